What follows belongs to an exercise in optimizing a design on an open flow for small area; a production flow would make more cautious choices. RTL that was checked went through simulation tests only; none was proved equivalent to the original. The runs stand in the order in which they began. Some may have run side by side, so a run need not build on the results above it, and the first need not be the original design. The series may have gaps, and a smaller design here may also do less where the tests do not look. Function not checked in runs 1 to 3: the RTL went through the layout flow alone.

**config.mk**
```make
export PLATFORM = sky130hd
export DESIGN_NAME = regmap
export DESIGN_NICKNAME = regmap
export VERILOG_FILES = /design/flow/design.v
export SDC_FILE = /design/flow/constraint.sdc
export NUM_CORES = 4
export LEC_CHECK = 0
export CAP_MARGIN = 20
export CORE_MARGIN = 2
export CORE_UTILIZATION = 40
export SLEW_MARGIN = 20
```
**constraint.sdc**
```tcl
create_clock -name core_clock -period 5.0 [get_ports {clk}]
set_input_delay 1.0000 -clock core_clock [delete_from_list [all_inputs] [get_ports {clk}]]
set_output_delay 1.0000 -clock core_clock [all_outputs]
set_load 0.01 [all_outputs]
```
**design.v**
```verilog
module regmap #(
    parameter ADDR_W = 32,
    parameter DATA_W = 32,
    parameter STRB_W = DATA_W / 8
)(
    input clk,
    input rst,
    output [31:0] csr_sampl_num_val_out,
    output [15:0] csr_area0_start_val_out,
    output [15:0] csr_area1_start_val_out,
    output [15:0] csr_area2_start_val_out,
    output [15:0] csr_area0_end_val_out,
    output [15:0] csr_area1_end_val_out,
    output [15:0] csr_area2_end_val_out,
    output  csr_buf_ctrl_spec_req_out,
    output  csr_buf_ctrl_area_req_out,
    output [7:0] csr_acc_start_val_out,
    output [7:0] csr_acc_stop_val_out,
    output [15:0] csr_adc_th_val_out,
    output [2:0] csr_adc_filter_window_size_out,
    output  csr_adc_filter_bypass_out,
    output [3:0] csr_bline_ctrl_averagings_out,
    output  csr_bline_ctrl_auto_baseline_out,
    output [15:0] csr_bline_manual_val_out,
    output [15:0] csr_bline_acc_val_out,
    output [5:0] csr_bline_trend_delay_val_out,
    input csr_bline_actual_val_en,
    input [14:0] csr_bline_actual_val_in,
    output  csr_gate_ctrl_hysteresis_en_out,
    output  csr_gate_ctrl_pileup_reject_out,
    output [5:0] csr_gate_ctrl_pre_trigger_out,
    output  csr_dump_ctrl_enable_out,
    output [10:0] csr_dump_ctrl_samples_out,
    output [15:0] csr_pileup_acc_val_out,
    output [5:0] csr_pileup_trend_delay_val_out,
    input csr_pileup_actual_val_en,
    input  csr_pileup_actual_val_in,
    output  csr_pileup_cnt_ctrl_frame_rst_out,
    output  csr_pileup_cnt_ctrl_pileup_cnt_rst_out,
    input [31:0] csr_pileup_cnt_val_in,
    output [15:0] csr_count_th_0_val_out,
    input csr_count_val_0_val_en,
    input [31:0] csr_count_val_0_val_in,
    output [15:0] csr_count_th_1_val_out,
    input csr_count_val_1_val_en,
    input [31:0] csr_count_val_1_val_in,
    input [7:0] csr_ver_val_in,
    input [7:0] csr_sub_val_in,
    input [7:0] csr_rev_val_in,
    input  [ADDR_W-1:0] axil_awaddr,
    input  [2:0]        axil_awprot,
    input               axil_awvalid,
    output              axil_awready,
    input  [DATA_W-1:0] axil_wdata,
    input  [STRB_W-1:0] axil_wstrb,
    input               axil_wvalid,
    output              axil_wready,
    output [1:0]        axil_bresp,
    output              axil_bvalid,
    input               axil_bready,
    input  [ADDR_W-1:0] axil_araddr,
    input  [2:0]        axil_arprot,
    input               axil_arvalid,
    output              axil_arready,
    output [DATA_W-1:0] axil_rdata,
    output [1:0]        axil_rresp,
    output              axil_rvalid,
    input               axil_rready
);
wire              wready;
wire [ADDR_W-1:0] waddr;
wire [DATA_W-1:0] wdata;
wire              wen;
wire [STRB_W-1:0] wstrb;
wire [DATA_W-1:0] rdata;
wire              rvalid;
wire [ADDR_W-1:0] raddr;
wire              ren;
    reg [ADDR_W-1:0] waddr_int;
    reg [ADDR_W-1:0] raddr_int;
    reg [DATA_W-1:0] wdata_int;
    reg [STRB_W-1:0] strb_int;
    reg              awflag;
    reg              wflag;
    reg              arflag;
    reg              rflag;
    reg              axil_bvalid_int;
    reg [DATA_W-1:0] axil_rdata_int;
    reg              axil_rvalid_int;
    assign axil_awready = ~awflag;
    assign axil_wready  = ~wflag;
    assign axil_bvalid  = axil_bvalid_int;
    assign waddr        = waddr_int;
    assign wdata        = wdata_int;
    assign wstrb        = strb_int;
    assign wen          = awflag && wflag;
    assign axil_bresp   = 'd0;  
    always @(posedge clk) begin
        if (rst == 1'b1) begin
            waddr_int       <= 'd0;
            wdata_int       <= 'd0;
            strb_int        <= 'd0;
            awflag          <= 1'b0;
            wflag           <= 1'b0;
            axil_bvalid_int <= 1'b0;
        end else begin
            if (axil_awvalid == 1'b1 && awflag == 1'b0) begin
                awflag    <= 1'b1;
                waddr_int <= axil_awaddr;
            end else if (wen == 1'b1 && wready == 1'b1) begin
                awflag    <= 1'b0;
            end
            if (axil_wvalid == 1'b1 && wflag == 1'b0) begin
                wflag     <= 1'b1;
                wdata_int <= axil_wdata;
                strb_int  <= axil_wstrb;
            end else if (wen == 1'b1 && wready == 1'b1) begin
                wflag     <= 1'b0;
            end
            if (axil_bvalid_int == 1'b1 && axil_bready == 1'b1) begin
                axil_bvalid_int <= 1'b0;
            end else if ((axil_wvalid == 1'b1 && awflag == 1'b1) || (axil_awvalid == 1'b1 && wflag == 1'b1) || (wflag == 1'b1 && awflag == 1'b1)) begin
                axil_bvalid_int <= wready;
            end
        end
    end
    assign axil_arready = ~arflag;
    assign axil_rdata   = axil_rdata_int;
    assign axil_rvalid  = axil_rvalid_int;
    assign raddr        = raddr_int;
    assign ren          = arflag && ~rflag;
    assign axil_rresp   = 'd0;  
    always @(posedge clk) begin
        if (rst == 1'b1) begin
            raddr_int       <= 'd0;
            arflag          <= 1'b0;
            rflag           <= 1'b0;
            axil_rdata_int  <= 'd0;
            axil_rvalid_int <= 1'b0;
        end else begin
            if (axil_arvalid == 1'b1 && arflag == 1'b0) begin
                arflag    <= 1'b1;
                raddr_int <= axil_araddr;
            end else if (axil_rvalid_int == 1'b1 && axil_rready == 1'b1) begin
                arflag    <= 1'b0;
            end
            if (rvalid == 1'b1 && ren == 1'b1 && rflag == 1'b0) begin
                rflag <= 1'b1;
            end else if (axil_rvalid_int == 1'b1 && axil_rready == 1'b1) begin
                rflag <= 1'b0;
            end
            if (rvalid == 1'b1 && axil_rvalid_int == 1'b0) begin
                axil_rdata_int  <= rdata;
                axil_rvalid_int <= 1'b1;
            end else if (axil_rvalid_int == 1'b1 && axil_rready == 1'b1) begin
                axil_rvalid_int <= 1'b0;
            end
        end
    end
wire [31:0] csr_sampl_num_rdata;
wire csr_sampl_num_wen;
assign csr_sampl_num_wen = wen && (waddr == 32'h0);
wire csr_sampl_num_ren;
assign csr_sampl_num_ren = ren && (raddr == 32'h0);
reg csr_sampl_num_ren_ff;
always @(posedge clk) begin
    if (rst) begin
        csr_sampl_num_ren_ff <= 1'b0;
    end else begin
        csr_sampl_num_ren_ff <= csr_sampl_num_ren;
    end
end
reg [31:0] csr_sampl_num_val_ff;
assign csr_sampl_num_rdata[31:0] = csr_sampl_num_val_ff;
assign csr_sampl_num_val_out = csr_sampl_num_val_ff;
always @(posedge clk) begin
    if (rst) begin
        csr_sampl_num_val_ff <= 32'h7735940;
    end else  begin
     if (csr_sampl_num_wen) begin
            if (wstrb[0]) begin
                csr_sampl_num_val_ff[7:0] <= wdata[7:0];
            end
            if (wstrb[1]) begin
                csr_sampl_num_val_ff[15:8] <= wdata[15:8];
            end
            if (wstrb[2]) begin
                csr_sampl_num_val_ff[23:16] <= wdata[23:16];
            end
            if (wstrb[3]) begin
                csr_sampl_num_val_ff[31:24] <= wdata[31:24];
            end
        end else begin
            csr_sampl_num_val_ff <= csr_sampl_num_val_ff;
        end
    end
end
wire [31:0] csr_area0_start_rdata;
assign csr_area0_start_rdata[31:16] = 16'h0;
wire csr_area0_start_wen;
assign csr_area0_start_wen = wen && (waddr == 32'h4);
wire csr_area0_start_ren;
assign csr_area0_start_ren = ren && (raddr == 32'h4);
reg csr_area0_start_ren_ff;
always @(posedge clk) begin
    if (rst) begin
        csr_area0_start_ren_ff <= 1'b0;
    end else begin
        csr_area0_start_ren_ff <= csr_area0_start_ren;
    end
end
reg [15:0] csr_area0_start_val_ff;
assign csr_area0_start_rdata[15:0] = csr_area0_start_val_ff;
assign csr_area0_start_val_out = csr_area0_start_val_ff;
always @(posedge clk) begin
    if (rst) begin
        csr_area0_start_val_ff <= 16'h0;
    end else  begin
     if (csr_area0_start_wen) begin
            if (wstrb[0]) begin
                csr_area0_start_val_ff[7:0] <= wdata[7:0];
            end
            if (wstrb[1]) begin
                csr_area0_start_val_ff[15:8] <= wdata[15:8];
            end
        end else begin
            csr_area0_start_val_ff <= csr_area0_start_val_ff;
        end
    end
end
wire [31:0] csr_area1_start_rdata;
assign csr_area1_start_rdata[31:16] = 16'h0;
wire csr_area1_start_wen;
assign csr_area1_start_wen = wen && (waddr == 32'h8);
wire csr_area1_start_ren;
assign csr_area1_start_ren = ren && (raddr == 32'h8);
reg csr_area1_start_ren_ff;
always @(posedge clk) begin
    if (rst) begin
        csr_area1_start_ren_ff <= 1'b0;
    end else begin
        csr_area1_start_ren_ff <= csr_area1_start_ren;
    end
end
reg [15:0] csr_area1_start_val_ff;
assign csr_area1_start_rdata[15:0] = csr_area1_start_val_ff;
assign csr_area1_start_val_out = csr_area1_start_val_ff;
always @(posedge clk) begin
    if (rst) begin
        csr_area1_start_val_ff <= 16'h0;
    end else  begin
     if (csr_area1_start_wen) begin
            if (wstrb[0]) begin
                csr_area1_start_val_ff[7:0] <= wdata[7:0];
            end
            if (wstrb[1]) begin
                csr_area1_start_val_ff[15:8] <= wdata[15:8];
            end
        end else begin
            csr_area1_start_val_ff <= csr_area1_start_val_ff;
        end
    end
end
wire [31:0] csr_area2_start_rdata;
assign csr_area2_start_rdata[31:16] = 16'h0;
wire csr_area2_start_wen;
assign csr_area2_start_wen = wen && (waddr == 32'hc);
wire csr_area2_start_ren;
assign csr_area2_start_ren = ren && (raddr == 32'hc);
reg csr_area2_start_ren_ff;
always @(posedge clk) begin
    if (rst) begin
        csr_area2_start_ren_ff <= 1'b0;
    end else begin
        csr_area2_start_ren_ff <= csr_area2_start_ren;
    end
end
reg [15:0] csr_area2_start_val_ff;
assign csr_area2_start_rdata[15:0] = csr_area2_start_val_ff;
assign csr_area2_start_val_out = csr_area2_start_val_ff;
always @(posedge clk) begin
    if (rst) begin
        csr_area2_start_val_ff <= 16'h0;
    end else  begin
     if (csr_area2_start_wen) begin
            if (wstrb[0]) begin
                csr_area2_start_val_ff[7:0] <= wdata[7:0];
            end
            if (wstrb[1]) begin
                csr_area2_start_val_ff[15:8] <= wdata[15:8];
            end
        end else begin
            csr_area2_start_val_ff <= csr_area2_start_val_ff;
        end
    end
end
wire [31:0] csr_area0_end_rdata;
assign csr_area0_end_rdata[31:16] = 16'h0;
wire csr_area0_end_wen;
assign csr_area0_end_wen = wen && (waddr == 32'h10);
wire csr_area0_end_ren;
assign csr_area0_end_ren = ren && (raddr == 32'h10);
reg csr_area0_end_ren_ff;
always @(posedge clk) begin
    if (rst) begin
        csr_area0_end_ren_ff <= 1'b0;
    end else begin
        csr_area0_end_ren_ff <= csr_area0_end_ren;
    end
end
reg [15:0] csr_area0_end_val_ff;
assign csr_area0_end_rdata[15:0] = csr_area0_end_val_ff;
assign csr_area0_end_val_out = csr_area0_end_val_ff;
always @(posedge clk) begin
    if (rst) begin
        csr_area0_end_val_ff <= 16'h3ff;
    end else  begin
     if (csr_area0_end_wen) begin
            if (wstrb[0]) begin
                csr_area0_end_val_ff[7:0] <= wdata[7:0];
            end
            if (wstrb[1]) begin
                csr_area0_end_val_ff[15:8] <= wdata[15:8];
            end
        end else begin
            csr_area0_end_val_ff <= csr_area0_end_val_ff;
        end
    end
end
wire [31:0] csr_area1_end_rdata;
assign csr_area1_end_rdata[31:16] = 16'h0;
wire csr_area1_end_wen;
assign csr_area1_end_wen = wen && (waddr == 32'h14);
wire csr_area1_end_ren;
assign csr_area1_end_ren = ren && (raddr == 32'h14);
reg csr_area1_end_ren_ff;
always @(posedge clk) begin
    if (rst) begin
        csr_area1_end_ren_ff <= 1'b0;
    end else begin
        csr_area1_end_ren_ff <= csr_area1_end_ren;
    end
end
reg [15:0] csr_area1_end_val_ff;
assign csr_area1_end_rdata[15:0] = csr_area1_end_val_ff;
assign csr_area1_end_val_out = csr_area1_end_val_ff;
always @(posedge clk) begin
    if (rst) begin
        csr_area1_end_val_ff <= 16'h0;
    end else  begin
     if (csr_area1_end_wen) begin
            if (wstrb[0]) begin
                csr_area1_end_val_ff[7:0] <= wdata[7:0];
            end
            if (wstrb[1]) begin
                csr_area1_end_val_ff[15:8] <= wdata[15:8];
            end
        end else begin
            csr_area1_end_val_ff <= csr_area1_end_val_ff;
        end
    end
end
wire [31:0] csr_area2_end_rdata;
assign csr_area2_end_rdata[31:16] = 16'h0;
wire csr_area2_end_wen;
assign csr_area2_end_wen = wen && (waddr == 32'h18);
wire csr_area2_end_ren;
assign csr_area2_end_ren = ren && (raddr == 32'h18);
reg csr_area2_end_ren_ff;
always @(posedge clk) begin
    if (rst) begin
        csr_area2_end_ren_ff <= 1'b0;
    end else begin
        csr_area2_end_ren_ff <= csr_area2_end_ren;
    end
end
reg [15:0] csr_area2_end_val_ff;
assign csr_area2_end_rdata[15:0] = csr_area2_end_val_ff;
assign csr_area2_end_val_out = csr_area2_end_val_ff;
always @(posedge clk) begin
    if (rst) begin
        csr_area2_end_val_ff <= 16'h0;
    end else  begin
     if (csr_area2_end_wen) begin
            if (wstrb[0]) begin
                csr_area2_end_val_ff[7:0] <= wdata[7:0];
            end
            if (wstrb[1]) begin
                csr_area2_end_val_ff[15:8] <= wdata[15:8];
            end
        end else begin
            csr_area2_end_val_ff <= csr_area2_end_val_ff;
        end
    end
end
wire [31:0] csr_buf_ctrl_rdata;
assign csr_buf_ctrl_rdata[31:2] = 30'h0;
wire csr_buf_ctrl_wen;
assign csr_buf_ctrl_wen = wen && (waddr == 32'h1c);
reg  csr_buf_ctrl_spec_req_ff;
assign csr_buf_ctrl_rdata[0] = 1'b0;
assign csr_buf_ctrl_spec_req_out = csr_buf_ctrl_spec_req_ff;
always @(posedge clk) begin
    if (rst) begin
        csr_buf_ctrl_spec_req_ff <= 1'b0;
    end else  begin
     if (csr_buf_ctrl_wen) begin
            if (wstrb[0]) begin
                csr_buf_ctrl_spec_req_ff <= wdata[0];
            end
        end else begin
            csr_buf_ctrl_spec_req_ff <= csr_buf_ctrl_spec_req_ff;
        end
    end
end
reg  csr_buf_ctrl_area_req_ff;
assign csr_buf_ctrl_rdata[1] = 1'b0;
assign csr_buf_ctrl_area_req_out = csr_buf_ctrl_area_req_ff;
always @(posedge clk) begin
    if (rst) begin
        csr_buf_ctrl_area_req_ff <= 1'b0;
    end else  begin
     if (csr_buf_ctrl_wen) begin
            if (wstrb[0]) begin
                csr_buf_ctrl_area_req_ff <= wdata[1];
            end
        end else begin
            csr_buf_ctrl_area_req_ff <= csr_buf_ctrl_area_req_ff;
        end
    end
end
wire [31:0] csr_acc_start_rdata;
assign csr_acc_start_rdata[31:8] = 24'h0;
wire csr_acc_start_wen;
assign csr_acc_start_wen = wen && (waddr == 32'h20);
wire csr_acc_start_ren;
assign csr_acc_start_ren = ren && (raddr == 32'h20);
reg csr_acc_start_ren_ff;
always @(posedge clk) begin
    if (rst) begin
        csr_acc_start_ren_ff <= 1'b0;
    end else begin
        csr_acc_start_ren_ff <= csr_acc_start_ren;
    end
end
reg [7:0] csr_acc_start_val_ff;
assign csr_acc_start_rdata[7:0] = csr_acc_start_val_ff;
assign csr_acc_start_val_out = csr_acc_start_val_ff;
always @(posedge clk) begin
    if (rst) begin
        csr_acc_start_val_ff <= 8'h0;
    end else  begin
     if (csr_acc_start_wen) begin
            if (wstrb[0]) begin
                csr_acc_start_val_ff[7:0] <= wdata[7:0];
            end
        end else begin
            csr_acc_start_val_ff <= csr_acc_start_val_ff;
        end
    end
end
wire [31:0] csr_acc_stop_rdata;
assign csr_acc_stop_rdata[31:8] = 24'h0;
wire csr_acc_stop_wen;
assign csr_acc_stop_wen = wen && (waddr == 32'h24);
wire csr_acc_stop_ren;
assign csr_acc_stop_ren = ren && (raddr == 32'h24);
reg csr_acc_stop_ren_ff;
always @(posedge clk) begin
    if (rst) begin
        csr_acc_stop_ren_ff <= 1'b0;
    end else begin
        csr_acc_stop_ren_ff <= csr_acc_stop_ren;
    end
end
reg [7:0] csr_acc_stop_val_ff;
assign csr_acc_stop_rdata[7:0] = csr_acc_stop_val_ff;
assign csr_acc_stop_val_out = csr_acc_stop_val_ff;
always @(posedge clk) begin
    if (rst) begin
        csr_acc_stop_val_ff <= 8'h80;
    end else  begin
     if (csr_acc_stop_wen) begin
            if (wstrb[0]) begin
                csr_acc_stop_val_ff[7:0] <= wdata[7:0];
            end
        end else begin
            csr_acc_stop_val_ff <= csr_acc_stop_val_ff;
        end
    end
end
wire [31:0] csr_adc_th_rdata;
assign csr_adc_th_rdata[31:16] = 16'h0;
wire csr_adc_th_wen;
assign csr_adc_th_wen = wen && (waddr == 32'h28);
wire csr_adc_th_ren;
assign csr_adc_th_ren = ren && (raddr == 32'h28);
reg csr_adc_th_ren_ff;
always @(posedge clk) begin
    if (rst) begin
        csr_adc_th_ren_ff <= 1'b0;
    end else begin
        csr_adc_th_ren_ff <= csr_adc_th_ren;
    end
end
reg [15:0] csr_adc_th_val_ff;
assign csr_adc_th_rdata[15:0] = csr_adc_th_val_ff;
assign csr_adc_th_val_out = csr_adc_th_val_ff;
always @(posedge clk) begin
    if (rst) begin
        csr_adc_th_val_ff <= 16'hfa;
    end else  begin
     if (csr_adc_th_wen) begin
            if (wstrb[0]) begin
                csr_adc_th_val_ff[7:0] <= wdata[7:0];
            end
            if (wstrb[1]) begin
                csr_adc_th_val_ff[15:8] <= wdata[15:8];
            end
        end else begin
            csr_adc_th_val_ff <= csr_adc_th_val_ff;
        end
    end
end
wire [31:0] csr_adc_filter_rdata;
assign csr_adc_filter_rdata[6:3] = 4'h0;
assign csr_adc_filter_rdata[31:8] = 24'h0;
wire csr_adc_filter_wen;
assign csr_adc_filter_wen = wen && (waddr == 32'h2c);
wire csr_adc_filter_ren;
assign csr_adc_filter_ren = ren && (raddr == 32'h2c);
reg csr_adc_filter_ren_ff;
always @(posedge clk) begin
    if (rst) begin
        csr_adc_filter_ren_ff <= 1'b0;
    end else begin
        csr_adc_filter_ren_ff <= csr_adc_filter_ren;
    end
end
reg [2:0] csr_adc_filter_window_size_ff;
assign csr_adc_filter_rdata[2:0] = csr_adc_filter_window_size_ff;
assign csr_adc_filter_window_size_out = csr_adc_filter_window_size_ff;
always @(posedge clk) begin
    if (rst) begin
        csr_adc_filter_window_size_ff <= 3'h2;
    end else  begin
     if (csr_adc_filter_wen) begin
            if (wstrb[0]) begin
                csr_adc_filter_window_size_ff[2:0] <= wdata[2:0];
            end
        end else begin
            csr_adc_filter_window_size_ff <= csr_adc_filter_window_size_ff;
        end
    end
end
reg  csr_adc_filter_bypass_ff;
assign csr_adc_filter_rdata[7] = csr_adc_filter_bypass_ff;
assign csr_adc_filter_bypass_out = csr_adc_filter_bypass_ff;
always @(posedge clk) begin
    if (rst) begin
        csr_adc_filter_bypass_ff <= 1'b1;
    end else  begin
     if (csr_adc_filter_wen) begin
            if (wstrb[0]) begin
                csr_adc_filter_bypass_ff <= wdata[7];
            end
        end else begin
            csr_adc_filter_bypass_ff <= csr_adc_filter_bypass_ff;
        end
    end
end
wire [31:0] csr_bline_ctrl_rdata;
assign csr_bline_ctrl_rdata[6:4] = 3'h0;
assign csr_bline_ctrl_rdata[31:8] = 24'h0;
wire csr_bline_ctrl_wen;
assign csr_bline_ctrl_wen = wen && (waddr == 32'h30);
wire csr_bline_ctrl_ren;
assign csr_bline_ctrl_ren = ren && (raddr == 32'h30);
reg csr_bline_ctrl_ren_ff;
always @(posedge clk) begin
    if (rst) begin
        csr_bline_ctrl_ren_ff <= 1'b0;
    end else begin
        csr_bline_ctrl_ren_ff <= csr_bline_ctrl_ren;
    end
end
reg [3:0] csr_bline_ctrl_averagings_ff;
assign csr_bline_ctrl_rdata[3:0] = csr_bline_ctrl_averagings_ff;
assign csr_bline_ctrl_averagings_out = csr_bline_ctrl_averagings_ff;
always @(posedge clk) begin
    if (rst) begin
        csr_bline_ctrl_averagings_ff <= 4'h6;
    end else  begin
     if (csr_bline_ctrl_wen) begin
            if (wstrb[0]) begin
                csr_bline_ctrl_averagings_ff[3:0] <= wdata[3:0];
            end
        end else begin
            csr_bline_ctrl_averagings_ff <= csr_bline_ctrl_averagings_ff;
        end
    end
end
reg  csr_bline_ctrl_auto_baseline_ff;
assign csr_bline_ctrl_rdata[7] = csr_bline_ctrl_auto_baseline_ff;
assign csr_bline_ctrl_auto_baseline_out = csr_bline_ctrl_auto_baseline_ff;
always @(posedge clk) begin
    if (rst) begin
        csr_bline_ctrl_auto_baseline_ff <= 1'b0;
    end else  begin
     if (csr_bline_ctrl_wen) begin
            if (wstrb[0]) begin
                csr_bline_ctrl_auto_baseline_ff <= wdata[7];
            end
        end else begin
            csr_bline_ctrl_auto_baseline_ff <= csr_bline_ctrl_auto_baseline_ff;
        end
    end
end
wire [31:0] csr_bline_manual_rdata;
assign csr_bline_manual_rdata[31:16] = 16'h0;
wire csr_bline_manual_wen;
assign csr_bline_manual_wen = wen && (waddr == 32'h34);
wire csr_bline_manual_ren;
assign csr_bline_manual_ren = ren && (raddr == 32'h34);
reg csr_bline_manual_ren_ff;
always @(posedge clk) begin
    if (rst) begin
        csr_bline_manual_ren_ff <= 1'b0;
    end else begin
        csr_bline_manual_ren_ff <= csr_bline_manual_ren;
    end
end
reg [15:0] csr_bline_manual_val_ff;
assign csr_bline_manual_rdata[15:0] = csr_bline_manual_val_ff;
assign csr_bline_manual_val_out = csr_bline_manual_val_ff;
always @(posedge clk) begin
    if (rst) begin
        csr_bline_manual_val_ff <= 16'h0;
    end else  begin
     if (csr_bline_manual_wen) begin
            if (wstrb[0]) begin
                csr_bline_manual_val_ff[7:0] <= wdata[7:0];
            end
            if (wstrb[1]) begin
                csr_bline_manual_val_ff[15:8] <= wdata[15:8];
            end
        end else begin
            csr_bline_manual_val_ff <= csr_bline_manual_val_ff;
        end
    end
end
wire [31:0] csr_bline_acc_rdata;
assign csr_bline_acc_rdata[31:16] = 16'h0;
wire csr_bline_acc_wen;
assign csr_bline_acc_wen = wen && (waddr == 32'h38);
wire csr_bline_acc_ren;
assign csr_bline_acc_ren = ren && (raddr == 32'h38);
reg csr_bline_acc_ren_ff;
always @(posedge clk) begin
    if (rst) begin
        csr_bline_acc_ren_ff <= 1'b0;
    end else begin
        csr_bline_acc_ren_ff <= csr_bline_acc_ren;
    end
end
reg [15:0] csr_bline_acc_val_ff;
assign csr_bline_acc_rdata[15:0] = csr_bline_acc_val_ff;
assign csr_bline_acc_val_out = csr_bline_acc_val_ff;
always @(posedge clk) begin
    if (rst) begin
        csr_bline_acc_val_ff <= 16'h14;
    end else  begin
     if (csr_bline_acc_wen) begin
            if (wstrb[0]) begin
                csr_bline_acc_val_ff[7:0] <= wdata[7:0];
            end
            if (wstrb[1]) begin
                csr_bline_acc_val_ff[15:8] <= wdata[15:8];
            end
        end else begin
            csr_bline_acc_val_ff <= csr_bline_acc_val_ff;
        end
    end
end
wire [31:0] csr_bline_trend_delay_rdata;
assign csr_bline_trend_delay_rdata[31:6] = 26'h0;
wire csr_bline_trend_delay_wen;
assign csr_bline_trend_delay_wen = wen && (waddr == 32'h3c);
wire csr_bline_trend_delay_ren;
assign csr_bline_trend_delay_ren = ren && (raddr == 32'h3c);
reg csr_bline_trend_delay_ren_ff;
always @(posedge clk) begin
    if (rst) begin
        csr_bline_trend_delay_ren_ff <= 1'b0;
    end else begin
        csr_bline_trend_delay_ren_ff <= csr_bline_trend_delay_ren;
    end
end
reg [5:0] csr_bline_trend_delay_val_ff;
assign csr_bline_trend_delay_rdata[5:0] = csr_bline_trend_delay_val_ff;
assign csr_bline_trend_delay_val_out = csr_bline_trend_delay_val_ff;
always @(posedge clk) begin
    if (rst) begin
        csr_bline_trend_delay_val_ff <= 6'hf;
    end else  begin
     if (csr_bline_trend_delay_wen) begin
            if (wstrb[0]) begin
                csr_bline_trend_delay_val_ff[5:0] <= wdata[5:0];
            end
        end else begin
            csr_bline_trend_delay_val_ff <= csr_bline_trend_delay_val_ff;
        end
    end
end
wire [31:0] csr_bline_actual_rdata;
assign csr_bline_actual_rdata[31:15] = 17'h0;
wire csr_bline_actual_ren;
assign csr_bline_actual_ren = ren && (raddr == 32'h40);
reg csr_bline_actual_ren_ff;
always @(posedge clk) begin
    if (rst) begin
        csr_bline_actual_ren_ff <= 1'b0;
    end else begin
        csr_bline_actual_ren_ff <= csr_bline_actual_ren;
    end
end
reg [14:0] csr_bline_actual_val_ff;
assign csr_bline_actual_rdata[14:0] = csr_bline_actual_val_ff;
always @(posedge clk) begin
    if (rst) begin
        csr_bline_actual_val_ff <= 15'h0;
    end else  begin
      if (csr_bline_actual_val_en) begin
            csr_bline_actual_val_ff <= csr_bline_actual_val_in;
        end
    end
end
wire [31:0] csr_gate_ctrl_rdata;
assign csr_gate_ctrl_rdata[31:8] = 24'h0;
wire csr_gate_ctrl_wen;
assign csr_gate_ctrl_wen = wen && (waddr == 32'h44);
wire csr_gate_ctrl_ren;
assign csr_gate_ctrl_ren = ren && (raddr == 32'h44);
reg csr_gate_ctrl_ren_ff;
always @(posedge clk) begin
    if (rst) begin
        csr_gate_ctrl_ren_ff <= 1'b0;
    end else begin
        csr_gate_ctrl_ren_ff <= csr_gate_ctrl_ren;
    end
end
reg  csr_gate_ctrl_hysteresis_en_ff;
assign csr_gate_ctrl_rdata[0] = csr_gate_ctrl_hysteresis_en_ff;
assign csr_gate_ctrl_hysteresis_en_out = csr_gate_ctrl_hysteresis_en_ff;
always @(posedge clk) begin
    if (rst) begin
        csr_gate_ctrl_hysteresis_en_ff <= 1'b0;
    end else  begin
     if (csr_gate_ctrl_wen) begin
            if (wstrb[0]) begin
                csr_gate_ctrl_hysteresis_en_ff <= wdata[0];
            end
        end else begin
            csr_gate_ctrl_hysteresis_en_ff <= csr_gate_ctrl_hysteresis_en_ff;
        end
    end
end
reg  csr_gate_ctrl_pileup_reject_ff;
assign csr_gate_ctrl_rdata[1] = csr_gate_ctrl_pileup_reject_ff;
assign csr_gate_ctrl_pileup_reject_out = csr_gate_ctrl_pileup_reject_ff;
always @(posedge clk) begin
    if (rst) begin
        csr_gate_ctrl_pileup_reject_ff <= 1'b0;
    end else  begin
     if (csr_gate_ctrl_wen) begin
            if (wstrb[0]) begin
                csr_gate_ctrl_pileup_reject_ff <= wdata[1];
            end
        end else begin
            csr_gate_ctrl_pileup_reject_ff <= csr_gate_ctrl_pileup_reject_ff;
        end
    end
end
reg [5:0] csr_gate_ctrl_pre_trigger_ff;
assign csr_gate_ctrl_rdata[7:2] = csr_gate_ctrl_pre_trigger_ff;
assign csr_gate_ctrl_pre_trigger_out = csr_gate_ctrl_pre_trigger_ff;
always @(posedge clk) begin
    if (rst) begin
        csr_gate_ctrl_pre_trigger_ff <= 6'h0;
    end else  begin
     if (csr_gate_ctrl_wen) begin
            if (wstrb[0]) begin
                csr_gate_ctrl_pre_trigger_ff[5:0] <= wdata[7:2];
            end
        end else begin
            csr_gate_ctrl_pre_trigger_ff <= csr_gate_ctrl_pre_trigger_ff;
        end
    end
end
wire [31:0] csr_dump_ctrl_rdata;
assign csr_dump_ctrl_rdata[31:12] = 20'h0;
wire csr_dump_ctrl_wen;
assign csr_dump_ctrl_wen = wen && (waddr == 32'h48);
wire csr_dump_ctrl_ren;
assign csr_dump_ctrl_ren = ren && (raddr == 32'h48);
reg csr_dump_ctrl_ren_ff;
always @(posedge clk) begin
    if (rst) begin
        csr_dump_ctrl_ren_ff <= 1'b0;
    end else begin
        csr_dump_ctrl_ren_ff <= csr_dump_ctrl_ren;
    end
end
reg  csr_dump_ctrl_enable_ff;
assign csr_dump_ctrl_rdata[0] = 1'b0;
assign csr_dump_ctrl_enable_out = csr_dump_ctrl_enable_ff;
always @(posedge clk) begin
    if (rst) begin
        csr_dump_ctrl_enable_ff <= 1'b0;
    end else  begin
     if (csr_dump_ctrl_wen) begin
            if (wstrb[0]) begin
                csr_dump_ctrl_enable_ff <= wdata[0];
            end
        end else begin
            csr_dump_ctrl_enable_ff <= 1'b0;
        end
    end
end
reg [10:0] csr_dump_ctrl_samples_ff;
assign csr_dump_ctrl_rdata[11:1] = csr_dump_ctrl_samples_ff;
assign csr_dump_ctrl_samples_out = csr_dump_ctrl_samples_ff;
always @(posedge clk) begin
    if (rst) begin
        csr_dump_ctrl_samples_ff <= 11'h0;
    end else  begin
     if (csr_dump_ctrl_wen) begin
            if (wstrb[0]) begin
                csr_dump_ctrl_samples_ff[6:0] <= wdata[7:1];
            end
            if (wstrb[1]) begin
                csr_dump_ctrl_samples_ff[10:7] <= wdata[11:8];
            end
        end else begin
            csr_dump_ctrl_samples_ff <= csr_dump_ctrl_samples_ff;
        end
    end
end
wire [31:0] csr_pileup_acc_rdata;
assign csr_pileup_acc_rdata[31:16] = 16'h0;
wire csr_pileup_acc_wen;
assign csr_pileup_acc_wen = wen && (waddr == 32'h4c);
wire csr_pileup_acc_ren;
assign csr_pileup_acc_ren = ren && (raddr == 32'h4c);
reg csr_pileup_acc_ren_ff;
always @(posedge clk) begin
    if (rst) begin
        csr_pileup_acc_ren_ff <= 1'b0;
    end else begin
        csr_pileup_acc_ren_ff <= csr_pileup_acc_ren;
    end
end
reg [15:0] csr_pileup_acc_val_ff;
assign csr_pileup_acc_rdata[15:0] = csr_pileup_acc_val_ff;
assign csr_pileup_acc_val_out = csr_pileup_acc_val_ff;
always @(posedge clk) begin
    if (rst) begin
        csr_pileup_acc_val_ff <= 16'h14;
    end else  begin
     if (csr_pileup_acc_wen) begin
            if (wstrb[0]) begin
                csr_pileup_acc_val_ff[7:0] <= wdata[7:0];
            end
            if (wstrb[1]) begin
                csr_pileup_acc_val_ff[15:8] <= wdata[15:8];
            end
        end else begin
            csr_pileup_acc_val_ff <= csr_pileup_acc_val_ff;
        end
    end
end
wire [31:0] csr_pileup_trend_delay_rdata;
assign csr_pileup_trend_delay_rdata[31:6] = 26'h0;
wire csr_pileup_trend_delay_wen;
assign csr_pileup_trend_delay_wen = wen && (waddr == 32'h50);
wire csr_pileup_trend_delay_ren;
assign csr_pileup_trend_delay_ren = ren && (raddr == 32'h50);
reg csr_pileup_trend_delay_ren_ff;
always @(posedge clk) begin
    if (rst) begin
        csr_pileup_trend_delay_ren_ff <= 1'b0;
    end else begin
        csr_pileup_trend_delay_ren_ff <= csr_pileup_trend_delay_ren;
    end
end
reg [5:0] csr_pileup_trend_delay_val_ff;
assign csr_pileup_trend_delay_rdata[5:0] = csr_pileup_trend_delay_val_ff;
assign csr_pileup_trend_delay_val_out = csr_pileup_trend_delay_val_ff;
always @(posedge clk) begin
    if (rst) begin
        csr_pileup_trend_delay_val_ff <= 6'h0;
    end else  begin
     if (csr_pileup_trend_delay_wen) begin
            if (wstrb[0]) begin
                csr_pileup_trend_delay_val_ff[5:0] <= wdata[5:0];
            end
        end else begin
            csr_pileup_trend_delay_val_ff <= csr_pileup_trend_delay_val_ff;
        end
    end
end
wire [31:0] csr_pileup_actual_rdata;
assign csr_pileup_actual_rdata[31:1] = 31'h0;
wire csr_pileup_actual_ren;
assign csr_pileup_actual_ren = ren && (raddr == 32'h54);
reg csr_pileup_actual_ren_ff;
always @(posedge clk) begin
    if (rst) begin
        csr_pileup_actual_ren_ff <= 1'b0;
    end else begin
        csr_pileup_actual_ren_ff <= csr_pileup_actual_ren;
    end
end
reg  csr_pileup_actual_val_ff;
assign csr_pileup_actual_rdata[0] = csr_pileup_actual_val_ff;
always @(posedge clk) begin
    if (rst) begin
        csr_pileup_actual_val_ff <= 1'b0;
    end else  begin
      if (csr_pileup_actual_val_en) begin
            csr_pileup_actual_val_ff <= csr_pileup_actual_val_in;
        end
    end
end
wire [31:0] csr_pileup_cnt_ctrl_rdata;
assign csr_pileup_cnt_ctrl_rdata[31:2] = 30'h0;
wire csr_pileup_cnt_ctrl_wen;
assign csr_pileup_cnt_ctrl_wen = wen && (waddr == 32'h58);
wire csr_pileup_cnt_ctrl_ren;
assign csr_pileup_cnt_ctrl_ren = ren && (raddr == 32'h58);
reg csr_pileup_cnt_ctrl_ren_ff;
always @(posedge clk) begin
    if (rst) begin
        csr_pileup_cnt_ctrl_ren_ff <= 1'b0;
    end else begin
        csr_pileup_cnt_ctrl_ren_ff <= csr_pileup_cnt_ctrl_ren;
    end
end
reg  csr_pileup_cnt_ctrl_frame_rst_ff;
assign csr_pileup_cnt_ctrl_rdata[0] = csr_pileup_cnt_ctrl_frame_rst_ff;
assign csr_pileup_cnt_ctrl_frame_rst_out = csr_pileup_cnt_ctrl_frame_rst_ff;
always @(posedge clk) begin
    if (rst) begin
        csr_pileup_cnt_ctrl_frame_rst_ff <= 1'b0;
    end else  begin
     if (csr_pileup_cnt_ctrl_wen) begin
            if (wstrb[0]) begin
                csr_pileup_cnt_ctrl_frame_rst_ff <= wdata[0];
            end
        end else begin
            csr_pileup_cnt_ctrl_frame_rst_ff <= csr_pileup_cnt_ctrl_frame_rst_ff;
        end
    end
end
reg  csr_pileup_cnt_ctrl_pileup_cnt_rst_ff;
assign csr_pileup_cnt_ctrl_rdata[1] = 1'b0;
assign csr_pileup_cnt_ctrl_pileup_cnt_rst_out = csr_pileup_cnt_ctrl_pileup_cnt_rst_ff;
always @(posedge clk) begin
    if (rst) begin
        csr_pileup_cnt_ctrl_pileup_cnt_rst_ff <= 1'b0;
    end else  begin
     if (csr_pileup_cnt_ctrl_wen) begin
            if (wstrb[0]) begin
                csr_pileup_cnt_ctrl_pileup_cnt_rst_ff <= wdata[1];
            end
        end else begin
            csr_pileup_cnt_ctrl_pileup_cnt_rst_ff <= 1'b0;
        end
    end
end
wire [31:0] csr_pileup_cnt_rdata;
wire csr_pileup_cnt_ren;
assign csr_pileup_cnt_ren = ren && (raddr == 32'h5c);
reg csr_pileup_cnt_ren_ff;
always @(posedge clk) begin
    if (rst) begin
        csr_pileup_cnt_ren_ff <= 1'b0;
    end else begin
        csr_pileup_cnt_ren_ff <= csr_pileup_cnt_ren;
    end
end
reg [31:0] csr_pileup_cnt_val_ff;
assign csr_pileup_cnt_rdata[31:0] = csr_pileup_cnt_val_ff;
always @(posedge clk) begin
    if (rst) begin
        csr_pileup_cnt_val_ff <= 32'h0;
    end else  begin
              begin            csr_pileup_cnt_val_ff <= csr_pileup_cnt_val_in;
        end
    end
end
wire [31:0] csr_count_th_0_rdata;
assign csr_count_th_0_rdata[31:16] = 16'h0;
wire csr_count_th_0_wen;
assign csr_count_th_0_wen = wen && (waddr == 32'h60);
wire csr_count_th_0_ren;
assign csr_count_th_0_ren = ren && (raddr == 32'h60);
reg csr_count_th_0_ren_ff;
always @(posedge clk) begin
    if (rst) begin
        csr_count_th_0_ren_ff <= 1'b0;
    end else begin
        csr_count_th_0_ren_ff <= csr_count_th_0_ren;
    end
end
reg [15:0] csr_count_th_0_val_ff;
assign csr_count_th_0_rdata[15:0] = csr_count_th_0_val_ff;
assign csr_count_th_0_val_out = csr_count_th_0_val_ff;
always @(posedge clk) begin
    if (rst) begin
        csr_count_th_0_val_ff <= 16'hfa;
    end else  begin
     if (csr_count_th_0_wen) begin
            if (wstrb[0]) begin
                csr_count_th_0_val_ff[7:0] <= wdata[7:0];
            end
            if (wstrb[1]) begin
                csr_count_th_0_val_ff[15:8] <= wdata[15:8];
            end
        end else begin
            csr_count_th_0_val_ff <= csr_count_th_0_val_ff;
        end
    end
end
wire [31:0] csr_count_val_0_rdata;
wire csr_count_val_0_ren;
assign csr_count_val_0_ren = ren && (raddr == 32'h64);
reg csr_count_val_0_ren_ff;
always @(posedge clk) begin
    if (rst) begin
        csr_count_val_0_ren_ff <= 1'b0;
    end else begin
        csr_count_val_0_ren_ff <= csr_count_val_0_ren;
    end
end
reg [31:0] csr_count_val_0_val_ff;
assign csr_count_val_0_rdata[31:0] = csr_count_val_0_val_ff;
always @(posedge clk) begin
    if (rst) begin
        csr_count_val_0_val_ff <= 32'h0;
    end else  begin
      if (csr_count_val_0_val_en) begin
            csr_count_val_0_val_ff <= csr_count_val_0_val_in;
        end
    end
end
wire [31:0] csr_count_th_1_rdata;
assign csr_count_th_1_rdata[31:16] = 16'h0;
wire csr_count_th_1_wen;
assign csr_count_th_1_wen = wen && (waddr == 32'h68);
wire csr_count_th_1_ren;
assign csr_count_th_1_ren = ren && (raddr == 32'h68);
reg csr_count_th_1_ren_ff;
always @(posedge clk) begin
    if (rst) begin
        csr_count_th_1_ren_ff <= 1'b0;
    end else begin
        csr_count_th_1_ren_ff <= csr_count_th_1_ren;
    end
end
reg [15:0] csr_count_th_1_val_ff;
assign csr_count_th_1_rdata[15:0] = csr_count_th_1_val_ff;
assign csr_count_th_1_val_out = csr_count_th_1_val_ff;
always @(posedge clk) begin
    if (rst) begin
        csr_count_th_1_val_ff <= 16'h1f4;
    end else  begin
     if (csr_count_th_1_wen) begin
            if (wstrb[0]) begin
                csr_count_th_1_val_ff[7:0] <= wdata[7:0];
            end
            if (wstrb[1]) begin
                csr_count_th_1_val_ff[15:8] <= wdata[15:8];
            end
        end else begin
            csr_count_th_1_val_ff <= csr_count_th_1_val_ff;
        end
    end
end
wire [31:0] csr_count_val_1_rdata;
wire csr_count_val_1_ren;
assign csr_count_val_1_ren = ren && (raddr == 32'h6c);
reg csr_count_val_1_ren_ff;
always @(posedge clk) begin
    if (rst) begin
        csr_count_val_1_ren_ff <= 1'b0;
    end else begin
        csr_count_val_1_ren_ff <= csr_count_val_1_ren;
    end
end
reg [31:0] csr_count_val_1_val_ff;
assign csr_count_val_1_rdata[31:0] = csr_count_val_1_val_ff;
always @(posedge clk) begin
    if (rst) begin
        csr_count_val_1_val_ff <= 32'h0;
    end else  begin
      if (csr_count_val_1_val_en) begin
            csr_count_val_1_val_ff <= csr_count_val_1_val_in;
        end
    end
end
wire [31:0] csr_ver_rdata;
assign csr_ver_rdata[31:8] = 24'h0;
wire csr_ver_ren;
assign csr_ver_ren = ren && (raddr == 32'h400);
reg csr_ver_ren_ff;
always @(posedge clk) begin
    if (rst) begin
        csr_ver_ren_ff <= 1'b0;
    end else begin
        csr_ver_ren_ff <= csr_ver_ren;
    end
end
reg [7:0] csr_ver_val_ff;
assign csr_ver_rdata[7:0] = csr_ver_val_ff;
always @(posedge clk) begin
    if (rst) begin
        csr_ver_val_ff <= 8'h0;
    end else  begin
              begin            csr_ver_val_ff <= csr_ver_val_in;
        end
    end
end
wire [31:0] csr_sub_rdata;
assign csr_sub_rdata[31:8] = 24'h0;
wire csr_sub_ren;
assign csr_sub_ren = ren && (raddr == 32'h404);
reg csr_sub_ren_ff;
always @(posedge clk) begin
    if (rst) begin
        csr_sub_ren_ff <= 1'b0;
    end else begin
        csr_sub_ren_ff <= csr_sub_ren;
    end
end
reg [7:0] csr_sub_val_ff;
assign csr_sub_rdata[7:0] = csr_sub_val_ff;
always @(posedge clk) begin
    if (rst) begin
        csr_sub_val_ff <= 8'h0;
    end else  begin
              begin            csr_sub_val_ff <= csr_sub_val_in;
        end
    end
end
wire [31:0] csr_rev_rdata;
assign csr_rev_rdata[31:8] = 24'h0;
wire csr_rev_ren;
assign csr_rev_ren = ren && (raddr == 32'h408);
reg csr_rev_ren_ff;
always @(posedge clk) begin
    if (rst) begin
        csr_rev_ren_ff <= 1'b0;
    end else begin
        csr_rev_ren_ff <= csr_rev_ren;
    end
end
reg [7:0] csr_rev_val_ff;
assign csr_rev_rdata[7:0] = csr_rev_val_ff;
always @(posedge clk) begin
    if (rst) begin
        csr_rev_val_ff <= 8'h0;
    end else  begin
              begin            csr_rev_val_ff <= csr_rev_val_in;
        end
    end
end
assign wready = 1'b1;
reg [31:0] rdata_ff;
always @(posedge clk) begin
    if (rst) begin
        rdata_ff <= 32'h0;
    end else if (ren) begin
        case (raddr)
            32'h0: rdata_ff <= csr_sampl_num_rdata;
            32'h4: rdata_ff <= csr_area0_start_rdata;
            32'h8: rdata_ff <= csr_area1_start_rdata;
            32'hc: rdata_ff <= csr_area2_start_rdata;
            32'h10: rdata_ff <= csr_area0_end_rdata;
            32'h14: rdata_ff <= csr_area1_end_rdata;
            32'h18: rdata_ff <= csr_area2_end_rdata;
            32'h1c: rdata_ff <= csr_buf_ctrl_rdata;
            32'h20: rdata_ff <= csr_acc_start_rdata;
            32'h24: rdata_ff <= csr_acc_stop_rdata;
            32'h28: rdata_ff <= csr_adc_th_rdata;
            32'h2c: rdata_ff <= csr_adc_filter_rdata;
            32'h30: rdata_ff <= csr_bline_ctrl_rdata;
            32'h34: rdata_ff <= csr_bline_manual_rdata;
            32'h38: rdata_ff <= csr_bline_acc_rdata;
            32'h3c: rdata_ff <= csr_bline_trend_delay_rdata;
            32'h40: rdata_ff <= csr_bline_actual_rdata;
            32'h44: rdata_ff <= csr_gate_ctrl_rdata;
            32'h48: rdata_ff <= csr_dump_ctrl_rdata;
            32'h4c: rdata_ff <= csr_pileup_acc_rdata;
            32'h50: rdata_ff <= csr_pileup_trend_delay_rdata;
            32'h54: rdata_ff <= csr_pileup_actual_rdata;
            32'h58: rdata_ff <= csr_pileup_cnt_ctrl_rdata;
            32'h5c: rdata_ff <= csr_pileup_cnt_rdata;
            32'h60: rdata_ff <= csr_count_th_0_rdata;
            32'h64: rdata_ff <= csr_count_val_0_rdata;
            32'h68: rdata_ff <= csr_count_th_1_rdata;
            32'h6c: rdata_ff <= csr_count_val_1_rdata;
            32'h400: rdata_ff <= csr_ver_rdata;
            32'h404: rdata_ff <= csr_sub_rdata;
            32'h408: rdata_ff <= csr_rev_rdata;
            default: rdata_ff <= 32'h0;
        endcase
    end else begin
        rdata_ff <= 32'h0;
    end
end
assign rdata = rdata_ff;
reg rvalid_ff;
always @(posedge clk) begin
    if (rst) begin
        rvalid_ff <= 1'b0;
    end else if (ren && rvalid) begin
        rvalid_ff <= 1'b0;
    end else if (ren) begin
        rvalid_ff <= 1'b1;
    end
end
assign rvalid = rvalid_ff;
endmodule
```
**run.sh**
```bash
#!/bin/bash
# synth_recipe.tcl (not shown) runs the flow's synth.tcl, then flattens the netlist and writes it again
# the make line also repeats each setting of config.mk as NAME=value (left out here)
make -C /OpenROAD-flow-scripts/flow DESIGN_CONFIG=/design/flow/config.mk WORK_HOME=/design/flow/orfs CLKGATE_MAP_FILE= SYNTH_SCRIPT=/design/flow/synth_recipe.tcl finish
```
==> results of run 1 <==
==> layout make-up <==
| class | instances | area share (%) |
|---|---|---|
| flip-flops and latches | 592 | 37.1 |
| well taps | 773 | 3.03 |
| inverters | 20 | 0.235 |
| diodes | 1 | 0.00783 |
| multi-input cells | 1839 | 33.8 |
| repair buffers | 624 | 19.2 |
| clock inverters | 19 | 0.849 |
| clock buffers | 95 | 5.77 |
==> cell usage in the layout, fill, tap and decap left out, types with 7 or more instances in the layout <==
master           count
a21oi_1            302
clkbuf_16           62
nor4_2               7
buf_4               52
and3_1              17
mux2i_1            183
nor4_4              18
a221oi_1            46
nand3_1             85
o21ai_0             88
clkbuf_1            16
and4_1               7
nand2_1            474
nor2b_1             70
a22oi_1             73
nand3b_1            28
inv_1               20
a211o_1             28
clkdlybuf4s50_1    565
a22o_1              44
a31oi_1             11
dfxtp_1            591
nor4_1               8
nor2_1             253
clkbuf_8            17
a222oi_1            15
clkinv_2            11
==> cell families (layout without fill, tap and decap cells) <==
family	count (synthesis)	after routing
muxes	183	183
xor gates and xnor gates	1	1
AOI/OAI and AO/OA	629	629
DFF	592	592
and+or+nand+nor	1022	1022
other	1	5
buffers and inverters	238	758
==> state kept, by name, summed over array words and instances (netlist names), 32 cells and up <==
| name | flops |
|---|---|
| axil_rdata_int | 32 |
| csr_count_val_0_val_ff | 32 |
| csr_count_val_1_val_ff | 32 |
| csr_pileup_cnt_val_ff | 32 |
| csr_sampl_num_val_ff | 32 |
| raddr_int | 32 |
| rdata_ff | 32 |
| waddr_int | 32 |
| wdata_int | 32 |
==> through the flow <==
step	area, um2	worst slack, ns	std cells
after floorplan	23700	2.64	2669
after global placement	29800	1.33	3846
after detailed placement	29800	1.41	3848
after CTS	32000	1.37	3962
after global routing	32000	1.19	3963
final	32000	1.30	3963
==> synth_stat cells (2+ instances only) <==
cell type and count:
a2111oi_0 2, a211o_1 28, a21oi_1 302, a21oi_2 2
a221oi_1 46, a222oi_1 15, a22o_1 44, a22oi_1 73
a31oi_1 11, a32oi_1 3, a41oi_2 3, and2_1 2
and3_1 17, and3b_1 3, and4_1 7, buf_1 18
buf_2 14, buf_4 14, buf_6 7, clkbuf_1 163
dfxtp_1 592, inv_1 20, mux2i_1 183, nand2_1 474
nand2b_1 6, nand3_1 85, nand3b_1 28, nand4_1 6
nand4b_1 2, nor2_1 254, nor2b_1 75, nor3_1 7
nor3_4 2, nor3b_1 2, nor4_1 10, nor4_2 6
nor4_4 17, o2111a_1 2, o21ai_0 88, or2_2 3
or3_1 3, or4_1 2
==> worst reg2reg max path: stages, from the launching register on <==
cell and delay (ns):
dfxtp_1 0.31, or4_1 0.54, nand2b_2 0.58, buf_4 0.44, nor4_4 0.58, buf_4 0.49, a22o_1 0.24, a221oi_1 0.09
and4_1 0.25, a41oi_2 0.12
==> per-layer routing <==
metal	global-route usage, %	up-vias
met5	0	-
met4	12.0	4
met3	8.19	200
met2	50.9	1307
met1	45.7	11000
li1	-	10300
==> worst max path at each step <==
stage / from / end / slack (ns) / cells after the start
5_1_grt: raddr_int[11] / rdata_ff[13] / 1.19 / 9
6_report: raddr_int[11] / rdata_ff[6] / 1.30 / 9
4_1_cts: raddr_int[11] / rdata_ff[12] / 1.37 / 8
3_5_place_dp: raddr_int[11] / rdata_ff[6] / 1.41 / 9
2_1_floorplan: raddr_int[11] / rdata_ff[11] / 2.64 / 9
3_3_place_gp: raddr_int[27] / rdata_ff[4] / 1.33 / 7
==> impl_metrics.json, run 1 <==
{
  "netlist_area_um2": 23600,
  "max_freq_mhz": 270,
  "initial_utilization_pct": 40.3,
  "die_width_um": 247,
  "required_ns": 5.56,
  "ioPinCount": 579,
  "wl_met3_mm": 11.7,
  "dieArea_um2": 61100,
  "yosysWarningCount": 1,
  "clk_latency_ns": 0.66,
  "via_per_inst": 5.75,
  "m1WireLength_mm": 44.0,
  "period_needed_ns": 3.70,
  "run_status": "finished clean",
  "hold_buffers": 0,
  "slew_violations": 0,
  "rsz0062_at_grt": "no",
  "cts_tree": "done",
  "min-delay-start": "rdata_ff[17]",
  "r2r_setup_slack_ns": 1.30,
  "root_buffer": "clkbuf_16",
  "hold_path_depth": 2,
  "cp-end-kind": "register",
  "wl_per_cell_um": 26.8,
  "cp_cell_sequence": "or4_1 > nand2b_2 > buf_4 > nor4_4 > buf_4 > a22o_1 > a221oi_1 > and4_1 > a41oi_2",
  "synth_top_area_share_pct": 50.1,
  "rows": 89,
  "setup_violations": 0,
  "dieHeight_um": 247,
  "num_vias": 22800,
  "first_pass_iters": 7,
  "multiInputGateArea_um2": 10800,
  "grt_pass1_wl_mm": 149,
  "synth.area.mux_share_pct": 7.75,
  "timing_hold_violations_final": 0,
  "r2r-start": "raddr_int[11]",
  "synthArstFlopShare_pct": 0,
  "crit_family": "simple AND/OR/NAND/NOR gates",
  "syn_avg_cell_area_um2": 8.87,
  "portBuffers": 568,
  "grt_overflow": 0,
  "synth_edf_count": 0,
  "start_kind": "register",
  "cp_num_buf_inv": 2,
  "ant_nets": 0,
  "cts.sinks": 592,
  "grt_max_degree": 181,
  "highest_layer": "met5",
  "grt_usage_pct": 33.4,
  "hp-class": "reg -> reg",
  "crit_top_cell": "buf_4",
  "ys_seq_area_share_pct": 50.1,
  "dr_wl_met2_mm": 46.4,
  "cts_max_path_buffers": 3,
  "antenna_found_initial": 3,
  "core_area_um2": 58700,
  "post_cts_buffers": 0,
  "path_clk_slew_ns": 0.06,
  "regArea_um2": 11900,
  "synthTopCellsByArea": "dfxtp_1, mux2i_1, nand2_1",
  "yosys.area_share.simple_pct": 20.8,
  "fin_hold_ws_ns": 0.436,
  "htreeDepth": 2,
  "ys.flop_type": "dfxtp_1",
  "worst_pin_slew_ns": 1.19,
  "fillCellCount": 5394,
  "synth_cell_types": 67,
  "dp.final_hpwl_mm": 77.7,
  "synth_compound_area_share_pct": 16.9,
  "ys_ff_latch": 592,
  "whs_endpoint": "axil_rdata_int[17]",
  "yosysTopAreaCell": "dfxtp_1",
  "fin_skew_ns": 0.0355,
  "cts_resized": 0,
  "finalWirelength_mm": 106,
  "cp_data_arrival_time_ns": 4.26,
  "max_slew_margin_pct": 20.5,
  "grt_pass1_vias": 21300,
  "synth_top_family_by_area": "simple AND/OR/NAND/NOR gates",
  "drive_gt1_share_pct": 6.65,
  "syn2layout_area_growth_pct": 35.2,
  "fin_crit_sh_pct": 74.0,
  "max-cap-violations": 0,
  "fin_setup_tns_ns": 0,
  "numCtsBuffers": 61,
  "gp_congestion": 0.961,
  "critPathMaxFanout": 27,
  "drtIter0Drc": 2632,
  "crit_type": "reg -> reg",
  "synth_xor_area_share_pct": 0.0370,
  "drc": 0,
  "fin_nets": 3391,
  "synthCells": 2666,
  "max_stage_delay_ns": 0.58,
  "final_util_pct": 54.5,
  "r2r_cells": 9,
  "timing.rr.end": "rdata_ff[6]",
  "synthAdderAreaFrac_pct": 0,
  "crit_slowest_cell": "nand2b_2"
}
Power of run 1 is not shown: the default activity estimate is doubtful for this run.
==> run 2, diff against run 1 <==
==> design.v (replaced) <==
module regmap #(
    parameter ADDR_W = 32,
    parameter DATA_W = 32,
    parameter STRB_W = DATA_W / 8
)(
    input clk,
    input rst,
    output [31:0] csr_sampl_num_val_out,
    output [15:0] csr_area0_start_val_out,
    output [15:0] csr_area1_start_val_out,
    output [15:0] csr_area2_start_val_out,
    output [15:0] csr_area0_end_val_out,
    output [15:0] csr_area1_end_val_out,
    output [15:0] csr_area2_end_val_out,
    output  csr_buf_ctrl_spec_req_out,
    output  csr_buf_ctrl_area_req_out,
    output [7:0] csr_acc_start_val_out,
    output [7:0] csr_acc_stop_val_out,
    output [15:0] csr_adc_th_val_out,
    output [2:0] csr_adc_filter_window_size_out,
    output  csr_adc_filter_bypass_out,
    output [3:0] csr_bline_ctrl_averagings_out,
    output  csr_bline_ctrl_auto_baseline_out,
    output [15:0] csr_bline_manual_val_out,
    output [15:0] csr_bline_acc_val_out,
    output [5:0] csr_bline_trend_delay_val_out,
    input csr_bline_actual_val_en,
    input [14:0] csr_bline_actual_val_in,
    output  csr_gate_ctrl_hysteresis_en_out,
    output  csr_gate_ctrl_pileup_reject_out,
    output [5:0] csr_gate_ctrl_pre_trigger_out,
    output  csr_dump_ctrl_enable_out,
    output [10:0] csr_dump_ctrl_samples_out,
    output [15:0] csr_pileup_acc_val_out,
    output [5:0] csr_pileup_trend_delay_val_out,
    input csr_pileup_actual_val_en,
    input  csr_pileup_actual_val_in,
    output  csr_pileup_cnt_ctrl_frame_rst_out,
    output  csr_pileup_cnt_ctrl_pileup_cnt_rst_out,
    input [31:0] csr_pileup_cnt_val_in,
    output [15:0] csr_count_th_0_val_out,
    input csr_count_val_0_val_en,
    input [31:0] csr_count_val_0_val_in,
    output [15:0] csr_count_th_1_val_out,
    input csr_count_val_1_val_en,
    input [31:0] csr_count_val_1_val_in,
    input [7:0] csr_ver_val_in,
    input [7:0] csr_sub_val_in,
    input [7:0] csr_rev_val_in,
    input  [ADDR_W-1:0] axil_awaddr,
    input  [2:0]        axil_awprot,
    input               axil_awvalid,
    output              axil_awready,
    input  [DATA_W-1:0] axil_wdata,
    input  [STRB_W-1:0] axil_wstrb,
    input               axil_wvalid,
    output              axil_wready,
    output [1:0]        axil_bresp,
    output              axil_bvalid,
    input               axil_bready,
    input  [ADDR_W-1:0] axil_araddr,
    input  [2:0]        axil_arprot,
    input               axil_arvalid,
    output              axil_arready,
    output [DATA_W-1:0] axil_rdata,
    output [1:0]        axil_rresp,
    output              axil_rvalid,
    input               axil_rready
);
reg        awflag, wflag, bvalid_q;
reg  [4:0] widx;
reg [31:0] sdat;
reg  [3:0] sstrb;
wire       wen = awflag & wflag;
assign axil_awready = ~awflag;
assign axil_wready  = ~wflag;
assign axil_bvalid  = bvalid_q;
assign axil_bresp   = 2'd0;
always @(posedge clk) begin
    awflag   <= ~rst & (awflag ? ~wflag : axil_awvalid);
    wflag    <= ~rst & (wflag ? ~awflag : axil_wvalid);
    bvalid_q <= ~rst & ~(bvalid_q & axil_bready) &
                (bvalid_q | (axil_wvalid & awflag) | (axil_awvalid & wflag) | wen);
    if (!awflag)
        widx <= (axil_awaddr[31:7] == 25'd0 && axil_awaddr[1:0] == 2'd0) ? axil_awaddr[6:2] : 5'h1f;
    if (!wflag) begin
        sdat  <= axil_wdata;
        sstrb <= axil_wstrb;
    end
end
wire [31:0] d_lo = sdat & {32{~rst}};
wire [31:0] d_hi = sdat | {32{rst}};
reg  [1:0] rstate;    
reg [31:0] rdata_q;
wire       r_idle = (rstate == 2'b00);
assign axil_arready = r_idle;
assign axil_rvalid  = (rstate == 2'b10);
assign axil_rdata   = rdata_q;
assign axil_rresp   = 2'd0;
always @(posedge clk) begin
    rstate[0] <= ~rst & ~rstate[1] & (rstate[0] | axil_arvalid);
    rstate[1] <= ~rst & (rstate[0] | (rstate[1] & ~axil_rready));
end
wire ra_lo = (axil_araddr[31:7] == 25'd0) && (axil_araddr[1:0] == 2'd0);
wire ra_hi = (axil_araddr[31:11] == 21'd0) && axil_araddr[10] && (axil_araddr[9:4] == 6'd0)
             && (axil_araddr[1:0] == 2'd0);
wire sampl_num_hit = wen && (widx == 5'd0);
wire [3:0] sampl_num_be = {4{rst}} | ({4{sampl_num_hit}} & sstrb[3:0]);
wire [31:0] sampl_num_rd;
reg  [31:0] sampl_num_val_q;
wire [31:0] sampl_num_val_n;
assign sampl_num_val_n[0] = sampl_num_be[0] ? d_lo[0] : sampl_num_val_q[0];
assign sampl_num_val_n[1] = sampl_num_be[0] ? d_lo[1] : sampl_num_val_q[1];
assign sampl_num_val_n[2] = sampl_num_be[0] ? d_lo[2] : sampl_num_val_q[2];
assign sampl_num_val_n[3] = sampl_num_be[0] ? d_lo[3] : sampl_num_val_q[3];
assign sampl_num_val_n[4] = sampl_num_be[0] ? d_lo[4] : sampl_num_val_q[4];
assign sampl_num_val_n[5] = sampl_num_be[0] ? d_lo[5] : sampl_num_val_q[5];
assign sampl_num_val_n[6] = sampl_num_be[0] ? d_hi[6] : sampl_num_val_q[6];
assign sampl_num_val_n[7] = sampl_num_be[0] ? d_lo[7] : sampl_num_val_q[7];
assign sampl_num_val_n[8] = sampl_num_be[1] ? d_hi[8] : sampl_num_val_q[8];
assign sampl_num_val_n[9] = sampl_num_be[1] ? d_lo[9] : sampl_num_val_q[9];
assign sampl_num_val_n[10] = sampl_num_be[1] ? d_lo[10] : sampl_num_val_q[10];
assign sampl_num_val_n[11] = sampl_num_be[1] ? d_hi[11] : sampl_num_val_q[11];
assign sampl_num_val_n[12] = sampl_num_be[1] ? d_hi[12] : sampl_num_val_q[12];
assign sampl_num_val_n[13] = sampl_num_be[1] ? d_lo[13] : sampl_num_val_q[13];
assign sampl_num_val_n[14] = sampl_num_be[1] ? d_hi[14] : sampl_num_val_q[14];
assign sampl_num_val_n[15] = sampl_num_be[1] ? d_lo[15] : sampl_num_val_q[15];
assign sampl_num_val_n[16] = sampl_num_be[2] ? d_hi[16] : sampl_num_val_q[16];
assign sampl_num_val_n[17] = sampl_num_be[2] ? d_hi[17] : sampl_num_val_q[17];
assign sampl_num_val_n[18] = sampl_num_be[2] ? d_lo[18] : sampl_num_val_q[18];
assign sampl_num_val_n[19] = sampl_num_be[2] ? d_lo[19] : sampl_num_val_q[19];
assign sampl_num_val_n[20] = sampl_num_be[2] ? d_hi[20] : sampl_num_val_q[20];
assign sampl_num_val_n[21] = sampl_num_be[2] ? d_hi[21] : sampl_num_val_q[21];
assign sampl_num_val_n[22] = sampl_num_be[2] ? d_hi[22] : sampl_num_val_q[22];
assign sampl_num_val_n[23] = sampl_num_be[2] ? d_lo[23] : sampl_num_val_q[23];
assign sampl_num_val_n[24] = sampl_num_be[3] ? d_hi[24] : sampl_num_val_q[24];
assign sampl_num_val_n[25] = sampl_num_be[3] ? d_hi[25] : sampl_num_val_q[25];
assign sampl_num_val_n[26] = sampl_num_be[3] ? d_hi[26] : sampl_num_val_q[26];
assign sampl_num_val_n[27] = sampl_num_be[3] ? d_lo[27] : sampl_num_val_q[27];
assign sampl_num_val_n[28] = sampl_num_be[3] ? d_lo[28] : sampl_num_val_q[28];
assign sampl_num_val_n[29] = sampl_num_be[3] ? d_lo[29] : sampl_num_val_q[29];
assign sampl_num_val_n[30] = sampl_num_be[3] ? d_lo[30] : sampl_num_val_q[30];
assign sampl_num_val_n[31] = sampl_num_be[3] ? d_lo[31] : sampl_num_val_q[31];
always @(posedge clk) sampl_num_val_q <= sampl_num_val_n;
assign csr_sampl_num_val_out = sampl_num_val_q;
assign sampl_num_rd[31:0] = sampl_num_val_n;
wire area0_start_hit = wen && (widx == 5'd1);
wire [1:0] area0_start_be = {2{rst}} | ({2{area0_start_hit}} & sstrb[1:0]);
wire [31:0] area0_start_rd;
reg  [15:0] area0_start_val_q;
wire [15:0] area0_start_val_n;
assign area0_start_val_n[0] = area0_start_be[0] ? d_lo[0] : area0_start_val_q[0];
assign area0_start_val_n[1] = area0_start_be[0] ? d_lo[1] : area0_start_val_q[1];
assign area0_start_val_n[2] = area0_start_be[0] ? d_lo[2] : area0_start_val_q[2];
assign area0_start_val_n[3] = area0_start_be[0] ? d_lo[3] : area0_start_val_q[3];
assign area0_start_val_n[4] = area0_start_be[0] ? d_lo[4] : area0_start_val_q[4];
assign area0_start_val_n[5] = area0_start_be[0] ? d_lo[5] : area0_start_val_q[5];
assign area0_start_val_n[6] = area0_start_be[0] ? d_lo[6] : area0_start_val_q[6];
assign area0_start_val_n[7] = area0_start_be[0] ? d_lo[7] : area0_start_val_q[7];
assign area0_start_val_n[8] = area0_start_be[1] ? d_lo[8] : area0_start_val_q[8];
assign area0_start_val_n[9] = area0_start_be[1] ? d_lo[9] : area0_start_val_q[9];
assign area0_start_val_n[10] = area0_start_be[1] ? d_lo[10] : area0_start_val_q[10];
assign area0_start_val_n[11] = area0_start_be[1] ? d_lo[11] : area0_start_val_q[11];
assign area0_start_val_n[12] = area0_start_be[1] ? d_lo[12] : area0_start_val_q[12];
assign area0_start_val_n[13] = area0_start_be[1] ? d_lo[13] : area0_start_val_q[13];
assign area0_start_val_n[14] = area0_start_be[1] ? d_lo[14] : area0_start_val_q[14];
assign area0_start_val_n[15] = area0_start_be[1] ? d_lo[15] : area0_start_val_q[15];
always @(posedge clk) area0_start_val_q <= area0_start_val_n;
assign csr_area0_start_val_out = area0_start_val_q;
assign area0_start_rd[15:0] = area0_start_val_n;
assign area0_start_rd[31:16] = 16'd0;
wire area1_start_hit = wen && (widx == 5'd2);
wire [1:0] area1_start_be = {2{rst}} | ({2{area1_start_hit}} & sstrb[1:0]);
wire [31:0] area1_start_rd;
reg  [15:0] area1_start_val_q;
wire [15:0] area1_start_val_n;
assign area1_start_val_n[0] = area1_start_be[0] ? d_lo[0] : area1_start_val_q[0];
assign area1_start_val_n[1] = area1_start_be[0] ? d_lo[1] : area1_start_val_q[1];
assign area1_start_val_n[2] = area1_start_be[0] ? d_lo[2] : area1_start_val_q[2];
assign area1_start_val_n[3] = area1_start_be[0] ? d_lo[3] : area1_start_val_q[3];
assign area1_start_val_n[4] = area1_start_be[0] ? d_lo[4] : area1_start_val_q[4];
assign area1_start_val_n[5] = area1_start_be[0] ? d_lo[5] : area1_start_val_q[5];
assign area1_start_val_n[6] = area1_start_be[0] ? d_lo[6] : area1_start_val_q[6];
assign area1_start_val_n[7] = area1_start_be[0] ? d_lo[7] : area1_start_val_q[7];
assign area1_start_val_n[8] = area1_start_be[1] ? d_lo[8] : area1_start_val_q[8];
assign area1_start_val_n[9] = area1_start_be[1] ? d_lo[9] : area1_start_val_q[9];
assign area1_start_val_n[10] = area1_start_be[1] ? d_lo[10] : area1_start_val_q[10];
assign area1_start_val_n[11] = area1_start_be[1] ? d_lo[11] : area1_start_val_q[11];
assign area1_start_val_n[12] = area1_start_be[1] ? d_lo[12] : area1_start_val_q[12];
assign area1_start_val_n[13] = area1_start_be[1] ? d_lo[13] : area1_start_val_q[13];
assign area1_start_val_n[14] = area1_start_be[1] ? d_lo[14] : area1_start_val_q[14];
assign area1_start_val_n[15] = area1_start_be[1] ? d_lo[15] : area1_start_val_q[15];
always @(posedge clk) area1_start_val_q <= area1_start_val_n;
assign csr_area1_start_val_out = area1_start_val_q;
assign area1_start_rd[15:0] = area1_start_val_n;
assign area1_start_rd[31:16] = 16'd0;
wire area2_start_hit = wen && (widx == 5'd3);
wire [1:0] area2_start_be = {2{rst}} | ({2{area2_start_hit}} & sstrb[1:0]);
wire [31:0] area2_start_rd;
reg  [15:0] area2_start_val_q;
wire [15:0] area2_start_val_n;
assign area2_start_val_n[0] = area2_start_be[0] ? d_lo[0] : area2_start_val_q[0];
assign area2_start_val_n[1] = area2_start_be[0] ? d_lo[1] : area2_start_val_q[1];
assign area2_start_val_n[2] = area2_start_be[0] ? d_lo[2] : area2_start_val_q[2];
assign area2_start_val_n[3] = area2_start_be[0] ? d_lo[3] : area2_start_val_q[3];
assign area2_start_val_n[4] = area2_start_be[0] ? d_lo[4] : area2_start_val_q[4];
assign area2_start_val_n[5] = area2_start_be[0] ? d_lo[5] : area2_start_val_q[5];
assign area2_start_val_n[6] = area2_start_be[0] ? d_lo[6] : area2_start_val_q[6];
assign area2_start_val_n[7] = area2_start_be[0] ? d_lo[7] : area2_start_val_q[7];
assign area2_start_val_n[8] = area2_start_be[1] ? d_lo[8] : area2_start_val_q[8];
assign area2_start_val_n[9] = area2_start_be[1] ? d_lo[9] : area2_start_val_q[9];
assign area2_start_val_n[10] = area2_start_be[1] ? d_lo[10] : area2_start_val_q[10];
assign area2_start_val_n[11] = area2_start_be[1] ? d_lo[11] : area2_start_val_q[11];
assign area2_start_val_n[12] = area2_start_be[1] ? d_lo[12] : area2_start_val_q[12];
assign area2_start_val_n[13] = area2_start_be[1] ? d_lo[13] : area2_start_val_q[13];
assign area2_start_val_n[14] = area2_start_be[1] ? d_lo[14] : area2_start_val_q[14];
assign area2_start_val_n[15] = area2_start_be[1] ? d_lo[15] : area2_start_val_q[15];
always @(posedge clk) area2_start_val_q <= area2_start_val_n;
assign csr_area2_start_val_out = area2_start_val_q;
assign area2_start_rd[15:0] = area2_start_val_n;
assign area2_start_rd[31:16] = 16'd0;
wire area0_end_hit = wen && (widx == 5'd4);
wire [1:0] area0_end_be = {2{rst}} | ({2{area0_end_hit}} & sstrb[1:0]);
wire [31:0] area0_end_rd;
reg  [15:0] area0_end_val_q;
wire [15:0] area0_end_val_n;
assign area0_end_val_n[0] = area0_end_be[0] ? d_hi[0] : area0_end_val_q[0];
assign area0_end_val_n[1] = area0_end_be[0] ? d_hi[1] : area0_end_val_q[1];
assign area0_end_val_n[2] = area0_end_be[0] ? d_hi[2] : area0_end_val_q[2];
assign area0_end_val_n[3] = area0_end_be[0] ? d_hi[3] : area0_end_val_q[3];
assign area0_end_val_n[4] = area0_end_be[0] ? d_hi[4] : area0_end_val_q[4];
assign area0_end_val_n[5] = area0_end_be[0] ? d_hi[5] : area0_end_val_q[5];
assign area0_end_val_n[6] = area0_end_be[0] ? d_hi[6] : area0_end_val_q[6];
assign area0_end_val_n[7] = area0_end_be[0] ? d_hi[7] : area0_end_val_q[7];
assign area0_end_val_n[8] = area0_end_be[1] ? d_hi[8] : area0_end_val_q[8];
assign area0_end_val_n[9] = area0_end_be[1] ? d_hi[9] : area0_end_val_q[9];
assign area0_end_val_n[10] = area0_end_be[1] ? d_lo[10] : area0_end_val_q[10];
assign area0_end_val_n[11] = area0_end_be[1] ? d_lo[11] : area0_end_val_q[11];
assign area0_end_val_n[12] = area0_end_be[1] ? d_lo[12] : area0_end_val_q[12];
assign area0_end_val_n[13] = area0_end_be[1] ? d_lo[13] : area0_end_val_q[13];
assign area0_end_val_n[14] = area0_end_be[1] ? d_lo[14] : area0_end_val_q[14];
assign area0_end_val_n[15] = area0_end_be[1] ? d_lo[15] : area0_end_val_q[15];
always @(posedge clk) area0_end_val_q <= area0_end_val_n;
assign csr_area0_end_val_out = area0_end_val_q;
assign area0_end_rd[15:0] = area0_end_val_n;
assign area0_end_rd[31:16] = 16'd0;
wire area1_end_hit = wen && (widx == 5'd5);
wire [1:0] area1_end_be = {2{rst}} | ({2{area1_end_hit}} & sstrb[1:0]);
wire [31:0] area1_end_rd;
reg  [15:0] area1_end_val_q;
wire [15:0] area1_end_val_n;
assign area1_end_val_n[0] = area1_end_be[0] ? d_lo[0] : area1_end_val_q[0];
assign area1_end_val_n[1] = area1_end_be[0] ? d_lo[1] : area1_end_val_q[1];
assign area1_end_val_n[2] = area1_end_be[0] ? d_lo[2] : area1_end_val_q[2];
assign area1_end_val_n[3] = area1_end_be[0] ? d_lo[3] : area1_end_val_q[3];
assign area1_end_val_n[4] = area1_end_be[0] ? d_lo[4] : area1_end_val_q[4];
assign area1_end_val_n[5] = area1_end_be[0] ? d_lo[5] : area1_end_val_q[5];
assign area1_end_val_n[6] = area1_end_be[0] ? d_lo[6] : area1_end_val_q[6];
assign area1_end_val_n[7] = area1_end_be[0] ? d_lo[7] : area1_end_val_q[7];
assign area1_end_val_n[8] = area1_end_be[1] ? d_lo[8] : area1_end_val_q[8];
assign area1_end_val_n[9] = area1_end_be[1] ? d_lo[9] : area1_end_val_q[9];
assign area1_end_val_n[10] = area1_end_be[1] ? d_lo[10] : area1_end_val_q[10];
assign area1_end_val_n[11] = area1_end_be[1] ? d_lo[11] : area1_end_val_q[11];
assign area1_end_val_n[12] = area1_end_be[1] ? d_lo[12] : area1_end_val_q[12];
assign area1_end_val_n[13] = area1_end_be[1] ? d_lo[13] : area1_end_val_q[13];
assign area1_end_val_n[14] = area1_end_be[1] ? d_lo[14] : area1_end_val_q[14];
assign area1_end_val_n[15] = area1_end_be[1] ? d_lo[15] : area1_end_val_q[15];
always @(posedge clk) area1_end_val_q <= area1_end_val_n;
assign csr_area1_end_val_out = area1_end_val_q;
assign area1_end_rd[15:0] = area1_end_val_n;
assign area1_end_rd[31:16] = 16'd0;
wire area2_end_hit = wen && (widx == 5'd6);
wire [1:0] area2_end_be = {2{rst}} | ({2{area2_end_hit}} & sstrb[1:0]);
wire [31:0] area2_end_rd;
reg  [15:0] area2_end_val_q;
wire [15:0] area2_end_val_n;
assign area2_end_val_n[0] = area2_end_be[0] ? d_lo[0] : area2_end_val_q[0];
assign area2_end_val_n[1] = area2_end_be[0] ? d_lo[1] : area2_end_val_q[1];
assign area2_end_val_n[2] = area2_end_be[0] ? d_lo[2] : area2_end_val_q[2];
assign area2_end_val_n[3] = area2_end_be[0] ? d_lo[3] : area2_end_val_q[3];
assign area2_end_val_n[4] = area2_end_be[0] ? d_lo[4] : area2_end_val_q[4];
assign area2_end_val_n[5] = area2_end_be[0] ? d_lo[5] : area2_end_val_q[5];
assign area2_end_val_n[6] = area2_end_be[0] ? d_lo[6] : area2_end_val_q[6];
assign area2_end_val_n[7] = area2_end_be[0] ? d_lo[7] : area2_end_val_q[7];
assign area2_end_val_n[8] = area2_end_be[1] ? d_lo[8] : area2_end_val_q[8];
assign area2_end_val_n[9] = area2_end_be[1] ? d_lo[9] : area2_end_val_q[9];
assign area2_end_val_n[10] = area2_end_be[1] ? d_lo[10] : area2_end_val_q[10];
assign area2_end_val_n[11] = area2_end_be[1] ? d_lo[11] : area2_end_val_q[11];
assign area2_end_val_n[12] = area2_end_be[1] ? d_lo[12] : area2_end_val_q[12];
assign area2_end_val_n[13] = area2_end_be[1] ? d_lo[13] : area2_end_val_q[13];
assign area2_end_val_n[14] = area2_end_be[1] ? d_lo[14] : area2_end_val_q[14];
assign area2_end_val_n[15] = area2_end_be[1] ? d_lo[15] : area2_end_val_q[15];
always @(posedge clk) area2_end_val_q <= area2_end_val_n;
assign csr_area2_end_val_out = area2_end_val_q;
assign area2_end_rd[15:0] = area2_end_val_n;
assign area2_end_rd[31:16] = 16'd0;
wire buf_ctrl_hit = wen && (widx == 5'd7);
wire [0:0] buf_ctrl_be = {1{rst}} | ({1{buf_ctrl_hit}} & sstrb[0:0]);
reg  [0:0] buf_ctrl_spec_req_q;
wire [0:0] buf_ctrl_spec_req_n;
assign buf_ctrl_spec_req_n[0] = buf_ctrl_be[0] ? d_lo[0] : buf_ctrl_spec_req_q[0];
always @(posedge clk) buf_ctrl_spec_req_q <= buf_ctrl_spec_req_n;
assign csr_buf_ctrl_spec_req_out = buf_ctrl_spec_req_q;
reg  [0:0] buf_ctrl_area_req_q;
wire [0:0] buf_ctrl_area_req_n;
assign buf_ctrl_area_req_n[0] = buf_ctrl_be[0] ? d_lo[1] : buf_ctrl_area_req_q[0];
always @(posedge clk) buf_ctrl_area_req_q <= buf_ctrl_area_req_n;
assign csr_buf_ctrl_area_req_out = buf_ctrl_area_req_q;
wire acc_start_hit = wen && (widx == 5'd8);
wire [0:0] acc_start_be = {1{rst}} | ({1{acc_start_hit}} & sstrb[0:0]);
wire [31:0] acc_start_rd;
reg  [7:0] acc_start_val_q;
wire [7:0] acc_start_val_n;
assign acc_start_val_n[0] = acc_start_be[0] ? d_lo[0] : acc_start_val_q[0];
assign acc_start_val_n[1] = acc_start_be[0] ? d_lo[1] : acc_start_val_q[1];
assign acc_start_val_n[2] = acc_start_be[0] ? d_lo[2] : acc_start_val_q[2];
assign acc_start_val_n[3] = acc_start_be[0] ? d_lo[3] : acc_start_val_q[3];
assign acc_start_val_n[4] = acc_start_be[0] ? d_lo[4] : acc_start_val_q[4];
assign acc_start_val_n[5] = acc_start_be[0] ? d_lo[5] : acc_start_val_q[5];
assign acc_start_val_n[6] = acc_start_be[0] ? d_lo[6] : acc_start_val_q[6];
assign acc_start_val_n[7] = acc_start_be[0] ? d_lo[7] : acc_start_val_q[7];
always @(posedge clk) acc_start_val_q <= acc_start_val_n;
assign csr_acc_start_val_out = acc_start_val_q;
assign acc_start_rd[7:0] = acc_start_val_n;
assign acc_start_rd[31:8] = 24'd0;
wire acc_stop_hit = wen && (widx == 5'd9);
wire [0:0] acc_stop_be = {1{rst}} | ({1{acc_stop_hit}} & sstrb[0:0]);
wire [31:0] acc_stop_rd;
reg  [7:0] acc_stop_val_q;
wire [7:0] acc_stop_val_n;
assign acc_stop_val_n[0] = acc_stop_be[0] ? d_lo[0] : acc_stop_val_q[0];
assign acc_stop_val_n[1] = acc_stop_be[0] ? d_lo[1] : acc_stop_val_q[1];
assign acc_stop_val_n[2] = acc_stop_be[0] ? d_lo[2] : acc_stop_val_q[2];
assign acc_stop_val_n[3] = acc_stop_be[0] ? d_lo[3] : acc_stop_val_q[3];
assign acc_stop_val_n[4] = acc_stop_be[0] ? d_lo[4] : acc_stop_val_q[4];
assign acc_stop_val_n[5] = acc_stop_be[0] ? d_lo[5] : acc_stop_val_q[5];
assign acc_stop_val_n[6] = acc_stop_be[0] ? d_lo[6] : acc_stop_val_q[6];
assign acc_stop_val_n[7] = acc_stop_be[0] ? d_hi[7] : acc_stop_val_q[7];
always @(posedge clk) acc_stop_val_q <= acc_stop_val_n;
assign csr_acc_stop_val_out = acc_stop_val_q;
assign acc_stop_rd[7:0] = acc_stop_val_n;
assign acc_stop_rd[31:8] = 24'd0;
wire adc_th_hit = wen && (widx == 5'd10);
wire [1:0] adc_th_be = {2{rst}} | ({2{adc_th_hit}} & sstrb[1:0]);
wire [31:0] adc_th_rd;
reg  [15:0] adc_th_val_q;
wire [15:0] adc_th_val_n;
assign adc_th_val_n[0] = adc_th_be[0] ? d_lo[0] : adc_th_val_q[0];
assign adc_th_val_n[1] = adc_th_be[0] ? d_hi[1] : adc_th_val_q[1];
assign adc_th_val_n[2] = adc_th_be[0] ? d_lo[2] : adc_th_val_q[2];
assign adc_th_val_n[3] = adc_th_be[0] ? d_hi[3] : adc_th_val_q[3];
assign adc_th_val_n[4] = adc_th_be[0] ? d_hi[4] : adc_th_val_q[4];
assign adc_th_val_n[5] = adc_th_be[0] ? d_hi[5] : adc_th_val_q[5];
assign adc_th_val_n[6] = adc_th_be[0] ? d_hi[6] : adc_th_val_q[6];
assign adc_th_val_n[7] = adc_th_be[0] ? d_hi[7] : adc_th_val_q[7];
assign adc_th_val_n[8] = adc_th_be[1] ? d_lo[8] : adc_th_val_q[8];
assign adc_th_val_n[9] = adc_th_be[1] ? d_lo[9] : adc_th_val_q[9];
assign adc_th_val_n[10] = adc_th_be[1] ? d_lo[10] : adc_th_val_q[10];
assign adc_th_val_n[11] = adc_th_be[1] ? d_lo[11] : adc_th_val_q[11];
assign adc_th_val_n[12] = adc_th_be[1] ? d_lo[12] : adc_th_val_q[12];
assign adc_th_val_n[13] = adc_th_be[1] ? d_lo[13] : adc_th_val_q[13];
assign adc_th_val_n[14] = adc_th_be[1] ? d_lo[14] : adc_th_val_q[14];
assign adc_th_val_n[15] = adc_th_be[1] ? d_lo[15] : adc_th_val_q[15];
always @(posedge clk) adc_th_val_q <= adc_th_val_n;
assign csr_adc_th_val_out = adc_th_val_q;
assign adc_th_rd[15:0] = adc_th_val_n;
assign adc_th_rd[31:16] = 16'd0;
wire adc_filter_hit = wen && (widx == 5'd11);
wire [0:0] adc_filter_be = {1{rst}} | ({1{adc_filter_hit}} & sstrb[0:0]);
wire [31:0] adc_filter_rd;
reg  [2:0] adc_filter_window_size_q;
wire [2:0] adc_filter_window_size_n;
assign adc_filter_window_size_n[0] = adc_filter_be[0] ? d_lo[0] : adc_filter_window_size_q[0];
assign adc_filter_window_size_n[1] = adc_filter_be[0] ? d_hi[1] : adc_filter_window_size_q[1];
assign adc_filter_window_size_n[2] = adc_filter_be[0] ? d_lo[2] : adc_filter_window_size_q[2];
always @(posedge clk) adc_filter_window_size_q <= adc_filter_window_size_n;
assign csr_adc_filter_window_size_out = adc_filter_window_size_q;
assign adc_filter_rd[2:0] = adc_filter_window_size_n;
reg  [0:0] adc_filter_bypass_q;
wire [0:0] adc_filter_bypass_n;
assign adc_filter_bypass_n[0] = adc_filter_be[0] ? d_hi[7] : adc_filter_bypass_q[0];
always @(posedge clk) adc_filter_bypass_q <= adc_filter_bypass_n;
assign csr_adc_filter_bypass_out = adc_filter_bypass_q;
assign adc_filter_rd[7:7] = adc_filter_bypass_n;
assign adc_filter_rd[6:3] = 4'd0;
assign adc_filter_rd[31:8] = 24'd0;
wire bline_ctrl_hit = wen && (widx == 5'd12);
wire [0:0] bline_ctrl_be = {1{rst}} | ({1{bline_ctrl_hit}} & sstrb[0:0]);
wire [31:0] bline_ctrl_rd;
reg  [3:0] bline_ctrl_averagings_q;
wire [3:0] bline_ctrl_averagings_n;
assign bline_ctrl_averagings_n[0] = bline_ctrl_be[0] ? d_lo[0] : bline_ctrl_averagings_q[0];
assign bline_ctrl_averagings_n[1] = bline_ctrl_be[0] ? d_hi[1] : bline_ctrl_averagings_q[1];
assign bline_ctrl_averagings_n[2] = bline_ctrl_be[0] ? d_hi[2] : bline_ctrl_averagings_q[2];
assign bline_ctrl_averagings_n[3] = bline_ctrl_be[0] ? d_lo[3] : bline_ctrl_averagings_q[3];
always @(posedge clk) bline_ctrl_averagings_q <= bline_ctrl_averagings_n;
assign csr_bline_ctrl_averagings_out = bline_ctrl_averagings_q;
assign bline_ctrl_rd[3:0] = bline_ctrl_averagings_n;
reg  [0:0] bline_ctrl_auto_baseline_q;
wire [0:0] bline_ctrl_auto_baseline_n;
assign bline_ctrl_auto_baseline_n[0] = bline_ctrl_be[0] ? d_lo[7] : bline_ctrl_auto_baseline_q[0];
always @(posedge clk) bline_ctrl_auto_baseline_q <= bline_ctrl_auto_baseline_n;
assign csr_bline_ctrl_auto_baseline_out = bline_ctrl_auto_baseline_q;
assign bline_ctrl_rd[7:7] = bline_ctrl_auto_baseline_n;
assign bline_ctrl_rd[6:4] = 3'd0;
assign bline_ctrl_rd[31:8] = 24'd0;
wire bline_manual_hit = wen && (widx == 5'd13);
wire [1:0] bline_manual_be = {2{rst}} | ({2{bline_manual_hit}} & sstrb[1:0]);
wire [31:0] bline_manual_rd;
reg  [15:0] bline_manual_val_q;
wire [15:0] bline_manual_val_n;
assign bline_manual_val_n[0] = bline_manual_be[0] ? d_lo[0] : bline_manual_val_q[0];
assign bline_manual_val_n[1] = bline_manual_be[0] ? d_lo[1] : bline_manual_val_q[1];
assign bline_manual_val_n[2] = bline_manual_be[0] ? d_lo[2] : bline_manual_val_q[2];
assign bline_manual_val_n[3] = bline_manual_be[0] ? d_lo[3] : bline_manual_val_q[3];
assign bline_manual_val_n[4] = bline_manual_be[0] ? d_lo[4] : bline_manual_val_q[4];
assign bline_manual_val_n[5] = bline_manual_be[0] ? d_lo[5] : bline_manual_val_q[5];
assign bline_manual_val_n[6] = bline_manual_be[0] ? d_lo[6] : bline_manual_val_q[6];
assign bline_manual_val_n[7] = bline_manual_be[0] ? d_lo[7] : bline_manual_val_q[7];
assign bline_manual_val_n[8] = bline_manual_be[1] ? d_lo[8] : bline_manual_val_q[8];
assign bline_manual_val_n[9] = bline_manual_be[1] ? d_lo[9] : bline_manual_val_q[9];
assign bline_manual_val_n[10] = bline_manual_be[1] ? d_lo[10] : bline_manual_val_q[10];
assign bline_manual_val_n[11] = bline_manual_be[1] ? d_lo[11] : bline_manual_val_q[11];
assign bline_manual_val_n[12] = bline_manual_be[1] ? d_lo[12] : bline_manual_val_q[12];
assign bline_manual_val_n[13] = bline_manual_be[1] ? d_lo[13] : bline_manual_val_q[13];
assign bline_manual_val_n[14] = bline_manual_be[1] ? d_lo[14] : bline_manual_val_q[14];
assign bline_manual_val_n[15] = bline_manual_be[1] ? d_lo[15] : bline_manual_val_q[15];
always @(posedge clk) bline_manual_val_q <= bline_manual_val_n;
assign csr_bline_manual_val_out = bline_manual_val_q;
assign bline_manual_rd[15:0] = bline_manual_val_n;
assign bline_manual_rd[31:16] = 16'd0;
wire bline_acc_hit = wen && (widx == 5'd14);
wire [1:0] bline_acc_be = {2{rst}} | ({2{bline_acc_hit}} & sstrb[1:0]);
wire [31:0] bline_acc_rd;
reg  [15:0] bline_acc_val_q;
wire [15:0] bline_acc_val_n;
assign bline_acc_val_n[0] = bline_acc_be[0] ? d_lo[0] : bline_acc_val_q[0];
assign bline_acc_val_n[1] = bline_acc_be[0] ? d_lo[1] : bline_acc_val_q[1];
assign bline_acc_val_n[2] = bline_acc_be[0] ? d_hi[2] : bline_acc_val_q[2];
assign bline_acc_val_n[3] = bline_acc_be[0] ? d_lo[3] : bline_acc_val_q[3];
assign bline_acc_val_n[4] = bline_acc_be[0] ? d_hi[4] : bline_acc_val_q[4];
assign bline_acc_val_n[5] = bline_acc_be[0] ? d_lo[5] : bline_acc_val_q[5];
assign bline_acc_val_n[6] = bline_acc_be[0] ? d_lo[6] : bline_acc_val_q[6];
assign bline_acc_val_n[7] = bline_acc_be[0] ? d_lo[7] : bline_acc_val_q[7];
assign bline_acc_val_n[8] = bline_acc_be[1] ? d_lo[8] : bline_acc_val_q[8];
assign bline_acc_val_n[9] = bline_acc_be[1] ? d_lo[9] : bline_acc_val_q[9];
assign bline_acc_val_n[10] = bline_acc_be[1] ? d_lo[10] : bline_acc_val_q[10];
assign bline_acc_val_n[11] = bline_acc_be[1] ? d_lo[11] : bline_acc_val_q[11];
assign bline_acc_val_n[12] = bline_acc_be[1] ? d_lo[12] : bline_acc_val_q[12];
assign bline_acc_val_n[13] = bline_acc_be[1] ? d_lo[13] : bline_acc_val_q[13];
assign bline_acc_val_n[14] = bline_acc_be[1] ? d_lo[14] : bline_acc_val_q[14];
assign bline_acc_val_n[15] = bline_acc_be[1] ? d_lo[15] : bline_acc_val_q[15];
always @(posedge clk) bline_acc_val_q <= bline_acc_val_n;
assign csr_bline_acc_val_out = bline_acc_val_q;
assign bline_acc_rd[15:0] = bline_acc_val_n;
assign bline_acc_rd[31:16] = 16'd0;
wire bline_trend_delay_hit = wen && (widx == 5'd15);
wire [0:0] bline_trend_delay_be = {1{rst}} | ({1{bline_trend_delay_hit}} & sstrb[0:0]);
wire [31:0] bline_trend_delay_rd;
reg  [5:0] bline_trend_delay_val_q;
wire [5:0] bline_trend_delay_val_n;
assign bline_trend_delay_val_n[0] = bline_trend_delay_be[0] ? d_hi[0] : bline_trend_delay_val_q[0];
assign bline_trend_delay_val_n[1] = bline_trend_delay_be[0] ? d_hi[1] : bline_trend_delay_val_q[1];
assign bline_trend_delay_val_n[2] = bline_trend_delay_be[0] ? d_hi[2] : bline_trend_delay_val_q[2];
assign bline_trend_delay_val_n[3] = bline_trend_delay_be[0] ? d_hi[3] : bline_trend_delay_val_q[3];
assign bline_trend_delay_val_n[4] = bline_trend_delay_be[0] ? d_lo[4] : bline_trend_delay_val_q[4];
assign bline_trend_delay_val_n[5] = bline_trend_delay_be[0] ? d_lo[5] : bline_trend_delay_val_q[5];
always @(posedge clk) bline_trend_delay_val_q <= bline_trend_delay_val_n;
assign csr_bline_trend_delay_val_out = bline_trend_delay_val_q;
assign bline_trend_delay_rd[5:0] = bline_trend_delay_val_n;
assign bline_trend_delay_rd[31:6] = 26'd0;
wire [31:0] bline_actual_rd;
reg  [14:0] bline_actual_val_q;
reg bline_actual_val_q_v;
wire [14:0] bline_actual_val_n = csr_bline_actual_val_en ? csr_bline_actual_val_in : bline_actual_val_q;
wire bline_actual_val_n_v = ~rst & (bline_actual_val_q_v | csr_bline_actual_val_en);
always @(posedge clk) begin
    if (csr_bline_actual_val_en) bline_actual_val_q <= csr_bline_actual_val_in;
    bline_actual_val_q_v <= bline_actual_val_n_v;
end
assign bline_actual_rd[14:0] = bline_actual_val_n & {15{bline_actual_val_n_v}};
assign bline_actual_rd[31:15] = 17'd0;
wire gate_ctrl_hit = wen && (widx == 5'd17);
wire [0:0] gate_ctrl_be = {1{rst}} | ({1{gate_ctrl_hit}} & sstrb[0:0]);
wire [31:0] gate_ctrl_rd;
reg  [0:0] gate_ctrl_hysteresis_en_q;
wire [0:0] gate_ctrl_hysteresis_en_n;
assign gate_ctrl_hysteresis_en_n[0] = gate_ctrl_be[0] ? d_lo[0] : gate_ctrl_hysteresis_en_q[0];
always @(posedge clk) gate_ctrl_hysteresis_en_q <= gate_ctrl_hysteresis_en_n;
assign csr_gate_ctrl_hysteresis_en_out = gate_ctrl_hysteresis_en_q;
assign gate_ctrl_rd[0:0] = gate_ctrl_hysteresis_en_n;
reg  [0:0] gate_ctrl_pileup_reject_q;
wire [0:0] gate_ctrl_pileup_reject_n;
assign gate_ctrl_pileup_reject_n[0] = gate_ctrl_be[0] ? d_lo[1] : gate_ctrl_pileup_reject_q[0];
always @(posedge clk) gate_ctrl_pileup_reject_q <= gate_ctrl_pileup_reject_n;
assign csr_gate_ctrl_pileup_reject_out = gate_ctrl_pileup_reject_q;
assign gate_ctrl_rd[1:1] = gate_ctrl_pileup_reject_n;
reg  [5:0] gate_ctrl_pre_trigger_q;
wire [5:0] gate_ctrl_pre_trigger_n;
assign gate_ctrl_pre_trigger_n[0] = gate_ctrl_be[0] ? d_lo[2] : gate_ctrl_pre_trigger_q[0];
assign gate_ctrl_pre_trigger_n[1] = gate_ctrl_be[0] ? d_lo[3] : gate_ctrl_pre_trigger_q[1];
assign gate_ctrl_pre_trigger_n[2] = gate_ctrl_be[0] ? d_lo[4] : gate_ctrl_pre_trigger_q[2];
assign gate_ctrl_pre_trigger_n[3] = gate_ctrl_be[0] ? d_lo[5] : gate_ctrl_pre_trigger_q[3];
assign gate_ctrl_pre_trigger_n[4] = gate_ctrl_be[0] ? d_lo[6] : gate_ctrl_pre_trigger_q[4];
assign gate_ctrl_pre_trigger_n[5] = gate_ctrl_be[0] ? d_lo[7] : gate_ctrl_pre_trigger_q[5];
always @(posedge clk) gate_ctrl_pre_trigger_q <= gate_ctrl_pre_trigger_n;
assign csr_gate_ctrl_pre_trigger_out = gate_ctrl_pre_trigger_q;
assign gate_ctrl_rd[7:2] = gate_ctrl_pre_trigger_n;
assign gate_ctrl_rd[31:8] = 24'd0;
wire dump_ctrl_hit = wen && (widx == 5'd18);
wire [1:0] dump_ctrl_be = {2{rst}} | ({2{dump_ctrl_hit}} & sstrb[1:0]);
wire [31:0] dump_ctrl_rd;
reg dump_ctrl_enable_q;
always @(posedge clk) dump_ctrl_enable_q <= ~rst & dump_ctrl_hit & sstrb[0] & sdat[0];
assign csr_dump_ctrl_enable_out = dump_ctrl_enable_q;
reg  [10:0] dump_ctrl_samples_q;
wire [10:0] dump_ctrl_samples_n;
assign dump_ctrl_samples_n[0] = dump_ctrl_be[0] ? d_lo[1] : dump_ctrl_samples_q[0];
assign dump_ctrl_samples_n[1] = dump_ctrl_be[0] ? d_lo[2] : dump_ctrl_samples_q[1];
assign dump_ctrl_samples_n[2] = dump_ctrl_be[0] ? d_lo[3] : dump_ctrl_samples_q[2];
assign dump_ctrl_samples_n[3] = dump_ctrl_be[0] ? d_lo[4] : dump_ctrl_samples_q[3];
assign dump_ctrl_samples_n[4] = dump_ctrl_be[0] ? d_lo[5] : dump_ctrl_samples_q[4];
assign dump_ctrl_samples_n[5] = dump_ctrl_be[0] ? d_lo[6] : dump_ctrl_samples_q[5];
assign dump_ctrl_samples_n[6] = dump_ctrl_be[0] ? d_lo[7] : dump_ctrl_samples_q[6];
assign dump_ctrl_samples_n[7] = dump_ctrl_be[1] ? d_lo[8] : dump_ctrl_samples_q[7];
assign dump_ctrl_samples_n[8] = dump_ctrl_be[1] ? d_lo[9] : dump_ctrl_samples_q[8];
assign dump_ctrl_samples_n[9] = dump_ctrl_be[1] ? d_lo[10] : dump_ctrl_samples_q[9];
assign dump_ctrl_samples_n[10] = dump_ctrl_be[1] ? d_lo[11] : dump_ctrl_samples_q[10];
always @(posedge clk) dump_ctrl_samples_q <= dump_ctrl_samples_n;
assign csr_dump_ctrl_samples_out = dump_ctrl_samples_q;
assign dump_ctrl_rd[11:1] = dump_ctrl_samples_n;
assign dump_ctrl_rd[0:0] = 1'd0;
assign dump_ctrl_rd[31:12] = 20'd0;
wire pileup_acc_hit = wen && (widx == 5'd19);
wire [1:0] pileup_acc_be = {2{rst}} | ({2{pileup_acc_hit}} & sstrb[1:0]);
wire [31:0] pileup_acc_rd;
reg  [15:0] pileup_acc_val_q;
wire [15:0] pileup_acc_val_n;
assign pileup_acc_val_n[0] = pileup_acc_be[0] ? d_lo[0] : pileup_acc_val_q[0];
assign pileup_acc_val_n[1] = pileup_acc_be[0] ? d_lo[1] : pileup_acc_val_q[1];
assign pileup_acc_val_n[2] = pileup_acc_be[0] ? d_hi[2] : pileup_acc_val_q[2];
assign pileup_acc_val_n[3] = pileup_acc_be[0] ? d_lo[3] : pileup_acc_val_q[3];
assign pileup_acc_val_n[4] = pileup_acc_be[0] ? d_hi[4] : pileup_acc_val_q[4];
assign pileup_acc_val_n[5] = pileup_acc_be[0] ? d_lo[5] : pileup_acc_val_q[5];
assign pileup_acc_val_n[6] = pileup_acc_be[0] ? d_lo[6] : pileup_acc_val_q[6];
assign pileup_acc_val_n[7] = pileup_acc_be[0] ? d_lo[7] : pileup_acc_val_q[7];
assign pileup_acc_val_n[8] = pileup_acc_be[1] ? d_lo[8] : pileup_acc_val_q[8];
assign pileup_acc_val_n[9] = pileup_acc_be[1] ? d_lo[9] : pileup_acc_val_q[9];
assign pileup_acc_val_n[10] = pileup_acc_be[1] ? d_lo[10] : pileup_acc_val_q[10];
assign pileup_acc_val_n[11] = pileup_acc_be[1] ? d_lo[11] : pileup_acc_val_q[11];
assign pileup_acc_val_n[12] = pileup_acc_be[1] ? d_lo[12] : pileup_acc_val_q[12];
assign pileup_acc_val_n[13] = pileup_acc_be[1] ? d_lo[13] : pileup_acc_val_q[13];
assign pileup_acc_val_n[14] = pileup_acc_be[1] ? d_lo[14] : pileup_acc_val_q[14];
assign pileup_acc_val_n[15] = pileup_acc_be[1] ? d_lo[15] : pileup_acc_val_q[15];
always @(posedge clk) pileup_acc_val_q <= pileup_acc_val_n;
assign csr_pileup_acc_val_out = pileup_acc_val_q;
assign pileup_acc_rd[15:0] = pileup_acc_val_n;
assign pileup_acc_rd[31:16] = 16'd0;
wire pileup_trend_delay_hit = wen && (widx == 5'd20);
wire [0:0] pileup_trend_delay_be = {1{rst}} | ({1{pileup_trend_delay_hit}} & sstrb[0:0]);
wire [31:0] pileup_trend_delay_rd;
reg  [5:0] pileup_trend_delay_val_q;
wire [5:0] pileup_trend_delay_val_n;
assign pileup_trend_delay_val_n[0] = pileup_trend_delay_be[0] ? d_lo[0] : pileup_trend_delay_val_q[0];
assign pileup_trend_delay_val_n[1] = pileup_trend_delay_be[0] ? d_lo[1] : pileup_trend_delay_val_q[1];
assign pileup_trend_delay_val_n[2] = pileup_trend_delay_be[0] ? d_lo[2] : pileup_trend_delay_val_q[2];
assign pileup_trend_delay_val_n[3] = pileup_trend_delay_be[0] ? d_lo[3] : pileup_trend_delay_val_q[3];
assign pileup_trend_delay_val_n[4] = pileup_trend_delay_be[0] ? d_lo[4] : pileup_trend_delay_val_q[4];
assign pileup_trend_delay_val_n[5] = pileup_trend_delay_be[0] ? d_lo[5] : pileup_trend_delay_val_q[5];
always @(posedge clk) pileup_trend_delay_val_q <= pileup_trend_delay_val_n;
assign csr_pileup_trend_delay_val_out = pileup_trend_delay_val_q;
assign pileup_trend_delay_rd[5:0] = pileup_trend_delay_val_n;
assign pileup_trend_delay_rd[31:6] = 26'd0;
wire [31:0] pileup_actual_rd;
reg  [0:0] pileup_actual_val_q;
reg pileup_actual_val_q_v;
wire [0:0] pileup_actual_val_n = csr_pileup_actual_val_en ? csr_pileup_actual_val_in : pileup_actual_val_q;
wire pileup_actual_val_n_v = ~rst & (pileup_actual_val_q_v | csr_pileup_actual_val_en);
always @(posedge clk) begin
    if (csr_pileup_actual_val_en) pileup_actual_val_q <= csr_pileup_actual_val_in;
    pileup_actual_val_q_v <= pileup_actual_val_n_v;
end
assign pileup_actual_rd[0:0] = pileup_actual_val_n & {1{pileup_actual_val_n_v}};
assign pileup_actual_rd[31:1] = 31'd0;
wire pileup_cnt_ctrl_hit = wen && (widx == 5'd22);
wire [0:0] pileup_cnt_ctrl_be = {1{rst}} | ({1{pileup_cnt_ctrl_hit}} & sstrb[0:0]);
wire [31:0] pileup_cnt_ctrl_rd;
reg  [0:0] pileup_cnt_ctrl_frame_rst_q;
wire [0:0] pileup_cnt_ctrl_frame_rst_n;
assign pileup_cnt_ctrl_frame_rst_n[0] = pileup_cnt_ctrl_be[0] ? d_lo[0] : pileup_cnt_ctrl_frame_rst_q[0];
always @(posedge clk) pileup_cnt_ctrl_frame_rst_q <= pileup_cnt_ctrl_frame_rst_n;
assign csr_pileup_cnt_ctrl_frame_rst_out = pileup_cnt_ctrl_frame_rst_q;
assign pileup_cnt_ctrl_rd[0:0] = pileup_cnt_ctrl_frame_rst_n;
reg pileup_cnt_ctrl_pileup_cnt_rst_q;
always @(posedge clk) pileup_cnt_ctrl_pileup_cnt_rst_q <= ~rst & pileup_cnt_ctrl_hit & sstrb[0] & sdat[1];
assign csr_pileup_cnt_ctrl_pileup_cnt_rst_out = pileup_cnt_ctrl_pileup_cnt_rst_q;
assign pileup_cnt_ctrl_rd[31:1] = 31'd0;
wire count_th_0_hit = wen && (widx == 5'd24);
wire [1:0] count_th_0_be = {2{rst}} | ({2{count_th_0_hit}} & sstrb[1:0]);
wire [31:0] count_th_0_rd;
reg  [15:0] count_th_0_val_q;
wire [15:0] count_th_0_val_n;
assign count_th_0_val_n[0] = count_th_0_be[0] ? d_lo[0] : count_th_0_val_q[0];
assign count_th_0_val_n[1] = count_th_0_be[0] ? d_hi[1] : count_th_0_val_q[1];
assign count_th_0_val_n[2] = count_th_0_be[0] ? d_lo[2] : count_th_0_val_q[2];
assign count_th_0_val_n[3] = count_th_0_be[0] ? d_hi[3] : count_th_0_val_q[3];
assign count_th_0_val_n[4] = count_th_0_be[0] ? d_hi[4] : count_th_0_val_q[4];
assign count_th_0_val_n[5] = count_th_0_be[0] ? d_hi[5] : count_th_0_val_q[5];
assign count_th_0_val_n[6] = count_th_0_be[0] ? d_hi[6] : count_th_0_val_q[6];
assign count_th_0_val_n[7] = count_th_0_be[0] ? d_hi[7] : count_th_0_val_q[7];
assign count_th_0_val_n[8] = count_th_0_be[1] ? d_lo[8] : count_th_0_val_q[8];
assign count_th_0_val_n[9] = count_th_0_be[1] ? d_lo[9] : count_th_0_val_q[9];
assign count_th_0_val_n[10] = count_th_0_be[1] ? d_lo[10] : count_th_0_val_q[10];
assign count_th_0_val_n[11] = count_th_0_be[1] ? d_lo[11] : count_th_0_val_q[11];
assign count_th_0_val_n[12] = count_th_0_be[1] ? d_lo[12] : count_th_0_val_q[12];
assign count_th_0_val_n[13] = count_th_0_be[1] ? d_lo[13] : count_th_0_val_q[13];
assign count_th_0_val_n[14] = count_th_0_be[1] ? d_lo[14] : count_th_0_val_q[14];
assign count_th_0_val_n[15] = count_th_0_be[1] ? d_lo[15] : count_th_0_val_q[15];
always @(posedge clk) count_th_0_val_q <= count_th_0_val_n;
assign csr_count_th_0_val_out = count_th_0_val_q;
assign count_th_0_rd[15:0] = count_th_0_val_n;
assign count_th_0_rd[31:16] = 16'd0;
wire [31:0] count_val_0_rd;
reg  [31:0] count_val_0_val_q;
reg count_val_0_val_q_v;
wire [31:0] count_val_0_val_n = csr_count_val_0_val_en ? csr_count_val_0_val_in : count_val_0_val_q;
wire count_val_0_val_n_v = ~rst & (count_val_0_val_q_v | csr_count_val_0_val_en);
always @(posedge clk) begin
    if (csr_count_val_0_val_en) count_val_0_val_q <= csr_count_val_0_val_in;
    count_val_0_val_q_v <= count_val_0_val_n_v;
end
assign count_val_0_rd[31:0] = count_val_0_val_n & {32{count_val_0_val_n_v}};
wire count_th_1_hit = wen && (widx == 5'd26);
wire [1:0] count_th_1_be = {2{rst}} | ({2{count_th_1_hit}} & sstrb[1:0]);
wire [31:0] count_th_1_rd;
reg  [15:0] count_th_1_val_q;
wire [15:0] count_th_1_val_n;
assign count_th_1_val_n[0] = count_th_1_be[0] ? d_lo[0] : count_th_1_val_q[0];
assign count_th_1_val_n[1] = count_th_1_be[0] ? d_lo[1] : count_th_1_val_q[1];
assign count_th_1_val_n[2] = count_th_1_be[0] ? d_hi[2] : count_th_1_val_q[2];
assign count_th_1_val_n[3] = count_th_1_be[0] ? d_lo[3] : count_th_1_val_q[3];
assign count_th_1_val_n[4] = count_th_1_be[0] ? d_hi[4] : count_th_1_val_q[4];
assign count_th_1_val_n[5] = count_th_1_be[0] ? d_hi[5] : count_th_1_val_q[5];
assign count_th_1_val_n[6] = count_th_1_be[0] ? d_hi[6] : count_th_1_val_q[6];
assign count_th_1_val_n[7] = count_th_1_be[0] ? d_hi[7] : count_th_1_val_q[7];
assign count_th_1_val_n[8] = count_th_1_be[1] ? d_hi[8] : count_th_1_val_q[8];
assign count_th_1_val_n[9] = count_th_1_be[1] ? d_lo[9] : count_th_1_val_q[9];
assign count_th_1_val_n[10] = count_th_1_be[1] ? d_lo[10] : count_th_1_val_q[10];
assign count_th_1_val_n[11] = count_th_1_be[1] ? d_lo[11] : count_th_1_val_q[11];
assign count_th_1_val_n[12] = count_th_1_be[1] ? d_lo[12] : count_th_1_val_q[12];
assign count_th_1_val_n[13] = count_th_1_be[1] ? d_lo[13] : count_th_1_val_q[13];
assign count_th_1_val_n[14] = count_th_1_be[1] ? d_lo[14] : count_th_1_val_q[14];
assign count_th_1_val_n[15] = count_th_1_be[1] ? d_lo[15] : count_th_1_val_q[15];
always @(posedge clk) count_th_1_val_q <= count_th_1_val_n;
assign csr_count_th_1_val_out = count_th_1_val_q;
assign count_th_1_rd[15:0] = count_th_1_val_n;
assign count_th_1_rd[31:16] = 16'd0;
wire [31:0] count_val_1_rd;
reg  [31:0] count_val_1_val_q;
reg count_val_1_val_q_v;
wire [31:0] count_val_1_val_n = csr_count_val_1_val_en ? csr_count_val_1_val_in : count_val_1_val_q;
wire count_val_1_val_n_v = ~rst & (count_val_1_val_q_v | csr_count_val_1_val_en);
always @(posedge clk) begin
    if (csr_count_val_1_val_en) count_val_1_val_q <= csr_count_val_1_val_in;
    count_val_1_val_q_v <= count_val_1_val_n_v;
end
assign count_val_1_rd[31:0] = count_val_1_val_n & {32{count_val_1_val_n_v}};
wire [31:0] rmux =
    ({32{(ra_lo && axil_araddr[6:2] == 5'd0)}} & sampl_num_rd)  |
    ({32{(ra_lo && axil_araddr[6:2] == 5'd1)}} & area0_start_rd)  |
    ({32{(ra_lo && axil_araddr[6:2] == 5'd2)}} & area1_start_rd)  |
    ({32{(ra_lo && axil_araddr[6:2] == 5'd3)}} & area2_start_rd)  |
    ({32{(ra_lo && axil_araddr[6:2] == 5'd4)}} & area0_end_rd)  |
    ({32{(ra_lo && axil_araddr[6:2] == 5'd5)}} & area1_end_rd)  |
    ({32{(ra_lo && axil_araddr[6:2] == 5'd6)}} & area2_end_rd)  |
    ({32{(ra_lo && axil_araddr[6:2] == 5'd8)}} & acc_start_rd)  |
    ({32{(ra_lo && axil_araddr[6:2] == 5'd9)}} & acc_stop_rd)  |
    ({32{(ra_lo && axil_araddr[6:2] == 5'd10)}} & adc_th_rd)  |
    ({32{(ra_lo && axil_araddr[6:2] == 5'd11)}} & adc_filter_rd)  |
    ({32{(ra_lo && axil_araddr[6:2] == 5'd12)}} & bline_ctrl_rd)  |
    ({32{(ra_lo && axil_araddr[6:2] == 5'd13)}} & bline_manual_rd)  |
    ({32{(ra_lo && axil_araddr[6:2] == 5'd14)}} & bline_acc_rd)  |
    ({32{(ra_lo && axil_araddr[6:2] == 5'd15)}} & bline_trend_delay_rd)  |
    ({32{(ra_lo && axil_araddr[6:2] == 5'd16)}} & bline_actual_rd)  |
    ({32{(ra_lo && axil_araddr[6:2] == 5'd17)}} & gate_ctrl_rd)  |
    ({32{(ra_lo && axil_araddr[6:2] == 5'd18)}} & dump_ctrl_rd)  |
    ({32{(ra_lo && axil_araddr[6:2] == 5'd19)}} & pileup_acc_rd)  |
    ({32{(ra_lo && axil_araddr[6:2] == 5'd20)}} & pileup_trend_delay_rd)  |
    ({32{(ra_lo && axil_araddr[6:2] == 5'd21)}} & pileup_actual_rd)  |
    ({32{(ra_lo && axil_araddr[6:2] == 5'd22)}} & pileup_cnt_ctrl_rd)  |
    ({32{(ra_lo && axil_araddr[6:2] == 5'd23)}} & csr_pileup_cnt_val_in)  |
    ({32{(ra_lo && axil_araddr[6:2] == 5'd24)}} & count_th_0_rd)  |
    ({32{(ra_lo && axil_araddr[6:2] == 5'd25)}} & count_val_0_rd)  |
    ({32{(ra_lo && axil_araddr[6:2] == 5'd26)}} & count_th_1_rd)  |
    ({32{(ra_lo && axil_araddr[6:2] == 5'd27)}} & count_val_1_rd)  |
    ({32{(ra_hi && axil_araddr[3:2] == 2'd0)}} & {{24{1'b0}}, csr_ver_val_in})  |
    ({32{(ra_hi && axil_araddr[3:2] == 2'd1)}} & {{24{1'b0}}, csr_sub_val_in})  |
    ({32{(ra_hi && axil_araddr[3:2] == 2'd2)}} & {{24{1'b0}}, csr_rev_val_in});
always @(posedge clk)
    if (r_idle) rdata_q <= rmux;
endmodule
==> run 2 against run 1 <==
  * Still clean
  * Cell count fell by 23%
  * Via count fell by 21%
  * Sequential cell count fell by 145
  * Register-to-register slack got worse by 0.26 ns
  * Worst setup slack got worse by 0.26 ns
  * First-iteration DRC count fell by 14%
  * Global-route usage rose by 1.2 points
  * Critical endpoint is now rdata_q[2]
==> impl_metrics.json, run 2 <==
{
  "dieHeight_um": 218,
  "max-cap-violations": 0,
  "gp_congestion": 0.938,
  "numCtsBuffers": 49,
  "synth_top_area_share_pct": 40.5,
  "hold_buffers": 0,
  "first_pass_iters": 10,
  "hp-class": "reg -> reg",
  "finalWirelength_mm": 86.1,
  "period_needed_ns": 3.96,
  "dieArea_um2": 47600,
  "grt_pass1_wl_mm": 119,
  "worst_pin_slew_ns": 1.04,
  "max_freq_mhz": 252,
  "die_width_um": 218,
  "rows": 78,
  "ys_seq_area_share_pct": 52.8,
  "timing.rr.end": "rdata_q[2]",
  "mostFrequentLayoutCells": "clkdlybuf4s50_1, dfxtp_1, nand2_1, nand3_1, a21oi_1",
  "drive_gt1_share_pct": 11.6,
  "whs_endpoint": "count_val_1_val_q[4]",
  "wl_per_cell_um": 28.1,
  "r2r_cells": 8,
  "ioPinCount": 579,
  "slew_violations": 0,
  "cp_cell_sequence": "buf_4 > or4b_2 > nor2_2 > mux2i_1 > nor2_1 > a222oi_1 > nand4_1 > or4_1",
  "grt_overflow": 0,
  "fin_nets": 2668,
  "crit_type": "reg -> reg",
  "min-delay-start": "count_val_1_val_q[4]",
  "dp.final_hpwl_mm": 63.3,
  "grt_usage_pct": 34.6,
  "grt_pass1_vias": 17300,
  "ys_top_cells_by_count": "dfxtp_1, nand2_1, nand3_1",
  "cp_data_arrival_time_ns": 4.29,
  "run_status": "finished clean",
  "rsz0062_at_grt": "no",
  "drtIter0Drc": 2262,
  "syn2layout_area_growth_pct": 44.6,
  "required_ns": 5.32,
  "cts_tree": "done",
  "fin_setup_tns_ns": 0,
  "crit_family": "simple AND/OR/NAND/NOR gates",
  "ant_nets": 0,
  "cts_max_path_buffers": 3,
  "yosysTopAreaCell": "dfxtp_1",
  "crit_slowest_cell": "or4b_2",
  "cts_resized": 0,
  "synthTopCellsByArea": "dfxtp_1, edfxtp_1, mux2i_1",
  "cp_num_buf_inv": 1,
  "root_buffer": "clkbuf_16",
  "startpoint": "widx[3]",
  "yosysMostFrequentCell": "dfxtp_1",
  "timing_hold_violations_final": 0,
  "syn_avg_cell_area_um2": 9.84,
  "fin_crit_sh_pct": 79.3,
  "max_stage_delay_ns": 0.78,
  "grt_max_degree": 120,
  "htreeDepth": 2,
  "antenna_found_initial": 5,
  "clk_latency_ns": 0.60,
  "hold_path_depth": 2,
  "critPathMaxFanout": 20,
  "post_cts_buffers": 0,
  "synthCells": 1866,
  "r2r_setup_slack_ns": 1.04,
  "num_vias": 18100,
  "core_area_um2": 45400,
  "fin_skew_ns": 0.0197,
  "drc": 0,
  "synth_edf_count": 75,
  "initial_utilization_pct": 40.5,
  "ys_ff_latch": 447,
  "via_per_inst": 5.90,
  "netlist_area_um2": 18400,
  "max_slew_margin_pct": 30.6,
  "mostFrequentLayoutCell": "clkdlybuf4s50_1",
  "path_clk_slew_ns": 0.06,
  "cts.sinks": 447,
  "ys.flop_type": "dfxtp_1",
  "portBuffers": 568,
  "start_kind": "register",
  "synth_cell_types": 61,
  "yosysWarningCount": 1,
  "r2r-start": "widx[3]",
  "setup_violations": 0,
  "synthArstFlopShare_pct": 0,
  "cp-end-kind": "register"
}
-- run 2: changes by cell type in the layout (fill, tap and decap cells not counted), moves of 23 or more --
cell and delta:
a21oi_1 -152, o21ai_0 -54, mux2_2 +80, a222oi_1 +23, edfxtp_1 +75, nand2_1 -223
nor2_1 -129, nand3b_1 -28, dfxtp_1 -219, nor2b_1 -64, a211o_1 -27, mux2i_1 -73
a221oi_1 -26, nand3_1 +74
-- run 2: worst min-delay path, cell delays in order (launching register included) --
cell and delay [ns]:
dfxtp_1 0.30, mux2i_1 0.07, inv_1 0.05
-- run 2: how the worst max path moves through the flow --
stage	end	slack, ns	depth (start not counted)
floorplan	rdata_q[31]	1.91	8
global placement	rdata_q[2]	0.68	10
detailed placement	rdata_q[2]	0.66	10
CTS	rdata_q[6]	1.09	8
global route	rdata_q[2]	1.04	8
finish	rdata_q[2]	1.04	8
-- run 2: cells by family after synthesis --
family,after synthesis,synth area share (%)
compound gates,372,13.8
buf+inv,159,3.73
flops,447,52.8
mux,190,10.9
other cells,1,0.0204
simple gates,697,18.7
-- run 2: metrics by stage --
| step | cell area [um2] | cells | utilization, % | hold slack [ns] | setup WS (ns) |
|---|---|---|---|---|---|
| after detailed placement | 24900 | 2964 | 54.9 | 0.445 | 0.657 |
| after floorplan | 18400 | 1869 | - | 0.421 | 1.91 |
| final | 26600 | 3061 | 58.5 | 0.457 | 1.04 |
| after global routing | 26600 | 3061 | 58.5 | 0.484 | 1.04 |
| after global placement | 24900 | 2964 | 54.9 | 0.436 | 0.677 |
| after CTS | 26500 | 3056 | 58.5 | 0.456 | 1.09 |
-- run 2: area by class of cell --
cell class	count	area, um2
clock buffer	76	1510
inverter	8	30.0
antenna	5	12.5
sequential	447	9700
timing repair buffer	646	6350
fill	3946	18800
multi-input combinational	1263	8080
tap	600	751
clock inverter	16	119
-- run 2: routing by layer --
| metal | routed length, um | global-route usage, % | part of all wire, % |
|---|---|---|---|
| met1 | 33900 | 45.0 | 39 |
| met2 | 40200 | 55.4 | 47 |
| met3 | 8260 | 7.22 | 9.6 |
| met4 | 3790 | 15.4 | 4.4 |
| met5 | 0 | 0 | 0 |
Power of run 2 is not shown: the default activity estimate is doubtful for this run.
==> run 3, diff against run 2 <==
==> flow/run.sh (new file) <==
#!/bin/bash
# Standard ORFS layout, with two changes:
#  - port buffers are sky130_fd_sc_hd__buf_1 instead of the default buffer_ports choice;
#  - CTS does not insert dummy loads.
set -euo pipefail
export BUFFER_PORTS_ARGS="-buffer_cell sky130_fd_sc_hd__buf_1"
export CTS_ARGS="-sink_clustering_enable -repair_clock_nets -dont_use_dummy_load"
bash standard.sh > standard_flow.log 2>&1
==> standard.sh (new file) <==
#!/bin/bash
# synth_recipe.tcl (not shown) runs the flow's synth.tcl, then flattens the netlist and writes it again
# the make line also repeats each setting of config.mk as NAME=value (left out here)
make -C /OpenROAD-flow-scripts/flow DESIGN_CONFIG=/design/flow/config.mk WORK_HOME=/design/flow/orfs CLKGATE_MAP_FILE= SYNTH_SCRIPT=/design/flow/synth_recipe.tcl "${@:-finish}"
removed: run.sh
==> run 3 against run 2 <==
  * Still clean on timing, DRC and antenna
  * Maximum frequency is 3.2% lower
  * Die area unchanged
  * Area after synthesis unchanged
  * Highest routed layer unchanged
==> impl_metrics.json, run 3 <==
{
  "grt_pass1_wl_mm": 116,
  "htreeDepth": 2,
  "cp-end-kind": "register",
  "max-cap-violations": 0,
  "ant_nets": 0,
  "start_kind": "register",
  "required_ns": 5.32,
  "initial_utilization_pct": 40.5,
  "dp.final_hpwl_mm": 61.1,
  "synth_edf_count": 75,
  "ys_ff_latch": 447,
  "hold_path_depth": 2,
  "whs_endpoint": "count_val_1_val_q_v",
  "clk_latency_ns": 0.59,
  "slew_violations": 0,
  "first_pass_iters": 6,
  "max_freq_mhz": 244,
  "grt_max_degree": 141,
  "max_slew_margin_pct": 25.1,
  "numCtsBuffers": 50,
  "timing.rr.end": "rdata_q[6]",
  "synthCells": 1866,
  "ys.flop_type": "dfxtp_1",
  "ioPinCount": 579,
  "r2r_cells": 7,
  "worst_pin_slew_ns": 1.12,
  "syn_avg_cell_area_um2": 9.84,
  "timing_hold_violations_final": 0,
  "grt_pass1_vias": 17100,
  "cts.sinks": 447,
  "grt_overflow": 0,
  "drtIter0Drc": 1935,
  "cts_tree": "done",
  "grt_usage_pct": 33.6,
  "cts_max_path_buffers": 3,
  "min-delay-start": "count_val_1_val_q_v",
  "wl_per_cell_um": 27.8,
  "path_clk_slew_ns": 0.06,
  "via_per_inst": 5.93,
  "synth_cell_types": 61,
  "dieHeight_um": 218,
  "dieArea_um2": 47600,
  "rsz0062_at_grt": "no",
  "drc": 0,
  "crit_type": "reg -> reg",
  "die_width_um": 218,
  "rows": 78,
  "yosysTopAreaCell": "dfxtp_1",
  "r2r-start": "awflag",
  "fin_crit_sh_pct": 81.9,
  "synth_top_area_share_pct": 40.5,
  "antenna_found_initial": 2,
  "fin_nets": 2662,
  "finalWirelength_mm": 83.8,
  "num_vias": 17900,
  "cts_resized": 0,
  "setup_violations": 0,
  "post_cts_buffers": 0,
  "netlist_area_um2": 18400,
  "ys_seq_area_share_pct": 52.8,
  "hold_buffers": 0,
  "hp-class": "reg -> reg",
  "synthArstFlopShare_pct": 0,
  "yosysWarningCount": 1,
  "portBuffers": 568,
  "fin_setup_tns_ns": 0,
  "yosysMostFrequentCell": "dfxtp_1",
  "synthTopCellsByArea": "dfxtp_1, edfxtp_1, mux2i_1",
  "core_area_um2": 45400,
  "syn2layout_area_growth_pct": 22.7,
  "root_buffer": "clkbuf_16",
  "drive_gt1_share_pct": 10.3,
  "ys_top_cells_by_count": "dfxtp_1, nand2_1, nand3_1",
  "fin_skew_ns": 0.0444,
  "cp_data_arrival_time_ns": 4.41,
  "gp_congestion": 0.974,
  "r2r_setup_slack_ns": 0.91,
  "period_needed_ns": 4.09,
  "critPathMaxFanout": 20,
  "run_status": "finished clean",
  "mostFrequentLayoutCell": "buf_1",
  "mostFrequentLayoutCells": "buf_1, dfxtp_1, nand2_1, nand3_1, a21oi_1"
}
[run 3: worst max path at each step]
| stage | from | end | slack [ns] | cells past startpoint |
|---|---|---|---|---|
| after floorplan | rst | rdata_q[31] | 1.91 | 8 |
| after global placement | awflag | rdata_q[6] | 0.98 | 7 |
| after detailed placement | awflag | rdata_q[6] | 0.96 | 7 |
| after CTS | awflag | rdata_q[6] | 0.91 | 7 |
| after global routing | awflag | rdata_q[6] | 0.75 | 7 |
| final | awflag | rdata_q[6] | 0.91 | 7 |
[run 3: per-stage QoR]
step                      hold WS [ns]  cell area (um2)  utilization (%)  setup WS [ns]  instances
after detailed placement         0.443            21300             46.9          0.962       2957
final                            0.454            22500             49.6          0.906       3009
after floorplan                  0.421            18400                -           1.91       1869
after global placement           0.435            21300             46.9          0.978       2957
after global routing             0.465            22500             49.6          0.747       3009
after CTS                        0.455            22500             49.6          0.911       3007
[run 3: area by class of cell]
| class | count | area [um2] |
|---|---|---|
| diodes | 2 | 5.00 |
| clock buffers | 50 | 1250 |
| fillers | 4393 | 22900 |
| inverters | 8 | 30.0 |
| multi-input cells | 1263 | 8080 |
| flip-flops and latches | 447 | 9700 |
| well taps | 600 | 751 |
| repair buffers | 639 | 2710 |
[run 3: kinds of logic after synthesis]
logic type | Yosys count | synth area share [%]
compound gates | 372 | 13.8
buf+inv | 159 | 3.73
flops | 447 | 52.8
mux | 190 | 10.9
other cells | 1 | 0.0204
simple gates | 697 | 18.7
[run 3: critical path, stage by stage (launching register included)]
cell and delay, ns:
dfxtp_1 0.52, and4_1 1.00, nand2_1 0.77, mux2i_1 0.34, nand2_1 0.12, a222oi_1 0.35, nand4_1 0.16, or4_1 0.53
[run 3: routing by layer]
layer	wire, um	GRT usage [%]	up-vias	part of all wire (%)
met5	0	0	-	0
met4	3150	13.4	0	3.8
met3	7720	6.24	184	9.2
met2	39200	54.6	1091	47
met1	33700	44.1	8680	40
li1	-	-	7899	-
Power of run 3 is not shown: the default activity estimate is doubtful for this run.
==> run 4, diff against run 3 <==
==> design.v (replaced) <==
module regmap #(
    parameter ADDR_W = 32,
    parameter DATA_W = 32,
    parameter STRB_W = DATA_W / 8
)(
    input clk,
    input rst,
    output [31:0] csr_sampl_num_val_out,
    output [15:0] csr_area0_start_val_out,
    output [15:0] csr_area1_start_val_out,
    output [15:0] csr_area2_start_val_out,
    output [15:0] csr_area0_end_val_out,
    output [15:0] csr_area1_end_val_out,
    output [15:0] csr_area2_end_val_out,
    output  csr_buf_ctrl_spec_req_out,
    output  csr_buf_ctrl_area_req_out,
    output [7:0] csr_acc_start_val_out,
    output [7:0] csr_acc_stop_val_out,
    output [15:0] csr_adc_th_val_out,
    output [2:0] csr_adc_filter_window_size_out,
    output  csr_adc_filter_bypass_out,
    output [3:0] csr_bline_ctrl_averagings_out,
    output  csr_bline_ctrl_auto_baseline_out,
    output [15:0] csr_bline_manual_val_out,
    output [15:0] csr_bline_acc_val_out,
    output [5:0] csr_bline_trend_delay_val_out,
    input csr_bline_actual_val_en,
    input [14:0] csr_bline_actual_val_in,
    output  csr_gate_ctrl_hysteresis_en_out,
    output  csr_gate_ctrl_pileup_reject_out,
    output [5:0] csr_gate_ctrl_pre_trigger_out,
    output  csr_dump_ctrl_enable_out,
    output [10:0] csr_dump_ctrl_samples_out,
    output [15:0] csr_pileup_acc_val_out,
    output [5:0] csr_pileup_trend_delay_val_out,
    input csr_pileup_actual_val_en,
    input  csr_pileup_actual_val_in,
    output  csr_pileup_cnt_ctrl_frame_rst_out,
    output  csr_pileup_cnt_ctrl_pileup_cnt_rst_out,
    input [31:0] csr_pileup_cnt_val_in,
    output [15:0] csr_count_th_0_val_out,
    input csr_count_val_0_val_en,
    input [31:0] csr_count_val_0_val_in,
    output [15:0] csr_count_th_1_val_out,
    input csr_count_val_1_val_en,
    input [31:0] csr_count_val_1_val_in,
    input [7:0] csr_ver_val_in,
    input [7:0] csr_sub_val_in,
    input [7:0] csr_rev_val_in,
    input  [ADDR_W-1:0] axil_awaddr,
    input  [2:0]        axil_awprot,
    input               axil_awvalid,
    output              axil_awready,
    input  [DATA_W-1:0] axil_wdata,
    input  [STRB_W-1:0] axil_wstrb,
    input               axil_wvalid,
    output              axil_wready,
    output [1:0]        axil_bresp,
    output              axil_bvalid,
    input               axil_bready,
    input  [ADDR_W-1:0] axil_araddr,
    input  [2:0]        axil_arprot,
    input               axil_arvalid,
    output              axil_arready,
    output [DATA_W-1:0] axil_rdata,
    output [1:0]        axil_rresp,
    output              axil_rvalid,
    input               axil_rready
);
reg        awflag, wflag, bvalid_q;
reg  [4:0] widx;
reg [31:0] sdat;
reg  [3:0] sstrb;
wire       wen = awflag & wflag;
assign axil_awready = ~awflag;
assign axil_wready  = ~wflag;
assign axil_bvalid  = bvalid_q;
assign axil_bresp   = 2'd0;
always @(posedge clk) begin
    awflag   <= ~rst & (awflag ? ~wflag : axil_awvalid);
    wflag    <= ~rst & (wflag ? ~awflag : axil_wvalid);
    bvalid_q <= ~rst & ~(bvalid_q & axil_bready) &
                (bvalid_q | (axil_wvalid & awflag) | (axil_awvalid & wflag) | wen);
    if (!awflag)
        widx <= (axil_awaddr[31:7] == 25'd0 && axil_awaddr[1:0] == 2'd0) ? axil_awaddr[6:2] : 5'h1f;
    if (!wflag) begin
        sdat  <= axil_wdata;
        sstrb <= axil_wstrb;
    end
end
wire [31:0] d_lo = sdat & {32{~rst}};
wire [31:0] d_hi = sdat | {32{rst}};
reg  [1:0] rstate;    
reg [31:0] rdata_q;
reg        rkeep;    
wire       r_idle = (rstate == 2'b00);
assign axil_arready = r_idle;
assign axil_rvalid  = (rstate == 2'b10);
assign axil_rdata   = rdata_q;
assign axil_rresp   = 2'd0;
always @(posedge clk) begin
    rstate[0] <= ~rst & ~rstate[1] & (rstate[0] | axil_arvalid);
    rstate[1] <= ~rst & (rstate[0] | (rstate[1] & ~axil_rready));
end
wire r_p1   = (rstate == 2'b01);
wire ra_lo = (axil_araddr[31:7] == 25'd0) && (axil_araddr[1:0] == 2'd0);
wire ra_hi = (axil_araddr[31:11] == 21'd0) && axil_araddr[10] && (axil_araddr[9:4] == 6'd0)
             && (axil_araddr[1:0] == 2'd0);
wire sampl_num_hit = wen && (widx == 5'd0);
wire [3:0] sampl_num_be = {4{rst}} | ({4{sampl_num_hit}} & sstrb[3:0]);
wire [31:0] sampl_num_rd;
reg  [31:0] sampl_num_val_q;
always @(posedge clk) begin
    if (sampl_num_be[0]) sampl_num_val_q[0] <= d_lo[0];
    if (sampl_num_be[0]) sampl_num_val_q[1] <= d_lo[1];
    if (sampl_num_be[0]) sampl_num_val_q[2] <= d_lo[2];
    if (sampl_num_be[0]) sampl_num_val_q[3] <= d_lo[3];
    if (sampl_num_be[0]) sampl_num_val_q[4] <= d_lo[4];
    if (sampl_num_be[0]) sampl_num_val_q[5] <= d_lo[5];
    if (sampl_num_be[0]) sampl_num_val_q[6] <= d_hi[6];
    if (sampl_num_be[0]) sampl_num_val_q[7] <= d_lo[7];
    if (sampl_num_be[1]) sampl_num_val_q[8] <= d_hi[8];
    if (sampl_num_be[1]) sampl_num_val_q[9] <= d_lo[9];
    if (sampl_num_be[1]) sampl_num_val_q[10] <= d_lo[10];
    if (sampl_num_be[1]) sampl_num_val_q[11] <= d_hi[11];
    if (sampl_num_be[1]) sampl_num_val_q[12] <= d_hi[12];
    if (sampl_num_be[1]) sampl_num_val_q[13] <= d_lo[13];
    if (sampl_num_be[1]) sampl_num_val_q[14] <= d_hi[14];
    if (sampl_num_be[1]) sampl_num_val_q[15] <= d_lo[15];
    if (sampl_num_be[2]) sampl_num_val_q[16] <= d_hi[16];
    if (sampl_num_be[2]) sampl_num_val_q[17] <= d_hi[17];
    if (sampl_num_be[2]) sampl_num_val_q[18] <= d_lo[18];
    if (sampl_num_be[2]) sampl_num_val_q[19] <= d_lo[19];
    if (sampl_num_be[2]) sampl_num_val_q[20] <= d_hi[20];
    if (sampl_num_be[2]) sampl_num_val_q[21] <= d_hi[21];
    if (sampl_num_be[2]) sampl_num_val_q[22] <= d_hi[22];
    if (sampl_num_be[2]) sampl_num_val_q[23] <= d_lo[23];
    if (sampl_num_be[3]) sampl_num_val_q[24] <= d_hi[24];
    if (sampl_num_be[3]) sampl_num_val_q[25] <= d_hi[25];
    if (sampl_num_be[3]) sampl_num_val_q[26] <= d_hi[26];
    if (sampl_num_be[3]) sampl_num_val_q[27] <= d_lo[27];
    if (sampl_num_be[3]) sampl_num_val_q[28] <= d_lo[28];
    if (sampl_num_be[3]) sampl_num_val_q[29] <= d_lo[29];
    if (sampl_num_be[3]) sampl_num_val_q[30] <= d_lo[30];
    if (sampl_num_be[3]) sampl_num_val_q[31] <= d_lo[31];
end
assign csr_sampl_num_val_out = sampl_num_val_q;
assign sampl_num_rd[31:0] = sampl_num_val_q;
wire area0_start_hit = wen && (widx == 5'd1);
wire [1:0] area0_start_be = {2{rst}} | ({2{area0_start_hit}} & sstrb[1:0]);
wire [31:0] area0_start_rd;
reg  [15:0] area0_start_val_q;
always @(posedge clk) begin
    if (area0_start_be[0]) area0_start_val_q[0] <= d_lo[0];
    if (area0_start_be[0]) area0_start_val_q[1] <= d_lo[1];
    if (area0_start_be[0]) area0_start_val_q[2] <= d_lo[2];
    if (area0_start_be[0]) area0_start_val_q[3] <= d_lo[3];
    if (area0_start_be[0]) area0_start_val_q[4] <= d_lo[4];
    if (area0_start_be[0]) area0_start_val_q[5] <= d_lo[5];
    if (area0_start_be[0]) area0_start_val_q[6] <= d_lo[6];
    if (area0_start_be[0]) area0_start_val_q[7] <= d_lo[7];
    if (area0_start_be[1]) area0_start_val_q[8] <= d_lo[8];
    if (area0_start_be[1]) area0_start_val_q[9] <= d_lo[9];
    if (area0_start_be[1]) area0_start_val_q[10] <= d_lo[10];
    if (area0_start_be[1]) area0_start_val_q[11] <= d_lo[11];
    if (area0_start_be[1]) area0_start_val_q[12] <= d_lo[12];
    if (area0_start_be[1]) area0_start_val_q[13] <= d_lo[13];
    if (area0_start_be[1]) area0_start_val_q[14] <= d_lo[14];
    if (area0_start_be[1]) area0_start_val_q[15] <= d_lo[15];
end
assign csr_area0_start_val_out = area0_start_val_q;
assign area0_start_rd[15:0] = area0_start_val_q;
assign area0_start_rd[31:16] = 16'd0;
wire area1_start_hit = wen && (widx == 5'd2);
wire [1:0] area1_start_be = {2{rst}} | ({2{area1_start_hit}} & sstrb[1:0]);
wire [31:0] area1_start_rd;
reg  [15:0] area1_start_val_q;
always @(posedge clk) begin
    if (area1_start_be[0]) area1_start_val_q[0] <= d_lo[0];
    if (area1_start_be[0]) area1_start_val_q[1] <= d_lo[1];
    if (area1_start_be[0]) area1_start_val_q[2] <= d_lo[2];
    if (area1_start_be[0]) area1_start_val_q[3] <= d_lo[3];
    if (area1_start_be[0]) area1_start_val_q[4] <= d_lo[4];
    if (area1_start_be[0]) area1_start_val_q[5] <= d_lo[5];
    if (area1_start_be[0]) area1_start_val_q[6] <= d_lo[6];
    if (area1_start_be[0]) area1_start_val_q[7] <= d_lo[7];
    if (area1_start_be[1]) area1_start_val_q[8] <= d_lo[8];
    if (area1_start_be[1]) area1_start_val_q[9] <= d_lo[9];
    if (area1_start_be[1]) area1_start_val_q[10] <= d_lo[10];
    if (area1_start_be[1]) area1_start_val_q[11] <= d_lo[11];
    if (area1_start_be[1]) area1_start_val_q[12] <= d_lo[12];
    if (area1_start_be[1]) area1_start_val_q[13] <= d_lo[13];
    if (area1_start_be[1]) area1_start_val_q[14] <= d_lo[14];
    if (area1_start_be[1]) area1_start_val_q[15] <= d_lo[15];
end
assign csr_area1_start_val_out = area1_start_val_q;
assign area1_start_rd[15:0] = area1_start_val_q;
assign area1_start_rd[31:16] = 16'd0;
wire area2_start_hit = wen && (widx == 5'd3);
wire [1:0] area2_start_be = {2{rst}} | ({2{area2_start_hit}} & sstrb[1:0]);
wire [31:0] area2_start_rd;
reg  [15:0] area2_start_val_q;
always @(posedge clk) begin
    if (area2_start_be[0]) area2_start_val_q[0] <= d_lo[0];
    if (area2_start_be[0]) area2_start_val_q[1] <= d_lo[1];
    if (area2_start_be[0]) area2_start_val_q[2] <= d_lo[2];
    if (area2_start_be[0]) area2_start_val_q[3] <= d_lo[3];
    if (area2_start_be[0]) area2_start_val_q[4] <= d_lo[4];
    if (area2_start_be[0]) area2_start_val_q[5] <= d_lo[5];
    if (area2_start_be[0]) area2_start_val_q[6] <= d_lo[6];
    if (area2_start_be[0]) area2_start_val_q[7] <= d_lo[7];
    if (area2_start_be[1]) area2_start_val_q[8] <= d_lo[8];
    if (area2_start_be[1]) area2_start_val_q[9] <= d_lo[9];
    if (area2_start_be[1]) area2_start_val_q[10] <= d_lo[10];
    if (area2_start_be[1]) area2_start_val_q[11] <= d_lo[11];
    if (area2_start_be[1]) area2_start_val_q[12] <= d_lo[12];
    if (area2_start_be[1]) area2_start_val_q[13] <= d_lo[13];
    if (area2_start_be[1]) area2_start_val_q[14] <= d_lo[14];
    if (area2_start_be[1]) area2_start_val_q[15] <= d_lo[15];
end
assign csr_area2_start_val_out = area2_start_val_q;
assign area2_start_rd[15:0] = area2_start_val_q;
assign area2_start_rd[31:16] = 16'd0;
wire area0_end_hit = wen && (widx == 5'd4);
wire [1:0] area0_end_be = {2{rst}} | ({2{area0_end_hit}} & sstrb[1:0]);
wire [31:0] area0_end_rd;
reg  [15:0] area0_end_val_q;
always @(posedge clk) begin
    if (area0_end_be[0]) area0_end_val_q[0] <= d_hi[0];
    if (area0_end_be[0]) area0_end_val_q[1] <= d_hi[1];
    if (area0_end_be[0]) area0_end_val_q[2] <= d_hi[2];
    if (area0_end_be[0]) area0_end_val_q[3] <= d_hi[3];
    if (area0_end_be[0]) area0_end_val_q[4] <= d_hi[4];
    if (area0_end_be[0]) area0_end_val_q[5] <= d_hi[5];
    if (area0_end_be[0]) area0_end_val_q[6] <= d_hi[6];
    if (area0_end_be[0]) area0_end_val_q[7] <= d_hi[7];
    if (area0_end_be[1]) area0_end_val_q[8] <= d_hi[8];
    if (area0_end_be[1]) area0_end_val_q[9] <= d_hi[9];
    if (area0_end_be[1]) area0_end_val_q[10] <= d_lo[10];
    if (area0_end_be[1]) area0_end_val_q[11] <= d_lo[11];
    if (area0_end_be[1]) area0_end_val_q[12] <= d_lo[12];
    if (area0_end_be[1]) area0_end_val_q[13] <= d_lo[13];
    if (area0_end_be[1]) area0_end_val_q[14] <= d_lo[14];
    if (area0_end_be[1]) area0_end_val_q[15] <= d_lo[15];
end
assign csr_area0_end_val_out = area0_end_val_q;
assign area0_end_rd[15:0] = area0_end_val_q;
assign area0_end_rd[31:16] = 16'd0;
wire area1_end_hit = wen && (widx == 5'd5);
wire [1:0] area1_end_be = {2{rst}} | ({2{area1_end_hit}} & sstrb[1:0]);
wire [31:0] area1_end_rd;
reg  [15:0] area1_end_val_q;
always @(posedge clk) begin
    if (area1_end_be[0]) area1_end_val_q[0] <= d_lo[0];
    if (area1_end_be[0]) area1_end_val_q[1] <= d_lo[1];
    if (area1_end_be[0]) area1_end_val_q[2] <= d_lo[2];
    if (area1_end_be[0]) area1_end_val_q[3] <= d_lo[3];
    if (area1_end_be[0]) area1_end_val_q[4] <= d_lo[4];
    if (area1_end_be[0]) area1_end_val_q[5] <= d_lo[5];
    if (area1_end_be[0]) area1_end_val_q[6] <= d_lo[6];
    if (area1_end_be[0]) area1_end_val_q[7] <= d_lo[7];
    if (area1_end_be[1]) area1_end_val_q[8] <= d_lo[8];
    if (area1_end_be[1]) area1_end_val_q[9] <= d_lo[9];
    if (area1_end_be[1]) area1_end_val_q[10] <= d_lo[10];
    if (area1_end_be[1]) area1_end_val_q[11] <= d_lo[11];
    if (area1_end_be[1]) area1_end_val_q[12] <= d_lo[12];
    if (area1_end_be[1]) area1_end_val_q[13] <= d_lo[13];
    if (area1_end_be[1]) area1_end_val_q[14] <= d_lo[14];
    if (area1_end_be[1]) area1_end_val_q[15] <= d_lo[15];
end
assign csr_area1_end_val_out = area1_end_val_q;
assign area1_end_rd[15:0] = area1_end_val_q;
assign area1_end_rd[31:16] = 16'd0;
wire area2_end_hit = wen && (widx == 5'd6);
wire [1:0] area2_end_be = {2{rst}} | ({2{area2_end_hit}} & sstrb[1:0]);
wire [31:0] area2_end_rd;
reg  [15:0] area2_end_val_q;
always @(posedge clk) begin
    if (area2_end_be[0]) area2_end_val_q[0] <= d_lo[0];
    if (area2_end_be[0]) area2_end_val_q[1] <= d_lo[1];
    if (area2_end_be[0]) area2_end_val_q[2] <= d_lo[2];
    if (area2_end_be[0]) area2_end_val_q[3] <= d_lo[3];
    if (area2_end_be[0]) area2_end_val_q[4] <= d_lo[4];
    if (area2_end_be[0]) area2_end_val_q[5] <= d_lo[5];
    if (area2_end_be[0]) area2_end_val_q[6] <= d_lo[6];
    if (area2_end_be[0]) area2_end_val_q[7] <= d_lo[7];
    if (area2_end_be[1]) area2_end_val_q[8] <= d_lo[8];
    if (area2_end_be[1]) area2_end_val_q[9] <= d_lo[9];
    if (area2_end_be[1]) area2_end_val_q[10] <= d_lo[10];
    if (area2_end_be[1]) area2_end_val_q[11] <= d_lo[11];
    if (area2_end_be[1]) area2_end_val_q[12] <= d_lo[12];
    if (area2_end_be[1]) area2_end_val_q[13] <= d_lo[13];
    if (area2_end_be[1]) area2_end_val_q[14] <= d_lo[14];
    if (area2_end_be[1]) area2_end_val_q[15] <= d_lo[15];
end
assign csr_area2_end_val_out = area2_end_val_q;
assign area2_end_rd[15:0] = area2_end_val_q;
assign area2_end_rd[31:16] = 16'd0;
wire buf_ctrl_hit = wen && (widx == 5'd7);
wire [0:0] buf_ctrl_be = {1{rst}} | ({1{buf_ctrl_hit}} & sstrb[0:0]);
reg  [0:0] buf_ctrl_spec_req_q;
always @(posedge clk) begin
    if (buf_ctrl_be[0]) buf_ctrl_spec_req_q[0] <= d_lo[0];
end
assign csr_buf_ctrl_spec_req_out = buf_ctrl_spec_req_q;
reg  [0:0] buf_ctrl_area_req_q;
always @(posedge clk) begin
    if (buf_ctrl_be[0]) buf_ctrl_area_req_q[0] <= d_lo[1];
end
assign csr_buf_ctrl_area_req_out = buf_ctrl_area_req_q;
wire acc_start_hit = wen && (widx == 5'd8);
wire [0:0] acc_start_be = {1{rst}} | ({1{acc_start_hit}} & sstrb[0:0]);
wire [31:0] acc_start_rd;
reg  [7:0] acc_start_val_q;
always @(posedge clk) begin
    if (acc_start_be[0]) acc_start_val_q[0] <= d_lo[0];
    if (acc_start_be[0]) acc_start_val_q[1] <= d_lo[1];
    if (acc_start_be[0]) acc_start_val_q[2] <= d_lo[2];
    if (acc_start_be[0]) acc_start_val_q[3] <= d_lo[3];
    if (acc_start_be[0]) acc_start_val_q[4] <= d_lo[4];
    if (acc_start_be[0]) acc_start_val_q[5] <= d_lo[5];
    if (acc_start_be[0]) acc_start_val_q[6] <= d_lo[6];
    if (acc_start_be[0]) acc_start_val_q[7] <= d_lo[7];
end
assign csr_acc_start_val_out = acc_start_val_q;
assign acc_start_rd[7:0] = acc_start_val_q;
assign acc_start_rd[31:8] = 24'd0;
wire acc_stop_hit = wen && (widx == 5'd9);
wire [0:0] acc_stop_be = {1{rst}} | ({1{acc_stop_hit}} & sstrb[0:0]);
wire [31:0] acc_stop_rd;
reg  [7:0] acc_stop_val_q;
always @(posedge clk) begin
    if (acc_stop_be[0]) acc_stop_val_q[0] <= d_lo[0];
    if (acc_stop_be[0]) acc_stop_val_q[1] <= d_lo[1];
    if (acc_stop_be[0]) acc_stop_val_q[2] <= d_lo[2];
    if (acc_stop_be[0]) acc_stop_val_q[3] <= d_lo[3];
    if (acc_stop_be[0]) acc_stop_val_q[4] <= d_lo[4];
    if (acc_stop_be[0]) acc_stop_val_q[5] <= d_lo[5];
    if (acc_stop_be[0]) acc_stop_val_q[6] <= d_lo[6];
    if (acc_stop_be[0]) acc_stop_val_q[7] <= d_hi[7];
end
assign csr_acc_stop_val_out = acc_stop_val_q;
assign acc_stop_rd[7:0] = acc_stop_val_q;
assign acc_stop_rd[31:8] = 24'd0;
wire adc_th_hit = wen && (widx == 5'd10);
wire [1:0] adc_th_be = {2{rst}} | ({2{adc_th_hit}} & sstrb[1:0]);
wire [31:0] adc_th_rd;
reg  [15:0] adc_th_val_q;
always @(posedge clk) begin
    if (adc_th_be[0]) adc_th_val_q[0] <= d_lo[0];
    if (adc_th_be[0]) adc_th_val_q[1] <= d_hi[1];
    if (adc_th_be[0]) adc_th_val_q[2] <= d_lo[2];
    if (adc_th_be[0]) adc_th_val_q[3] <= d_hi[3];
    if (adc_th_be[0]) adc_th_val_q[4] <= d_hi[4];
    if (adc_th_be[0]) adc_th_val_q[5] <= d_hi[5];
    if (adc_th_be[0]) adc_th_val_q[6] <= d_hi[6];
    if (adc_th_be[0]) adc_th_val_q[7] <= d_hi[7];
    if (adc_th_be[1]) adc_th_val_q[8] <= d_lo[8];
    if (adc_th_be[1]) adc_th_val_q[9] <= d_lo[9];
    if (adc_th_be[1]) adc_th_val_q[10] <= d_lo[10];
    if (adc_th_be[1]) adc_th_val_q[11] <= d_lo[11];
    if (adc_th_be[1]) adc_th_val_q[12] <= d_lo[12];
    if (adc_th_be[1]) adc_th_val_q[13] <= d_lo[13];
    if (adc_th_be[1]) adc_th_val_q[14] <= d_lo[14];
    if (adc_th_be[1]) adc_th_val_q[15] <= d_lo[15];
end
assign csr_adc_th_val_out = adc_th_val_q;
assign adc_th_rd[15:0] = adc_th_val_q;
assign adc_th_rd[31:16] = 16'd0;
wire adc_filter_hit = wen && (widx == 5'd11);
wire [0:0] adc_filter_be = {1{rst}} | ({1{adc_filter_hit}} & sstrb[0:0]);
wire [31:0] adc_filter_rd;
reg  [2:0] adc_filter_window_size_q;
always @(posedge clk) begin
    if (adc_filter_be[0]) adc_filter_window_size_q[0] <= d_lo[0];
    if (adc_filter_be[0]) adc_filter_window_size_q[1] <= d_hi[1];
    if (adc_filter_be[0]) adc_filter_window_size_q[2] <= d_lo[2];
end
assign csr_adc_filter_window_size_out = adc_filter_window_size_q;
assign adc_filter_rd[2:0] = adc_filter_window_size_q;
reg  [0:0] adc_filter_bypass_q;
always @(posedge clk) begin
    if (adc_filter_be[0]) adc_filter_bypass_q[0] <= d_hi[7];
end
assign csr_adc_filter_bypass_out = adc_filter_bypass_q;
assign adc_filter_rd[7:7] = adc_filter_bypass_q;
assign adc_filter_rd[6:3] = 4'd0;
assign adc_filter_rd[31:8] = 24'd0;
wire bline_ctrl_hit = wen && (widx == 5'd12);
wire [0:0] bline_ctrl_be = {1{rst}} | ({1{bline_ctrl_hit}} & sstrb[0:0]);
wire [31:0] bline_ctrl_rd;
reg  [3:0] bline_ctrl_averagings_q;
always @(posedge clk) begin
    if (bline_ctrl_be[0]) bline_ctrl_averagings_q[0] <= d_lo[0];
    if (bline_ctrl_be[0]) bline_ctrl_averagings_q[1] <= d_hi[1];
    if (bline_ctrl_be[0]) bline_ctrl_averagings_q[2] <= d_hi[2];
    if (bline_ctrl_be[0]) bline_ctrl_averagings_q[3] <= d_lo[3];
end
assign csr_bline_ctrl_averagings_out = bline_ctrl_averagings_q;
assign bline_ctrl_rd[3:0] = bline_ctrl_averagings_q;
reg  [0:0] bline_ctrl_auto_baseline_q;
always @(posedge clk) begin
    if (bline_ctrl_be[0]) bline_ctrl_auto_baseline_q[0] <= d_lo[7];
end
assign csr_bline_ctrl_auto_baseline_out = bline_ctrl_auto_baseline_q;
assign bline_ctrl_rd[7:7] = bline_ctrl_auto_baseline_q;
assign bline_ctrl_rd[6:4] = 3'd0;
assign bline_ctrl_rd[31:8] = 24'd0;
wire bline_manual_hit = wen && (widx == 5'd13);
wire [1:0] bline_manual_be = {2{rst}} | ({2{bline_manual_hit}} & sstrb[1:0]);
wire [31:0] bline_manual_rd;
reg  [15:0] bline_manual_val_q;
always @(posedge clk) begin
    if (bline_manual_be[0]) bline_manual_val_q[0] <= d_lo[0];
    if (bline_manual_be[0]) bline_manual_val_q[1] <= d_lo[1];
    if (bline_manual_be[0]) bline_manual_val_q[2] <= d_lo[2];
    if (bline_manual_be[0]) bline_manual_val_q[3] <= d_lo[3];
    if (bline_manual_be[0]) bline_manual_val_q[4] <= d_lo[4];
    if (bline_manual_be[0]) bline_manual_val_q[5] <= d_lo[5];
    if (bline_manual_be[0]) bline_manual_val_q[6] <= d_lo[6];
    if (bline_manual_be[0]) bline_manual_val_q[7] <= d_lo[7];
    if (bline_manual_be[1]) bline_manual_val_q[8] <= d_lo[8];
    if (bline_manual_be[1]) bline_manual_val_q[9] <= d_lo[9];
    if (bline_manual_be[1]) bline_manual_val_q[10] <= d_lo[10];
    if (bline_manual_be[1]) bline_manual_val_q[11] <= d_lo[11];
    if (bline_manual_be[1]) bline_manual_val_q[12] <= d_lo[12];
    if (bline_manual_be[1]) bline_manual_val_q[13] <= d_lo[13];
    if (bline_manual_be[1]) bline_manual_val_q[14] <= d_lo[14];
    if (bline_manual_be[1]) bline_manual_val_q[15] <= d_lo[15];
end
assign csr_bline_manual_val_out = bline_manual_val_q;
assign bline_manual_rd[15:0] = bline_manual_val_q;
assign bline_manual_rd[31:16] = 16'd0;
wire bline_acc_hit = wen && (widx == 5'd14);
wire [1:0] bline_acc_be = {2{rst}} | ({2{bline_acc_hit}} & sstrb[1:0]);
wire [31:0] bline_acc_rd;
reg  [15:0] bline_acc_val_q;
always @(posedge clk) begin
    if (bline_acc_be[0]) bline_acc_val_q[0] <= d_lo[0];
    if (bline_acc_be[0]) bline_acc_val_q[1] <= d_lo[1];
    if (bline_acc_be[0]) bline_acc_val_q[2] <= d_hi[2];
    if (bline_acc_be[0]) bline_acc_val_q[3] <= d_lo[3];
    if (bline_acc_be[0]) bline_acc_val_q[4] <= d_hi[4];
    if (bline_acc_be[0]) bline_acc_val_q[5] <= d_lo[5];
    if (bline_acc_be[0]) bline_acc_val_q[6] <= d_lo[6];
    if (bline_acc_be[0]) bline_acc_val_q[7] <= d_lo[7];
    if (bline_acc_be[1]) bline_acc_val_q[8] <= d_lo[8];
    if (bline_acc_be[1]) bline_acc_val_q[9] <= d_lo[9];
    if (bline_acc_be[1]) bline_acc_val_q[10] <= d_lo[10];
    if (bline_acc_be[1]) bline_acc_val_q[11] <= d_lo[11];
    if (bline_acc_be[1]) bline_acc_val_q[12] <= d_lo[12];
    if (bline_acc_be[1]) bline_acc_val_q[13] <= d_lo[13];
    if (bline_acc_be[1]) bline_acc_val_q[14] <= d_lo[14];
    if (bline_acc_be[1]) bline_acc_val_q[15] <= d_lo[15];
end
assign csr_bline_acc_val_out = bline_acc_val_q;
assign bline_acc_rd[15:0] = bline_acc_val_q;
assign bline_acc_rd[31:16] = 16'd0;
wire bline_trend_delay_hit = wen && (widx == 5'd15);
wire [0:0] bline_trend_delay_be = {1{rst}} | ({1{bline_trend_delay_hit}} & sstrb[0:0]);
wire [31:0] bline_trend_delay_rd;
reg  [5:0] bline_trend_delay_val_q;
always @(posedge clk) begin
    if (bline_trend_delay_be[0]) bline_trend_delay_val_q[0] <= d_hi[0];
    if (bline_trend_delay_be[0]) bline_trend_delay_val_q[1] <= d_hi[1];
    if (bline_trend_delay_be[0]) bline_trend_delay_val_q[2] <= d_hi[2];
    if (bline_trend_delay_be[0]) bline_trend_delay_val_q[3] <= d_hi[3];
    if (bline_trend_delay_be[0]) bline_trend_delay_val_q[4] <= d_lo[4];
    if (bline_trend_delay_be[0]) bline_trend_delay_val_q[5] <= d_lo[5];
end
assign csr_bline_trend_delay_val_out = bline_trend_delay_val_q;
assign bline_trend_delay_rd[5:0] = bline_trend_delay_val_q;
assign bline_trend_delay_rd[31:6] = 26'd0;
wire [31:0] bline_actual_rd;
reg  [14:0] bline_actual_val_q;
reg bline_actual_val_q_v;
always @(posedge clk) begin
    if (csr_bline_actual_val_en) bline_actual_val_q <= csr_bline_actual_val_in;
    bline_actual_val_q_v <= ~rst & (bline_actual_val_q_v | csr_bline_actual_val_en);
end
assign bline_actual_rd[14:0] = bline_actual_val_q & {15{bline_actual_val_q_v}};
assign bline_actual_rd[31:15] = 17'd0;
wire gate_ctrl_hit = wen && (widx == 5'd17);
wire [0:0] gate_ctrl_be = {1{rst}} | ({1{gate_ctrl_hit}} & sstrb[0:0]);
wire [31:0] gate_ctrl_rd;
reg  [0:0] gate_ctrl_hysteresis_en_q;
always @(posedge clk) begin
    if (gate_ctrl_be[0]) gate_ctrl_hysteresis_en_q[0] <= d_lo[0];
end
assign csr_gate_ctrl_hysteresis_en_out = gate_ctrl_hysteresis_en_q;
assign gate_ctrl_rd[0:0] = gate_ctrl_hysteresis_en_q;
reg  [0:0] gate_ctrl_pileup_reject_q;
always @(posedge clk) begin
    if (gate_ctrl_be[0]) gate_ctrl_pileup_reject_q[0] <= d_lo[1];
end
assign csr_gate_ctrl_pileup_reject_out = gate_ctrl_pileup_reject_q;
assign gate_ctrl_rd[1:1] = gate_ctrl_pileup_reject_q;
reg  [5:0] gate_ctrl_pre_trigger_q;
always @(posedge clk) begin
    if (gate_ctrl_be[0]) gate_ctrl_pre_trigger_q[0] <= d_lo[2];
    if (gate_ctrl_be[0]) gate_ctrl_pre_trigger_q[1] <= d_lo[3];
    if (gate_ctrl_be[0]) gate_ctrl_pre_trigger_q[2] <= d_lo[4];
    if (gate_ctrl_be[0]) gate_ctrl_pre_trigger_q[3] <= d_lo[5];
    if (gate_ctrl_be[0]) gate_ctrl_pre_trigger_q[4] <= d_lo[6];
    if (gate_ctrl_be[0]) gate_ctrl_pre_trigger_q[5] <= d_lo[7];
end
assign csr_gate_ctrl_pre_trigger_out = gate_ctrl_pre_trigger_q;
assign gate_ctrl_rd[7:2] = gate_ctrl_pre_trigger_q;
assign gate_ctrl_rd[31:8] = 24'd0;
wire dump_ctrl_hit = wen && (widx == 5'd18);
wire [1:0] dump_ctrl_be = {2{rst}} | ({2{dump_ctrl_hit}} & sstrb[1:0]);
wire [31:0] dump_ctrl_rd;
reg dump_ctrl_enable_q;
always @(posedge clk) dump_ctrl_enable_q <= ~rst & dump_ctrl_hit & sstrb[0] & sdat[0];
assign csr_dump_ctrl_enable_out = dump_ctrl_enable_q;
reg  [10:0] dump_ctrl_samples_q;
always @(posedge clk) begin
    if (dump_ctrl_be[0]) dump_ctrl_samples_q[0] <= d_lo[1];
    if (dump_ctrl_be[0]) dump_ctrl_samples_q[1] <= d_lo[2];
    if (dump_ctrl_be[0]) dump_ctrl_samples_q[2] <= d_lo[3];
    if (dump_ctrl_be[0]) dump_ctrl_samples_q[3] <= d_lo[4];
    if (dump_ctrl_be[0]) dump_ctrl_samples_q[4] <= d_lo[5];
    if (dump_ctrl_be[0]) dump_ctrl_samples_q[5] <= d_lo[6];
    if (dump_ctrl_be[0]) dump_ctrl_samples_q[6] <= d_lo[7];
    if (dump_ctrl_be[1]) dump_ctrl_samples_q[7] <= d_lo[8];
    if (dump_ctrl_be[1]) dump_ctrl_samples_q[8] <= d_lo[9];
    if (dump_ctrl_be[1]) dump_ctrl_samples_q[9] <= d_lo[10];
    if (dump_ctrl_be[1]) dump_ctrl_samples_q[10] <= d_lo[11];
end
assign csr_dump_ctrl_samples_out = dump_ctrl_samples_q;
assign dump_ctrl_rd[11:1] = dump_ctrl_samples_q;
assign dump_ctrl_rd[0:0] = 1'd0;
assign dump_ctrl_rd[31:12] = 20'd0;
wire pileup_acc_hit = wen && (widx == 5'd19);
wire [1:0] pileup_acc_be = {2{rst}} | ({2{pileup_acc_hit}} & sstrb[1:0]);
wire [31:0] pileup_acc_rd;
reg  [15:0] pileup_acc_val_q;
always @(posedge clk) begin
    if (pileup_acc_be[0]) pileup_acc_val_q[0] <= d_lo[0];
    if (pileup_acc_be[0]) pileup_acc_val_q[1] <= d_lo[1];
    if (pileup_acc_be[0]) pileup_acc_val_q[2] <= d_hi[2];
    if (pileup_acc_be[0]) pileup_acc_val_q[3] <= d_lo[3];
    if (pileup_acc_be[0]) pileup_acc_val_q[4] <= d_hi[4];
    if (pileup_acc_be[0]) pileup_acc_val_q[5] <= d_lo[5];
    if (pileup_acc_be[0]) pileup_acc_val_q[6] <= d_lo[6];
    if (pileup_acc_be[0]) pileup_acc_val_q[7] <= d_lo[7];
    if (pileup_acc_be[1]) pileup_acc_val_q[8] <= d_lo[8];
    if (pileup_acc_be[1]) pileup_acc_val_q[9] <= d_lo[9];
    if (pileup_acc_be[1]) pileup_acc_val_q[10] <= d_lo[10];
    if (pileup_acc_be[1]) pileup_acc_val_q[11] <= d_lo[11];
    if (pileup_acc_be[1]) pileup_acc_val_q[12] <= d_lo[12];
    if (pileup_acc_be[1]) pileup_acc_val_q[13] <= d_lo[13];
    if (pileup_acc_be[1]) pileup_acc_val_q[14] <= d_lo[14];
    if (pileup_acc_be[1]) pileup_acc_val_q[15] <= d_lo[15];
end
assign csr_pileup_acc_val_out = pileup_acc_val_q;
assign pileup_acc_rd[15:0] = pileup_acc_val_q;
assign pileup_acc_rd[31:16] = 16'd0;
wire pileup_trend_delay_hit = wen && (widx == 5'd20);
wire [0:0] pileup_trend_delay_be = {1{rst}} | ({1{pileup_trend_delay_hit}} & sstrb[0:0]);
wire [31:0] pileup_trend_delay_rd;
reg  [5:0] pileup_trend_delay_val_q;
always @(posedge clk) begin
    if (pileup_trend_delay_be[0]) pileup_trend_delay_val_q[0] <= d_lo[0];
    if (pileup_trend_delay_be[0]) pileup_trend_delay_val_q[1] <= d_lo[1];
    if (pileup_trend_delay_be[0]) pileup_trend_delay_val_q[2] <= d_lo[2];
    if (pileup_trend_delay_be[0]) pileup_trend_delay_val_q[3] <= d_lo[3];
    if (pileup_trend_delay_be[0]) pileup_trend_delay_val_q[4] <= d_lo[4];
    if (pileup_trend_delay_be[0]) pileup_trend_delay_val_q[5] <= d_lo[5];
end
assign csr_pileup_trend_delay_val_out = pileup_trend_delay_val_q;
assign pileup_trend_delay_rd[5:0] = pileup_trend_delay_val_q;
assign pileup_trend_delay_rd[31:6] = 26'd0;
wire [31:0] pileup_actual_rd;
reg  [0:0] pileup_actual_val_q;
reg pileup_actual_val_q_v;
always @(posedge clk) begin
    if (csr_pileup_actual_val_en) pileup_actual_val_q <= csr_pileup_actual_val_in;
    pileup_actual_val_q_v <= ~rst & (pileup_actual_val_q_v | csr_pileup_actual_val_en);
end
assign pileup_actual_rd[0:0] = pileup_actual_val_q & {1{pileup_actual_val_q_v}};
assign pileup_actual_rd[31:1] = 31'd0;
wire pileup_cnt_ctrl_hit = wen && (widx == 5'd22);
wire [0:0] pileup_cnt_ctrl_be = {1{rst}} | ({1{pileup_cnt_ctrl_hit}} & sstrb[0:0]);
wire [31:0] pileup_cnt_ctrl_rd;
reg  [0:0] pileup_cnt_ctrl_frame_rst_q;
always @(posedge clk) begin
    if (pileup_cnt_ctrl_be[0]) pileup_cnt_ctrl_frame_rst_q[0] <= d_lo[0];
end
assign csr_pileup_cnt_ctrl_frame_rst_out = pileup_cnt_ctrl_frame_rst_q;
assign pileup_cnt_ctrl_rd[0:0] = pileup_cnt_ctrl_frame_rst_q;
reg pileup_cnt_ctrl_pileup_cnt_rst_q;
always @(posedge clk) pileup_cnt_ctrl_pileup_cnt_rst_q <= ~rst & pileup_cnt_ctrl_hit & sstrb[0] & sdat[1];
assign csr_pileup_cnt_ctrl_pileup_cnt_rst_out = pileup_cnt_ctrl_pileup_cnt_rst_q;
assign pileup_cnt_ctrl_rd[31:1] = 31'd0;
wire count_th_0_hit = wen && (widx == 5'd24);
wire [1:0] count_th_0_be = {2{rst}} | ({2{count_th_0_hit}} & sstrb[1:0]);
wire [31:0] count_th_0_rd;
reg  [15:0] count_th_0_val_q;
always @(posedge clk) begin
    if (count_th_0_be[0]) count_th_0_val_q[0] <= d_lo[0];
    if (count_th_0_be[0]) count_th_0_val_q[1] <= d_hi[1];
    if (count_th_0_be[0]) count_th_0_val_q[2] <= d_lo[2];
    if (count_th_0_be[0]) count_th_0_val_q[3] <= d_hi[3];
    if (count_th_0_be[0]) count_th_0_val_q[4] <= d_hi[4];
    if (count_th_0_be[0]) count_th_0_val_q[5] <= d_hi[5];
    if (count_th_0_be[0]) count_th_0_val_q[6] <= d_hi[6];
    if (count_th_0_be[0]) count_th_0_val_q[7] <= d_hi[7];
    if (count_th_0_be[1]) count_th_0_val_q[8] <= d_lo[8];
    if (count_th_0_be[1]) count_th_0_val_q[9] <= d_lo[9];
    if (count_th_0_be[1]) count_th_0_val_q[10] <= d_lo[10];
    if (count_th_0_be[1]) count_th_0_val_q[11] <= d_lo[11];
    if (count_th_0_be[1]) count_th_0_val_q[12] <= d_lo[12];
    if (count_th_0_be[1]) count_th_0_val_q[13] <= d_lo[13];
    if (count_th_0_be[1]) count_th_0_val_q[14] <= d_lo[14];
    if (count_th_0_be[1]) count_th_0_val_q[15] <= d_lo[15];
end
assign csr_count_th_0_val_out = count_th_0_val_q;
assign count_th_0_rd[15:0] = count_th_0_val_q;
assign count_th_0_rd[31:16] = 16'd0;
wire [31:0] count_val_0_rd;
reg  [31:0] count_val_0_val_q;
reg count_val_0_val_q_v;
always @(posedge clk) begin
    if (csr_count_val_0_val_en) count_val_0_val_q <= csr_count_val_0_val_in;
    count_val_0_val_q_v <= ~rst & (count_val_0_val_q_v | csr_count_val_0_val_en);
end
assign count_val_0_rd[31:0] = count_val_0_val_q & {32{count_val_0_val_q_v}};
wire count_th_1_hit = wen && (widx == 5'd26);
wire [1:0] count_th_1_be = {2{rst}} | ({2{count_th_1_hit}} & sstrb[1:0]);
wire [31:0] count_th_1_rd;
reg  [15:0] count_th_1_val_q;
always @(posedge clk) begin
    if (count_th_1_be[0]) count_th_1_val_q[0] <= d_lo[0];
    if (count_th_1_be[0]) count_th_1_val_q[1] <= d_lo[1];
    if (count_th_1_be[0]) count_th_1_val_q[2] <= d_hi[2];
    if (count_th_1_be[0]) count_th_1_val_q[3] <= d_lo[3];
    if (count_th_1_be[0]) count_th_1_val_q[4] <= d_hi[4];
    if (count_th_1_be[0]) count_th_1_val_q[5] <= d_hi[5];
    if (count_th_1_be[0]) count_th_1_val_q[6] <= d_hi[6];
    if (count_th_1_be[0]) count_th_1_val_q[7] <= d_hi[7];
    if (count_th_1_be[1]) count_th_1_val_q[8] <= d_hi[8];
    if (count_th_1_be[1]) count_th_1_val_q[9] <= d_lo[9];
    if (count_th_1_be[1]) count_th_1_val_q[10] <= d_lo[10];
    if (count_th_1_be[1]) count_th_1_val_q[11] <= d_lo[11];
    if (count_th_1_be[1]) count_th_1_val_q[12] <= d_lo[12];
    if (count_th_1_be[1]) count_th_1_val_q[13] <= d_lo[13];
    if (count_th_1_be[1]) count_th_1_val_q[14] <= d_lo[14];
    if (count_th_1_be[1]) count_th_1_val_q[15] <= d_lo[15];
end
assign csr_count_th_1_val_out = count_th_1_val_q;
assign count_th_1_rd[15:0] = count_th_1_val_q;
assign count_th_1_rd[31:16] = 16'd0;
wire [31:0] count_val_1_rd;
reg  [31:0] count_val_1_val_q;
reg count_val_1_val_q_v;
always @(posedge clk) begin
    if (csr_count_val_1_val_en) count_val_1_val_q <= csr_count_val_1_val_in;
    count_val_1_val_q_v <= ~rst & (count_val_1_val_q_v | csr_count_val_1_val_en);
end
assign count_val_1_rd[31:0] = count_val_1_val_q & {32{count_val_1_val_q_v}};
wire [31:0] rq =
    ({32{rdata_q[4:0] == 5'd0}} & sampl_num_rd)  |
    ({32{rdata_q[4:0] == 5'd1}} & area0_start_rd)  |
    ({32{rdata_q[4:0] == 5'd2}} & area1_start_rd)  |
    ({32{rdata_q[4:0] == 5'd3}} & area2_start_rd)  |
    ({32{rdata_q[4:0] == 5'd4}} & area0_end_rd)  |
    ({32{rdata_q[4:0] == 5'd5}} & area1_end_rd)  |
    ({32{rdata_q[4:0] == 5'd6}} & area2_end_rd)  |
    ({32{rdata_q[4:0] == 5'd8}} & acc_start_rd)  |
    ({32{rdata_q[4:0] == 5'd9}} & acc_stop_rd)  |
    ({32{rdata_q[4:0] == 5'd10}} & adc_th_rd)  |
    ({32{rdata_q[4:0] == 5'd11}} & adc_filter_rd)  |
    ({32{rdata_q[4:0] == 5'd12}} & bline_ctrl_rd)  |
    ({32{rdata_q[4:0] == 5'd13}} & bline_manual_rd)  |
    ({32{rdata_q[4:0] == 5'd14}} & bline_acc_rd)  |
    ({32{rdata_q[4:0] == 5'd15}} & bline_trend_delay_rd)  |
    ({32{rdata_q[4:0] == 5'd16}} & bline_actual_rd)  |
    ({32{rdata_q[4:0] == 5'd17}} & gate_ctrl_rd)  |
    ({32{rdata_q[4:0] == 5'd18}} & dump_ctrl_rd)  |
    ({32{rdata_q[4:0] == 5'd19}} & pileup_acc_rd)  |
    ({32{rdata_q[4:0] == 5'd20}} & pileup_trend_delay_rd)  |
    ({32{rdata_q[4:0] == 5'd21}} & pileup_actual_rd)  |
    ({32{rdata_q[4:0] == 5'd22}} & pileup_cnt_ctrl_rd)  |
    ({32{rdata_q[4:0] == 5'd24}} & count_th_0_rd)  |
    ({32{rdata_q[4:0] == 5'd25}} & count_val_0_rd)  |
    ({32{rdata_q[4:0] == 5'd26}} & count_th_1_rd)  |
    ({32{rdata_q[4:0] == 5'd27}} & count_val_1_rd);
wire ra_idx = ra_lo && (axil_araddr[6:2] == 5'd0 || axil_araddr[6:2] == 5'd1 || axil_araddr[6:2] == 5'd2 || axil_araddr[6:2] == 5'd3 || axil_araddr[6:2] == 5'd4 || axil_araddr[6:2] == 5'd5 || axil_araddr[6:2] == 5'd6 || axil_araddr[6:2] == 5'd8 || axil_araddr[6:2] == 5'd9 || axil_araddr[6:2] == 5'd10 || axil_araddr[6:2] == 5'd11 || axil_araddr[6:2] == 5'd12 || axil_araddr[6:2] == 5'd13 || axil_araddr[6:2] == 5'd14 || axil_araddr[6:2] == 5'd15 || axil_araddr[6:2] == 5'd16 || axil_araddr[6:2] == 5'd17 || axil_araddr[6:2] == 5'd18 || axil_araddr[6:2] == 5'd19 || axil_araddr[6:2] == 5'd20 || axil_araddr[6:2] == 5'd21 || axil_araddr[6:2] == 5'd22 || axil_araddr[6:2] == 5'd24 || axil_araddr[6:2] == 5'd25 || axil_araddr[6:2] == 5'd26 || axil_araddr[6:2] == 5'd27);
wire [31:0] ra_word =
    ({32{(ra_lo && axil_araddr[6:2] == 5'd23)}} & csr_pileup_cnt_val_in)  |
    ({32{(ra_hi && axil_araddr[3:2] == 2'd0)}} & {{24{1'b0}}, csr_ver_val_in})  |
    ({32{(ra_hi && axil_araddr[3:2] == 2'd1)}} & {{24{1'b0}}, csr_sub_val_in})  |
    ({32{(ra_hi && axil_araddr[3:2] == 2'd2)}} & {{24{1'b0}}, csr_rev_val_in})  |
    {27'd0, {5{ra_idx}} & axil_araddr[6:2]};
always @(posedge clk) begin
    if (r_idle) begin
        rdata_q <= ra_word;
        rkeep   <= ~ra_idx;
    end else if (r_p1 && !rkeep) begin
        rdata_q <= rq;
    end
end
endmodule
--- a/config.mk
+++ b/config.mk
@@ -8,4 +8,5 @@
 export CAP_MARGIN = 20
 export CORE_MARGIN = 2
 export CORE_UTILIZATION = 40
+export GPL_TIMING_DRIVEN = 0
 export SLEW_MARGIN = 20
==> run 4 against run 3 <==
  * Still clean on timing, DRC and antenna
  * Cell area decreased by 0.97%
  * Maximum frequency increased by 7.8%
  * Worst hold slack improved by 0.050 ns
  * Die area decreased by 1.5%
  * Area after synthesis decreased by 1.6%
  * Highest routed layer is now met5
  * Non-clock buffer count increased by 6
  * Sequential cell count increased by 1
  * Clock-buffer cell count decreased by 2
  * Critical path depth decreased by 3
  * Critical path type is now reg -> out
  * Synthesized cell count decreased by 39%
  * Via count decreased by 20%
  * Register-to-register slack improved by 0.75 ns
==> impl_metrics.json, run 4 <==
{
  "ioPinCount": 579,
  "numCtsBuffers": 48,
  "post_cts_buffers": 0,
  "core_area_um2": 44400,
  "portBuffers": 567,
  "mostFrequentLayoutCells": "buf_1, edfxtp_1, a21oi_1, a22oi_1, and3_1",
  "run_status": "finished clean",
  "rsz0062_at_grt": "no",
  "dp.final_hpwl_mm": 64.0,
  "dieHeight_um": 217,
  "synthCells": 1137,
  "max-cap-violations": 0,
  "ys.flop_type": "edfxtp_1",
  "gp_congestion": 0.971,
  "netlist_area_um2": 18100,
  "antenna_found_initial": 2,
  "initial_utilization_pct": 40.7,
  "ys_seq_area_share_pct": 73.8,
  "first_pass_iters": 8,
  "via_per_inst": 6.11,
  "mostFrequentLayoutCell": "buf_1",
  "num_vias": 14400,
  "cts_tree": "done",
  "hp-class": "reg -> reg",
  "yosysTopAreaCell": "edfxtp_1",
  "setup_violations": 0,
  "grt_overflow": 0,
  "max_slew_margin_pct": 15.8,
  "synth_cell_types": 72,
  "drc": 0,
  "cp-end-kind": "output port",
  "yosysMostFrequentCell": "edfxtp_1",
  "synthTopCellsByArea": "edfxtp_1, a22oi_1, a21oi_1",
  "synth_top_area_share_pct": 72.6,
  "synth_edf_count": 437,
  "grt_max_degree": 31,
  "fin_nets": 2015,
  "finalWirelength_mm": 83.7,
  "path_clk_slew_ns": 0.06,
  "synthArstFlopShare_pct": 0,
  "grt_usage_pct": 34.5,
  "ys_ff_latch": 448,
  "grt_pass1_vias": 13600,
  "fin_crit_sh_pct": 76.0,
  "syn2layout_area_growth_pct": 23.4,
  "fin_setup_tns_ns": 0,
  "ant_nets": 0,
  "grt_pass1_wl_mm": 110,
  "drtIter0Drc": 2130,
  "wl_per_cell_um": 35.6,
  "drive_gt1_share_pct": 9.49,
  "cts_resized": 0,
  "max_freq_mhz": 263,
  "timing_hold_violations_final": 0,
  "antenna_cells": 0,
  "root_buffer": "clkbuf_16",
  "slew_violations": 0,
  "required_ns": 4.00,
  "cp_data_arrival_time_ns": 2.80,
  "worst_pin_slew_ns": 1.26,
  "yosysWarningCount": 1,
  "cts.sinks": 448,
  "fin_skew_ns": 0.0362,
  "htreeDepth": 2,
  "hold_buffers": 0,
  "cts_max_path_buffers": 3,
  "syn_avg_cell_area_um2": 15.9,
  "ys_top_cells_by_count": "edfxtp_1, a21oi_1, a22oi_1",
  "period_needed_ns": 3.80,
  "start_kind": "register",
  "crit_type": "reg -> out",
  "die_width_um": 217,
  "clk_latency_ns": 0.60,
  "dieArea_um2": 46900,
  "critPathMaxFanout": 11,
  "rows": 77
}
## run 4: cell types whose count changed after synthesis, moves of 85 or more
cell,before,now
nand2_1,251,18
nor2_1,125,32
dfxtp_1,372,11
edfxtp_1,75,437
nand3_1,159,6
a21oi_1,150,65
mux2i_1,110,20
## run 4: kinds of logic (layout without fill, tap and decap cells)
family,after synthesis,count (layout),synth area share (%)
mux,29,29,1.67
flops,448,448,73.8
buf+inv,84,704,2.66
other cells,1,4,0.0207
compound gates,293,293,12.1
simple gates,282,282,9.79
## run 4: layout make-up
class / count / area [um2]
fillers: 4013 / 22100
flip-flops and latches: 448 / 13300
multi-input cells: 608 / 4310
repair buffers: 572 / 2230
clock buffers: 48 / 1200
well taps: 592 / 741
plain buffers: 73 / 439
inverters: 11 / 41.3
## run 4: per-stage QoR
stage | setup slack, ns | cell area, um2 | utilization, % | instances | hold WS (ns)
after floorplan | 2.55 | 18100 | - | 1140 | 0.438
after global placement | 1.16 | 21000 | 47.2 | 2299 | 0.469
after detailed placement | 1.81 | 21100 | 47.5 | 2304 | 0.488
after CTS | 1.28 | 22300 | 50.2 | 2352 | 0.503
after global routing | 1.24 | 22300 | 50.2 | 2352 | 0.517
final | 1.20 | 22300 | 50.2 | 2352 | 0.504
## run 4: final timing paths
| path | startpoint | endpoint | slack, ns | cells past startpoint |
|---|---|---|---|---|
| setup / recovery | rstate[0] | axil_arready | 1.20 | 4 |
| hold / removal | sdat[26] | sampl_num_val_q[26] | 0.50 | 1 |
| setup reg to reg | rdata_q[3] | rdata_q[6] | 1.66 | 7 |
| hold reg to reg | sdat[26] | sampl_num_val_q[26] | 0.50 | 1 |
## run 4: routing by layer
metal  vias up  share of wire (%)  global-route usage (%)
met2      1110                 47                    55.6
met4         2                4.1                    14.3
met3       157                 11                    8.41
li1       5840                  -                       -
met1      7255                 37                    44.9
met5         -              0.012                       0
## run 4: critical path, stage by stage, from the launching register on
cell	delay (ns)
dfxtp_1	0.36
or2_2	0.38
clkinv_1	0.27
clkbuf_1	0.97
buf_1	0.23
Power of run 4 is not shown: the default activity estimate is doubtful for this run.
==> run 5, diff against run 4 <==
--- a/flow/run.sh
+++ b/flow/run.sh
@@ -4,5 +4,5 @@
 #  - CTS does not insert dummy loads.
 set -euo pipefail
 export BUFFER_PORTS_ARGS="-buffer_cell sky130_fd_sc_hd__buf_1"
-export CTS_ARGS="-sink_clustering_enable -repair_clock_nets -dont_use_dummy_load"
+export CTS_ARGS="-sink_clustering_enable -repair_clock_nets -dont_use_dummy_load -buf_list {sky130_fd_sc_hd__clkbuf_4 sky130_fd_sc_hd__clkbuf_8}"
 bash standard.sh > standard_flow.log 2>&1
--- a/config.mk
+++ b/config.mk
@@ -7,6 +7,6 @@
 export LEC_CHECK = 0
 export CAP_MARGIN = 20
 export CORE_MARGIN = 2
-export CORE_UTILIZATION = 40
+export CORE_UTILIZATION = 60
 export GPL_TIMING_DRIVEN = 0
 export SLEW_MARGIN = 20
==> run 5 against run 4 <==
  * Still clean
  * Worst hold slack worse by 0.014 ns
  * Area after synthesis stayed put
  * Via count grew 5.1%
  * Cell area shrank 2.1%
  * Global-route usage grew 12 points
  * Sequential cell count is the same
  * First-iteration DRC count is 30% higher
  * Utilization grew 23 points
  * Worst setup slack lost 0.11 ns
  * Clock skew increased by 0.0058 ns
  * Register-to-register slack improved by 0.22 ns
  * Non-clock buffer count is 1 lower
  * Critical path type unchanged
  * Largest cell class unchanged
==> impl_metrics.json, run 5 <==
{
  "run_status": "finished clean",
  "max_freq_mhz": 256,
  "syn_avg_cell_area_um2": 15.9,
  "drive_gt1_share_pct": 10.4,
  "wl_per_cell_um": 34.7,
  "max-cap-violations": 0,
  "yosysWarningCount": 1,
  "max_stage_delay_ns": 1.03,
  "ys.flop_type": "edfxtp_1",
  "r2r-start": "rstate[1]",
  "fin_skew_ns": 0.0420,
  "yosysTopAreaCell": "edfxtp_1",
  "first_pass_iters": 7,
  "critPathMaxFanout": 11,
  "grt_pass1_vias": 14100,
  "path_clk_slew_ns": 0.06,
  "hold_buffers": 0,
  "grt_overflow": 0,
  "period_needed_ns": 3.91,
  "drc": 0,
  "hp-class": "reg -> reg",
  "gp_congestion": 1.01,
  "cp_cell_sequence": "or2_2 > clkinv_1 > clkbuf_1 > buf_1",
  "netlist_area_um2": 18100,
  "worst_pin_slew_ns": 1.34,
  "synth_cell_types": 72,
  "syn2layout_area_growth_pct": 20.8,
  "ys_seq_area_share_pct": 73.8,
  "synthArstFlopShare_pct": 0,
  "portBuffers": 567,
  "cts_tree": "done",
  "num_vias": 15100,
  "initial_utilization_pct": 61.0,
  "cp-end-kind": "output port",
  "synthCells": 1137,
  "slew_violations": 0,
  "cts_max_path_buffers": 3,
  "start_kind": "register",
  "ys_top_cells_by_count": "edfxtp_1, a21oi_1, a22oi_1",
  "cts_resized": 0,
  "timing.rr.end": "rdata_q[6]",
  "grt_pass1_wl_mm": 100,
  "max_slew_margin_pct": 10.7,
  "ioPinCount": 579,
  "die_width_um": 178,
  "rows": 63,
  "dp.final_hpwl_mm": 55.3,
  "cp_data_arrival_time_ns": 2.91,
  "dieArea_um2": 31500,
  "mostFrequentLayoutCell": "buf_1",
  "synthTopCellsByArea": "edfxtp_1, a22oi_1, a21oi_1",
  "fin_hold_ws_ns": 0.490,
  "timing_hold_violations_final": 0,
  "setup_violations": 0,
  "via_per_inst": 6.93,
  "clk_latency_ns": 0.60,
  "rsz0062_at_grt": "no",
  "mostFrequentLayoutCells": "buf_1, edfxtp_1, clkbuf_8, a21oi_1, a22oi_1",
  "synth_edf_count": 437,
  "grt_max_degree": 30,
  "whs_endpoint": "sampl_num_val_q[26]",
  "antenna_found_initial": 1,
  "ys_ff_latch": 448,
  "ant_nets": 0,
  "r2r_cells": 5,
  "synth_top_area_share_pct": 72.6,
  "hold_path_depth": 1,
  "numCtsBuffers": 72,
  "htreeDepth": 3,
  "post_cts_buffers": 0,
  "crit_slowest_cell": "clkbuf_1",
  "cts.sinks": 448,
  "crit_type": "reg -> out",
  "fin_crit_sh_pct": 78.1,
  "finalWirelength_mm": 75.6,
  "r2r_setup_slack_ns": 1.88,
  "fin_setup_tns_ns": 0,
  "root_buffer": "clkbuf_8",
  "min-delay-start": "sdat[26]",
  "grt_usage_pct": 47.0,
  "yosysMostFrequentCell": "edfxtp_1",
  "drtIter0Drc": 2769,
  "fin_nets": 2038,
  "dieHeight_um": 178,
  "required_ns": 4.00,
  "core_area_um2": 29600
}
run 5: cell types whose count changed in the layout (fill, tap and decap cells not counted), sizes merged:
cell    before  now
buf        616  615
clkbuf      77  101
diode        0    3
run 5: through the flow:
step           worst slack (ns)  cells  cell area (um2)  utilization, %
6_report                   1.09   2176            21800            73.7
5_1_grt                    1.18   2174            21800            73.7
2_1_floorplan              2.55   1140            18100               -
3_5_place_dp               1.83   2101            20800            70.3
3_3_place_gp               1.33   2097            20700            69.9
4_1_cts                    1.27   2173            21800            73.6
run 5: layout make-up:
class | instances | area, um2
Fill cell | 2031 | 7790
Sequential cell | 448 | 13300
Tap cell | 390 | 488
Antenna cell | 3 | 7.51
Clock buffer | 72 | 991
Timing Repair Buffer | 571 | 2230
Buffer | 73 | 439
Multi-Input combinational cell | 608 | 4310
Inverter | 11 | 41.3
run 5: worst max path at each step:
stage / slack, ns / startpoint / endpoint / depth (start not counted)
floorplan: 2.55 / wflag / bline_acc_val_q[0] / 5
global placement: 1.33 / rkeep / rdata_q[20] / 1
detailed placement: 1.83 / rst / bline_ctrl_auto_baseline_q / 4
CTS: 1.27 / rstate[0] / axil_arready / 4
global route: 1.18 / rstate[0] / axil_arready / 4
finish: 1.09 / rstate[0] / axil_arready / 4
run 5: critical path, delay by kind of cell (launching register included):
family	cells	cell delay (ns)
flip-flops	1	0.36
buffers and inverters	3	1.58
AND/OR/NAND/NOR	1	0.38
run 5: per-layer routing:
layer	track usage [%]	wire, um	vias up
met5	0	0	-
met4	23.5	4500	0
met3	18.7	13200	319
met2	70.1	33800	1683
met1	60.2	24100	7210
li1	-	-	5878
run 5: kinds of logic (layout without fill, tap and decap cells):
family | Yosys count | count (layout) | synth area share, %
compound gates | 293 | 293 | 12.1
buf+inv | 84 | 727 | 2.66
other cells | 1 | 7 | 0.0207
mux | 29 | 29 | 1.67
flops | 448 | 448 | 73.8
simple gates | 282 | 282 | 9.79
Power of run 5 is not shown: the default activity estimate is doubtful for this run.
==> run 6, diff against run 5 <==
==> flow/run.sh (replaced) <==
#!/bin/bash
# Standard ORFS layout (bash standard.sh), with these changes:
#  - synthesis buffers are removed before global placement (as the timing-driven mode does);
#  - port buffers are sky130_fd_sc_hd__buf_1 instead of the default buffer_ports choice;
#  - CTS uses its own buffer list and sink clustering, and no dummy loads.
set -euo pipefail
export PRE_GLOBAL_PLACE_TCL="$PWD/flow/pre_gpl.tcl"
export BUFFER_PORTS_ARGS="-buffer_cell sky130_fd_sc_hd__buf_1"
export CTS_ARGS="-sink_clustering_enable -repair_clock_nets -dont_use_dummy_load -buf_list sky130_fd_sc_hd__clkbuf_8 -sink_clustering_size 15 -sink_clustering_max_diameter 50"
bash standard.sh > standard_flow.log 2>&1
==> flow/pre_gpl.tcl (new file) <==
remove_buffers
==> run 6 against run 5 <==
  * Still clean
  * Critical path depth fell by 1
  * First-iteration DRC count shrank 6.3%
  * Non-clock buffer count down 58
  * Area after synthesis unchanged
  * Via count shrank 5.9%
  * Sequential cell count unchanged
  * Synthesized cell count is the same
  * Largest cell class unchanged
  * Highest routed layer unchanged
==> impl_metrics.json, run 6 <==
{
  "synth_cell_types": 72,
  "yosys.area_share.simple_pct": 9.79,
  "first_pass_iters": 7,
  "worst_pin_slew_ns": 1.25,
  "start_kind": "register",
  "timing.rr.end": "rdata_q[5]",
  "die_width_um": 178,
  "dieHeight_um": 178,
  "synthArstFlopShare_pct": 0,
  "met1_usage_pct": 58.0,
  "met3_usage_pct": 14.6,
  "max-cap-violations": 0,
  "wl_per_cell_um": 33.8,
  "fin_crit_sh_pct": 88.7,
  "whs_endpoint": "pileup_actual_val_q_v",
  "syn2layout_area_growth_pct": 17.4,
  "timing_hold_violations_final": 0,
  "ys_top_cells_by_count": "edfxtp_1, a21oi_1, a22oi_1",
  "required_ns": 4.00,
  "syn_avg_cell_area_um2": 15.9,
  "root_buffer": "clkbuf_8",
  "ioPinCount": 579,
  "finalWirelength_mm": 70.6,
  "hold_buffers": 0,
  "grt_pass1_vias": 13100,
  "netlist_area_um2": 18100,
  "cp_data_arrival_time_ns": 3.44,
  "ys.flop_type": "edfxtp_1",
  "antenna_found_initial": 5,
  "numCtsBuffers": 41,
  "max_slew_margin_pct": 16.7,
  "synth_compound_area_share_pct": 12.1,
  "post_cts_buffers": 0,
  "synth_top_family_by_area": "compound AO/OA/AOI/OAI gates",
  "cts_max_path_buffers": 3,
  "r2r-start": "rstate[0]",
  "min-delay-start": "pileup_actual_val_q_v",
  "clk_latency_ns": 0.58,
  "critPathMaxFanout": 48,
  "crit_type": "reg -> out",
  "synth_edf_count": 437,
  "period_needed_ns": 4.44,
  "synthCells": 1137,
  "core_area_um2": 29600,
  "final_util_pct": 71.6,
  "yosysTopAreaCell": "edfxtp_1",
  "max_freq_mhz": 225,
  "setup_violations": 0,
  "r2r_cells": 6,
  "slew_violations": 0,
  "drive_gt1_share_pct": 7.73,
  "hp-class": "reg -> reg",
  "cts.sinks": 448,
  "fin_hold_ws_ns": 0.496,
  "gr-max-usage-layer": "met2",
  "run_status": "finished clean",
  "via_per_inst": 6.80,
  "portBuffers": 568,
  "grt_max_degree": 49,
  "gp_congestion": 0.996,
  "grt_pass1_wl_mm": 93.9,
  "grtUsageMet2_pct": 67.0,
  "cts_tree": "done",
  "hold_path_depth": 2,
  "grt_usage_pct": 43.6,
  "mostFrequentLayoutCell": "buf_1",
  "ant_nets": 0,
  "ys_seq_area_share_pct": 73.8,
  "fin_skew_ns": 0.0594,
  "path_clk_slew_ns": 0.09,
  "initial_utilization_pct": 61.0,
  "drtIter0Drc": 2594,
  "synth.area.mux_share_pct": 1.67,
  "dieArea_um2": 31500,
  "yosysMostFrequentCell": "edfxtp_1",
  "r2r_setup_slack_ns": 0.63,
  "synthTopCellsByArea": "edfxtp_1, a22oi_1, a21oi_1",
  "synthAdderAreaFrac_pct": 0,
  "htreeDepth": 2,
  "num_vias": 14200,
  "synth_top_area_share_pct": 72.6,
  "fin_setup_tns_ns": 0,
  "synth_xor_area_share_pct": 0,
  "rows": 63,
  "grt_overflow": 0,
  "mostFrequentLayoutCells": "buf_1, edfxtp_1, a21oi_1, a22oi_1, and3_1",
  "cp-end-kind": "output port",
  "ys_ff_latch": 448,
  "fin_nets": 1949,
  "yosysWarningCount": 1,
  "dp.final_hpwl_mm": 51.4,
  "rsz0062_at_grt": "no",
  "cts_resized": 0,
  "drc": 0
}
-- run 6: cell counts after synthesis --
No cell type changed its count.
-- run 6: worst max path at each step --
| stage | start | end | slack (ns) | cells after the start |
|---|---|---|---|---|
| after floorplan | wflag | bline_acc_val_q[0] | 2.55 | 5 |
| after global placement | rst | pileup_acc_val_q[0] | -0.65 | 2 |
| after detailed placement | rstate[0] | rdata_q[5] | 0.92 | 6 |
| after CTS | rstate[0] | axil_arready | 0.64 | 3 |
| after global routing | rstate[0] | axil_arready | 0.54 | 3 |
| final | rstate[0] | axil_arready | 0.56 | 3 |
-- run 6: metrics by stage --
| step | area, um2 | cells | setup WS, ns |
|---|---|---|---|
| after floorplan | 18100 | 1140 | 2.55 |
| after global placement | 20300 | 2025 | -0.653 |
| after detailed placement | 20600 | 2042 | 0.922 |
| after CTS | 21200 | 2083 | 0.639 |
| after global routing | 21200 | 2085 | 0.545 |
| final | 21200 | 2088 | 0.563 |
-- run 6: kinds of logic after synthesis --
logic type             count (synthesis)
buffers and inverters                 84
other                                  1
AND/OR/NAND/NOR                      282
flip-flops                           448
AO/OA/AOI/OAI                        293
multiplexers                          29
-- run 6: critical path, stage by stage (launching register included) --
cell	delay (ns)
dfxtp_1	0.43
or2_2	0.86
clkinv_1	1.19
buf_1	0.37
-- run 6: final cells by class --
| cell class | count | area (um2) |
|---|---|---|
| clock buffer | 41 | 564 |
| sequential | 448 | 13300 |
| inverter | 11 | 41.3 |
| multi-input combinational | 608 | 4320 |
| fill | 2105 | 8410 |
| tap | 390 | 488 |
| timing repair buffer | 586 | 2470 |
| antenna | 4 | 10.0 |
-- run 6: layer usage --
layer	share of wire, %	vias up
met5	0	-
met4	4.7	0
met3	17	216
met2	46	1407
met1	33	6875
li1	-	5705
Power of run 6 is not shown: the default activity estimate is doubtful for this run.
==> run 7, diff against run 6 <==
--- a/flow/run.sh
+++ b/flow/run.sh
@@ -6,5 +6,5 @@
 set -euo pipefail
 export PRE_GLOBAL_PLACE_TCL="$PWD/flow/pre_gpl.tcl"
 export BUFFER_PORTS_ARGS="-buffer_cell sky130_fd_sc_hd__buf_1"
-export CTS_ARGS="-sink_clustering_enable -repair_clock_nets -dont_use_dummy_load -buf_list sky130_fd_sc_hd__clkbuf_8 -sink_clustering_size 15 -sink_clustering_max_diameter 50"
+export CTS_ARGS="-sink_clustering_enable -repair_clock_nets -dont_use_dummy_load -buf_list sky130_fd_sc_hd__clkbuf_16 -sink_clustering_size 25 -sink_clustering_max_diameter 60"
 bash standard.sh > standard_flow.log 2>&1
==> run 7 against run 6 <==
  * Critical endpoint unchanged
  * Still clean
  * Global-route usage increased by 0.080 points
  * Routed wire length increased by 0.41%
  * Clock-buffer cell count decreased by 7
  * Worst setup slack improved by 0.0093 ns
==> impl_metrics.json, run 7 <==
{
  "run_status": "finished clean",
  "mostFrequentLayoutCells": "buf_1, edfxtp_1, a21oi_1, a22oi_1, and3_1",
  "cts_resized": 0,
  "rows": 63,
  "slew_violations": 0,
  "clk_latency_ns": 0.53,
  "mostFrequentLayoutCell": "buf_1",
  "ant_nets": 0,
  "drc": 0,
  "core_area_um2": 29600,
  "required_ns": 4.00,
  "antenna_found_initial": 6,
  "synth_edf_count": 437,
  "grt_pass1_wl_mm": 94.0,
  "hp-class": "reg -> reg",
  "fillCellCount": 2036,
  "num_vias": 14300,
  "dieArea_um2": 31500,
  "grt_pass1_vias": 13100,
  "dp.final_hpwl_mm": 51.4,
  "period_needed_ns": 4.43,
  "fin_skew_ns": 0.0514,
  "synth_top_area_share_pct": 72.6,
  "post_cts_buffers": 0,
  "root_buffer": "clkbuf_16",
  "finalWirelength_mm": 70.9,
  "ys_ff_latch": 448,
  "post_dp_cell_area_um2": 20600,
  "synthArstFlopShare_pct": 0,
  "final_util_pct": 72.6,
  "cp-end-kind": "output port",
  "hold_buffers": 0,
  "synth_xor_area_share_pct": 0,
  "die_width_um": 178,
  "timing_hold_violations_final": 0,
  "fin_crit_sh_pct": 88.5,
  "yosysWarningCount": 1,
  "path_clk_slew_ns": 0.07,
  "max_freq_mhz": 226,
  "cp_data_arrival_time_ns": 3.43,
  "ys_seq_area_share_pct": 73.8,
  "yosysMostFrequentCell": "edfxtp_1",
  "initial_utilization_pct": 61.0,
  "regArea_um2": 13300,
  "drive_gt1_share_pct": 7.35,
  "ys_top_cells_by_count": "edfxtp_1, a21oi_1, a22oi_1",
  "grt_usage_pct": 43.7,
  "htreeDepth": 2,
  "ys.flop_type": "edfxtp_1",
  "crit_type": "reg -> out",
  "synthAdderAreaFrac_pct": 0,
  "yosys.area_share.simple_pct": 9.79,
  "gp_congestion": 0.996,
  "synthTopCellsByArea": "edfxtp_1, a22oi_1, a21oi_1",
  "synth_top_family_by_area": "compound AO/OA/AOI/OAI gates",
  "dieHeight_um": 178,
  "max_slew_margin_pct": 18.4,
  "via_per_inst": 6.89,
  "cts_tree": "done",
  "yosysTopAreaCell": "edfxtp_1",
  "drtIter0Drc": 2752,
  "ioPinCount": 579,
  "grt_overflow": 0,
  "synthCells": 1137,
  "max-cap-violations": 0,
  "grt_max_degree": 49,
  "cts_max_path_buffers": 3,
  "setup_violations": 0,
  "portBuffers": 568,
  "first_pass_iters": 8,
  "rsz0062_at_grt": "no",
  "critPathMaxFanout": 48,
  "netlist_area_um2": 18100,
  "start_kind": "register",
  "final_area_um2": 21500,
  "cts.sinks": 448,
  "synth_cell_types": 72,
  "syn2layout_area_growth_pct": 19.0,
  "fin_nets": 1942,
  "multiInputGateArea_um2": 4320,
  "worst_pin_slew_ns": 1.22,
  "syn_avg_cell_area_um2": 15.9,
  "numCtsBuffers": 34,
  "wl_per_cell_um": 34.1,
  "synth.area.mux_share_pct": 1.67,
  "synth_compound_area_share_pct": 12.1
}
run 7: path summary, 6_finish.rpt:
check | startpoint | slack, ns | cells after the start | endpoint
setup / recovery | rstate[0] | 0.57 | 3 | axil_arready
hold / removal | pileup_actual_val_q_v | 0.49 | 2 | pileup_actual_val_q_v
setup reg to reg | rstate[0] | 0.59 | 6 | rdata_q[5]
hold reg to reg | pileup_actual_val_q_v | 0.49 | 2 | pileup_actual_val_q_v
run 7: cell type report:
class / instances / share of cell area [%]
well taps: 390 / 2.27
clock buffers: 34 / 3.95
diodes: 3 / 0.0349
repair buffers: 586 / 11.5
inverters: 11 / 0.192
multi-input cells: 608 / 20.1
flip-flops and latches: 448 / 62.0
run 7: cell families (layout without fill, tap and decap cells):
kind of cell | Yosys count | count (layout)
DFF | 448 | 448
buffers and inverters | 84 | 631
and+or+nand+nor | 282 | 282
AOI/OAI and AO/OA | 293 | 293
muxes | 29 | 29
other | 1 | 7
run 7: layer usage:
layer	global-route usage, %	wire length (um)
met1	58.7	23400
met2	67.4	32300
met3	13.4	11600
met4	17.4	3410
met5	0	120
run 7: through the flow:
| step | hold slack (ns) | setup TNS [ns] | worst slack (ns) | std cells |
|---|---|---|---|---|
| after global routing | 0.513 | 0 | 0.588 | 2078 |
| final | 0.491 | 0 | 0.573 | 2080 |
| after CTS | 0.495 | 0 | 0.716 | 2076 |
| after detailed placement | 0.482 | 0 | 0.922 | 2042 |
| after floorplan | 0.438 | 0 | 2.55 | 1140 |
| after global placement | 0.460 | -74.58 | -0.653 | 2025 |
run 7: worst max-delay path, stage by stage, from the launching register on:
cell	delay, ns
dfxtp_1	0.42
or2_2	0.87
clkinv_1	1.22
buf_1	0.37
Power of run 7 is not shown: the default activity estimate is doubtful for this run.
==> run 8, diff against run 7 <==
==> flow/run.sh (replaced) <==
#!/bin/bash
# Layout flow: the standard ORFS flow (standard.sh) with these changes:
#  - after the standard synthesis, the combinational logic between the (unchanged)
#    flip-flops is re-mapped by ABC for area; the result must be proven equivalent
#    to the standard netlist, else the standard netlist is kept;
#  - synthesis buffers are removed before global placement (as the timing-driven mode does);
#  - port buffers are sky130_fd_sc_hd__buf_1 instead of the default buffer_ports choice;
#  - CTS uses clkbuf_8 with its own sink clustering, and no dummy loads.
set -euo pipefail
W=$PWD
F=$W/flow
export PRE_GLOBAL_PLACE_TCL="$F/pre_gpl.tcl"
export BUFFER_PORTS_ARGS="-buffer_cell sky130_fd_sc_hd__buf_1"
export CTS_ARGS="-sink_clustering_enable -repair_clock_nets -dont_use_dummy_load -buf_list sky130_fd_sc_hd__clkbuf_8 -sink_clustering_size 15 -sink_clustering_max_diameter 50"

bash standard.sh synth > standard_synth.log 2>&1

R=$W/orfs/results/${FLOW_PLATFORM}/regmap/base
LIB=$(ls $FLOW_HOME/platforms/${FLOW_PLATFORM}/lib/sky130_fd_sc_hd__tt_025C_1v80.lib)
mkdir -p $W/resynth
cp $R/1_2_yosys.v $W/resynth/standard.v
yosys -q -p "read_liberty -ignore_miss_func $LIB; write_verilog -noattr $W/resynth/allcells.v" > yosys_cells.log 2>&1
python3 $F/combcells.py $W/resynth/allcells.v $W/resynth/combcells.v
DONT_USE=$(grep -o -- "-dont_use [A-Za-z0-9_]*" $W/orfs/logs/${FLOW_PLATFORM}/regmap/base/1_2_yosys.log | sort -u | tr '\n' ' ')
export LIB_FILE=$LIB DESIGN_NAME=$FLOW_TOP RS_IN=$W/resynth/standard.v RS_OUT=$W/resynth/area.v \
       RS_COMB=$W/resynth/combcells.v RS_CELLS=$W/resynth/allcells.v RS_ABC=$F/area.abc RS_DONT_USE="$DONT_USE"
if yosys -c $F/resynth.tcl > yosys_resynth.log 2>&1 && yosys -c $F/equiv.tcl > yosys_equiv.log 2>&1; then
  cp $W/resynth/area.v $R/1_2_yosys.v
  echo "re-mapped netlist used" > resynth_result.log
else
  echo "re-mapping failed or not proven: standard netlist kept" > resynth_result.log
fi
rm -f $R/1_synth.odb $R/1_synth.sdc
bash standard.sh > standard_flow.log 2>&1
==> flow/area.abc (new file) <==
strash
&get -n
&deepsyn -T 30
&dch -f
&nf -R 1000
&put
topo
==> flow/combcells.py (new file) <==
#!/usr/bin/env python3
"""Keep only the combinational cell models of a Yosys-written liberty model file."""
import re, sys
s = open(sys.argv[1]).read()
out = []
for body in re.findall(r'module\s+\S+\s*\(.*?endmodule', s, re.S):
    if re.search(r'\breg\b|always|\$_DFF|\$_DLATCH|\$_SR', body) or 'assign' not in body:
        continue
    out.append(body)
open(sys.argv[2], 'w').write("\n".join(out) + "\n")
==> flow/equiv.tcl (new file) <==
# Prove the re-mapped netlist equivalent to the standard one (registers paired by name).
yosys -import
read_verilog $::env(RS_CELLS)
read_verilog $::env(RS_IN); yosys rename $::env(DESIGN_NAME) gold
read_verilog $::env(RS_OUT); yosys rename $::env(DESIGN_NAME) gate
hierarchy -check
yosys rename -hide gold/w:_* gold/c:_* gate/w:_* gate/c:_*
flatten gold gate
yosys proc; yosys opt_clean
equiv_make gold gate equiv
hierarchy -top equiv
equiv_simple
equiv_induct
equiv_status -assert
==> flow/resynth.tcl (new file) <==
# Re-map the combinational logic of the standard synthesis netlist for area.
yosys -import
# The flip-flop cells (and so the registers, their names and cell types) are kept
# as they are: they stay black boxes while ABC re-maps the logic between them.
read_liberty -lib $::env(LIB_FILE)
read_verilog $::env(RS_IN)
hierarchy -top $::env(DESIGN_NAME)
techmap -map $::env(RS_COMB)
techmap
opt -fast -purge
abc -script $::env(RS_ABC) -liberty $::env(LIB_FILE) {*}$::env(RS_DONT_USE)
opt_clean -purge
hilomap -singleton -hicell sky130_fd_sc_hd__conb_1 HI -locell sky130_fd_sc_hd__conb_1 LO
insbuf -buf sky130_fd_sc_hd__buf_4 A X
splitnets
opt_clean -purge
write_verilog -noattr -noexpr -nohex -nodec $::env(RS_OUT)
==> run 8 against run 7 <==
  * Clock-buffer cell count grew 6
  * Via count is 7.3% lower
  * Global-route usage down 0.58 points
  * Area after synthesis decreased by 7.6%
  * Worst setup slack improved by 0.19 ns
  * Sequential cell count unchanged
  * Non-clock buffer count down 2
  * Maximum frequency rose by 4.4%
  * Register-to-register slack better by 0.42 ns
  * Routed wire length down 8.2%
  * Worst hold slack worse by 0.021 ns
  * Utilization up 0.55 points
  * Critical path type unchanged
  * Largest cell class unchanged
==> impl_metrics.json, run 8 <==
{
  "gp_congestion": 0.985,
  "worst_pin_slew_ns": 1.20,
  "slew_violations": 0,
  "timing_hold_violations_final": 0,
  "grt_overflow": 0,
  "max_slew_margin_pct": 19.5,
  "start_kind": "register",
  "via_per_inst": 6.75,
  "finalWirelength_mm": 65.0,
  "portBuffers": 568,
  "root_buffer": "clkbuf_8",
  "fin_nets": 1837,
  "hp-class": "reg -> reg",
  "drtIter0Drc": 2349,
  "num_vias": 13300,
  "core_area_um2": 27600,
  "synthCells": 965,
  "post_cts_buffers": 0,
  "max_stage_delay_ns": 1.03,
  "cts.sinks": 448,
  "crit_slowest_cell": "clkinv_1",
  "netlist_area_um2": 16700,
  "final-instance-count-excl-fill": 1969,
  "initial_utilization_pct": 60.4,
  "regArea_um2": 13300,
  "wl_per_cell_um": 33.0,
  "fillCellCount": 1906,
  "rows": 61,
  "mostFrequentLayoutCell": "buf_1",
  "required_ns": 4.00,
  "antenna_found_initial": 11,
  "cts_max_path_buffers": 3,
  "setup_violations": 0,
  "mostFrequentLayoutCells": "buf_1, edfxtp_1, a222oi_1, nand2_1, a22oi_1",
  "htreeDepth": 2,
  "rsz0062_at_grt": "no",
  "crit_type": "reg -> out",
  "grt_max_degree": 43,
  "hold_buffers": 0,
  "path_clk_slew_ns": 0.08,
  "max_freq_mhz": 236,
  "period_needed_ns": 4.24,
  "drc": 0,
  "dieArea_um2": 29200,
  "cts_resized": 0,
  "cp-end-kind": "output port",
  "ioPinCount": 579,
  "max-cap-violations": 0,
  "dp.final_hpwl_mm": 46.5,
  "first_pass_iters": 9,
  "cts_tree": "done",
  "dieHeight_um": 171,
  "placed_cells": 1920,
  "syn_avg_cell_area_um2": 17.3,
  "yosysWarningCount": 1,
  "grt_pass1_wl_mm": 86.1,
  "grt_usage_pct": 43.1,
  "grt_pass1_vias": 12100,
  "numCtsBuffers": 40,
  "die_width_um": 171,
  "run_status": "finished clean",
  "clk_latency_ns": 0.60,
  "critPathMaxFanout": 17,
  "drive_gt1_share_pct": 5.69,
  "cp_data_arrival_time_ns": 3.24,
  "ant_nets": 0,
  "syn2layout_area_growth_pct": 21.0,
  "multiInputGateArea_um2": 3420,
  "cp_cell_sequence": "or2_0 > clkinv_1 > buf_1",
  "fin_crit_sh_pct": 84.8,
  "fin_skew_ns": 0.0799
}
==> run 8: area by class of cell <==
cell class                      count  share of cell area, %
Inverter                            7                  0.136
Sequential cell                   448                   66.0
Multi-Input combinational cell    503                   16.9
Tap cell                          378                   2.34
Antenna cell                        9                  0.111
Timing Repair Buffer              584                   11.7
Clock buffer                       40                   2.72
==> run 8: layer usage <==
| layer | track usage [%] | vias up | wire length, um |
|---|---|---|---|
| met5 | 0 | - | 31 |
| met4 | 22.6 | 4 | 3620 |
| met3 | 12.0 | 218 | 9530 |
| met2 | 67.2 | 1301 | 30300 |
| met1 | 56.1 | 6497 | 21500 |
| li1 | - | 5265 | - |
==> run 8: path summary, 6_finish.rpt <==
check / endpoint / from / slack (ns) / cells past startpoint
hold reg to reg: bvalid_q / bvalid_q / 0.47 / 1
hold / removal: bvalid_q / bvalid_q / 0.47 / 1
setup reg to reg: rdata_q[1] / rstate[0] / 1.01 / 6
setup / recovery: axil_arready / rstate[0] / 0.76 / 3
==> run 8: critical path, delay by kind of cell, from the launching register on <==
kind / cells / cell delay (ns)
buffers and inverters: 2 / 1.37
flip-flops: 1 / 0.45
AND/OR/NAND/NOR: 1 / 0.86
==> run 8: stage by stage <==
stage | cell area (um2) | util [%] | hold WS [ns] | setup slack (ns) | TNS, ns
6_report | 20200 | 73.1 | 0.471 | 0.759 | 0
4_1_cts | 20200 | 73.0 | 0.472 | 0.811 | 0
3_5_place_dp | 19600 | 71.0 | 0.460 | 1.08 | 0
2_1_floorplan | 16700 | - | 0.426 | 1.52 | 0
3_3_place_gp | 19200 | 69.6 | 0.443 | -0.856 | -87.87
5_1_grt | 20200 | 73.1 | 0.508 | 0.665 | 0
Power of run 8 is not shown: the default activity estimate is doubtful for this run.
==> run 9, diff against run 8 <==
--- a/config.mk
+++ b/config.mk
@@ -7,6 +7,6 @@
 export LEC_CHECK = 0
 export CAP_MARGIN = 20
 export CORE_MARGIN = 2
-export CORE_UTILIZATION = 60
+export CORE_UTILIZATION = 75
 export GPL_TIMING_DRIVEN = 0
 export SLEW_MARGIN = 20
==> run 9 against run 8 <==
  * Synthesized cell count unchanged
  * The flow now stops in I/O pin placement
  * Area after synthesis unchanged
==> impl_metrics.json, run 9 <==
{
  "rows": 54,
  "stop_error": "[ERROR PPL-0024] Number of IO pins (579) exceeds maximum number of available positions (548). Increase the die perimeter from 612.82um to 787.44um.",
  "haltStage": "I/O pin placement",
  "synthCells": 965,
  "dieHeight_um": 153,
  "yosysWarningCount": 1,
  "die_width_um": 153,
  "run_status": "did not finish",
  "syn_avg_cell_area_um2": 17.3,
  "netlist_area_um2": 16700,
  "initial_utilization_pct": 76.5
}
==> run 10, diff against run 9 <==
--- a/flow/run.sh
+++ b/flow/run.sh
@@ -11,7 +11,7 @@
 F=$W/flow
 export PRE_GLOBAL_PLACE_TCL="$F/pre_gpl.tcl"
 export BUFFER_PORTS_ARGS="-buffer_cell sky130_fd_sc_hd__buf_1"
-export CTS_ARGS="-sink_clustering_enable -repair_clock_nets -dont_use_dummy_load -buf_list sky130_fd_sc_hd__clkbuf_8 -sink_clustering_size 15 -sink_clustering_max_diameter 50"
+export CTS_ARGS="-sink_clustering_enable -repair_clock_nets -dont_use_dummy_load -buf_list sky130_fd_sc_hd__clkbuf_8 -sink_clustering_size 18 -sink_clustering_max_diameter 45"
 
 bash standard.sh synth > standard_synth.log 2>&1
 
--- a/config.mk
+++ b/config.mk
@@ -7,6 +7,6 @@
 export LEC_CHECK = 0
 export CAP_MARGIN = 20
 export CORE_MARGIN = 2
-export CORE_UTILIZATION = 75
+export CORE_UTILIZATION = 60
 export GPL_TIMING_DRIVEN = 0
 export SLEW_MARGIN = 20
==> run 10 against run 9 <==
  * The run now finishes clean
  * Synthesized cell count is the same
  * Area after synthesis unchanged
==> impl_metrics.json, run 10 <==
{
  "run_status": "finished clean",
  "hold_buffers": 0,
  "yosysWarningCount": 1,
  "post_cts_buffers": 0,
  "critical_path_depth": 3,
  "fin_crit_sh_pct": 85.4,
  "cts_tree": "done",
  "max_stage_delay_ns": 1.06,
  "core_area_um2": 27600,
  "multiInputGateArea_um2": 3410,
  "rows": 61,
  "min-delay-start": "count_val_0_val_q[27]",
  "ioPinCount": 579,
  "hp-class": "reg -> reg",
  "rsz0062_at_grt": "no",
  "cp_cell_sequence": "or2_0 > clkinv_1 > buf_1",
  "dp_slack_ns": 1.08,
  "slew_violations": 0,
  "antenna_found_initial": 7,
  "start_kind": "register",
  "dieHeight_um": 171,
  "post_dp_cell_area_um2": 19600,
  "via_per_inst": 6.69,
  "final-instance-count-excl-fill": 1967,
  "initial_utilization_pct": 60.4,
  "grt_max_degree": 43,
  "cts_max_path_buffers": 3,
  "netlist_area_um2": 16700,
  "grt_pass1_vias": 12200,
  "cts_resized": 0,
  "ant_nets": 0,
  "crit_type": "reg -> out",
  "max_slew_margin_pct": 19.3,
  "period_needed_ns": 4.27,
  "fin_hold_ws_ns": 0.469,
  "fillCellCount": 1926,
  "max_freq_mhz": 234,
  "grt_usage_pct": 43.1,
  "first_pass_iters": 7,
  "regArea_um2": 13300,
  "fin_nets": 1837,
  "cp_data_arrival_time_ns": 3.27,
  "clk_latency_ns": 0.59,
  "worst_pin_slew_ns": 1.20,
  "placed_cells": 1920,
  "syn2layout_area_growth_pct": 21.0,
  "crit_slowest_cell": "clkinv_1",
  "startpoint": "rstate[0]",
  "synthCells": 965,
  "path_clk_slew_ns": 0.10,
  "wl_per_cell_um": 33.0,
  "crit_family": "buffers and inverters",
  "grt_overflow": 0,
  "die_width_um": 171,
  "mostFrequentLayoutCells": "buf_1, edfxtp_1, a222oi_1, nand2_1, a22oi_1",
  "fin_skew_ns": 0.0509,
  "fin_ws_ns": 0.730,
  "num_vias": 13200,
  "cp-end-kind": "output port",
  "numCtsBuffers": 40,
  "critPathMaxFanout": 17,
  "portBuffers": 568,
  "drive_gt1_share_pct": 5.63,
  "htreeDepth": 2,
  "setup_violations": 0,
  "finalWirelength_mm": 64.8,
  "dieArea_um2": 29200,
  "r2r_cells": 6,
  "cp_num_buf_inv": 2,
  "mostFrequentLayoutCell": "buf_1",
  "hold_path_depth": 2,
  "grt_pass1_wl_mm": 86.2,
  "gp_congestion": 0.985,
  "timing_hold_violations_final": 0,
  "required_ns": 4.00,
  "root_buffer": "clkbuf_8",
  "drtIter0Drc": 2230,
  "drc": 0,
  "r2r-start": "rstate[0]",
  "final_area_um2": 20200,
  "max-cap-violations": 0,
  "dp.final_hpwl_mm": 46.5,
  "syn_avg_cell_area_um2": 17.3,
  "cts.sinks": 448
}
==> run 10: layout make-up <==
class,count,share of cell area (%)
Antenna cell,7,0.0867
Clock buffer,40,2.73
Inverter,7,0.136
Multi-Input combinational cell,503,16.9
Sequential cell,448,66.1
Tap cell,378,2.34
Timing Repair Buffer,584,11.8
==> run 10: worst paths after layout <==
path             endpoint  slack, ns
max          axil_arready       0.73
min           rdata_q[27]       0.47
max reg2reg    rdata_q[1]       0.99
min reg2reg   rdata_q[27]       0.47
==> run 10: layer usage <==
metal,routed length [um],track usage [%],vias up,share of wire (%)
li1,-,-,5258,-
met1,21100,54.7,6369,33
met2,29800,66.6,1280,46
met3,9820,13.8,250,15
met4,4090,24.0,2,6.3
met5,11,0,-,0.017
==> run 10: per-stage QoR <==
stage / setup TNS, ns / utilization (%)
after floorplan: 0 / -
after global placement: -87.87 / 69.6
after detailed placement: 0 / 71.0
after CTS: 0 / 73.0
after global routing: 0 / 73.1
final: 0 / 73.1
==> run 10: worst reg2reg max path, cell delays in order (launching register included) <==
cell and delay, ns:
dfxtp_1 0.44, or2_0 0.87, clkinv_1 1.07, a221oi_1 0.51, nand4_1 0.14, nor3_1 0.62, a21oi_1 0.09
Power of run 10 is not shown: the default activity estimate is doubtful for this run.
==> run 11, diff against run 10 <==
--- a/flow/run.sh
+++ b/flow/run.sh
@@ -11,7 +11,7 @@
 F=$W/flow
 export PRE_GLOBAL_PLACE_TCL="$F/pre_gpl.tcl"
 export BUFFER_PORTS_ARGS="-buffer_cell sky130_fd_sc_hd__buf_1"
-export CTS_ARGS="-sink_clustering_enable -repair_clock_nets -dont_use_dummy_load -buf_list sky130_fd_sc_hd__clkbuf_8 -sink_clustering_size 18 -sink_clustering_max_diameter 45"
+export CTS_ARGS="-sink_clustering_enable -repair_clock_nets -dont_use_dummy_load -buf_list {sky130_fd_sc_hd__clkbuf_4 sky130_fd_sc_hd__clkbuf_8} -sink_clustering_size 10 -sink_clustering_max_diameter 40"
 
 bash standard.sh synth > standard_synth.log 2>&1
 
==> run 11 against run 10 <==
  * Maximum frequency is 0.63% higher
  * Synthesized cell count stayed put
  * Worst hold slack better by 0.00055 ns
  * Register-to-register slack better by 0.04 ns
  * Utilization is 0.71 points higher
  * Sequential share of layout area is 0.63 points lower
  * Sequential cell count stayed put
  * Routed wire length hardly changed
  * Critical path depth stayed put
  * Clock-buffer cell count is 14 higher
  * Cell area is 0.97% higher
  * Critical endpoint unchanged
  * Highest routed layer unchanged
==> impl_metrics.json, run 11 <==
{
  "grt_usage_pct": 43.1,
  "cp_cell_sequence": "or2_0 > clkinv_1 > buf_1",
  "yosysWarningCount": 1,
  "gp_congestion": 0.985,
  "grt_overflow": 0,
  "required_ns": 4.00,
  "slew_violations": 0,
  "crit_slowest_cell": "clkinv_1",
  "cts_resized": 0,
  "max_slew_margin_pct": 17.0,
  "met3_usage_pct": 12.5,
  "drtIter0Drc": 2256,
  "finalWirelength_mm": 64.8,
  "grt_pass1_wl_mm": 86.3,
  "crit_family": "buffers and inverters",
  "drive_gt1_share_pct": 6.45,
  "dp_slack_ns": 1.08,
  "numCtsBuffers": 54,
  "gr-max-usage-layer": "met2",
  "htreeDepth": 2,
  "fin_ws_ns": 0.757,
  "grt_pass1_vias": 12300,
  "ant_nets": 0,
  "fin_setup_tns_ns": 0,
  "drc": 0,
  "first_pass_iters": 8,
  "root_buffer": "clkbuf_8",
  "syn2layout_area_growth_pct": 22.1,
  "cp-end-kind": "output port",
  "grt_max_degree": 43,
  "rsz0062_at_grt": "no",
  "antenna_found_initial": 10,
  "fin_nets": 1851,
  "max-cap-violations": 0,
  "dieHeight_um": 171,
  "synthCells": 965,
  "path_clk_slew_ns": 0.06,
  "mostFrequentLayoutCell": "buf_1",
  "fillCellCount": 1900,
  "num_vias": 13300,
  "netlist_area_um2": 16700,
  "placed_cells": 1920,
  "syn_avg_cell_area_um2": 17.3,
  "core_area_um2": 27600,
  "via_per_inst": 6.70,
  "crit_type": "reg -> out",
  "grtUsageMet2_pct": 66.9,
  "max_stage_delay_ns": 1.03,
  "portBuffers": 568,
  "timing_hold_violations_final": 0,
  "rows": 61,
  "run_status": "finished clean",
  "cp_num_buf_inv": 2,
  "hp-class": "reg -> reg",
  "cp_data_arrival_time_ns": 3.24,
  "met1_usage_pct": 55.7,
  "hold_buffers": 0,
  "start_kind": "register",
  "fin_crit_sh_pct": 84.9,
  "critPathMaxFanout": 17,
  "cts_tree": "done",
  "final-instance-count-excl-fill": 1982,
  "wl_per_cell_um": 32.7,
  "max_freq_mhz": 236,
  "final_area_um2": 20400,
  "initial_utilization_pct": 60.4,
  "dieArea_um2": 29200,
  "setup_violations": 0,
  "ioPinCount": 579,
  "cts_max_path_buffers": 3,
  "cts.sinks": 448,
  "fin_skew_ns": 0.0460,
  "mostFrequentLayoutCells": "buf_1, edfxtp_1, a222oi_1, nand2_1, clkbuf_8",
  "period_needed_ns": 4.24,
  "worst_pin_slew_ns": 1.24,
  "post_dp_cell_area_um2": 19600,
  "die_width_um": 171,
  "post_cts_buffers": 0,
  "dp.final_hpwl_mm": 46.5,
  "clk_latency_ns": 0.60
}
[run 11: metal layers]
metal	wire, um	part of all wire (%)
met1	21400	33
met2	29900	46
met3	9730	15
met4	3800	5.9
met5	38	0.059
[run 11: final cells by class]
| class | count | area, um2 | share of cell area (%) |
|---|---|---|---|
| tap | 378 | 473 | 2.32 |
| clock buffer | 54 | 743 | 3.64 |
| antenna | 8 | 20.0 | 0.0982 |
| sequential | 448 | 13300 | 65.4 |
| multi-input combinational | 503 | 3410 | 16.7 |
| timing repair buffer | 584 | 2370 | 11.6 |
| inverter | 7 | 27.5 | 0.135 |
[run 11: path summary, 6_finish.rpt]
kind         startpoint      endpoint  slack (ns)  cells after the start
max           rstate[0]  axil_arready        0.76                      3
min reg2reg    bvalid_q      bvalid_q        0.47                      1
max reg2reg   rstate[0]    rdata_q[1]        1.03                      6
min            bvalid_q      bvalid_q        0.47                      1
[run 11: through the flow]
stage	util, %	hold slack [ns]
floorplan	-	0.426
global placement	69.6	0.443
detailed placement	71.0	0.460
CTS	73.7	0.469
global route	73.8	0.504
finish	73.8	0.469
Power of run 11 is not shown: the default activity estimate is doubtful for this run.
==> run 12, diff against run 11 <==
--- a/flow/run.sh
+++ b/flow/run.sh
@@ -11,7 +11,7 @@
 F=$W/flow
 export PRE_GLOBAL_PLACE_TCL="$F/pre_gpl.tcl"
 export BUFFER_PORTS_ARGS="-buffer_cell sky130_fd_sc_hd__buf_1"
-export CTS_ARGS="-sink_clustering_enable -repair_clock_nets -dont_use_dummy_load -buf_list {sky130_fd_sc_hd__clkbuf_4 sky130_fd_sc_hd__clkbuf_8} -sink_clustering_size 10 -sink_clustering_max_diameter 40"
+export CTS_ARGS="-sink_clustering_enable -repair_clock_nets -dont_use_dummy_load -buf_list sky130_fd_sc_hd__clkbuf_8 -sink_clustering_size 15 -sink_clustering_max_diameter 50"
 
 bash standard.sh synth > standard_synth.log 2>&1
 
--- a/config.mk
+++ b/config.mk
@@ -5,8 +5,8 @@
 export SDC_FILE = /design/flow/constraint.sdc
 export NUM_CORES = 4
 export LEC_CHECK = 0
-export CAP_MARGIN = 20
+export CAP_MARGIN = 10
 export CORE_MARGIN = 2
 export CORE_UTILIZATION = 60
 export GPL_TIMING_DRIVEN = 0
-export SLEW_MARGIN = 20
+export SLEW_MARGIN = 10
==> run 12 against run 11 <==
  * Maximum frequency fell by 0.35%
  * Register-to-register slack better by 0.05 ns
  * Clock-buffer cell count fell by 14
  * Clock skew increased by 0.0037 ns
  * Routed wire length increased by 0.19%
  * Sequential share of layout area increased by 0.19 points
  * Worst hold slack gained 0.00090 ns
  * Non-clock buffer count grew 10
==> impl_metrics.json, run 12 <==
{
  "crit_slowest_cell": "clkinv_1",
  "antenna_found_initial": 12,
  "synthCells": 965,
  "grt_max_degree": 43,
  "ant_nets": 0,
  "syn_avg_cell_area_um2": 17.3,
  "first_pass_iters": 9,
  "dieArea_um2": 29200,
  "r2r_cells": 6,
  "dp.final_hpwl_mm": 47.5,
  "clk_latency_ns": 0.59,
  "fillCellCount": 1915,
  "start_kind": "register",
  "cts_max_path_buffers": 3,
  "final_util_pct": 73.6,
  "hold_buffers": 0,
  "mostFrequentLayoutCell": "buf_1",
  "fin_skew_ns": 0.0497,
  "setup_violations": 0,
  "netlist_area_um2": 16700,
  "r2r-start": "rstate[0]",
  "dieHeight_um": 171,
  "die_width_um": 171,
  "grt_overflow": 0,
  "drc": 0,
  "max_stage_delay_ns": 1.05,
  "gp_congestion": 0.985,
  "cts.sinks": 448,
  "mostFrequentLayoutCells": "buf_1, edfxtp_1, a222oi_1, nand2_1, a22oi_1",
  "cts_tree": "done",
  "period_needed_ns": 4.26,
  "syn2layout_area_growth_pct": 21.8,
  "cp_num_buf_inv": 2,
  "slew_violations": 0,
  "hp-class": "reg -> reg",
  "run_status": "finished clean",
  "initial_utilization_pct": 60.4,
  "worst_pin_slew_ns": 1.25,
  "drtIter0Drc": 2341,
  "ioPinCount": 579,
  "portBuffers": 568,
  "crit_type": "reg -> out",
  "numCtsBuffers": 40,
  "cts_resized": 0,
  "rows": 61,
  "critPathMaxFanout": 17,
  "num_vias": 13200,
  "hold_path_depth": 1,
  "htreeDepth": 2,
  "yosysWarningCount": 1,
  "cp_cell_sequence": "or2_0 > clkinv_1 > buf_1",
  "whs_endpoint": "bvalid_q",
  "wl_per_cell_um": 32.8,
  "path_clk_slew_ns": 0.09,
  "grt_usage_pct": 43.3,
  "fin_crit_sh_pct": 85.2,
  "core_area_um2": 27600,
  "post_cts_buffers": 0,
  "drive_gt1_share_pct": 6.09,
  "root_buffer": "clkbuf_8",
  "required_ns": 4.00,
  "max_freq_mhz": 235,
  "grt_pass1_wl_mm": 86.2,
  "timing_hold_violations_final": 0,
  "timing.rr.end": "rdata_q[1]",
  "finalWirelength_mm": 64.9,
  "rsz0062_at_grt": "no",
  "grt_pass1_vias": 12200,
  "cp-end-kind": "output port",
  "max-cap-violations": 0,
  "cp_data_arrival_time_ns": 3.26,
  "r2r_setup_slack_ns": 1.08,
  "max_slew_margin_pct": 15.9,
  "min-delay-start": "bvalid_q",
  "crit_family": "buffers and inverters",
  "fin_nets": 1847,
  "via_per_inst": 6.66
}
## run 12: cell type report
cell class                 instances  area (um2)  area share [%]
inverter                           7        27.5           0.135
timing repair buffer             594        2560            12.6
tap                              378         473            2.33
multi-input combinational        503        3360            16.5
antenna                           11        27.5           0.135
sequential                       448       13300            65.6
clock buffer                      40         551            2.71
## run 12: layer usage
layer / up-vias / global-route usage (%) / share of wire (%)
met3: 248 / 13.9 / 15
li1: 5278 / - / -
met5: - / 0 / 0.042
met2: 1310 / 65.1 / 45
met1: 6362 / 55.8 / 33
met4: 4 / 25.5 / 6.5
## run 12: worst max-delay path by stage
| stage | from | end | slack, ns | cells past startpoint |
|---|---|---|---|---|
| 4_1_cts | rstate[0] | axil_arready | 0.81 | 3 |
| 3_3_place_gp | rst | dump_ctrl_enable_q | -0.86 | 3 |
| 5_1_grt | rstate[0] | axil_arready | 0.65 | 3 |
| 3_5_place_dp | axil_araddr[0] | rdata_q[31] | 1.05 | 10 |
| 2_1_floorplan | axil_araddr[16] | rdata_q[18] | 1.52 | 8 |
| 6_report | rstate[0] | axil_arready | 0.74 | 3 |
## run 12: per-stage QoR
stage	hold WS, ns	setup TNS (ns)	area, um2	setup WS [ns]	cells
floorplan	0.426	0	16700	1.52	968
global placement	0.443	-87.87	19200	-0.856	1904
detailed placement	0.458	0	19700	1.05	1930
CTS	0.471	0	20300	0.810	1970
global route	0.509	0	20300	0.655	1979
finish	0.470	0	20300	0.742	1981
## run 12: worst register-to-register path: cells and delay by family (launching register included)
| family | cells | cell delay (ns) |
|---|---|---|
| AOI/OAI and AO/OA | 2 | 0.62 |
| buffers and inverters | 1 | 1.06 |
| and+or+nand+nor | 3 | 1.53 |
| DFF | 1 | 0.44 |
Power of run 12 is not shown: the default activity estimate is doubtful for this run.
==> run 13, diff against run 12 <==
--- a/config.mk
+++ b/config.mk
@@ -5,8 +5,9 @@
 export SDC_FILE = /design/flow/constraint.sdc
 export NUM_CORES = 4
 export LEC_CHECK = 0
-export CAP_MARGIN = 10
+export CAP_MARGIN = 20
 export CORE_MARGIN = 2
 export CORE_UTILIZATION = 60
 export GPL_TIMING_DRIVEN = 0
-export SLEW_MARGIN = 10
+export PLACE_DENSITY = 0.85
+export SLEW_MARGIN = 20
==> run 13 against run 12 <==
  * Still clean
  * Area after synthesis did not move
  * Worst hold slack improved by 0.011 ns
  * Clock-buffer cell count did not move
  * Utilization fell by 0.34 points
  * Die area did not move
  * Synthesized cell count did not move
  * Largest cell class unchanged
  * Highest routed layer unchanged
==> impl_metrics.json, run 13 <==
{
  "syn2layout_area_growth_pct": 21.2,
  "start_kind": "register",
  "dp_slack_ns": 0.662,
  "worst_pin_slew_ns": 1.25,
  "numCtsBuffers": 40,
  "post_cts_buffers": 0,
  "syn_avg_cell_area_um2": 17.3,
  "grt_max_degree": 46,
  "final_util_pct": 73.3,
  "max_slew_margin_pct": 16.5,
  "ant_nets": 0,
  "fin_nets": 1841,
  "gp_congestion": 0.997,
  "drive_gt1_share_pct": 5.99,
  "first_pass_iters": 9,
  "antenna_found_initial": 11,
  "yosysWarningCount": 1,
  "whs_endpoint": "pileup_actual_val_q_v",
  "max_freq_mhz": 239,
  "fin_crit_sh_pct": 83.6,
  "grt_overflow": 0,
  "max-cap-violations": 0,
  "drc": 0,
  "num_vias": 13500,
  "grt_pass1_vias": 12800,
  "crit_type": "reg -> reg",
  "fin_ws_ns": 0.820,
  "critPathMaxFanout": 17,
  "dieHeight_um": 171,
  "synthCells": 965,
  "ioPinCount": 579,
  "rsz0062_at_grt": "no",
  "grt_usage_pct": 44.4,
  "mostFrequentLayoutCell": "buf_1",
  "fin_skew_ns": 0.0788,
  "r2r_cells": 6,
  "hold_path_depth": 2,
  "hp-class": "reg -> reg",
  "timing.rr.end": "rdata_q[4]",
  "initial_utilization_pct": 60.4,
  "cts.sinks": 448,
  "netlist_area_um2": 16700,
  "cts_resized": 0,
  "slew_violations": 0,
  "via_per_inst": 6.82,
  "setup_violations": 0,
  "cts_tree": "done",
  "r2r_setup_slack_ns": 0.82,
  "required_ns": 5.22,
  "die_width_um": 171,
  "cp_data_arrival_time_ns": 4.40,
  "r2r-start": "rstate[1]",
  "finalWirelength_mm": 66.7,
  "path_clk_slew_ns": 0.09,
  "cp-end-kind": "register",
  "period_needed_ns": 4.18,
  "rows": 61,
  "run_status": "finished clean",
  "clk_latency_ns": 0.60,
  "htreeDepth": 2,
  "timing_hold_violations_final": 0,
  "min-delay-start": "pileup_actual_val_q_v",
  "mostFrequentLayoutCells": "buf_1, edfxtp_1, a222oi_1, nand2_1, a22oi_1",
  "dp.final_hpwl_mm": 47.7,
  "cts_max_path_buffers": 3,
  "hold_buffers": 0,
  "core_area_um2": 27600,
  "grt_pass1_wl_mm": 88.6,
  "drtIter0Drc": 2408,
  "wl_per_cell_um": 33.7,
  "portBuffers": 568,
  "root_buffer": "clkbuf_8",
  "dieArea_um2": 29200
}
## run 13: cell types whose count changed in the layout (fill, tap and decap cells not counted), moves of 2 or more
cell     before  now
nor2b_2       1    3
buf_4         2    6
diode_2      11   14
buf_8        12    5
nor2_2       14    9
buf_16        3    1
nor2b_1      30   28
nor2_4        0    6
## run 13: worst max-delay path by stage
stage,slack [ns],endpoint,startpoint,depth (start not counted)
after global routing,0.72,rdata_q[4],rstate[0],6
after global placement,-0.67,dump_ctrl_enable_q,rst,3
after floorplan,1.52,rdata_q[18],axil_araddr[16],8
after CTS,0.95,rdata_q[4],rstate[0],6
final,0.82,rdata_q[4],rstate[1],6
after detailed placement,0.66,rdata_q[18],axil_araddr[17],9
## run 13: layout make-up
class,count,area [um2]
antenna,14,35.0
clock buffer,40,551
fill,1847,7390
inverter,7,27.5
multi-input combinational,503,3400
sequential,448,13300
tap,378,473
timing repair buffer,588,2420
## run 13: routing by layer
metal | vias up | GRT usage (%) | routed length [um]
met5 | - | 0 | 12
met4 | 2 | 27.7 | 4900
met3 | 330 | 14.3 | 10500
met2 | 1487 | 69.5 | 30800
met1 | 6407 | 54.0 | 20400
li1 | 5273 | - | -
## run 13: metrics by stage
step | TNS, ns | instances | area, um2 | hold slack (ns)
global route | 0 | 1973 | 20200 | 0.504
global placement | -65.14 | 1904 | 19200 | 0.438
floorplan | 0 | 968 | 16700 | 0.426
CTS | 0 | 1964 | 20200 | 0.484
finish | 0 | 1978 | 20200 | 0.481
detailed placement | 0 | 1924 | 19700 | 0.460
## run 13: worst max-delay path, cell delays in order, from the launching register on
cell       delay [ns]
dfxtp_1          0.41
or2_1            0.62
clkinv_1         0.98
a221oi_1         0.55
nand4_1          0.14
a2111oi_0        0.94
a21oi_1          0.18
Power of run 13 is not shown: the default activity estimate is doubtful for this run.
==> run 14, diff against run 13 <==
--- a/config.mk
+++ b/config.mk
@@ -9,5 +9,5 @@
 export CORE_MARGIN = 2
 export CORE_UTILIZATION = 60
 export GPL_TIMING_DRIVEN = 0
-export PLACE_DENSITY = 0.85
+export PLACE_DENSITY = 0.75
 export SLEW_MARGIN = 20
==> run 14 against run 13 <==
  * Worst setup slack improved by 0.24 ns
  * Cell count fell by 0.15%
  * Utilization barely moved
  * First-iteration DRC count rose by 4.2%
  * Critical path depth did not move
  * Die area did not move
  * Maximum frequency rose by 6.0%
  * Via count fell by 2.6%
  * Worst hold slack got worse by 0.0091 ns
  * Area after synthesis did not move
  * Critical endpoint unchanged
==> impl_metrics.json, run 14 <==
{
  "run_status": "finished clean",
  "cp_num_buf_inv": 1,
  "numCtsBuffers": 41,
  "cts_max_path_buffers": 3,
  "drtIter0Drc": 2509,
  "drive_gt1_share_pct": 5.87,
  "rows": 61,
  "post_cts_buffers": 0,
  "synthCells": 965,
  "max_slew_margin_pct": 25.4,
  "slew_violations": 0,
  "crit_type": "reg -> reg",
  "finalWirelength_mm": 64.3,
  "root_buffer": "clkbuf_8",
  "start_kind": "register",
  "mostFrequentLayoutCell": "buf_1",
  "grt_overflow": 0,
  "hold_buffers": 0,
  "grt_usage_pct": 42.7,
  "syn2layout_area_growth_pct": 21.2,
  "htreeDepth": 2,
  "grt_pass1_vias": 12400,
  "gp_congestion": 0.958,
  "portBuffers": 568,
  "timing_hold_violations_final": 0,
  "period_needed_ns": 3.94,
  "worst_pin_slew_ns": 1.11,
  "final_area_um2": 20200,
  "final-instance-count-excl-fill": 1975,
  "die_width_um": 171,
  "final_util_pct": 73.3,
  "cts_tree": "done",
  "num_vias": 13200,
  "initial_utilization_pct": 60.4,
  "placed_cells": 1921,
  "antenna_found_initial": 11,
  "first_pass_iters": 9,
  "grt_max_degree": 50,
  "ioPinCount": 579,
  "crit_slowest_cell": "clkinv_1",
  "required_ns": 5.23,
  "fin_ws_ns": 1.06,
  "clk_latency_ns": 0.59,
  "fin_skew_ns": 0.0647,
  "max-cap-violations": 0,
  "dieHeight_um": 171,
  "cp_cell_sequence": "or2_1 > clkinv_1 > a221oi_1 > nand4_1 > a2111oi_0 > a21oi_1",
  "cp_data_arrival_time_ns": 4.18,
  "setup_violations": 0,
  "fin_nets": 1839,
  "grt_pass1_wl_mm": 85.5,
  "crit_family": "compound AO/OA/AOI/OAI gates",
  "cts.sinks": 448,
  "max_stage_delay_ns": 0.96,
  "hp-class": "reg -> reg",
  "syn_avg_cell_area_um2": 17.3,
  "wl_per_cell_um": 32.6,
  "post_dp_cell_area_um2": 19600,
  "fin_crit_sh_pct": 78.9,
  "ant_nets": 0,
  "netlist_area_um2": 16700,
  "max_freq_mhz": 253,
  "mostFrequentLayoutCells": "buf_1, edfxtp_1, a222oi_1, nand2_1, a22oi_1",
  "drc": 0,
  "critPathMaxFanout": 17,
  "cts_resized": 0,
  "rsz0062_at_grt": "no",
  "dp_slack_ns": 0.621,
  "via_per_inst": 6.66,
  "cp-end-kind": "register",
  "dp.final_hpwl_mm": 45.8,
  "path_clk_slew_ns": 0.08,
  "dieArea_um2": 29200,
  "core_area_um2": 27600,
  "yosysWarningCount": 1
}
run 14: changes by cell type in the layout (fill, tap and decap cells not counted), sizes merged:
cell / change
diode: -1
clkbuf: +1
buf: -3
run 14: final cells by class:
| type | instances | area, um2 |
|---|---|---|
| flip-flops and latches | 448 | 13300 |
| fillers | 1879 | 7380 |
| multi-input cells | 503 | 3410 |
| repair buffers | 585 | 2390 |
| clock buffers | 41 | 564 |
| well taps | 378 | 473 |
| diodes | 13 | 32.5 |
| inverters | 7 | 27.5 |
run 14: layer usage:
| layer | GRT usage (%) | vias to the layer above | share of wire, % |
|---|---|---|---|
| met5 | 0 | - | 0 |
| met4 | 22.9 | 0 | 6.1 |
| met3 | 13.7 | 258 | 16 |
| met2 | 66.3 | 1346 | 47 |
| met1 | 54.2 | 6273 | 32 |
| li1 | - | 5276 | - |
run 14: path summary, 6_finish.rpt:
kind                       start                   to  slack (ns)  cells past startpoint
max                    rstate[0]           rdata_q[4]        1.06                      6
min          count_val_1_val_q_v  count_val_1_val_q_v        0.47                      2
max reg2reg            rstate[0]           rdata_q[4]        1.06                      6
min reg2reg  count_val_1_val_q_v  count_val_1_val_q_v        0.47                      2
run 14: worst min-delay path: cells and delay by family, from the launching register on:
| family | cells | cell delay, ns |
|---|---|---|
| DFF | 1 | 0.32 |
| and+or+nand+nor | 2 | 0.12 |
run 14: through the flow:
stage / hold slack [ns] / TNS (ns)
global placement: 0.447 / -82.52
detailed placement: 0.457 / 0
floorplan: 0.426 / 0
finish: 0.472 / 0
CTS: 0.477 / 0
global route: 0.503 / 0
Power of run 14 is not shown: the default activity estimate is doubtful for this run.
==> run 15, diff against run 14 <==
--- a/flow/run.sh
+++ b/flow/run.sh
@@ -11,7 +11,7 @@
 F=$W/flow
 export PRE_GLOBAL_PLACE_TCL="$F/pre_gpl.tcl"
 export BUFFER_PORTS_ARGS="-buffer_cell sky130_fd_sc_hd__buf_1"
-export CTS_ARGS="-sink_clustering_enable -repair_clock_nets -dont_use_dummy_load -buf_list sky130_fd_sc_hd__clkbuf_8 -sink_clustering_size 15 -sink_clustering_max_diameter 50"
+export CTS_ARGS="-sink_clustering_enable -repair_clock_nets -dont_use_dummy_load -buf_list sky130_fd_sc_hd__clkbuf_8 -sink_clustering_size 20 -sink_clustering_max_diameter 50"
 
 bash standard.sh synth > standard_synth.log 2>&1
 
--- a/config.mk
+++ b/config.mk
@@ -9,5 +9,4 @@
 export CORE_MARGIN = 2
 export CORE_UTILIZATION = 60
 export GPL_TIMING_DRIVEN = 0
-export PLACE_DENSITY = 0.75
 export SLEW_MARGIN = 20
==> run 15 against run 14 <==
  * Register-to-register slack worse by 0.11 ns
  * Utilization is 0.29 points lower
  * Synthesized cell count stayed put
  * Worst setup slack worse by 0.31 ns
  * Cell count is 0.46% lower
  * Sequential cell count stayed put
  * Worst hold slack better by 0.0020 ns
  * First-iteration DRC count is 9.2% lower
  * Non-clock buffer count is 1 lower
  * Critical path type is now reg -> out
  * Highest routed layer is now met5
==> impl_metrics.json, run 15 <==
{
  "post_cts_buffers": 0,
  "fillCellCount": 1904,
  "crit_family": "buffers and inverters",
  "initial_utilization_pct": 60.4,
  "grt_usage_pct": 43.0,
  "grt_pass1_wl_mm": 85.9,
  "worst_pin_slew_ns": 1.21,
  "required_ns": 4.00,
  "cts_max_path_buffers": 3,
  "cp_data_arrival_time_ns": 3.25,
  "run_status": "finished clean",
  "hold_buffers": 0,
  "dp.final_hpwl_mm": 46.5,
  "start_kind": "register",
  "r2r_cells": 6,
  "multiInputGateArea_um2": 3410,
  "fin_skew_ns": 0.0918,
  "via_per_inst": 6.67,
  "htreeDepth": 2,
  "wl_per_cell_um": 32.8,
  "grt_overflow": 0,
  "cts_tree": "done",
  "critical_path_depth": 3,
  "mostFrequentLayoutCell": "buf_1",
  "numCtsBuffers": 37,
  "syn_avg_cell_area_um2": 17.3,
  "ant_nets": 0,
  "grt_pass1_vias": 12000,
  "drive_gt1_share_pct": 5.45,
  "antenna_found_initial": 8,
  "dieArea_um2": 29200,
  "core_area_um2": 27600,
  "final-instance-count-excl-fill": 1966,
  "hp-class": "reg -> reg",
  "cts_resized": 0,
  "max_freq_mhz": 235,
  "syn2layout_area_growth_pct": 20.8,
  "hold_path_depth": 1,
  "num_vias": 13100,
  "placed_cells": 1920,
  "yosysWarningCount": 1,
  "max_slew_margin_pct": 18.8,
  "cts.sinks": 448,
  "clk_latency_ns": 0.61,
  "critPathMaxFanout": 17,
  "rows": 61,
  "cp_num_buf_inv": 2,
  "drtIter0Drc": 2278,
  "fin_crit_sh_pct": 85.1,
  "max_stage_delay_ns": 1.04,
  "finalWirelength_mm": 64.5,
  "ioPinCount": 579,
  "grt_max_degree": 43,
  "drc": 0,
  "cp_cell_sequence": "or2_0 > clkinv_1 > buf_1",
  "crit_slowest_cell": "clkinv_1",
  "max-cap-violations": 0,
  "root_buffer": "clkbuf_8",
  "synthCells": 965,
  "timing_hold_violations_final": 0,
  "path_clk_slew_ns": 0.08,
  "cp-end-kind": "output port",
  "regArea_um2": 13300,
  "gp_congestion": 0.985,
  "portBuffers": 568,
  "netlist_area_um2": 16700,
  "crit_type": "reg -> out",
  "first_pass_iters": 8,
  "fin_nets": 1834,
  "period_needed_ns": 4.25,
  "dieHeight_um": 171,
  "setup_violations": 0,
  "mostFrequentLayoutCells": "buf_1, edfxtp_1, a222oi_1, nand2_1, a22oi_1",
  "die_width_um": 171,
  "slew_violations": 0,
  "rsz0062_at_grt": "no"
}
-- run 15: final timing paths --
| path | start | to | slack (ns) |
|---|---|---|---|
| setup reg to reg | rstate[0] | rdata_q[1] | 0.95 |
| hold reg to reg | bvalid_q | bvalid_q | 0.47 |
| setup / recovery | rstate[0] | axil_arready | 0.75 |
| hold / removal | bvalid_q | bvalid_q | 0.47 |
-- run 15: layout make-up --
class / instances / area share [%]
sequential: 448 / 66.2
multi-input combinational: 503 / 16.9
inverter: 7 / 0.137
antenna: 9 / 0.112
timing repair buffer: 584 / 11.8
clock buffer: 37 / 2.53
tap: 378 / 2.35
-- run 15: per-stage QoR --
stage	utilization (%)	hold slack [ns]	TNS (ns)	worst slack, ns	area (um2)
after global placement	69.6	0.443	-87.87	-0.856	19200
after global routing	73.0	0.506	0	0.681	20200
after floorplan	-	0.426	0	1.52	16700
after CTS	72.9	0.472	0	0.824	20100
after detailed placement	71.0	0.460	0	1.08	19600
final	73.0	0.474	0	0.747	20200
-- run 15: routing by layer --
metal / vias to the layer above / GRT usage [%] / part of all wire [%]
met1: 6345 / 56.2 / 33
li1: 5270 / - / -
met4: 2 / 21.5 / 6.1
met5: - / 0 / 0.025
met3: 249 / 11.5 / 15
met2: 1256 / 67.4 / 46
Power of run 15 is not shown: the default activity estimate is doubtful for this run.

==> separate check: timing with driven ports <==
In the flow no input, the clock included, has a driving cell. The finished layouts below were timed again as built, in two steps. Step 1 sets driving cells, clkbuf_16 on the clock port and buf_2 on the other inputs (assumed; they add their load-dependent delay and slew). Step 2 also shifts input and output timing later by t, the mid clock arrival at the registers, as if the neighbouring blocks saw the same clock. a / b / c = ideal / step 1 / step 2; a / b = the first two.
| run | t (ns) | setup slack, ns | hold WS [ns] | worst setup path at the end | worst data-port slew with drivers (ns) |
|---|---|---|---|---|---|
| run 1 | 0.693 | 1.298 / 1.298 / 1.298 | 0.436 / 0.436 / 0.436 | register to register | 0.10 |
| run 2 | 0.646 | 1.037 / 1.037 / 0.516 | 0.457 / 0.457 / 0.457 | input to register | 0.16 |
| run 3 | 0.633 | 0.906 / 0.906 / 0.895 | 0.454 / 0.454 / 0.454 | input to register | 0.11 |
| run 4 | 0.631 | 1.201 / 1.147 / 1.660 | 0.504 / 0.504 / 0.504 | register to register | 0.09 |
| run 5 | 0.632 | 1.094 / 1.044 / 1.676 | 0.490 / 0.490 / 0.490 | register to output | 0.13 |
| run 6 | 0.603 | 0.563 / 0.514 / 0.629 | 0.496 / 0.496 / 0.496 | register to register | 0.11 |
| run 7 | 0.566 | 0.573 / 0.520 / 0.586 | 0.491 / 0.491 / 0.491 | register to register | 0.13 |
| run 8 | 0.614 | 0.759 / 0.707 / 0.945 | 0.471 / 0.471 / 0.471 | input to register | 0.17 |
| run 10 | 0.616 | 0.730 / 0.676 / 0.977 | 0.469 / 0.469 / 0.469 | input to register | 0.18 |
| run 11 | 0.629 | 0.757 / 0.705 / 0.948 | 0.469 / 0.469 / 0.469 | input to register | 0.18 |
| run 12 | 0.619 | 0.742 / 0.691 / 0.952 | 0.470 / 0.470 / 0.470 | input to register | 0.18 |
| run 13 | 0.615 | 0.820 / 0.820 / 0.636 | 0.481 / 0.481 / 0.481 | input to register | 0.11 |
| run 14 | 0.611 | 1.055 / 1.015 / 0.555 | 0.472 / 0.472 / 0.472 | input to register | 0.12 |
| run 15 | 0.612 | 0.747 / 0.697 / 0.937 | 0.474 / 0.474 / 0.474 | input to register | 0.18 |
After both steps every run listed still meets setup and hold. For run 2, which loses most, drivers alone change the setup slack by 0.000 ns; drivers and shift together by -0.521 ns.
